From an optimization exercise on the open Yosys and OpenROAD flow, aimed at small area; shortcuts taken in it are not production practice.
In this exercise RTL edits were held to simulation tests only and were not proved equivalent to the original.
The runs stand in the order in which they began. Some may have run side by side, so a run need not build on the results above it, and the first need not be the original design.
Not every run is shown, and edits may drop behaviour that the tests do not exercise.
The clock cells of runs 7 to 15 come from the design's own scripts or RTL, not from TritonCTS.
No driver is modelled on the clock port, so clock power and skew are understated where the tree is cut down; a real chip needs a root buffer or a tree.
Power is estimated from default activity; no workload was simulated.

$ cat design/flow/design.v
module t1b_ultrasonic(
    input clk_50M, 
    input reset, 
    input echo_rx,
    output reg trig,
    output op,
    output wire [15:0] distance_out
);
parameter IDLE        = 3'b000; 
parameter PRE_TRIGGER = 3'b001; 
parameter TRIGGER_ON  = 3'b010; 
parameter WAIT_ECHO   = 3'b011; 
parameter COUNT_ECHO_CALC_DIST  = 3'b100; 
parameter SET_OP_REG   = 3'b101; 
parameter GO_NEXT      = 3'b110; 
parameter WAIT_NEXT   = 3'b111; 
reg [2:0] state;
reg [19:0] counter;
reg [19:0] echo_counter;
reg op_reg;
reg [15:0] distance_reg;
assign op = op_reg;
assign distance_out = distance_reg;
localparam ONE_US     = 50;
localparam TEN_US     = 500;
localparam TWELVE_MS  = 600000;
always @(posedge clk_50M or negedge reset) begin
    if (!reset) begin
        state         <= IDLE;
        trig          <= 0;
        op_reg        <= 0;
        distance_reg  <= 0;
        counter       <= 0;
        echo_counter  <= 0;
    end
    else begin
        case (state)
        IDLE: begin
            trig <= 0;
            if (counter < ONE_US)
                counter <= counter + 1;
            else begin		
                counter <= 0;
                state <= PRE_TRIGGER;
            end
        end
        PRE_TRIGGER: begin
            trig    <= 1;
            counter <= 1;
            state   <= TRIGGER_ON;
        end
        TRIGGER_ON: begin   
            if (counter < TEN_US) begin 
                counter <= counter + 1;
                trig <= 1;
            end
            else begin 
                trig <= 0;
                counter <= 0;
                state <= WAIT_ECHO;
            end
        end
        WAIT_ECHO: begin
            counter <= counter + 1;
            if (echo_rx == 1) begin
                echo_counter <= 0;
                state <= COUNT_ECHO_CALC_DIST;
            end
        end
        COUNT_ECHO_CALC_DIST: begin
            counter <= counter + 1;
            if (echo_rx == 1) begin
                echo_counter <= echo_counter + 1;
            end
            else begin
                distance_reg <= (echo_counter * 34) / 10000;
                state <= SET_OP_REG;
            end
        end
        SET_OP_REG: begin
            if (distance_reg < 70) begin
                op_reg <= 1;
            end
            else begin
                op_reg <= 0;
            end
            state <= GO_NEXT;
        end
        GO_NEXT: begin
            state <= WAIT_NEXT;
        end
        WAIT_NEXT: begin
            counter <= counter + 1;
            if (counter == TWELVE_MS - 1) begin
                counter <= 0;
                state <= IDLE;
            end
        end
        endcase
    end
end
endmodule
$ cat design/flow/run.sh
#!/bin/bash
# synth_recipe.tcl (not shown) runs the flow's synth.tcl, then flattens the netlist and writes it again
# the make line also repeats each setting of config.mk as NAME=value (left out here)
make -C /OpenROAD-flow-scripts/flow DESIGN_CONFIG=/design/flow/config.mk WORK_HOME=/design/flow/orfs CLKGATE_MAP_FILE= SYNTH_SCRIPT=/design/flow/synth_recipe.tcl finish
$ cat design/flow/config.mk
export PLATFORM = sky130hd
export DESIGN_NAME = t1b_ultrasonic
export DESIGN_NICKNAME = t1b_ultrasonic
export VERILOG_FILES = /design/flow/design.v
export SDC_FILE = /design/flow/constraint.sdc
export NUM_CORES = 4
export LEC_CHECK = 0
export CAP_MARGIN = 20
export CORE_MARGIN = 2
export CORE_UTILIZATION = 40
export PLACE_DENSITY = 0.6
export SLEW_MARGIN = 20
$ cat design/flow/constraint.sdc
create_clock -name core_clock -period 20.0 [get_ports {clk_50M}]
set_input_delay 4.0000 -clock core_clock [delete_from_list [all_inputs] [get_ports {clk_50M}]]
set_output_delay 4.0000 -clock core_clock [all_outputs]
set_load 0.01 [all_outputs]
==> flow_metrics.tcl, run 1 <==
set metrics [dict create \
    result_of_the_run "timing/DRC/antenna clean" \
    die_h_um 178 \
    core.rowCount 63 \
    setup_viol_count_final 0 \
    ys_async_sr_fraction_pct 100 \
    synth_sequential_area_ratio_pct 12.0 \
    via_count_of_the_routed_design 13900 \
    worst_r2r_path_depth 50 \
    yosys_warnings 1 \
    area.sequential_um2 1450 \
    multiInputGateArea_um2 10300 \
    accumulated_negative_setup_slack_ns 0 \
    die_area_um2 31700 \
    max-clock-path-buffers 2 \
    worst-endpoint-required_ns 20.20 \
    port_buffers 17 \
    synth_area_per_cell_um2 7.01 \
    critPathMostFrequentCell "sky130_fd_sc_hd__or4_1" \
    timing.final.max_slew_violations 0 \
    synthFlopType "sky130_fd_sc_hd__dfrtp_1" \
    fin_skew_ns 0.00780 \
    post-cts-setup-buffers 0 \
    critical_path_cell_with_the_highest_stage_delay "sky130_fd_sc_hd__dfrtp_1" \
    critPathMaxFanout 22 \
    timing_worst_slew_pin_value_ns 0.981 \
    detail_route.wirelength_um 42100 \
    worst_hold_path_cell_count 1 \
    design.core.area_um2 29700 \
    max_cap_violations 0 \
    grt.overflow.total 0 \
    setup.worst_path.start_class "flop" \
    detailedRoute.firstIterationViolations 1569 \
    most_common_cell_after_layout_fill_and_taps_aside "sky130_fd_sc_hd__nand2_1" \
    diodes 0 \
    worst_setup_path_end_kind "flop" \
    holdCritPathClass "reg2reg" \
    floorplan.io_pins 21 \
    fillers 3064 \
    rsz0062_at_grt "no" \
    flow.area_growth_from_synthesis_pct 6.25 \
    synth.distinct_cells 126 \
    tritoncts "built" \
    viasPerCell 6.64 \
    detailedPlacementHpwl_um 33200 \
    clk_root_buffer_cell "sky130_fd_sc_hd__clkbuf_16" \
    clock_tree.htree_level_count 3 \
    number_of_clock_sinks 58 \
    clkTransAtPathRegs_ns 0.06 \
    worstPathArrival_ns 19.15 \
    floorplan.die.width_um 178 \
    floorplan.initialDensity_pct 40.7 \
    grt_start_max_net_pins 59 \
    antenna_violating_nets_post_route 0 \
    grt_pass1_vias 12700 \
    layout.cells.most_common_list "193 x sky130_fd_sc_hd__nand2_1, 178 x sky130_fd_sc_hd__nor2_1, 128 x sky130_fd_sc_hd__o21ai_0" \
    cts_inserted_buffers 9 \
    drive_above_1_share_pct 7.88 \
    gr-usage-all-layers_pct 26.2 \
    worst-setup-path-type "reg2reg" \
    drt_pass1_iterations 6 \
    critical-path-max-stage-delay_ns 0.78 \
    first_pass_grt_wire_length_um 67700 \
    clk_latency_ns 0.33 \
    final.min_clock_period_ns 18.95 \
    synth-seq-cells 58 \
    fin_crit_sh_pct 94.7 \
    synthesis.instances 1727 \
    drc 0 \
    report.final.hold_viol_count 0 \
    finalWeightedCongestion 0.978 \
    wl_per_cell_um 20.1 \
    max_clock_freq_mhz 52.8 \
    final_net_count 1735 \
    synth_enable_flop_cells 0 \
    synth_area_um2 12100 \
    slew_headroom_pct 34.1 \
    number_of_antenna_violations_at_the_first_check_in_global_routing 0 \
]
## per-layer routing
| metal | part of all wire (%) | global-route usage (%) |
|---|---|---|
| met5 | 0 | 0 |
| met3 | 7.5 | 3.88 |
| met4 | 2.3 | 7.89 |
| met2 | 44 | 40.8 |
| met1 | 46 | 37.2 |
## worst max-delay path: cells and delay by family, from the launching register on
family,cells,cell delay (ns)
AOI/OAI and AO/OA,19,6.75
xor gates and xnor gates,3,1.12
adders and majority gates,2,0.92
DFF,1,0.78
muxes,3,1.00
and+or+nand+nor,23,8.20
## final timing paths
check / start / endpoint / slack (ns)
min: op_reg$_DFFE_PN0P_ / op_reg$_DFFE_PN0P_ / 0.51
max in group asynchronous: reset / counter[1]$_DFFE_PN0P_ / 15.68
min reg2reg: op_reg$_DFFE_PN0P_ / op_reg$_DFFE_PN0P_ / 0.51
min in group asynchronous: reset / echo_counter[19]$_DFFE_PN0P_ / 3.81
max reg2reg: echo_counter[2]$_DFFE_PN0P_ / distance_reg[0]$_DFFE_PN0P_ / 1.05
max: echo_counter[2]$_DFFE_PN0P_ / distance_reg[0]$_DFFE_PN0P_ / 1.05
## stage by stage
stage               utilization (%)  std cells  setup WS, ns  area, um2  hold slack, ns
floorplan                         -       1729          5.13      12100           0.483
global placement               42.1       2074         0.813      12500           0.490
detailed placement             42.1       2074         0.430      12500           0.503
CTS                            43.1       2090         0.422      12800           0.514
global route                   43.3       2090       0.00479      12900           0.543
finish                         43.3       2090          1.05      12900           0.515
## cells in the mapped netlist (7+ instances only)
| master | number | area [um2] |
|---|---|---|
| sky130_fd_sc_hd__nand2_1 | 193 | 724 |
| sky130_fd_sc_hd__nor2_1 | 179 | 672 |
| sky130_fd_sc_hd__o21ai_0 | 129 | 646 |
| sky130_fd_sc_hd__a21oi_1 | 94 | 470 |
| sky130_fd_sc_hd__nor3_1 | 77 | 385 |
| sky130_fd_sc_hd__nand3_1 | 75 | 375 |
| sky130_fd_sc_hd__xnor2_1 | 74 | 648 |
| sky130_fd_sc_hd__dfrtp_1 | 58 | 1450 |
| sky130_fd_sc_hd__xor2_1 | 45 | 394 |
| sky130_fd_sc_hd__and3_1 | 42 | 263 |
| sky130_fd_sc_hd__a31oi_1 | 41 | 257 |
| sky130_fd_sc_hd__ha_1 | 36 | 450 |
| sky130_fd_sc_hd__clkbuf_1 | 34 | 128 |
| sky130_fd_sc_hd__o211ai_1 | 33 | 248 |
| sky130_fd_sc_hd__nand4_1 | 32 | 200 |
| sky130_fd_sc_hd__nor4_1 | 28 | 175 |
| sky130_fd_sc_hd__o21ai_1 | 27 | 135 |
| sky130_fd_sc_hd__a211oi_1 | 26 | 195 |
| sky130_fd_sc_hd__buf_2 | 24 | 120 |
| sky130_fd_sc_hd__a21o_1 | 23 | 173 |
| sky130_fd_sc_hd__inv_1 | 23 | 86.3 |
| sky130_fd_sc_hd__and2_1 | 21 | 131 |
| sky130_fd_sc_hd__nand2b_1 | 20 | 125 |
| sky130_fd_sc_hd__or3_1 | 20 | 125 |
| sky130_fd_sc_hd__o21a_1 | 19 | 143 |
| sky130_fd_sc_hd__mux2i_1 | 17 | 170 |
| sky130_fd_sc_hd__or4_1 | 14 | 105 |
| sky130_fd_sc_hd__o31ai_1 | 13 | 97.6 |
| sky130_fd_sc_hd__or2_2 | 11 | 68.8 |
| sky130_fd_sc_hd__a2111oi_0 | 10 | 87.6 |
| sky130_fd_sc_hd__a22o_1 | 9 | 78.8 |
| sky130_fd_sc_hd__o21bai_1 | 9 | 67.6 |
| sky130_fd_sc_hd__o22ai_1 | 9 | 56.3 |
| sky130_fd_sc_hd__a22oi_1 | 8 | 60.1 |
| sky130_fd_sc_hd__o311ai_0 | 8 | 70.1 |
| sky130_fd_sc_hd__and4_1 | 7 | 61.3 |
| sky130_fd_sc_hd__buf_4 | 7 | 52.6 |
| sky130_fd_sc_hd__nor2b_1 | 7 | 43.8 |
| sky130_fd_sc_hd__o31a_1 | 7 | 61.3 |
| sky130_fd_sc_hd__or2_1 | 7 | 43.8 |
## repair_timing
item,CTS,global route
hold buffers,0,0
hold endpoints to repair,0,0
endpoints found under the setup margin,0,2
resized for setup,0,11
## layout make-up
class,count,area share [%]
Clock buffer,12,1.99
Clock inverter,4,0.389
Inverter,23,0.671
Multi-Input combinational cell,1578,80.1
Sequential cell,58,11.3
Tap cell,390,3.79
Timing Repair Buffer,25,1.75
## cells by family (layout without fill, tap and decap cells)
kind of cell,Yosys count,after routing,synth area share [%]
buffers and inverters,93,64,3.41
flip-flops,58,58,12.0
AO/OA/AOI/OAI,599,599,35.5
XOR/XNOR,124,124,9.28
AND/OR/NAND/NOR,790,790,33.7
multiplexers,25,25,2.17
adder cells (fa/ha/maj),37,37,3.89
other,1,3,0.0310
Power of run 1 is not shown: the default activity estimate is doubtful for this run.
==> run 2: changes to the inputs <==
==> design/flow/design.v (replaced) <==
module t1b_ultrasonic(
    input clk_50M,
    input reset,
    input echo_rx,
    output trig,
    output op,
    output wire [15:0] distance_out
);
localparam IDLE = 3'd0, TRIG = 3'd2, WAIT_ECHO = 3'd3,
           COUNT = 3'd4, SET_OP = 3'd5, GO_NEXT = 3'd6, WAIT_NEXT = 3'd7;
localparam [19:0] CNT_START = 20'h3021e;       
localparam [19:0] CNT_P51_M = 20'h000a4;       
localparam [19:0] CNT_P51_V = 20'h00000;
localparam [19:0] CNT_P551_M = 20'h0d808;      
localparam [19:0] CNT_P551_V = 20'h00008;
localparam [19:0] CNT_END = 20'h98507;         
localparam [8:0] H_END_M = 9'h17a;             
localparam [8:0] H_END_V = 9'h02a;
reg [2:0]  state;
reg [19:0] cnt;
reg        op_reg;
reg [11:0] dreg;
reg [11:0] q;
reg [4:0]  g;
reg [8:0]  h;
assign trig = (state == TRIG);
assign op = op_reg;
assign distance_out = {4'b0, dreg};
wire        cnt_fb = cnt[19] ^ cnt[2] ^ (cnt[18:0] == 19'd0);
wire        cnt_end = (cnt == CNT_END);
wire        leave_wait = (state == WAIT_NEXT) && cnt_end;
wire [19:0] cnt_step = {cnt[18:0], cnt_fb};
always @(posedge clk_50M or negedge reset) begin
    if (!reset) begin
        state  <= IDLE;
        cnt    <= CNT_START;
        op_reg <= 1'b0;
        dreg   <= 12'd0;
    end else begin
        cnt <= cnt_step;
        if (leave_wait) begin
            cnt[4]  <= CNT_START[4];
            cnt[11] <= CNT_START[11];
        end
        case (state)
        IDLE:      if ((cnt & CNT_P51_M) == CNT_P51_V) state <= TRIG;
        TRIG:      if ((cnt & CNT_P551_M) == CNT_P551_V) state <= WAIT_ECHO;
        WAIT_ECHO: if (echo_rx) state <= COUNT;
        COUNT:     if (!echo_rx) begin
                       dreg  <= q;
                       state <= SET_OP;
                   end
        SET_OP:    begin
                       op_reg <= (dreg < 12'd70);
                       state  <= GO_NEXT;
                   end
        GO_NEXT:   state <= WAIT_NEXT;
        WAIT_NEXT: if (cnt_end) state <= IDLE;
        default:   state <= IDLE;
        endcase
    end
end
wire h_end = ((h & H_END_M) == H_END_V);
wire g_last = (g == 5'd16);
wire long_next = g_last || (g == 5'd7);        
wire wrap = (q[11] & q[10] & q[8] & q[7] & q[6] & q[5]) & (g[3] & g[2]) &
            (h[8] & ~h[7] & ~h[0] & h[4]);
always @(posedge clk_50M) begin
    if (state != COUNT || wrap) begin
        q <= 12'd0;
        g <= 5'd0;
        h <= 9'd0;
    end else if (h_end) begin
        q <= q + 12'd1;
        g <= g_last ? 5'd0 : g + 5'd1;
        h <= {8'd0, ~long_next};
    end else begin
        h <= {h[7:0], ~(h[8] ^ h[4])};
    end
end
endmodule
==> run 2 against run 1 <==
Compared with the run above:
- area after synthesis shrank 79%
- highest routed layer unchanged
- register-to-register slack gained 17 ns
- fmax grew to 3.3 times the previous value
- still clean on timing, DRC and antenna
- critical endpoint is now trig
- worst hold slack lost 0.15 ns
- critical path type is now reg2out
- count of clock-buffer cells in the layout shrank 1
- via count shrank 88%
==> flow_metrics.tcl, run 2 <==
set metrics [dict create \
    result_of_the_run "timing/DRC/antenna clean" \
    port_buffers 16 \
    gr-usage-all-layers_pct 15.1 \
    final.min_clock_period_ns 5.68 \
    placedCellCount 309 \
    ys_async_sr_fraction_pct 58.1 \
    synth_area_per_cell_um2 11.1 \
    worst-setup-path-type "reg2out" \
    most_common_cell_after_layout_fill_and_taps_aside "sky130_fd_sc_hd__dfrtp_1" \
    clkTransAtPathRegs_ns 0.08 \
    total_power_of_the_final_layout_w 0.000243 \
    viasPerCell 5.26 \
    cts.hold.buffers_added 0 \
    power.density_nw_per_um2 82.8 \
    worst-endpoint-required_ns 16.00 \
    synth.most_common_cell "sky130_fd_sc_hd__dfrtp_1" \
    dpl_cell_area_um2 2720 \
    fin_skew_ns 0.0139 \
    worst_setup_path_end_kind "output pin" \
    critical_path_cell_with_the_highest_stage_delay "sky130_fd_sc_hd__clkdlybuf4s50_1" \
    final_design_area_no_fill_um2 2930 \
    antenna_violating_nets_post_route 0 \
    worstPathArrival_ns 1.68 \
    crit_chain "nor3b_1 -> clkdlybuf4s50_1" \
    leading_post_synthesis_cells_by_instance_count "29 x sky130_fd_sc_hd__dfrtp_1, 26 x sky130_fd_sc_hd__dfxtp_1, 19 x sky130_fd_sc_hd__nor2_1, 12 x sky130_fd_sc_hd__mux2_2" \
    synth_enable_flop_cells 0 \
    via_count_of_the_routed_design 1708 \
    rsz0062_at_grt "no" \
    timing_worst_slew_pin_value_ns 0.723 \
    grt_pass1_vias 1604 \
    die_h_um 82.9 \
    synth_top_cell_area_share_pct 29.1 \
    cts_resized 0 \
    floorplan.die.width_um 82.9 \
    drc 0 \
    setup_viol_count_final 0 \
    floorplan.io_pins 21 \
    detailedRoute.firstIterationViolations 122 \
    grt_start_max_net_pins 37 \
    vdd_ir_drop_max_mv 0.0522 \
    cts_inserted_buffers 9 \
    synthesis.instances 225 \
    grt.overflow.total 0 \
    static-leakage-power_nw 1.09 \
    fin_crit_sh_pct 28.4 \
    accumulated_negative_setup_slack_ns 0 \
    max_clock_freq_mhz 176 \
    report.final.hold_viol_count 0 \
    synth_sequential_area_ratio_pct 57.4 \
    design.core.area_um2 5960 \
    drt_pass1_iterations 4 \
    tritoncts "built" \
    die_area_um2 6870 \
    number_of_antenna_violations_at_the_first_check_in_global_routing 0 \
    instances_no_fill 325 \
    synth_area_leader "sky130_fd_sc_hd__dfrtp_1" \
    timing.final.max_slew_violations 0 \
    synth-seq-cells 62 \
    max_flop_register "cnt" \
    clk_root_buffer_cell "sky130_fd_sc_hd__clkbuf_8" \
    largest_register_ff_count 20 \
    critical-path-max-stage-delay_ns 0.56 \
    critPathMaxFanout 13 \
    max-clock-path-buffers 2 \
    holdCritPathClass "reg2reg" \
    max_cap_violations 0 \
    detail_route.wirelength_um 4740 \
    top_cells_by_area_in_the_synthesized_netlist "sky130_fd_sc_hd__dfrtp_1 29%, sky130_fd_sc_hd__dfxtp_1 21%, sky130_fd_sc_hd__dfstp_2 7.4%, sky130_fd_sc_hd__mux2_2 5.4%, sky130_fd_sc_hd__xnor2_1 3.2%" \
    setup.worst_path.start_class "flop" \
    number_of_clock_sinks 62 \
    path_delay_family "buffers and inverters" \
    layout.cells.most_common_list "29 x sky130_fd_sc_hd__dfrtp_1, 26 x sky130_fd_sc_hd__dfxtp_1, 19 x sky130_fd_sc_hd__nor2_1" \
    flow.area_growth_from_synthesis_pct 17.6 \
    clk_latency_ns 0.34 \
    yosys_warnings 1 \
    synth_area_um2 2490 \
    detailedPlacementHpwl_um 3260 \
    worst-path-buf-inv 1 \
    diodes 0 \
    slew_headroom_pct 51.3 \
    clock_tree.htree_level_count 3 \
    first_pass_grt_wire_length_um 8190 \
    synthFlopType "sky130_fd_sc_hd__dfrtp_1" \
    r2r_slack_ns 17.87 \
    drive_above_1_share_pct 17.6 \
    post-cts-setup-buffers 0 \
    final_net_count 251 \
    wl_per_cell_um 14.6 \
    core.rowCount 28 \
    synth.distinct_cells 47 \
    finalWeightedCongestion 0.796 \
    floorplan.initialDensity_pct 41.8 \
    hold_slack_ns 0.366 \
]
run 2: per-layer routing:
metal  vias up  track usage [%]  share of wire [%]
met5         -                0                  0
met4         0             6.26                1.6
met3        10             5.07                4.5
met2        34             19.6                 41
met1       830             22.6                 53
li1        834                -                  -
run 2: metrics by stage:
step | utilization [%] | setup slack [ns]
6_report | 49.2 | 14.32
5_1_grt | 49.2 | 14.26
4_1_cts | 49.1 | 14.31
3_5_place_dp | 45.7 | 14.58
3_3_place_gp | 45.7 | 14.59
2_1_floorplan | - | 14.71
run 2: cells by family (layout without fill, tap and decap cells):
logic type | count (synthesis) | after routing | synth area share, %
simple gates | 88 | 88 | 20.0
flops | 62 | 62 | 57.4
compound gates | 28 | 28 | 7.58
buf+inv | 19 | 41 | 3.62
mux | 13 | 13 | 5.83
xor+xnor | 11 | 11 | 3.87
fa+ha+maj | 3 | 3 | 1.51
other cells | 1 | 4 | 0.151
run 2: final cells by class:
type | instances | area, um2
fillers | 560 | 3030
flip-flops and latches | 62 | 1430
multi-input cells | 147 | 1000
repair buffers | 19 | 183
clock buffers | 11 | 141
well taps | 75 | 93.8
clock inverters | 5 | 57.6
inverters | 6 | 22.5
run 2: report_power, final:
part,internal [W],total [W],switching [W]
sequential,0.000126,0.000126,0.000000606
clock,0.0000612,0.000111,0.0000493
combinational,0.00000279,0.00000579,0.00000300
total,0.000190,0.000243,0.0000529
run 2: path summary, 6_finish.rpt:
check,start,endpoint,cells past startpoint
max,state[0]$_DFFE_PN0P_,trig,2
max reg2reg,h[6]$_SDFF_PP0_,q[11]$_SDFFE_PP0P_,4
min,cnt[16]$_DFF_PN1_,cnt[17]$_DFF_PN1_,0
max in group asynchronous,reset,cnt[9]$_DFF_PN1_,2
min in group asynchronous,reset,state[2]$_DFFE_PN0P_,2
min reg2reg,cnt[16]$_DFF_PN1_,cnt[17]$_DFF_PN1_,0
==> run 3: changes to the inputs <==
--- a/design/flow/config.mk
+++ b/design/flow/config.mk
@@ -8,5 +8,7 @@
 export CAP_MARGIN = 20
 export CORE_MARGIN = 2
 export CORE_UTILIZATION = 40
+export CTS_CLUSTER_DIAMETER = 500
+export CTS_CLUSTER_SIZE = 64
 export PLACE_DENSITY = 0.6
 export SLEW_MARGIN = 20
==> run 3 against run 2 <==
Compared with the run above:
- critical endpoint unchanged
- still clean on timing, DRC and antenna
- routed wire length did not move
- via count did not move
- worst hold slack did not move
==> flow_metrics.tcl, run 3 <==
set metrics [dict create \
    result_of_the_run "timing/DRC/antenna clean" \
    vdd_ir_drop_max_mv 0.0522 \
    setup.worst_path.start_class "flop" \
    floorplan.initialDensity_pct 41.8 \
    most_common_cell_after_layout_fill_and_taps_aside "sky130_fd_sc_hd__dfrtp_1" \
    diodes 0 \
    drc 0 \
    first_pass_grt_wire_length_um 8190 \
    grt.overflow.total 0 \
    worst_setup_path_end_kind "output pin" \
    setup_viol_count_final 0 \
    wl_per_cell_um 14.6 \
    largest_register_ff_count 20 \
    die_area_um2 6870 \
    gr-usage-all-layers_pct 15.1 \
    synth.distinct_cells 47 \
    tritoncts "built" \
    worst-path-buf-inv 1 \
    drive_above_1_share_pct 17.6 \
    cts_resized 0 \
    crit_chain "nor3b_1 -> clkdlybuf4s50_1" \
    final_net_count 251 \
    yosys_warnings 1 \
    max_cap_violations 0 \
    synth_area_um2 2490 \
    synthesis.instances 225 \
    design.core.area_um2 5960 \
    leading_post_synthesis_cells_by_instance_count "29 x sky130_fd_sc_hd__dfrtp_1, 26 x sky130_fd_sc_hd__dfxtp_1, 19 x sky130_fd_sc_hd__nor2_1, 12 x sky130_fd_sc_hd__mux2_2" \
    floorplan.io_pins 21 \
    drt_pass1_iterations 4 \
    path_delay_family "buffers and inverters" \
    antenna_violating_nets_post_route 0 \
    slew_headroom_pct 51.3 \
    accumulated_negative_setup_slack_ns 0 \
    finalWeightedCongestion 0.796 \
    detailedPlacementHpwl_um 3260 \
    max-clock-path-buffers 2 \
    post-cts-setup-buffers 0 \
    number_of_clock_sinks 62 \
    synth-seq-cells 62 \
    worst-setup-path-type "reg2out" \
    cts_inserted_buffers 9 \
    clock_tree.htree_level_count 3 \
    synth_enable_flop_cells 0 \
    critical-path-max-stage-delay_ns 0.56 \
    detailedRoute.firstIterationViolations 122 \
    report.final.hold_viol_count 0 \
    worstPathArrival_ns 1.68 \
    final.min_clock_period_ns 5.68 \
    fin_skew_ns 0.0139 \
    core.rowCount 28 \
    synth.most_common_cell "sky130_fd_sc_hd__dfrtp_1" \
    clkTransAtPathRegs_ns 0.08 \
    grt_pass1_vias 1604 \
    port_buffers 16 \
    static-leakage-power_nw 1.09 \
    rsz0062_at_grt "no" \
    synthFlopType "sky130_fd_sc_hd__dfrtp_1" \
    die_h_um 82.9 \
    ys_async_sr_fraction_pct 58.1 \
    fillers 560 \
    synth_sequential_area_ratio_pct 57.4 \
    fin_crit_sh_pct 28.4 \
    clk_latency_ns 0.34 \
    synth_top_cell_area_share_pct 29.1 \
    synth_area_per_cell_um2 11.1 \
    flow.area_growth_from_synthesis_pct 17.6 \
    detail_route.wirelength_um 4740 \
    via_count_of_the_routed_design 1708 \
    critPathMaxFanout 13 \
    top_cells_by_area_in_the_synthesized_netlist "sky130_fd_sc_hd__dfrtp_1 29%, sky130_fd_sc_hd__dfxtp_1 21%, sky130_fd_sc_hd__dfstp_2 7.4%, sky130_fd_sc_hd__mux2_2 5.4%, sky130_fd_sc_hd__xnor2_1 3.2%" \
    timing_worst_slew_pin_value_ns 0.723 \
    grt_start_max_net_pins 37 \
    layout.cells.most_common_list "29 x sky130_fd_sc_hd__dfrtp_1, 26 x sky130_fd_sc_hd__dfxtp_1, 19 x sky130_fd_sc_hd__nor2_1" \
    floorplan.die.width_um 82.9 \
    clk_root_buffer_cell "sky130_fd_sc_hd__clkbuf_8" \
    number_of_antenna_violations_at_the_first_check_in_global_routing 0 \
    max_flop_register "cnt" \
    instances_no_fill 325 \
    worst-endpoint-required_ns 16.00 \
    critical_path_cell_with_the_highest_stage_delay "sky130_fd_sc_hd__clkdlybuf4s50_1" \
    timing.final.max_slew_violations 0 \
    placedCellCount 309 \
    max_clock_freq_mhz 176 \
    cts.hold.buffers_added 0 \
    holdCritPathClass "reg2reg" \
    power.density_nw_per_um2 82.8 \
    synth_area_leader "sky130_fd_sc_hd__dfrtp_1" \
    viasPerCell 5.26 \
]
[run 3: cell counts in the layout (fill, tap and decap cells not counted)]
No cell type changed its count.
[run 3: per-stage QoR]
stage	total power (W)	hold slack (ns)	utilization, %	area (um2)	worst slack, ns
CTS	0.000245	0.365	49.1	2920	14.31
global route	0.000252	0.372	49.2	2930	14.26
global placement	0.000135	0.352	45.7	2720	14.59
finish	0.000243	0.366	49.2	2930	14.32
detailed placement	0.000135	0.358	45.7	2720	14.58
floorplan	0.000131	0.346	-	2500	14.71
[run 3: logic make-up (layout without fill, tap and decap cells)]
kind of cell    after synthesis  count (layout)  share of synthesized area (%)
compound gates               28              28                           7.58
flops                        62              62                           57.4
fa+ha+maj                     3               3                           1.51
buf+inv                      19              41                           3.62
other cells                   1               4                          0.151
xor+xnor                     11              11                           3.87
mux                          13              13                           5.83
simple gates                 88              88                           20.0
[run 3: worst paths after layout]
path	endpoint	start	slack [ns]	cells after the start
worst max register to register	q[11]$_SDFFE_PP0P_	h[6]$_SDFF_PP0_	17.87	4
worst max-delay path	trig	state[0]$_DFFE_PN0P_	14.32	2
worst min-delay path	cnt[17]$_DFF_PN1_	cnt[16]$_DFF_PN1_	0.37	0
min in group asynchronous	state[2]$_DFFE_PN0P_	reset	4.07	2
max in group asynchronous	cnt[9]$_DFF_PN1_	reset	15.58	2
worst min register to register	cnt[17]$_DFF_PN1_	cnt[16]$_DFF_PN1_	0.37	0
[run 3: report_power, final]
group           total (W)  leakage (nW)  internal (W)  switching, W
Sequential       0.000126         0.634      0.000126   0.000000606
Clock            0.000111         0.104     0.0000612     0.0000493
Combinational  0.00000579         0.349    0.00000279    0.00000300
Total            0.000243          1.09      0.000190     0.0000529
[run 3: layout make-up]
cell class                      instances  area (um2)  share of cell area [%]
Multi-Input combinational cell        147        1000                    34.2
Clock inverter                          5        57.6                    1.96
Sequential cell                        62        1430                    48.8
Tap cell                               75        93.8                    3.20
Clock buffer                           11         141                    4.82
Inverter                                6        22.5                   0.769
Timing Repair Buffer                   19         183                    6.23
[run 3: per-layer routing]
metal  GRT usage, %  vias up  share of wire (%)
li1               -      834                  -
met4           6.26        0                1.6
met2           19.6       34                 41
met5              0        -                  0
met3           5.07       10                4.5
met1           22.6      830                 53
==> run 4: changes to the inputs <==
==> design/flow/flow/run.sh (new file) <==
#!/bin/bash
# Layout flow: the standard ORFS flow with three changes.
#  1. Synthesis is the standard flow's script unchanged, except that the final ABC
#     technology mapping of the combinational logic uses an area-oriented
#     script (flow/abc_area_deep.script). Flip-flops are mapped before ABC,
#     so the registers are exactly the standard synthesis's.
#  2. Ports are buffered with sky130_fd_sc_hd__buf_1 (the smallest buffer).
#  3. CTS without dummy loads and with larger sink clusters.
# Each tool's output goes to the ORFS logs under orfs/logs/; make's output to
# flow_make.log here.
set -euo pipefail
W=$PWD
F=$W/flow
cat > $W/my_synth.tcl <<EOT
# Replace the ABC script in ORFS's abc call; everything else as the standard flow's synthesis.
proc abc {args} {
  set out {}
  set skip 0
  foreach a \$args {
    if {\$skip} { set skip 0; lappend out $F/abc_area_deep.script; continue }
    if {\$a eq "-script"} { set skip 1; lappend out -script; continue }
    lappend out \$a
  }
  yosys abc {*}\$out
}
source $W/synth_recipe.tcl
EOT
bash standard.sh \
  SYNTH_SCRIPT=$W/my_synth.tcl \
  "BUFFER_PORTS_ARGS=-buffer_cell sky130_fd_sc_hd__buf_1" \
  "CTS_ARGS=-sink_clustering_enable -repair_clock_nets -dont_use_dummy_load -sink_clustering_size 64 -sink_clustering_max_diameter 500" \
  finish > $W/flow_make.log 2>&1
==> design/flow/flow/abc_area_deep.script (new file) <==
strash
&get -n
&deepsyn -T 10 -S 1
&put
&get -n
&dch -f
&nf -a -R 1000
&put
==> design/flow/standard.sh (new file) <==
#!/bin/bash
# synth_recipe.tcl (not shown) runs the flow's synth.tcl, then flattens the netlist and writes it again
# the make line also repeats each setting of config.mk as NAME=value (left out here)
make -C /OpenROAD-flow-scripts/flow DESIGN_CONFIG=/design/flow/config.mk WORK_HOME=/design/flow/orfs CLKGATE_MAP_FILE= SYNTH_SCRIPT=/design/flow/synth_recipe.tcl "${@:-finish}"
--- a/design/flow/config.mk
+++ b/design/flow/config.mk
@@ -8,7 +8,5 @@
 export CAP_MARGIN = 20
 export CORE_MARGIN = 2
 export CORE_UTILIZATION = 40
-export CTS_CLUSTER_DIAMETER = 500
-export CTS_CLUSTER_SIZE = 64
 export PLACE_DENSITY = 0.6
 export SLEW_MARGIN = 20
removed: design/flow/run.sh
==> run 4 against run 3 <==
Compared with the run above:
- still clean on timing, DRC and antenna
- register-to-register slack worse by 0.03 ns
- count of clock-buffer cells in the layout is 2 lower
- routed wire length down 11%
- flip-flop and latch count unchanged
- largest power group unchanged
==> flow_metrics.tcl, run 4 <==
set metrics [dict create \
    clkTransAtPathRegs_ns 0.07 \
    max_flop_register "cnt" \
    worst_hold_path_cell_count 0 \
    floorplan.io_pins 21 \
    max_cap_violations 0 \
    core.rowCount 27 \
    final.min_clock_period_ns 5.30 \
    power.density_nw_per_um2 86.3 \
    die_h_um 79.7 \
    design.core.area_um2 5510 \
    fin_crit_sh_pct 26.5 \
    setup.worst_path.start_class "flop" \
    worst-endpoint-required_ns 16.00 \
    path_delay_family "flip-flops" \
    synth.distinct_cells 33 \
    leading_post_synthesis_cells_by_instance_count "29 x sky130_fd_sc_hd__dfrtp_1, 26 x sky130_fd_sc_hd__dfxtp_1, 12 x sky130_fd_sc_hd__mux2_1, 11 x sky130_fd_sc_hd__and2_0, 11 x sky130_fd_sc_hd__nor3_1" \
    largest_register_ff_count 20 \
    floorplan.initialDensity_pct 41.6 \
    fillers 524 \
    detail_route.wirelength_um 4230 \
    synth_enable_flop_cells 0 \
    path_depth 2 \
    holdCritPathClass "reg2reg" \
    result_of_the_run "timing/DRC/antenna clean" \
    worst-setup-path-type "reg2out" \
    synthFlopType "sky130_fd_sc_hd__dfrtp_1" \
    layout.cells.most_common_list "29 x sky130_fd_sc_hd__dfrtp_1, 26 x sky130_fd_sc_hd__dfxtp_1, 15 x sky130_fd_sc_hd__buf_1" \
    critical-path-max-stage-delay_ns 0.44 \
    drive_above_1_share_pct 9.13 \
    final_net_count 227 \
    floorplan.die.width_um 79.7 \
    tritoncts "built" \
    worst-path-buf-inv 1 \
    cts_inserted_buffers 9 \
    via_count_of_the_routed_design 1526 \
    yosys_warnings 1 \
    setup_viol_count_final 0 \
    max_clock_freq_mhz 189 \
    viasPerCell 5.24 \
    total_power_of_the_final_layout_w 0.000222 \
    gr-usage-all-layers_pct 15.5 \
    most_common_cell_after_layout_fill_and_taps_aside "sky130_fd_sc_hd__dfrtp_1" \
    cts.hold.buffers_added 0 \
    detailedPlacementHpwl_um 2880 \
    grt.overflow.total 0 \
    wl_per_cell_um 14.5 \
    grt_start_max_net_pins 37 \
    clock_tree.htree_level_count 3 \
    synth.most_common_cell "sky130_fd_sc_hd__dfrtp_1" \
    static-leakage-power_nw 1.03 \
    diodes 0 \
    fin_skew_ns 0.0147 \
    timing_worst_slew_pin_value_ns 0.853 \
    synthesis.instances 192 \
    worst_setup_path_end_kind "output pin" \
    critical_path_cell_with_the_highest_stage_delay "sky130_fd_sc_hd__dfrtp_1" \
    rsz0062_at_grt "no" \
    max-clock-path-buffers 2 \
    slew_headroom_pct 43.1 \
    clk_root_buffer_cell "sky130_fd_sc_hd__clkbuf_8" \
    accumulated_negative_setup_slack_ns 0 \
    synth_area_per_cell_um2 11.9 \
    antenna_violating_nets_post_route 0 \
    finalWeightedCongestion 0.747 \
    detailedRoute.firstIterationViolations 90 \
    port_buffers 16 \
    clk_latency_ns 0.33 \
    grt_pass1_vias 1515 \
    critPathMaxFanout 7 \
    number_of_antenna_violations_at_the_first_check_in_global_routing 0 \
    synth_sequential_area_ratio_pct 62.4 \
    timing.final.max_slew_violations 0 \
    drt_pass1_iterations 4 \
    vdd_ir_drop_max_mv 0.0433 \
    post-cts-setup-buffers 0 \
    top_cells_by_area_in_the_synthesized_netlist "sky130_fd_sc_hd__dfrtp_1 32%, sky130_fd_sc_hd__dfxtp_1 23%, sky130_fd_sc_hd__dfstp_2 8.0%, sky130_fd_sc_hd__mux2_1 5.9%, sky130_fd_sc_hd__and2_0 3.0%" \
    crit_chain "nor3b_1 -> buf_1" \
    number_of_clock_sinks 62 \
    worst_r2r_path_depth 5 \
    first_pass_grt_wire_length_um 7320 \
    synth_area_leader "sky130_fd_sc_hd__dfrtp_1" \
    drc 0 \
    cts_resized 0 \
    worstPathArrival_ns 1.30 \
    synth-seq-cells 62 \
    ys_async_sr_fraction_pct 58.1 \
    report.final.hold_viol_count 0 \
    die_area_um2 6360 \
    flow.area_growth_from_synthesis_pct 12.2 \
    synth_area_um2 2290 \
    synth_top_cell_area_share_pct 31.6 \
]
[run 4: area by class of cell]
type | count | area (um2) | share of cell area [%]
multi-input cells | 124 | 826 | 32.1
inverters | 5 | 18.8 | 0.730
repair buffers | 19 | 83.8 | 3.26
clock buffers | 9 | 124 | 4.82
flip-flops and latches | 62 | 1430 | 55.6
well taps | 72 | 90.1 | 3.50
[run 4: final timing paths]
check | endpoint | slack (ns) | start
setup / recovery | trig | 14.70 | state[0]$_DFFE_PN0P_
hold / removal | cnt[19]$_DFF_PN0_ | 0.38 | cnt[18]$_DFF_PN0_
setup reg to reg | g[1]$_SDFFE_PP0P_ | 17.84 | q[5]$_SDFFE_PP0P_
hold reg to reg | cnt[19]$_DFF_PN0_ | 0.38 | cnt[18]$_DFF_PN0_
max in group asynchronous | dreg[0]$_DFFE_PN0P_ | 15.69 | reset
min in group asynchronous | state[1]$_DFFE_PN0P_ | 3.76 | reset
[run 4: kinds of logic after synthesis]
kind of cell | Yosys count | share of synthesized area (%)
AO/OA/AOI/OAI | 25 | 7.15
multiplexers | 12 | 5.89
buffers and inverters | 9 | 2.13
XOR/XNOR | 6 | 2.29
AND/OR/NAND/NOR | 74 | 18.4
adder cells (fa/ha/maj) | 3 | 1.64
flip-flops | 62 | 62.4
other | 1 | 0.164
[run 4: power breakdown]
part | total [W] | internal, W | switching (W)
Combinational | 0.0000113 | 0.00000430 | 0.00000696
Clock | 0.0000800 | 0.0000399 | 0.0000401
Sequential | 0.000131 | 0.000128 | 0.00000316
[run 4: metal layers]
layer / track usage, % / vias up / part of all wire [%]
met5: 0 / - / 0
met4: 8.79 / 0 / 1.8
met3: 5.09 / 7 / 4.5
met2: 20.9 / 29 / 43
met1: 21.5 / 747 / 51
li1: - / 743 / -
[run 4: per-stage QoR]
| stage | hold slack, ns | utilization [%] | setup WS [ns] | instance area (um2) | std cells |
|---|---|---|---|---|---|
| final | 0.380 | 46.7 | 14.70 | 2570 | 291 |
| after global placement | 0.362 | 44.5 | 15.08 | 2450 | 282 |
| after CTS | 0.381 | 46.7 | 14.67 | 2570 | 291 |
| after global routing | 0.388 | 46.7 | 14.55 | 2570 | 291 |
| after detailed placement | 0.369 | 44.5 | 15.05 | 2450 | 282 |
| after floorplan | 0.354 | - | 14.87 | 2300 | 195 |
==> run 5: changes to the inputs <==
--- a/design/flow/flow/run.sh
+++ b/design/flow/flow/run.sh
@@ -5,7 +5,9 @@
 #     script (flow/abc_area_deep.script). Flip-flops are mapped before ABC,
 #     so the registers are exactly the standard synthesis's.
 #  2. Ports are buffered with sky130_fd_sc_hd__buf_1 (the smallest buffer).
-#  3. CTS without dummy loads and with larger sink clusters.
+#  3. CTS without dummy loads, with sky130_fd_sc_hd__clkbuf_4 buffers.
+#  4. No full/half-adder extraction before ABC (ADDER_MAP_FILE empty), so
+#     ABC maps the adders with the rest of the logic.
 # Each tool's output goes to the ORFS logs under orfs/logs/; make's output to
 # flow_make.log here.
 set -euo pipefail
@@ -28,5 +30,6 @@
 bash standard.sh \
   SYNTH_SCRIPT=$W/my_synth.tcl \
   "BUFFER_PORTS_ARGS=-buffer_cell sky130_fd_sc_hd__buf_1" \
-  "CTS_ARGS=-sink_clustering_enable -repair_clock_nets -dont_use_dummy_load -sink_clustering_size 64 -sink_clustering_max_diameter 500" \
+  "CTS_ARGS=-sink_clustering_enable -repair_clock_nets -dont_use_dummy_load -buf_list sky130_fd_sc_hd__clkbuf_4" \
+  ADDER_MAP_FILE= \
   finish > $W/flow_make.log 2>&1
==> run 5 against run 4 <==
Compared with the run above:
- final area down 5.5%
- fmax up 0.68%
- critical path type unchanged
- largest power group unchanged
- first-iteration DRC count up 19%
==> flow_metrics.tcl, run 5 <==
set metrics [dict create \
    result_of_the_run "timing/DRC/antenna clean" \
    m1WireLength_um 1980 \
    floorplan.die.width_um 78.7 \
    critPathMaxFanout 7 \
    viasPerCell 5.07 \
    fin_skew_ns 0.0274 \
    detailedPlacementHpwl_um 2660 \
    core.rowCount 27 \
    synth_sequential_area_ratio_pct 64.1 \
    most_common_cell_after_layout_fill_and_taps_aside "sky130_fd_sc_hd__dfrtp_1" \
    worst-path-buf-inv 1 \
    synth.most_common_cell "sky130_fd_sc_hd__dfrtp_1" \
    max_clock_freq_mhz 190 \
    grt_pass1_vias 1377 \
    wl_per_cell_um 13.5 \
    clk_root_buffer_cell "sky130_fd_sc_hd__clkbuf_4" \
    final_net_count 216 \
    placedCellCount 274 \
    yosys_warnings 1 \
    path_delay_family "flip-flops" \
    detail_route.wirelength_um 3830 \
    floorplan.initialDensity_pct 41.0 \
    clkTransAtPathRegs_ns 0.10 \
    dp_slack_ns 14.55 \
    worst-endpoint-required_ns 16.00 \
    instances_no_fill 283 \
    synth_area_leader "sky130_fd_sc_hd__dfrtp_1" \
    fillers 516 \
    grt.overflow.total 0 \
    floorplan.io_pins 21 \
    finalWeightedCongestion 0.701 \
    slew_headroom_pct 30.1 \
    ys_async_sr_fraction_pct 58.1 \
    flow.area_growth_from_synthesis_pct 8.98 \
    worst-setup-path-type "reg2out" \
    synth_area_um2 2230 \
    utilization_pct 44.7 \
    power.density_nw_per_um2 91.1 \
    worstPathArrival_ns 1.27 \
    rsz0062_at_grt "no" \
    crit_chain "nand2b_1 -> nor2_1 -> buf_1" \
    synth-seq-cells 62 \
    detailedRoute.firstIterationViolations 107 \
    clock_tree.htree_level_count 3 \
    setup_viol_count_final 0 \
    synth_top_cell_area_share_pct 32.5 \
    final.min_clock_period_ns 5.27 \
    leading_post_synthesis_cells_by_instance_count "29 x sky130_fd_sc_hd__dfrtp_1, 26 x sky130_fd_sc_hd__dfxtp_1, 22 x sky130_fd_sc_hd__nor2_1, 12 x sky130_fd_sc_hd__mux2_1, 12 x sky130_fd_sc_hd__nor3_1" \
    design.core.area_um2 5440 \
    gr-usage-all-layers_pct 14.1 \
    cts_resized 0 \
    largest_register_ff_count 20 \
    port_buffers 16 \
    max_flop_register "cnt" \
    max-clock-path-buffers 2 \
    synth.distinct_cells 37 \
    fin_crit_sh_pct 26.3 \
    die_h_um 78.7 \
    grt_start_max_net_pins 37 \
    number_of_antenna_violations_at_the_first_check_in_global_routing 0 \
    setup.worst_path.start_class "flop" \
    worst_setup_path_end_kind "output pin" \
    topRoutingLayerUsed "met4" \
    layout.cells.most_common_list "29 x sky130_fd_sc_hd__dfrtp_1, 26 x sky130_fd_sc_hd__dfxtp_1, 22 x sky130_fd_sc_hd__nor2_1" \
    antenna_violating_nets_post_route 0 \
    timing.final.max_slew_violations 0 \
    static-leakage-power_nw 0.971 \
    clk_latency_ns 0.38 \
    number_of_clock_sinks 62 \
    vdd_ir_drop_max_mv 0.0378 \
    critical-path-max-stage-delay_ns 0.45 \
    via_count_of_the_routed_design 1434 \
    met3RoutedLength_um 162 \
    drc 0 \
    report.final.hold_viol_count 0 \
    tritoncts "built" \
    holdCritPathClass "reg2reg" \
    drive_above_1_share_pct 8.06 \
    timing_worst_slew_pin_value_ns 1.05 \
    layout_setup_ws_ns 14.73 \
    top_cells_by_area_in_the_synthesized_netlist "sky130_fd_sc_hd__dfrtp_1 33%, sky130_fd_sc_hd__dfxtp_1 23%, sky130_fd_sc_hd__dfstp_2 8.2%, sky130_fd_sc_hd__mux2_1 6.1%, sky130_fd_sc_hd__nor2_1 3.7%" \
    accumulated_negative_setup_slack_ns 0 \
    critical_path_cell_with_the_highest_stage_delay "sky130_fd_sc_hd__dfrtp_1" \
    die_area_um2 6190 \
    cts.hold.buffers_added 0 \
    synthFlopType "sky130_fd_sc_hd__dfrtp_1" \
    post-cts-setup-buffers 0 \
    drt_pass1_iterations 4 \
    synth_enable_flop_cells 0 \
    hold_slack_ns 0.358 \
    detailroute.wirelength.met2_um 1650 \
    diodes 0 \
    first_pass_grt_wire_length_um 6640 \
    synthesis.instances 187 \
    synth_area_per_cell_um2 11.9 \
    max_cap_violations 0 \
    cts_inserted_buffers 9 \
]
## run 5: cell types whose count changed after synthesis, moves of 3 or more
cell,before,now
sky130_fd_sc_hd__and2_0,11,8
sky130_fd_sc_hd__a211oi_1,0,5
sky130_fd_sc_hd__ha_1,3,0
sky130_fd_sc_hd__a31oi_1,5,2
sky130_fd_sc_hd__nor2_1,8,22
sky130_fd_sc_hd__nor3b_1,4,1
sky130_fd_sc_hd__a21oi_1,9,6
sky130_fd_sc_hd__nand4_1,5,2
sky130_fd_sc_hd__xnor2_1,4,1
sky130_fd_sc_hd__nand2b_1,4,1
sky130_fd_sc_hd__clkinv_1,5,2
## run 5: worst paths after layout
path                                      start                   to  slack, ns  cells after the start
setup / recovery           state[0]$_DFFE_PN0P_                 trig      14.73                      3
hold / removal                 cnt[7]$_DFF_PN0_     cnt[8]$_DFF_PN0_       0.36                      0
setup reg to reg                h[1]$_SDFF_PP0_   q[11]$_SDFFE_PP0P_      17.68                      9
hold reg to reg                cnt[7]$_DFF_PN0_     cnt[8]$_DFF_PN0_       0.36                      0
max in group asynchronous                 reset  dreg[0]$_DFFE_PN0P_      15.72                      1
min in group asynchronous                 reset    cnt[13]$_DFF_PN0_       3.71                      1
## run 5: area by class of cell
class | count | area [um2] | area share [%]
inverters | 2 | 7.51 | 0.309
clock buffers | 9 | 67.6 | 2.78
well taps | 72 | 90.1 | 3.71
repair buffers | 16 | 61.3 | 2.52
flip-flops and latches | 62 | 1430 | 58.9
multi-input cells | 122 | 773 | 31.8
## run 5: per-stage QoR
step	total power (W)	instance area (um2)
after floorplan	0.000159	2240
after global placement	0.000168	2360
after detailed placement	0.000168	2360
after CTS	0.000225	2430
after global routing	0.000236	2430
final	0.000221	2430
## run 5: metal layers
layer,up-vias,global-route usage (%)
met1,683,18.2
met3,4,6.44
met4,0,5.26
li1,724,-
met5,-,0
met2,23,20.6
## run 5: cells by family after synthesis
| family | Yosys count | share of synthesized area, % |
|---|---|---|
| buffers and inverters | 6 | 1.68 |
| other | 1 | 0.168 |
| xor gates and xnor gates | 4 | 1.57 |
| AOI/OAI and AO/OA | 22 | 6.73 |
| DFF | 62 | 64.1 |
| and+or+nand+nor | 80 | 19.6 |
| muxes | 12 | 6.06 |
## run 5: worst reg2reg max path, delay by kind of cell, from the launching register on
family,cells,cell delay [ns]
XOR/XNOR,1,0.14
flip-flops,1,0.37
AND/OR/NAND/NOR,8,1.66
## run 5: power by group
group / internal (W) / switching (W) / total [W]
Sequential: 0.000130 / 0.00000473 / 0.000134
Clock: 0.0000209 / 0.0000352 / 0.0000561
Combinational: 0.0000110 / 0.0000197 / 0.0000307
Total: 0.000162 / 0.0000597 / 0.000221
==> run 6: changes to the inputs <==
--- a/design/flow/config.mk
+++ b/design/flow/config.mk
@@ -7,6 +7,6 @@
 export LEC_CHECK = 0
 export CAP_MARGIN = 20
 export CORE_MARGIN = 2
-export CORE_UTILIZATION = 40
-export PLACE_DENSITY = 0.6
+export CORE_UTILIZATION = 70
+export PLACE_DENSITY = 0.85
 export SLEW_MARGIN = 20
==> run 6 against run 5 <==
Compared with the run above:
- global-route usage grew 12 points
- first-iteration DRC count increased by 64%
- via count rose by 5.4%
- final cell count down 9.9%
- combinational power shrank 3%
- utilization rose by 34 points
- routed wire length grew 4.2%
- largest cell class unchanged
- highest routed layer unchanged
==> flow_metrics.tcl, run 6 <==
set metrics [dict create \
    grt.overflow.total 0 \
    max-clock-path-buffers 2 \
    worst-endpoint-required_ns 16.00 \
    globalRouteMet3Util_pct 8.32 \
    drive_above_1_share_pct 8.06 \
    core.rowCount 20 \
    final_net_count 216 \
    gr-usage-all-layers_pct 26.4 \
    rsz0062_at_grt "no" \
    max_cap_violations 0 \
    antenna_violating_nets_post_route 0 \
    synth_area_um2 2230 \
    max_flop_register "cnt" \
    die_h_um 60.4 \
    worst-setup-path-type "reg2out" \
    yosys_warnings 1 \
    synthFlopType "sky130_fd_sc_hd__dfrtp_1" \
    floorplan.die.width_um 60.4 \
    wl_per_cell_um 15.7 \
    max_clock_freq_mhz 190 \
    grt-busiest-layer "met1" \
    met1_usage_pct 36.9 \
    most_common_cell_after_layout_fill_and_taps_aside "sky130_fd_sc_hd__dfrtp_1" \
    ys_async_sr_fraction_pct 58.1 \
    accumulated_negative_setup_slack_ns 0 \
    cts.hold.buffers_added 0 \
    use_met2_pct 36.6 \
    largest_register_ff_count 20 \
    vdd_ir_drop_max_mv 0.0728 \
    number_of_antenna_violations_at_the_first_check_in_global_routing 0 \
    clkTransAtPathRegs_ns 0.09 \
    synth_enable_flop_cells 0 \
    flow.area_growth_from_synthesis_pct 7.41 \
    finalWeightedCongestion 0.827 \
    static-leakage-power_nw 0.971 \
    synth_area_leader "sky130_fd_sc_hd__dfrtp_1" \
    design.core.area_um2 3050 \
    first_pass_grt_wire_length_um 6780 \
    via_count_of_the_routed_design 1511 \
    synth_sequential_area_ratio_pct 64.1 \
    fin_crit_sh_pct 26.4 \
    diodes 0 \
    drc 0 \
    synth.most_common_cell "sky130_fd_sc_hd__dfrtp_1" \
    tritoncts "built" \
    power.density_nw_per_um2 92.1 \
    setup.worst_path.start_class "flop" \
    hold_slack_ns 0.357 \
    result_of_the_run "timing/DRC/antenna clean" \
    grt_pass1_vias 1406 \
    worst_setup_path_end_kind "output pin" \
    report.final.hold_viol_count 0 \
    clock_tree.htree_level_count 3 \
    clk_latency_ns 0.38 \
    instances_no_fill 255 \
    leading_post_synthesis_cells_by_instance_count "29 x sky130_fd_sc_hd__dfrtp_1, 26 x sky130_fd_sc_hd__dfxtp_1, 22 x sky130_fd_sc_hd__nor2_1, 12 x sky130_fd_sc_hd__mux2_1, 12 x sky130_fd_sc_hd__nor3_1" \
    port_buffers 16 \
    clk_root_buffer_cell "sky130_fd_sc_hd__clkbuf_4" \
    detailedPlacementHpwl_um 2840 \
    post-cts-setup-buffers 0 \
    detail_route.wirelength_um 3990 \
    grt_start_max_net_pins 37 \
    synth-seq-cells 62 \
    timing_worst_slew_pin_value_ns 0.975 \
    slew_headroom_pct 34.8 \
    die_area_um2 3650 \
    floorplan.initialDensity_pct 73.0 \
    detailedRoute.firstIterationViolations 175 \
    floorplan.io_pins 21 \
    critPathMaxFanout 7 \
    top_cells_by_area_in_the_synthesized_netlist "sky130_fd_sc_hd__dfrtp_1 33%, sky130_fd_sc_hd__dfxtp_1 23%, sky130_fd_sc_hd__dfstp_2 8.2%, sky130_fd_sc_hd__mux2_1 6.1%, sky130_fd_sc_hd__nor2_1 3.7%" \
    worstPathArrival_ns 1.27 \
    holdCritPathClass "reg2reg" \
    cts_resized 0 \
    synth_area_per_cell_um2 11.9 \
    final.min_clock_period_ns 5.27 \
    setup_viol_count_final 0 \
    viasPerCell 5.93 \
    cts_inserted_buffers 9 \
    timing.final.max_slew_violations 0 \
    layout.cells.most_common_list "29 x sky130_fd_sc_hd__dfrtp_1, 26 x sky130_fd_sc_hd__dfxtp_1, 22 x sky130_fd_sc_hd__nor2_1" \
    number_of_clock_sinks 62 \
    drt_pass1_iterations 4 \
    synthesis.instances 187 \
    synth.distinct_cells 37 \
    fin_skew_ns 0.0230 \
    placedCellCount 246 \
    synth_top_cell_area_share_pct 32.5 \
]
[run 6: cell type report]
| cell class | count | area [um2] |
|---|---|---|
| Timing Repair Buffer | 16 | 61.3 |
| Inverter | 2 | 7.51 |
| Multi-Input combinational cell | 122 | 773 |
| Fill cell | 193 | 658 |
| Tap cell | 44 | 55.1 |
| Sequential cell | 62 | 1430 |
| Clock buffer | 9 | 67.6 |
[run 6: worst paths after layout]
path / start / cells past startpoint / slack (ns) / end
max: state[0]$_DFFE_PN0P_ / 3 / 14.73 / trig
max in group asynchronous: reset / 1 / 15.76 / cnt[5]$_DFF_PN0_
max reg2reg: h[6]$_SDFF_PP0_ / 10 / 17.68 / q[11]$_SDFFE_PP0P_
min reg2reg: cnt[5]$_DFF_PN0_ / 0 / 0.36 / cnt[6]$_DFF_PN0_
min: cnt[5]$_DFF_PN0_ / 0 / 0.36 / cnt[6]$_DFF_PN0_
min in group asynchronous: reset / 1 / 3.70 / cnt[0]$_DFF_PN0_
[run 6: logic make-up after synthesis]
family	after synthesis	share of synthesized area, %
and+or+nand+nor	80	19.6
DFF	62	64.1
AOI/OAI and AO/OA	22	6.73
muxes	12	6.06
buffers and inverters	6	1.68
xor gates and xnor gates	4	1.57
other	1	0.168
[run 6: power by group]
group	switching [W]	internal (W)	leakage [nW]
logic	0.0000188	0.0000110	0.290
clock network	0.0000353	0.0000209	0.0414
registers	0.00000482	0.000130	0.640
total	0.0000589	0.000162	0.971
[run 6: per-layer routing]
metal,wire length (um),vias to the layer above
met3,195,10
met5,0,-
met1,1820,734
met2,1900,48
li1,-,719
met4,80,0
[run 6: critical path, cell delays in order, from the launching register on]
cell and delay (ns):
sky130_fd_sc_hd__dfrtp_1 0.45, sky130_fd_sc_hd__nand2b_1 0.21, sky130_fd_sc_hd__nor2_1 0.09, sky130_fd_sc_hd__buf_1 0.15
[run 6: per-stage QoR]
step,util (%),total power (W),cell area [um2],setup WS (ns)
6_report,78.4,0.000220,2390,14.73
3_3_place_gp,76.2,0.000165,2330,14.72
4_1_cts,78.4,0.000222,2390,14.71
2_1_floorplan,-,0.000159,2240,14.94
5_1_grt,78.4,0.000233,2390,14.61
3_5_place_dp,76.2,0.000167,2330,14.62
==> run 7: changes to the inputs <==
==> design/flow/design.v (replaced) <==
module t1b_ultrasonic(
    input clk_50M,
    input reset,
    input echo_rx,
    output trig,
    output op,
    output wire [15:0] distance_out
);
localparam IDLE = 3'd0, TRIG = 3'd2, WAIT_ECHO = 3'd3,
           COUNT = 3'd4, SET_OP = 3'd5, GO_NEXT = 3'd6, WAIT_NEXT = 3'd7;
localparam [19:0] CNT_P499_M = 20'h04a64;      
localparam [19:0] CNT_P499_V = 20'h04000;
localparam [19:0] CNT_END = 20'h02180;         
localparam [8:0] H_END_M = 9'h17a;             
localparam [8:0] H_END_V = 9'h02a;
reg [2:0]  state;
reg [19:0] cnt;
reg        op_reg;
reg [11:0] dreg;
reg [5:0]  q_lo;           
reg [11:6] q_hi;
wire [11:0] q = {q_hi, q_lo};
reg [4:0]  g;
reg [8:0]  h;
assign trig = (state == TRIG);
assign op = op_reg;
assign distance_out = {4'b0, dreg};
wire in_idle  = (state == IDLE);
wire in_count = (state == COUNT);
wire cnt_fb = cnt[19] ^ cnt[18] ^ cnt[15] ^ cnt[1] ^ (cnt[18:0] == 19'd0);
wire cnt_end = (cnt == CNT_END);
always @(posedge clk_50M) begin
    cnt <= {cnt[18:0], cnt_fb & ~in_idle};
end
always @(posedge clk_50M or negedge reset) begin
    if (!reset) begin
        state  <= IDLE;
        op_reg <= 1'b0;
        dreg   <= 12'd0;
    end else begin
        case (state)
        IDLE:      if (q[5] & q[4] & q[1] & q[0]) state <= TRIG;    
        TRIG:      if ((cnt & CNT_P499_M) == CNT_P499_V) state <= WAIT_ECHO;
        WAIT_ECHO: if (echo_rx) state <= COUNT;
        COUNT:     if (!echo_rx) begin
                       dreg  <= q;
                       state <= SET_OP;
                   end
        SET_OP:    begin
                       op_reg <= (dreg < 12'd70);
                       state  <= GO_NEXT;
                   end
        GO_NEXT:   state <= WAIT_NEXT;
        WAIT_NEXT: if (cnt_end) state <= IDLE;
        default:   state <= IDLE;
        endcase
    end
end
wire h_end = ((h & H_END_M) == H_END_V);
wire g_last = (g == 5'd16);
wire long_next = g_last || (g == 5'd7);        
wire wrap = (q[11] & q[10] & q[8] & q[7] & q[6] & q[5]) & (g[3] & g[2]) &
            (h[8] & ~h[7] & ~h[0] & h[4]);
wire q_run = in_idle || (in_count && !wrap);
wire q_inc = in_idle || h_end;
always @(posedge clk_50M or negedge reset) begin
    if (!reset)
        q_lo <= 6'd0;
    else
        q_lo <= q_run ? q_lo + {5'd0, q_inc} : 6'd0;
end
always @(posedge clk_50M) begin
    q_hi <= q_run ? q_hi + {5'd0, q_inc && (q_lo == 6'h3f)} : 6'd0;
end
always @(posedge clk_50M) begin
    if (!in_count || wrap) begin
        g <= 5'd0;
        h <= 9'd0;
    end else if (h_end) begin
        g <= g_last ? 5'd0 : g + 5'd1;
        h <= {8'd0, ~long_next};
    end else begin
        h <= {h[7:0], ~(h[8] ^ h[4])};
    end
end
endmodule
==> design/flow/flow/run.sh (replaced) <==
#!/bin/bash
# Layout flow: the standard ORFS flow (standard.sh) with these changes.
#  1. Synthesis is the standard flow's script unchanged, except that the final ABC
#     technology mapping of the combinational logic uses an area-oriented
#     script (flow/abc_area_deep.script), and no full/half-adder cells are
#     extracted before it (ADDER_MAP_FILE empty), so ABC maps the adders with
#     the rest of the logic. Flip-flops are mapped before ABC, so the
#     registers are exactly the standard synthesis's.
#  2. Ports are buffered with sky130_fd_sc_hd__buf_1 (the smallest buffer).
#  3. Clock tree: flow/manual_cts.tcl (sourced as PRE_CTS_TCL) replaces
#     TritonCTS with one level of three clock buffers, each driving a third of
#     the flip-flops; the rest of ORFS's CTS step (placement legalisation,
#     timing repair) runs as usual.
# Each tool's output goes to ORFS's own logs under orfs/logs/, and make's
# output to flow_make.log in this folder.
set -euo pipefail
W=$PWD
F=$W/flow
cat > $W/my_synth.tcl <<EOT
# Replace the ABC script in ORFS's abc call; everything else as the standard flow's synthesis.
proc abc {args} {
  set out {}
  set skip 0
  foreach a \$args {
    if {\$skip} { set skip 0; lappend out $F/abc_area_deep.script; continue }
    if {\$a eq "-script"} { set skip 1; lappend out -script; continue }
    lappend out \$a
  }
  yosys abc {*}\$out
}
source $W/synth_recipe.tcl
EOT
bash standard.sh \
  SYNTH_SCRIPT=$W/my_synth.tcl \
  ADDER_MAP_FILE= \
  "BUFFER_PORTS_ARGS=-buffer_cell sky130_fd_sc_hd__buf_1" \
  PRE_CTS_TCL=$F/manual_cts.tcl \
  finish > $W/flow_make.log 2>&1
==> design/flow/flow/manual_cts.tcl (new file) <==
proc mcts_split {sinks ngroups} {
  if {$ngroups <= 1 || [llength $sinks] < 2} { return [list $sinks] }
  set xs [lmap s $sinks {lindex $s 1}]
  set ys [lmap s $sinks {lindex $s 2}]
  set dx [expr {[tcl::mathfunc::max {*}$xs] - [tcl::mathfunc::min {*}$xs]}]
  set dy [expr {[tcl::mathfunc::max {*}$ys] - [tcl::mathfunc::min {*}$ys]}]
  set ax [expr {$dx >= $dy ? 1 : 2}]
  set sorted [lsort -real -index $ax $sinks]
  set g1 [expr {$ngroups / 2}]
  set g2 [expr {$ngroups - $g1}]
  set n1 [expr {([llength $sorted] * $g1) / $ngroups}]
  return [concat [mcts_split [lrange $sorted 0 [expr {$n1 - 1}]] $g1] \
                 [mcts_split [lrange $sorted $n1 end] $g2]]
}

proc clock_tree_synthesis {args} {
  set ngroups 3
  set bufname sky130_fd_sc_hd__clkbuf_8
  if {[info exists ::env(MCTS_GROUPS)]} { set ngroups $::env(MCTS_GROUPS) }
  if {[info exists ::env(MCTS_BUF)]} { set bufname $::env(MCTS_BUF) }
  set db [ord::get_db]
  set block [ord::get_db_block]
  set src [lindex [get_property [lindex [all_clocks] 0] sources] 0]
  set clk [[$block findBTerm [get_full_name $src]] getNet]
  set master [$db findMaster $bufname]
  set sinks {}
  foreach it [$clk getITerms] {
    set b [[$it getInst] getBBox]
    lappend sinks [list $it [expr {([$b xMin] + [$b xMax]) / 2.0}] [expr {([$b yMin] + [$b yMax]) / 2.0}]]
  }
  puts "manual CTS: [llength $sinks] sinks, $ngroups buffers of $bufname"
  set g 0
  foreach grp [mcts_split $sinks $ngroups] {
    set buf [odb::dbInst_create $block $master "clkbuf_mcts_$g"]
    set net [odb::dbNet_create $block "clknet_mcts_$g"]
    $net setSigType CLOCK
    set sx 0.0; set sy 0.0
    foreach s $grp {
      lassign $s it x y
      set sx [expr {$sx + $x}]; set sy [expr {$sy + $y}]
      $it disconnect
      $it connect $net
    }
    set k [llength $grp]
    [$buf findITerm A] connect $clk
    [$buf findITerm X] connect $net
    $buf setLocation [expr {int($sx / $k)}] [expr {int($sy / $k)}]
    $buf setPlacementStatus PLACED
    puts "manual CTS: clkbuf_mcts_$g drives $k sinks"
    incr g
  }
  set_propagated_clock [all_clocks]
}
==> run 7 against run 6 <==
Compared with the run above:
- clock power down 24%
- largest power group unchanged
- final cell count down 5.9%
- synthesized cell count up 0.53%
- setup slack better by 0.17 ns
- utilization down 2.2 points
- critical endpoint unchanged
- combinational power up 130%
- largest cell class unchanged
- sequential power up 29%
- highest routed layer unchanged
- die area down 3.0%
- global-route usage down 5.6 points
==> flow_metrics.tcl, run 7 <==
set metrics [dict create \
    timing_worst_slew_pin_value_ns 0.776 \
    diodes 0 \
    multiInputGateArea_um2 772 \
    flow.area_growth_from_synthesis_pct 6.15 \
    port_buffers 16 \
    complex_gate_fraction_of_the_synthesized_area_pct 7.08 \
    ys_async_sr_fraction_pct 35.5 \
    worstPathArrival_ns 1.11 \
    synth_top_cell_area_share_pct 37.1 \
    synthesis.instances 188 \
    result_of_the_run "timing/DRC/antenna clean" \
    crit_chain "nor3b_1 -> buf_1" \
    synth_area_per_cell_um2 11.5 \
    synth_area_um2 2160 \
    cts_resized 0 \
    grt_start_max_net_pins 23 \
    max_cap_violations 0 \
    setup_viol_count_final 0 \
    grt.overflow.total 0 \
    final_net_count 212 \
    synth_sequential_area_ratio_pct 62.6 \
    area.sequential_um2 1350 \
    critical-path-max-stage-delay_ns 0.50 \
    static-leakage-power_nw 0.970 \
    post-cts-setup-buffers 0 \
    worst-endpoint-required_ns 16.00 \
    floorplan.die.width_um 59.5 \
    drive_above_1_share_pct 2.42 \
    clk_latency_ns 0.17 \
    synthXorXnorAreaFrac_pct 4.47 \
    synth_mux_area_share_pct 6.26 \
    synth_top_family_by_area "simple AND/OR/NAND/NOR gates" \
    synthFlopType "sky130_fd_sc_hd__dfxtp_1" \
    critPathMaxFanout 9 \
    accumulated_negative_setup_slack_ns 0 \
    fillers 215 \
    max_clock_freq_mhz 196 \
    clkTransAtPathRegs_ns 0.11 \
    grt_pass1_vias 1314 \
    die_h_um 59.5 \
    power.density_nw_per_um2 125 \
    number_of_antenna_violations_at_the_first_check_in_global_routing 0 \
    worst-setup-path-type "reg2out" \
    holdCritPathClass "reg2reg" \
    largest_register_ff_count 20 \
    core.rowCount 20 \
    slew_headroom_pct 48.1 \
    finalWeightedCongestion 0.790 \
    path_delay_family "flip-flops" \
    synth_area_leader "sky130_fd_sc_hd__dfxtp_1" \
    final.min_clock_period_ns 5.11 \
    die_area_um2 3540 \
    viasPerCell 5.80 \
    setup.worst_path.start_class "flop" \
    synth-seq-cells 62 \
    floorplan.io_pins 21 \
    via_count_of_the_routed_design 1392 \
    fin_skew_ns 0.00669 \
    top_cells_by_area_in_the_synthesized_netlist "sky130_fd_sc_hd__dfxtp_1 37%, sky130_fd_sc_hd__dfrtp_1 26%, sky130_fd_sc_hd__mux2_1 6.3%, sky130_fd_sc_hd__nor2_1 3.0%, sky130_fd_sc_hd__and2_0 2.9%" \
    worst_setup_path_end_kind "output pin" \
    first_pass_grt_wire_length_um 5860 \
    drt_pass1_iterations 4 \
    detail_route.wirelength_um 3490 \
    post_synth_and_or_nand_nor_area_fraction_pct 17.3 \
    critical_path_cell_with_the_highest_stage_delay "sky130_fd_sc_hd__dfrtp_1" \
    cts.hold.buffers_added 0 \
    most_common_cell_after_layout_fill_and_taps_aside "sky130_fd_sc_hd__dfxtp_1" \
    synth_enable_flop_cells 0 \
    wl_per_cell_um 14.5 \
    utilization_pct 76.3 \
    antenna_violating_nets_post_route 0 \
    synth.most_common_cell "sky130_fd_sc_hd__dfxtp_1" \
    synth.distinct_cells 35 \
    design.core.area_um2 3000 \
    timing.final.max_slew_violations 0 \
    detailedRoute.firstIterationViolations 26 \
    post_synth_fa_ha_maj_area_fraction_pct 0 \
    yosys_warnings 1 \
    gr-usage-all-layers_pct 20.8 \
    floorplan.initialDensity_pct 71.8 \
    max_flop_register "cnt" \
    vdd_ir_drop_max_mv 0.0824 \
    detailedPlacementHpwl_um 2600 \
    fin_crit_sh_pct 25.5 \
    layout.cells.most_common_list "40 x sky130_fd_sc_hd__dfxtp_1, 22 x sky130_fd_sc_hd__dfrtp_1, 17 x sky130_fd_sc_hd__nor2_1" \
    worst-path-buf-inv 1 \
    total_power_of_the_final_layout_w 0.000285 \
    report.final.hold_viol_count 0 \
    drc 0 \
    rsz0062_at_grt "no" \
    leading_post_synthesis_cells_by_instance_count "40 x sky130_fd_sc_hd__dfxtp_1, 22 x sky130_fd_sc_hd__dfrtp_1, 17 x sky130_fd_sc_hd__nor2_1, 12 x sky130_fd_sc_hd__mux2_1" \
]
-- run 7: cell count changes in the layout (fill, tap and decap cells not counted), sizes merged, moves of 3 or more --
cell    delta
dfxtp     +14
dfrtp      -7
dfstp      -7
clkbuf     -6
a21oi      +5
nor2       -5
xnor2      +5
a211oi     -4
nand4b     -3
-- run 7: final cells by class --
cell class / count / share of cell area (%)
inverters: 4 / 0.656
repair buffers: 17 / 3.01
well taps: 33 / 1.80
plain buffers: 3 / 1.80
flip-flops and latches: 62 / 59.0
multi-input cells: 121 / 33.7
-- run 7: per-layer routing --
metal / up-vias / GRT usage, % / routed length [um]
met5: - / 0 / 0
met4: 0 / 2.22 / 39
met3: 4 / 1.31 / 93
met2: 24 / 35.9 / 1690
met1: 666 / 30.2 / 1660
li1: 698 / - / -
-- run 7: cell families (layout without fill, tap and decap cells) --
group | after synthesis | count (layout)
XOR/XNOR | 11 | 11
multiplexers | 12 | 12
AO/OA/AOI/OAI | 23 | 23
other | 1 | 4
AND/OR/NAND/NOR | 71 | 71
flip-flops | 62 | 62
buffers and inverters | 8 | 24
-- run 7: report_power, final --
group          total [W]  switching (W)  internal, W
logic          0.0000691      0.0000402    0.0000289
clock network  0.0000427      0.0000286    0.0000141
registers       0.000174      0.0000220     0.000152
total           0.000285      0.0000908     0.000195
-- run 7: final timing paths --
kind	from	endpoint	slack (ns)	cells past startpoint
min in group asynchronous	reset	dreg[4]$_DFFE_PN0P_	3.78	1
setup / recovery	state[2]$_DFFE_PN0P_	trig	14.89	2
max in group asynchronous	reset	state[2]$_DFFE_PN0P_	15.87	1
hold reg to reg	cnt[4]$_DFF_P_	cnt[5]$_DFF_P_	0.36	0
hold / removal	cnt[4]$_DFF_P_	cnt[5]$_DFF_P_	0.36	0
setup reg to reg	g[2]$_SDFFE_PP0P_	q_hi[10]$_SDFF_PN0_	17.35	6
-- run 7: per-stage QoR --
step	area (um2)	cells	setup WS, ns	hold WS (ns)
2_1_floorplan	2170	191	14.52	0.331
5_1_grt	2290	240	14.85	0.368
3_5_place_dp	2250	237	15.00	0.343
6_report	2290	240	14.89	0.359
3_3_place_gp	2250	237	15.06	0.336
4_1_cts	2290	240	14.91	0.361
==> run 8: changes to the inputs <==
--- a/design/flow/flow/run.sh
+++ b/design/flow/flow/run.sh
@@ -11,6 +11,7 @@
 #     TritonCTS with one level of three clock buffers, each driving a third of
 #     the flip-flops; the rest of ORFS's CTS step (placement legalisation,
 #     timing repair) runs as usual.
+#  4. The constant-0 outputs share one tie cell (SKIP_REPAIR_TIE_FANOUT=1).
 # Each tool's output goes to ORFS's own logs under orfs/logs/, and make's
 # output to flow_make.log in this folder.
 set -euo pipefail
@@ -35,4 +36,5 @@
   ADDER_MAP_FILE= \
   "BUFFER_PORTS_ARGS=-buffer_cell sky130_fd_sc_hd__buf_1" \
   PRE_CTS_TCL=$F/manual_cts.tcl \
+  SKIP_REPAIR_TIE_FANOUT=1 \
   finish > $W/flow_make.log 2>&1
--- a/design/flow/config.mk
+++ b/design/flow/config.mk
@@ -5,8 +5,9 @@
 export SDC_FILE = /design/flow/constraint.sdc
 export NUM_CORES = 4
 export LEC_CHECK = 0
-export CAP_MARGIN = 20
+export CAP_MARGIN = 0
 export CORE_MARGIN = 2
 export CORE_UTILIZATION = 70
+export GPL_TIMING_DRIVEN = 0
 export PLACE_DENSITY = 0.85
-export SLEW_MARGIN = 20
+export SLEW_MARGIN = 0
==> run 8 against run 7 <==
Compared with the run above:
- critical path depth up 1
- die area unchanged
- final cell count unchanged
- area after synthesis unchanged
- global-route usage up 2.0 points
- flip-flop and latch count unchanged
- clock power up 1%
- sequential share of layout area down 0.38 points
- clock skew down 0.0026 ns
- combinational power up 1%
- final area up 0.66%
- worst hold slack worse by 0.0011 ns
- highest routed layer unchanged
==> flow_metrics.tcl, run 8 <==
set metrics [dict create \
    synth-seq-cells 62 \
    timing.final.max_slew_violations 0 \
    worst_r2r_path_depth 6 \
    synth_area_per_cell_um2 11.5 \
    worstSetupEndpoint "dreg[1]$_DFFE_PN0P_" \
    floorplan.die.width_um 59.5 \
    antenna_violating_nets_post_route 0 \
    wl_per_cell_um 15.7 \
    utilization_pct 76.8 \
    report.final.hold_viol_count 0 \
    worst_setup_path_end_kind "flop" \
    final.min_clock_period_ns 5.23 \
    fin_crit_sh_pct 26.2 \
    drive_above_1_share_pct 3.86 \
    detailedPlacementHpwl_um 2850 \
    worstReg2RegEnd "q_hi[6]$_SDFF_PN0_" \
    static-leakage-power_nw 0.976 \
    layout.cells.most_common_list "40 x sky130_fd_sc_hd__dfxtp_1, 22 x sky130_fd_sc_hd__dfrtp_1, 17 x sky130_fd_sc_hd__nor2_1" \
    core.rowCount 20 \
    max_clock_freq_mhz 191 \
    viasPerCell 6.01 \
    diodes 0 \
    max_flop_register "cnt" \
    synth_area_um2 2160 \
    largest_register_ff_count 20 \
    detail_route.wirelength_um 3770 \
    via_count_of_the_routed_design 1442 \
    worst-path-buf-inv 1 \
    top_cells_by_area_in_the_synthesized_netlist "sky130_fd_sc_hd__dfxtp_1 37%, sky130_fd_sc_hd__dfrtp_1 26%, sky130_fd_sc_hd__mux2_1 6.3%, sky130_fd_sc_hd__nor2_1 3.0%, sky130_fd_sc_hd__and2_0 2.9%" \
    setup.worst_path.start_class "input port" \
    grt_start_max_net_pins 23 \
    post-cts-setup-buffers 0 \
    cts_resized 0 \
    finalWeightedCongestion 0.784 \
    synthesis.instances 188 \
    floorplan.initialDensity_pct 71.8 \
    r2r_slack_ns 17.23 \
    timing_worst_slew_pin_value_ns 1.11 \
    worst-setup-path-type "in2reg" \
    floorplan.io_pins 21 \
    drc 0 \
    vdd_ir_drop_max_mv 0.0817 \
    first_pass_grt_wire_length_um 6310 \
    synthFlopType "sky130_fd_sc_hd__dfxtp_1" \
    synth.most_common_cell "sky130_fd_sc_hd__dfxtp_1" \
    critical_path_start "echo_rx" \
    synth.distinct_cells 35 \
    gr-usage-all-layers_pct 22.8 \
    r2r_start "g[2]$_SDFFE_PP0P_" \
    flow.area_growth_from_synthesis_pct 6.84 \
    path_depth 3 \
    die_h_um 59.5 \
    synth_area_leader "sky130_fd_sc_hd__dfxtp_1" \
    clk_latency_ns 0.17 \
    design.core.area_um2 3000 \
    ys_async_sr_fraction_pct 35.5 \
    fin_skew_ns 0.00409 \
    critical_path_cell_with_the_highest_stage_delay "sky130_fd_sc_hd__nor3_2" \
    synth_enable_flop_cells 0 \
    leading_post_synthesis_cells_by_instance_count "40 x sky130_fd_sc_hd__dfxtp_1, 22 x sky130_fd_sc_hd__dfrtp_1, 17 x sky130_fd_sc_hd__nor2_1, 12 x sky130_fd_sc_hd__mux2_1" \
    slew_headroom_pct 26.3 \
    max_cap_violations 0 \
    final_design_area_no_fill_um2 2300 \
    power.density_nw_per_um2 125 \
    holdCritPathClass "reg2reg" \
    critPathMaxFanout 13 \
    fillers 194 \
    critical-path-max-stage-delay_ns 0.79 \
    number_of_antenna_violations_at_the_first_check_in_global_routing 0 \
    synth_top_cell_area_share_pct 37.1 \
    grt.overflow.total 0 \
    detailedRoute.firstIterationViolations 40 \
    yosys_warnings 1 \
    die_area_um2 3540 \
    crit_chain "buf_1 -> nor3_2 -> mux2_1" \
    rsz0062_at_grt "no" \
    worst-endpoint-required_ns 20.06 \
    cts.hold.buffers_added 0 \
    synth_sequential_area_ratio_pct 62.6 \
    drt_pass1_iterations 5 \
    dpl_cell_area_um2 2260 \
    clkTransAtPathRegs_ns 0.11 \
    path_delay_family "simple AND/OR/NAND/NOR gates" \
    worstPathArrival_ns 5.29 \
    grt_pass1_vias 1475 \
    final_net_count 212 \
    accumulated_negative_setup_slack_ns 0 \
    port_buffers 16 \
    result_of_the_run "timing/DRC/antenna clean" \
    setup_viol_count_final 0 \
    most_common_cell_after_layout_fill_and_taps_aside "sky130_fd_sc_hd__dfxtp_1" \
]
run 8: cell types whose count changed in the layout (fill, tap and decap cells not counted), sizes merged:
cell,change
buf,+4
clkbuf,-1
conb,-3
run 8: worst min path at each step:
stage / start / endpoint / cells past startpoint
finish: cnt[11]$_DFF_P_ / cnt[12]$_DFF_P_ / 0
global route: cnt[17]$_DFF_P_ / cnt[18]$_DFF_P_ / 0
CTS: cnt[6]$_DFF_P_ / cnt[7]$_DFF_P_ / 0
detailed placement: cnt[6]$_DFF_P_ / cnt[7]$_DFF_P_ / 0
global placement: cnt[17]$_DFF_P_ / cnt[18]$_DFF_P_ / 0
floorplan: cnt[10]$_DFF_P_ / cnt[11]$_DFF_P_ / 0
run 8: kinds of logic (layout without fill, tap and decap cells):
group / after synthesis / in the layout / synth area share [%]
xor+xnor: 11 / 11 / 4.47
simple gates: 71 / 71 / 17.3
flops: 62 / 62 / 62.6
mux: 12 / 12 / 6.26
compound gates: 23 / 23 / 7.08
other cells: 1 / 1 / 0.174
buf+inv: 8 / 27 / 2.09
run 8: cell type report:
type	instances	area [um2]	area share, %
sequential	62	1350	58.6
multi-input combinational	118	766	33.2
buffer	7	71.3	3.09
timing repair buffer	16	60.1	2.61
tap	33	41.3	1.79
inverter	4	15.0	0.651
run 8: where the power goes:
group,internal (W),switching (W),total [W]
logic,0.0000287,0.0000412,0.0000699
clock network,0.0000141,0.0000291,0.0000432
registers,0.000152,0.0000226,0.000174
total,0.000194,0.0000929,0.000287
run 8: worst reg2reg max path: stages (launching register included):
cell,delay (ns)
sky130_fd_sc_hd__dfxtp_1,0.46
sky130_fd_sc_hd__nand4_1,0.13
sky130_fd_sc_hd__or4_1,0.49
sky130_fd_sc_hd__o21ai_0,0.58
sky130_fd_sc_hd__nor2b_1,0.72
sky130_fd_sc_hd__o21bai_1,0.22
sky130_fd_sc_hd__a21oi_1,0.06
run 8: routing by layer:
layer | track usage, % | routed length, um
met3 | 2.40 | 149
met4 | 6.35 | 91
met5 | 0 | 0
met1 | 26.8 | 1580
met2 | 43.5 | 1950
run 8: metrics by stage:
stage / std cells / hold WS, ns / total power (W) / setup WS (ns)
5_1_grt: 240 / 0.365 / 0.000304 / 14.66
6_report: 240 / 0.358 / 0.000287 / 14.77
3_3_place_gp: 237 / 0.335 / 0.000240 / 14.12
4_1_cts: 240 / 0.359 / 0.000288 / 14.74
3_5_place_dp: 237 / 0.340 / 0.000247 / 14.55
2_1_floorplan: 188 / 0.331 / 0.000223 / 14.52
==> run 9: changes to the inputs <==
--- a/design/flow/design.v
+++ b/design/flow/design.v
@@ -6,8 +6,7 @@
     output op,
     output wire [15:0] distance_out
 );
-localparam IDLE = 3'd0, TRIG = 3'd2, WAIT_ECHO = 3'd3,
-           COUNT = 3'd4, SET_OP = 3'd5, GO_NEXT = 3'd6, WAIT_NEXT = 3'd7;
+localparam IDLE = 3'd7, TRIG = 3'd1, WAIT_ECHO = 3'd2, COUNT = 3'd0, SET_OP = 3'd3, GO_NEXT = 3'd4, WAIT_NEXT = 3'd6;
 localparam [19:0] CNT_P499_M = 20'h04a64;      
 localparam [19:0] CNT_P499_V = 20'h04000;
 localparam [19:0] CNT_END = 20'h02180;         
@@ -73,14 +72,17 @@
     q_hi <= q_run ? q_hi + {5'd0, q_inc && (q_lo == 6'h3f)} : 6'd0;
 end
 always @(posedge clk_50M) begin
-    if (!in_count || wrap) begin
+    if (!in_count || wrap)
         g <= 5'd0;
-        h <= 9'd0;
-    end else if (h_end) begin
+    else if (h_end)
         g <= g_last ? 5'd0 : g + 5'd1;
-        h <= {8'd0, ~long_next};
-    end else begin
-        h <= {h[7:0], ~(h[8] ^ h[4])};
-    end
+end
+wire h_fb = ~(h[8] ^ h[4]);
+wire h_restart = wrap || h_end;
+always @(posedge clk_50M) begin
+    h[8]   <= h[7];
+    h[7:2] <= h[6:1] & ~({6{h_restart}} & 6'b111111);
+    h[1]   <= h[0];
+    h[0]   <= in_count && (h_restart ? (h_end && !wrap && !long_next) : h_fb);
 end
 endmodule
--- a/design/flow/flow/run.sh
+++ b/design/flow/flow/run.sh
@@ -11,7 +11,6 @@
 #     TritonCTS with one level of three clock buffers, each driving a third of
 #     the flip-flops; the rest of ORFS's CTS step (placement legalisation,
 #     timing repair) runs as usual.
-#  4. The constant-0 outputs share one tie cell (SKIP_REPAIR_TIE_FANOUT=1).
 # Each tool's output goes to ORFS's own logs under orfs/logs/, and make's
 # output to flow_make.log in this folder.
 set -euo pipefail
@@ -36,5 +35,4 @@
   ADDER_MAP_FILE= \
   "BUFFER_PORTS_ARGS=-buffer_cell sky130_fd_sc_hd__buf_1" \
   PRE_CTS_TCL=$F/manual_cts.tcl \
-  SKIP_REPAIR_TIE_FANOUT=1 \
   finish > $W/flow_make.log 2>&1
--- a/design/flow/config.mk
+++ b/design/flow/config.mk
@@ -6,8 +6,8 @@
 export NUM_CORES = 4
 export LEC_CHECK = 0
 export CAP_MARGIN = 0
-export CORE_MARGIN = 2
-export CORE_UTILIZATION = 70
+export CORE_AREA = 2.3 2.72 57.5 57.12
+export DIE_AREA = 0 0 59.51 59.51
 export GPL_TIMING_DRIVEN = 0
 export PLACE_DENSITY = 0.85
 export SLEW_MARGIN = 0
==> run 9 against run 8 <==
Compared with the run above:
- still clean on timing, DRC and antenna
- setup slack improved by 0.0040 ns
- global-route usage down 2.0 points
- fmax about the same
- final area decreased by 1.6%
- sequential share of layout area grew 1.1 points
- worst hold slack about the same
- utilization fell by 1.2 points
- clock skew up 0.0034 ns
- synthesized cell count down 4.3%
- critical endpoint is now trig
==> flow_metrics.tcl, run 9 <==
set metrics [dict create \
    antenna_violating_nets_post_route 0 \
    die_h_um 59.5 \
    timing.final.max_slew_violations 0 \
    layout.cells.most_common_list "40 x sky130_fd_sc_hd__dfxtp_1, 19 x sky130_fd_sc_hd__dfrtp_1, 16 x sky130_fd_sc_hd__buf_1" \
    worst-setup-path-type "reg2out" \
    met1_usage_pct 28.1 \
    detailedPlacementHpwl_um 2670 \
    holdCritPathClass "reg2reg" \
    max_clock_freq_mhz 191 \
    setup_viol_count_final 0 \
    clkTransAtPathRegs_ns 0.11 \
    wl_per_cell_um 15.2 \
    gr-usage-all-layers_pct 20.8 \
    synthXorXnorAreaFrac_pct 2.09 \
    worst-endpoint-required_ns 16.00 \
    slew_headroom_pct 25.5 \
    top_cells_by_area_in_the_synthesized_netlist "sky130_fd_sc_hd__dfxtp_1 38%, sky130_fd_sc_hd__dfrtp_1 23%, sky130_fd_sc_hd__mux2_1 6.4%, sky130_fd_sc_hd__dfstp_2 3.8%, sky130_fd_sc_hd__nor3_1 3.6%" \
    synth_area_um2 2100 \
    post_synth_and_or_nand_nor_area_fraction_pct 16.9 \
    post-cts-setup-buffers 0 \
    synthFlopType "sky130_fd_sc_hd__dfxtp_1" \
    flow.area_growth_from_synthesis_pct 7.99 \
    grt.overflow.total 0 \
    worstPathArrival_ns 1.23 \
    report.final.hold_viol_count 0 \
    critical-path-max-stage-delay_ns 0.63 \
    drc 0 \
    die_area_um2 3540 \
    max_flop_register "cnt" \
    synth_enable_flop_cells 0 \
    worst-path-buf-inv 1 \
    leading_post_synthesis_cells_by_instance_count "40 x sky130_fd_sc_hd__dfxtp_1, 19 x sky130_fd_sc_hd__dfrtp_1, 15 x sky130_fd_sc_hd__nor3_1, 14 x sky130_fd_sc_hd__a21oi_1, 12 x sky130_fd_sc_hd__mux2_1" \
    complex_gate_fraction_of_the_synthesized_area_pct 8.46 \
    crit_chain "nor3b_1 -> buf_1" \
    grt-busiest-layer "met2" \
    yosys_warnings 1 \
    critPathMaxFanout 9 \
    clk_latency_ns 0.17 \
    synth-seq-cells 62 \
    synth_sequential_area_ratio_pct 64.5 \
    dp_slack_ns 14.79 \
    final.min_clock_period_ns 5.23 \
    floorplan.die.width_um 59.5 \
    grt_pass1_vias 1325 \
    fillers 215 \
    ys_async_sr_fraction_pct 35.5 \
    setup.worst_path.start_class "flop" \
    cts_resized 0 \
    fin_crit_sh_pct 26.1 \
    instances_no_fill 236 \
    drt_pass1_iterations 4 \
    synth_area_per_cell_um2 11.7 \
    rsz0062_at_grt "no" \
    detail_route.wirelength_um 3600 \
    drive_above_1_share_pct 5.91 \
    core.rowCount 20 \
    viasPerCell 5.86 \
    port_buffers 16 \
    first_pass_grt_wire_length_um 5890 \
    floorplan.io_pins 21 \
    most_common_cell_after_layout_fill_and_taps_aside "sky130_fd_sc_hd__dfxtp_1" \
    synth.most_common_cell "sky130_fd_sc_hd__dfxtp_1" \
    final_net_count 208 \
    synth_top_cell_area_share_pct 38.1 \
    floorplan.initialDensity_pct 69.9 \
    globalRouteMet3Util_pct 1.53 \
    largest_register_ff_count 20 \
    synth_area_leader "sky130_fd_sc_hd__dfxtp_1" \
    diodes 0 \
    use_met2_pct 37.0 \
    max_cap_violations 0 \
    grt_start_max_net_pins 23 \
    detailedRoute.firstIterationViolations 49 \
    design.core.area_um2 3000 \
    layout_setup_ws_ns 14.77 \
    timing_worst_slew_pin_value_ns 1.12 \
    accumulated_negative_setup_slack_ns 0 \
    number_of_antenna_violations_at_the_first_check_in_global_routing 0 \
    synth.distinct_cells 29 \
    synthesis.instances 180 \
    path_delay_family "flip-flops" \
    cts.hold.buffers_added 0 \
    synth_top_family_by_area "simple AND/OR/NAND/NOR gates" \
    placedCellCount 233 \
    critical_path_cell_with_the_highest_stage_delay "sky130_fd_sc_hd__dfstp_2" \
    via_count_of_the_routed_design 1384 \
    fin_skew_ns 0.00746 \
    worst_setup_path_end_kind "output pin" \
    post_synth_fa_ha_maj_area_fraction_pct 0 \
    synth_mux_area_share_pct 6.44 \
    finalWeightedCongestion 0.749 \
    result_of_the_run "timing/DRC/antenna clean" \
]
[run 9: worst register-to-register path: stages (launching register included)]
cell and delay [ns]:
sky130_fd_sc_hd__dfxtp_1 0.33, sky130_fd_sc_hd__nand4b_1 0.16, sky130_fd_sc_hd__nor3_1 0.58, sky130_fd_sc_hd__o21a_1 0.24, sky130_fd_sc_hd__and2_0 0.27, sky130_fd_sc_hd__and3_1 0.29, sky130_fd_sc_hd__and3_1 0.27, sky130_fd_sc_hd__and3_1 0.27
sky130_fd_sc_hd__and3_1 0.28, sky130_fd_sc_hd__and3_1 0.18, sky130_fd_sc_hd__nor3_1 0.05
[run 9: path summary, 6_finish.rpt]
path,startpoint,cells after the start,slack (ns),endpoint
worst min register to register,cnt[5]$_DFF_P_,0,0.36,cnt[6]$_DFF_P_
worst max-delay path,state[0]$_DFFE_PN1P_,2,14.77,trig
min in group asynchronous,reset,1,4.01,dreg[0]$_DFFE_PN0P_
worst min-delay path,cnt[5]$_DFF_P_,0,0.36,cnt[6]$_DFF_P_
max in group asynchronous,reset,1,15.33,dreg[10]$_DFFE_PN0P_
worst max register to register,h[6]$_DFF_P_,10,16.95,q_hi[11]$_SDFF_PN0_
[run 9: layout make-up]
class                   count  area (um2)  share of cell area, %
flip-flops and latches     62        1360                   59.8
well taps                  33        41.3                   1.82
repair buffers             17        67.6                   2.98
multi-input cells         117         732                   32.3
plain buffers               7        71.3                   3.15
[run 9: logic make-up (layout without fill, tap and decap cells)]
logic type      Yosys count  in the layout
simple gates             66             66
flops                    62             62
compound gates           30             30
mux                      12             12
xor+xnor                  5              5
buf+inv                   4             24
other cells               1              4
[run 9: metal layers]
layer	share of wire, %	up-vias	wire length [um]
met3	2.8	2	101
met5	0	-	0
li1	-	686	-
met4	1.1	0	38
met1	46	668	1660
met2	50	28	1790
[run 9: stage by stage]
step                      cell area, um2  util (%)  hold WS [ns]
after floorplan                     2110         -         0.323
after global placement              2210      73.7         0.330
after detailed placement            2230      74.1         0.341
after CTS                           2270      75.5         0.360
after global routing                2270      75.5         0.368
final                               2270      75.5         0.358
Power of run 9 is not shown: the default activity estimate is doubtful for this run.
==> run 10: changes to the inputs <==
--- a/design/flow/flow/run.sh
+++ b/design/flow/flow/run.sh
@@ -11,6 +11,9 @@
 #     TritonCTS with one level of three clock buffers, each driving a third of
 #     the flip-flops; the rest of ORFS's CTS step (placement legalisation,
 #     timing repair) runs as usual.
+#  4. Buffers from synthesis are removed at floorplan (REMOVE_ABC_BUFFERS=1,
+#     as timing-driven global placement would), and the constant-0 outputs
+#     share one tie cell (SKIP_REPAIR_TIE_FANOUT=1).
 # Each tool's output goes to ORFS's own logs under orfs/logs/, and make's
 # output to flow_make.log in this folder.
 set -euo pipefail
@@ -35,4 +38,6 @@
   ADDER_MAP_FILE= \
   "BUFFER_PORTS_ARGS=-buffer_cell sky130_fd_sc_hd__buf_1" \
   PRE_CTS_TCL=$F/manual_cts.tcl \
+  REMOVE_ABC_BUFFERS=1 \
+  SKIP_REPAIR_TIE_FANOUT=1 \
   finish > $W/flow_make.log 2>&1
==> run 10 against run 9 <==
Compared with the run above:
- still clean on timing, DRC and antenna
- synthesized cell count did not move
- clock skew rose by 0.0041 ns
- flip-flop and latch count is the same
- highest routed layer unchanged
==> flow_metrics.tcl, run 10 <==
set metrics [dict create \
    worstPathArrival_ns 1.19 \
    design.core.area_um2 3000 \
    flow.area_growth_from_synthesis_pct 6.02 \
    via_count_of_the_routed_design 1374 \
    accumulated_negative_setup_slack_ns 0 \
    die_h_um 59.5 \
    floorplan.io_pins 21 \
    max_cap_violations 0 \
    post-cts-setup-buffers 0 \
    slew_headroom_pct 26.3 \
    diodes 0 \
    finalWeightedCongestion 0.779 \
    leading_post_synthesis_cells_by_instance_count "40 x sky130_fd_sc_hd__dfxtp_1, 19 x sky130_fd_sc_hd__dfrtp_1, 15 x sky130_fd_sc_hd__nor3_1, 14 x sky130_fd_sc_hd__a21oi_1, 12 x sky130_fd_sc_hd__mux2_1" \
    r2r_slack_ns 17.01 \
    drive_above_1_share_pct 4.08 \
    largest_register_ff_count 20 \
    drt_pass1_iterations 4 \
    detailedRoute.firstIterationViolations 42 \
    worst-endpoint-required_ns 16.00 \
    clkTransAtPathRegs_ns 0.12 \
    worst-setup-path-type "reg2out" \
    floorplan.die.width_um 59.5 \
    synth-seq-cells 62 \
    floorplan.initialDensity_pct 69.9 \
    synth_sequential_area_ratio_pct 64.5 \
    final_net_count 201 \
    viasPerCell 6.00 \
    max_clock_freq_mhz 192 \
    synthesis.instances 180 \
    grt_pass1_vias 1334 \
    fin_crit_sh_pct 26.0 \
    synth.most_common_cell "sky130_fd_sc_hd__dfxtp_1" \
    result_of_the_run "timing/DRC/antenna clean" \
    fin_skew_ns 0.0116 \
    detail_route.wirelength_um 3450 \
    die_area_um2 3540 \
    number_of_antenna_violations_at_the_first_check_in_global_routing 0 \
    most_common_cell_after_layout_fill_and_taps_aside "sky130_fd_sc_hd__dfxtp_1" \
    synth_enable_flop_cells 0 \
    fillers 217 \
    synth_area_leader "sky130_fd_sc_hd__dfxtp_1" \
    cts_resized 0 \
    synth_area_per_cell_um2 11.7 \
    worst_setup_path_end_kind "output pin" \
    setup.worst_path.start_class "flop" \
    grt.overflow.total 0 \
    wl_per_cell_um 15.1 \
    top_cells_by_area_in_the_synthesized_netlist "sky130_fd_sc_hd__dfxtp_1 38%, sky130_fd_sc_hd__dfrtp_1 23%, sky130_fd_sc_hd__mux2_1 6.4%, sky130_fd_sc_hd__dfstp_2 3.8%, sky130_fd_sc_hd__nor3_1 3.6%" \
    synth_top_cell_area_share_pct 38.1 \
    timing_worst_slew_pin_value_ns 1.10 \
    yosys_warnings 1 \
    rsz0062_at_grt "no" \
    setup_viol_count_final 0 \
    synth_area_um2 2100 \
    grt_start_max_net_pins 23 \
    ys_async_sr_fraction_pct 35.5 \
    cts.hold.buffers_added 0 \
    synth.distinct_cells 29 \
    core.rowCount 20 \
    report.final.hold_viol_count 0 \
    critPathMaxFanout 9 \
    final.min_clock_period_ns 5.19 \
    antenna_violating_nets_post_route 0 \
    first_pass_grt_wire_length_um 5750 \
    timing.final.max_slew_violations 0 \
    drc 0 \
    holdCritPathClass "reg2reg" \
    detailedPlacementHpwl_um 2580 \
    gr-usage-all-layers_pct 20.5 \
    clk_latency_ns 0.17 \
    synthFlopType "sky130_fd_sc_hd__dfxtp_1" \
    layout.cells.most_common_list "40 x sky130_fd_sc_hd__dfxtp_1, 19 x sky130_fd_sc_hd__dfrtp_1, 16 x sky130_fd_sc_hd__buf_1" \
    port_buffers 16 \
    max_flop_register "cnt" \
]
-- run 10: stage by stage --
stage          util [%]  setup slack [ns]  area [um2]  hold slack [ns]  cells
6_report           74.1             14.81        2230            0.355    229
5_1_grt            74.1             14.67        2230            0.366    229
4_1_cts            74.1             14.80        2230            0.358    229
3_5_place_dp       72.8             14.72        2180            0.338    226
3_3_place_gp       72.3             13.69        2170            0.329    225
2_1_floorplan         -             14.25        2070            0.323    176
-- run 10: path summary, 6_finish.rpt --
check | to | startpoint | depth (start not counted)
worst max-delay path | trig | state[0]$_DFFE_PN1P_ | 2
worst min-delay path | cnt[10]$_DFF_P_ | cnt[9]$_DFF_P_ | 0
worst max register to register | q_hi[11]$_SDFF_PN0_ | h[6]$_DFF_P_ | 10
worst min register to register | cnt[10]$_DFF_P_ | cnt[9]$_DFF_P_ | 0
max in group asynchronous | dreg[11]$_DFFE_PN0P_ | reset | 1
min in group asynchronous | dreg[6]$_DFFE_PN0P_ | reset | 1
-- run 10: final cells by class --
cell class | instances | area (um2) | area share, %
timing repair buffer | 17 | 67.6 | 3.04
multi-input combinational | 114 | 721 | 32.4
tap | 33 | 41.3 | 1.85
buffer | 3 | 41.3 | 1.85
sequential | 62 | 1360 | 60.9
-- run 10: critical path: stages (launching register included) --
cell and delay (ns):
sky130_fd_sc_hd__dfstp_2 0.63, sky130_fd_sc_hd__nor3b_1 0.20, sky130_fd_sc_hd__buf_1 0.20
-- run 10: per-layer routing --
layer  vias up  GRT usage, %  part of all wire, %
met5         -             0                    0
met4         0          6.03                  1.6
met3         7          1.97                  3.5
met2        29          37.4                   50
met1       659          25.7                   44
li1        679             -                    -
-- run 10: cell families (layout without fill, tap and decap cells) --
logic type	after synthesis	count (layout)	share of synthesized area (%)
xor gates and xnor gates	5	5	2.09
other	1	1	0.179
buffers and inverters	4	20	1.43
muxes	12	12	6.44
and+or+nand+nor	66	66	16.9
DFF	62	62	64.5
AOI/OAI and AO/OA	30	30	8.46
Power of run 10 is not shown: the default activity estimate is doubtful for this run.
==> run 11: changes to the inputs <==
==> design/flow/design.v (replaced) <==
module t1b_ultrasonic(
    input clk_50M,
    input reset,
    input echo_rx,
    output trig,
    output op,
    output wire [15:0] distance_out
);
localparam IDLE = 3'd3, TRIG = 3'd1, WAIT_ECHO = 3'd5, COUNT = 3'd7, SET_OP = 3'd4, GO_NEXT = 3'd6, WAIT_NEXT = 3'd2;
localparam [19:0] CNT_P499_M = 20'h04a64;      
localparam [19:0] CNT_P499_V = 20'h04000;
localparam [19:0] CNT_END = 20'h02180;         
localparam [8:0] H_END_M = 9'h17a;             
localparam [8:0] H_END_V = 9'h02a;
reg [2:0]  state;
reg [19:0] cnt;
reg        op_reg;
reg [11:0] dreg;
reg [5:0]  q_lo;           
reg [11:6] q_hi;
wire [11:0] q = {q_hi, q_lo};
reg [4:0]  g;
reg [8:0]  h;
wire [2:0] s = state;
wire in_trig  = (~s[1] & ~s[2]);
wire in_count = (s[0] & s[1] & s[2]);
wire in_idle  = (s[0] & s[1] & ~s[2]);
wire q_clear  = (~s[0]) | (~s[1]);     
wire q_tick   = (~s[2]);      
wire g_clear  = (~s[1]);     
wire h_flush  = (~s[1]);     
wire op_upd   = (~s[0]);      
assign trig = in_trig;
assign op = op_reg;
assign distance_out = {4'b0, dreg};
wire cnt_fb = cnt[19] ^ cnt[18] ^ cnt[15] ^ cnt[1] ^ (cnt[18:0] == 19'd0);
wire cnt_end = (cnt == CNT_END);
always @(posedge clk_50M) begin
    cnt <= {cnt[18:0], cnt_fb & ~in_idle};
end
always @(posedge clk_50M or negedge reset) begin
    if (!reset) begin
        state  <= IDLE;
        op_reg <= 1'b0;
        dreg   <= 12'd0;
    end else begin
        if (in_count && !echo_rx)
            dreg <= q;
        if (op_upd)
            op_reg <= (dreg < 12'd70);
        case (state)
        IDLE:      if (q[5] & q[4] & q[1] & q[0]) state <= TRIG;    
        TRIG:      if ((cnt & CNT_P499_M) == CNT_P499_V) state <= WAIT_ECHO;
        WAIT_ECHO: if (echo_rx) state <= COUNT;
        COUNT:     if (!echo_rx) state <= SET_OP;
        SET_OP:    state <= GO_NEXT;
        GO_NEXT:   state <= WAIT_NEXT;
        WAIT_NEXT: if (cnt_end) state <= IDLE;
        default:   state <= IDLE;
        endcase
    end
end
wire h_end = ((h & H_END_M) == H_END_V);
wire g_last = (g == 5'd16);
wire long_next = g_last || (g == 5'd7);        
wire wrap = (q[11] & q[10] & q[8] & q[7] & q[6] & q[5]) & (g[3] & g[2]) &
            (h[8] & ~h[7] & ~h[0] & h[4]);
wire q_zero = q_clear || (in_count && wrap);
wire q_inc = q_tick || h_end;
always @(posedge clk_50M or negedge reset) begin
    if (!reset)
        q_lo <= 6'd0;
    else
        q_lo <= q_zero ? 6'd0 : q_lo + {5'd0, q_inc};
end
always @(posedge clk_50M) begin
    q_hi <= q_zero ? 6'd0 : q_hi + {5'd0, q_inc && (q_lo == 6'h3f)};
end
always @(posedge clk_50M) begin
    if (g_clear || wrap)
        g <= 5'd0;
    else if (h_end)
        g <= g_last ? 5'd0 : g + 5'd1;
end
wire h_fb = ~(h[8] ^ h[4]);
wire h_restart = wrap || h_end;
always @(posedge clk_50M) begin
    h[8]   <= h[7];
    h[7:2] <= h[6:1] & ~{6{h_restart}};
    h[1]   <= h[0];
    h[0]   <= ~h_flush && (h_restart ? (h_end && !wrap && !long_next) : h_fb);
end
endmodule
==> design/flow/flow/run.sh (replaced) <==
#!/bin/bash
# Layout flow: the standard ORFS flow (standard.sh) with these changes.
#  1. Synthesis is the standard flow's script unchanged, except for ORFS's final ABC
#     technology mapping of the combinational logic: it is run with an
#     area-oriented script (&deepsyn, then &dch/&nf area mapping) for a few
#     random seeds, and the smallest result is kept. No full/half-adder cells
#     are extracted before it (ADDER_MAP_FILE empty), so ABC maps the adders
#     with the rest of the logic. Flip-flops are mapped before ABC, so the
#     registers are exactly the standard synthesis's.
#  2. Ports are buffered with sky130_fd_sc_hd__buf_1 (the smallest buffer).
#  3. Clock tree: flow/manual_cts.tcl (sourced as PRE_CTS_TCL) replaces
#     TritonCTS with one level of 2-4 clock buffers driven by the clock port,
#     each driving a cluster of flip-flops; the rest of ORFS's CTS step
#     (placement legalisation, timing repair) runs as usual.
#  4. Buffers from synthesis are removed at floorplan (REMOVE_ABC_BUFFERS=1,
#     as timing-driven global placement would), and the constant-0 outputs
#     share one tie cell (SKIP_REPAIR_TIE_FANOUT=1).
# Each tool's output goes to ORFS's own logs under orfs/logs/ (the ABC seed
# results are in orfs/logs/.../1_2_yosys.log), and make's output to
# flow_make.log in this folder.
set -euo pipefail
W=$PWD
F=$W/flow
SEEDS="1 2 3 4 5"
for k in $SEEDS; do
  printf 'strash\n&get -n\n&deepsyn -T 10 -S %s\n&put\n&get -n\n&dch -f\n&nf -a -R 1000\n&put\n' $k > $W/abc_deep_$k.script
done
cat > $W/my_synth.tcl <<EOT
# ORFS's abc call, run with each ABC script; the smallest result is kept.
# Everything else is the standard flow's synthesis script.
proc abc {args} {
  yosys design -save pre_abc
  set best -1
  set bestk ""
  foreach k {$SEEDS} {
    yosys design -load pre_abc
    set out {}
    set skip 0
    foreach a \$args {
      if {\$skip} { set skip 0; lappend out "$W/abc_deep_\$k.script"; continue }
      if {\$a eq "-script"} { set skip 1; lappend out -script; continue }
      lappend out \$a
    }
    yosys abc {*}\$out
    set st [tee -q -s result.string stat -liberty [string trim \$::env(LIB_FILES)]]
    regexp {Chip area for module [^:]*: ([0-9.]+)} \$st -> area
    puts "ABC seed \$k: area \$area"
    if {\$best < 0 || \$area < \$best} {
      set best \$area
      set bestk \$k
      yosys design -save best_abc
    }
  }
  puts "ABC: keeping seed \$bestk, area \$best"
  yosys design -load best_abc
}
source $W/synth_recipe.tcl
EOT
bash standard.sh \
  SYNTH_SCRIPT=$W/my_synth.tcl \
  ADDER_MAP_FILE= \
  "BUFFER_PORTS_ARGS=-buffer_cell sky130_fd_sc_hd__buf_1" \
  PRE_CTS_TCL=$F/manual_cts.tcl \
  REMOVE_ABC_BUFFERS=1 \
  SKIP_REPAIR_TIE_FANOUT=1 \
  finish > $W/flow_make.log 2>&1
--- a/design/flow/flow/manual_cts.tcl
+++ b/design/flow/flow/manual_cts.tcl
@@ -13,22 +13,11 @@
                  [mcts_split [lrange $sorted $n1 end] $g2]]
 }
 
-proc clock_tree_synthesis {args} {
-  set ngroups 3
-  set bufname sky130_fd_sc_hd__clkbuf_8
-  if {[info exists ::env(MCTS_GROUPS)]} { set ngroups $::env(MCTS_GROUPS) }
-  if {[info exists ::env(MCTS_BUF)]} { set bufname $::env(MCTS_BUF) }
+proc mcts_build {clk sinks ngroups bufname} {
   set db [ord::get_db]
   set block [ord::get_db_block]
-  set src [lindex [get_property [lindex [all_clocks] 0] sources] 0]
-  set clk [[$block findBTerm [get_full_name $src]] getNet]
   set master [$db findMaster $bufname]
-  set sinks {}
-  foreach it [$clk getITerms] {
-    set b [[$it getInst] getBBox]
-    lappend sinks [list $it [expr {([$b xMin] + [$b xMax]) / 2.0}] [expr {([$b yMin] + [$b yMax]) / 2.0}]]
-  }
-  puts "manual CTS: [llength $sinks] sinks, $ngroups buffers of $bufname"
+  set made {}
   set g 0
   foreach grp [mcts_split $sinks $ngroups] {
     set buf [odb::dbInst_create $block $master "clkbuf_mcts_$g"]
@@ -46,8 +35,61 @@
     [$buf findITerm X] connect $net
     $buf setLocation [expr {int($sx / $k)}] [expr {int($sy / $k)}]
     $buf setPlacementStatus PLACED
-    puts "manual CTS: clkbuf_mcts_$g drives $k sinks"
+    puts "manual CTS: clkbuf_mcts_$g ($bufname) drives $k sinks"
+    lappend made [list $buf $net]
     incr g
   }
+  return $made
+}
+
+proc mcts_undo {clk sinks made} {
+  foreach s $sinks {
+    set it [lindex $s 0]
+    $it disconnect
+    $it connect $clk
+  }
+  foreach m $made {
+    lassign $m buf net
+    odb::dbInst_destroy $buf
+    odb::dbNet_destroy $net
+  }
+}
+
+proc mcts_worst_slew {} {
+  estimate_parasitics -placement
+  set worst 0.0
+  foreach pin [get_pins -of_objects [get_cells *] -filter "is_clock==1"] {
+    set sl [get_property $pin slew_max]
+    if {$sl > $worst} { set worst $sl }
+  }
+  return $worst
+}
+
+proc clock_tree_synthesis {args} {
+  # Try the smallest tree first; use more buffers while the estimated
+  # flip-flop clock slew (before routing) is above the limit.
+  set limit 0.118
+  set tries {{3 sky130_fd_sc_hd__clkbuf_8} {2 sky130_fd_sc_hd__clkbuf_16}
+             {4 sky130_fd_sc_hd__clkbuf_8} {4 sky130_fd_sc_hd__clkbuf_16}}
+  if {[info exists ::env(MCTS_TRIES)]} { set tries $::env(MCTS_TRIES) }
+  if {[info exists ::env(MCTS_LIMIT)]} { set limit $::env(MCTS_LIMIT) }
+  set block [ord::get_db_block]
+  set src [lindex [get_property [lindex [all_clocks] 0] sources] 0]
+  set clk [[$block findBTerm [get_full_name $src]] getNet]
+  set sinks {}
+  foreach it [$clk getITerms] {
+    set b [[$it getInst] getBBox]
+    lappend sinks [list $it [expr {([$b xMin] + [$b xMax]) / 2.0}] [expr {([$b yMin] + [$b yMax]) / 2.0}]]
+  }
   set_propagated_clock [all_clocks]
+  set n [llength $tries]
+  for {set i 0} {$i < $n} {incr i} {
+    lassign [lindex $tries $i] ngroups bufname
+    puts "manual CTS: [llength $sinks] sinks, $ngroups buffers of $bufname"
+    set made [mcts_build $clk $sinks $ngroups $bufname]
+    set w [mcts_worst_slew]
+    puts "manual CTS: estimated worst clock pin slew [format %.4f $w] (limit $limit)"
+    if {$w <= $limit || $i == $n - 1} { break }
+    mcts_undo $clk $sinks $made
+  }
 }
removed: design/flow/flow/abc_area_deep.script
==> run 11 against run 10 <==
Compared with the run above:
- die area is the same
- synthesized cell count did not move
- area after synthesis fell by 0.24%
- worst hold slack about the same
==> flow_metrics.tcl, run 11 <==
set metrics [dict create \
    synth_area_um2 2090 \
    synthesis.instances 180 \
    antenna_violating_nets_post_route 0 \
    fin_skew_ns 0.00810 \
    die_area_um2 3540 \
    slew_headroom_pct 27.4 \
    leading_post_synthesis_cells_by_instance_count "40 x sky130_fd_sc_hd__dfxtp_1, 20 x sky130_fd_sc_hd__dfrtp_1, 16 x sky130_fd_sc_hd__nor2_1, 14 x sky130_fd_sc_hd__a21oi_1, 14 x sky130_fd_sc_hd__nor3_1" \
    synth_area_per_cell_um2 11.6 \
    synth_enable_flop_cells 0 \
    hold_slack_ns 0.355 \
    ys_async_sr_fraction_pct 35.5 \
    port_buffers 16 \
    design.core.area_um2 3000 \
    clkTransAtPathRegs_ns 0.11 \
    holdCritPathClass "reg2reg" \
    final_design_area_no_fill_um2 2210 \
    floorplan.io_pins 21 \
    synth.most_common_cell "sky130_fd_sc_hd__dfxtp_1" \
    first_pass_grt_wire_length_um 6140 \
    area.sequential_um2 1350 \
    clk_latency_ns 0.17 \
    wl_per_cell_um 16.0 \
    core.rowCount 20 \
    r2r_slack_ns 17.13 \
    via_count_of_the_routed_design 1392 \
    drt_pass1_iterations 4 \
    multiInputGateArea_um2 707 \
    timing_worst_slew_pin_value_ns 1.09 \
    final.min_clock_period_ns 5.18 \
    synth_sequential_area_ratio_pct 64.6 \
    flow.area_growth_from_synthesis_pct 5.38 \
    synth-seq-cells 62 \
    result_of_the_run "timing/DRC/antenna clean" \
    grt_pass1_vias 1304 \
    drc 0 \
    fillers 224 \
    accumulated_negative_setup_slack_ns 0 \
    synth.distinct_cells 32 \
    detailedRoute.firstIterationViolations 66 \
    final_net_count 200 \
    layout.cells.most_common_list "40 x sky130_fd_sc_hd__dfxtp_1, 20 x sky130_fd_sc_hd__dfrtp_1, 16 x sky130_fd_sc_hd__nor2_1, 16 x sky130_fd_sc_hd__buf_1" \
    max_flop_register "cnt" \
    worstPathArrival_ns 5.23 \
    synth_area_leader "sky130_fd_sc_hd__dfxtp_1" \
    gr-usage-all-layers_pct 22.5 \
    max_clock_freq_mhz 193 \
    viasPerCell 6.11 \
    setup_viol_count_final 0 \
    rsz0062_at_grt "no" \
    worst-setup-path-type "in2reg" \
    diodes 0 \
    yosys_warnings 1 \
    number_of_antenna_violations_at_the_first_check_in_global_routing 0 \
    worst_setup_path_end_kind "flop" \
    floorplan.die.width_um 59.5 \
    dpl_cell_area_um2 2170 \
    post-cts-setup-buffers 0 \
    top_cells_by_area_in_the_synthesized_netlist "sky130_fd_sc_hd__dfxtp_1 38%, sky130_fd_sc_hd__dfrtp_1 24%, sky130_fd_sc_hd__mux2_1 6.5%, sky130_fd_sc_hd__a21oi_1 3.3%, sky130_fd_sc_hd__nor3_1 3.3%" \
    synth_top_cell_area_share_pct 38.2 \
    most_common_cell_after_layout_fill_and_taps_aside "sky130_fd_sc_hd__dfxtp_1" \
    cts_resized 0 \
    grt.overflow.total 0 \
    setup.worst_path.start_class "input port" \
    critPathMaxFanout 12 \
    grt_start_max_net_pins 23 \
    report.final.hold_viol_count 0 \
    cts.hold.buffers_added 0 \
    drive_above_1_share_pct 2.56 \
    worst-endpoint-required_ns 20.05 \
    die_h_um 59.5 \
    timing.final.max_slew_violations 0 \
    max_cap_violations 0 \
    fin_crit_sh_pct 25.9 \
    detailedPlacementHpwl_um 2720 \
    detail_route.wirelength_um 3640 \
    floorplan.initialDensity_pct 69.8 \
    largest_register_ff_count 20 \
    synthFlopType "sky130_fd_sc_hd__dfxtp_1" \
    finalWeightedCongestion 0.726 \
    utilization_pct 73.5 \
]
[run 11: final cells by class]
class	instances	share of cell area, %
Sequential cell	62	61.3
Tap cell	33	1.87
Inverter	1	0.170
Timing Repair Buffer	16	2.72
Multi-Input combinational cell	113	32.0
Buffer	3	1.87
[run 11: worst paths after layout]
kind / depth (start not counted) / end / start
setup reg to reg: 11 / q_hi[11]$_SDFF_PN0_ / h[8]$_DFF_P_
min in group asynchronous: 1 / dreg[0]$_DFFE_PN0P_ / reset
hold reg to reg: 0 / cnt[6]$_DFF_P_ / cnt[5]$_DFF_P_
max in group asynchronous: 1 / dreg[11]$_DFFE_PN0P_ / reset
hold / removal: 0 / cnt[6]$_DFF_P_ / cnt[5]$_DFF_P_
setup / recovery: 4 / dreg[10]$_DFFE_PN0P_ / echo_rx
[run 11: metal layers]
metal	share of wire [%]	global-route usage [%]
met2	51	40.3
met4	1.3	2.86
met5	0	0
met1	44	30.6
met3	3.7	1.75
[run 11: kinds of logic after synthesis]
family	count (synthesis)	share of synthesized area [%]
buf+inv	5	1.61
compound gates	28	8.18
other cells	1	0.179
mux	12	6.45
xor+xnor	6	2.51
flops	62	64.6
simple gates	66	16.4
[run 11: per-stage QoR]
step,std cells,setup slack (ns)
2_1_floorplan,176,15.02
6_report,228,14.82
3_3_place_gp,225,14.75
4_1_cts,228,14.80
3_5_place_dp,225,14.61
5_1_grt,228,14.74
[run 11: critical path, stage by stage]
cell and delay (ns):
sky130_fd_sc_hd__buf_1 0.10, sky130_fd_sc_hd__nor2_1 0.13, sky130_fd_sc_hd__nand3_1 0.48, sky130_fd_sc_hd__mux2_1 0.52
Power of run 11 is not shown: the default activity estimate is doubtful for this run.
==> run 12: changes to the inputs <==
--- a/design/flow/flow/manual_cts.tcl
+++ b/design/flow/flow/manual_cts.tcl
@@ -69,7 +69,7 @@
   # Try the smallest tree first; use more buffers while the estimated
   # flip-flop clock slew (before routing) is above the limit.
   set limit 0.118
-  set tries {{3 sky130_fd_sc_hd__clkbuf_8} {2 sky130_fd_sc_hd__clkbuf_16}
+  set tries {{2 sky130_fd_sc_hd__clkbuf_8} {3 sky130_fd_sc_hd__clkbuf_8} {2 sky130_fd_sc_hd__clkbuf_16}
              {4 sky130_fd_sc_hd__clkbuf_8} {4 sky130_fd_sc_hd__clkbuf_16}}
   if {[info exists ::env(MCTS_TRIES)]} { set tries $::env(MCTS_TRIES) }
   if {[info exists ::env(MCTS_LIMIT)]} { set limit $::env(MCTS_LIMIT) }
--- a/design/flow/config.mk
+++ b/design/flow/config.mk
@@ -6,8 +6,8 @@
 export NUM_CORES = 4
 export LEC_CHECK = 0
 export CAP_MARGIN = 0
-export CORE_AREA = 2.3 2.72 57.5 57.12
-export DIE_AREA = 0 0 59.51 59.51
+export CORE_AREA = 2.3 2.72 51.98 51.68
+export DIE_AREA = 0 0 54.0 54.0
 export GPL_TIMING_DRIVEN = 0
-export PLACE_DENSITY = 0.85
+export PLACE_DENSITY = 0.92
 export SLEW_MARGIN = 0
==> run 12 against run 11 <==
Compared with the run above:
- synthesized cell count unchanged
- sequential share of layout area increased by 0.10 points
- final cell count decreased by 1.3%
- fmax decreased by 0.84%
- area after synthesis unchanged
- die area decreased by 18%
- final area decreased by 0.17%
- flip-flop and latch count unchanged
- utilization increased by 17 points
- global-route usage increased by 6.9 points
- largest cell class unchanged
==> flow_metrics.tcl, run 12 <==
set metrics [dict create \
    result_of_the_run "timing/DRC/antenna clean" \
    top_cells_by_area_in_the_synthesized_netlist "sky130_fd_sc_hd__dfxtp_1 38%, sky130_fd_sc_hd__dfrtp_1 24%, sky130_fd_sc_hd__mux2_1 6.5%, sky130_fd_sc_hd__a21oi_1 3.3%, sky130_fd_sc_hd__nor3_1 3.3%" \
    crit_chain "buf_1 -> nor2_1 -> nand3_1 -> mux2_1" \
    die_h_um 54 \
    detailedRoute.firstIterationViolations 37 \
    synth.most_common_cell "sky130_fd_sc_hd__dfxtp_1" \
    utilization_pct 90.6 \
    number_of_antenna_violations_at_the_first_check_in_global_routing 0 \
    worstPathArrival_ns 5.27 \
    drive_above_1_share_pct 2.56 \
    synth_top_cell_area_share_pct 38.2 \
    fin_skew_ns 0.00961 \
    design.core.area_um2 2430 \
    detail_route.wirelength_um 4140 \
    ys_async_sr_fraction_pct 35.5 \
    worst-setup-path-type "in2reg" \
    timing.final.max_slew_violations 0 \
    viasPerCell 6.44 \
    setup_viol_count_final 0 \
    synth_area_leader "sky130_fd_sc_hd__dfxtp_1" \
    worst-endpoint-required_ns 20.05 \
    grt_pass1_vias 1418 \
    accumulated_negative_setup_slack_ns 0 \
    critical_path_cell_with_the_highest_stage_delay "sky130_fd_sc_hd__mux2_1" \
    core.rowCount 18 \
    clk_latency_ns 0.17 \
    synthesis.instances 180 \
    grt_start_max_net_pins 23 \
    port_buffers 16 \
    first_pass_grt_wire_length_um 6190 \
    flow.area_growth_from_synthesis_pct 5.20 \
    synth-seq-cells 62 \
    diodes 0 \
    layout.cells.most_common_list "40 x sky130_fd_sc_hd__dfxtp_1, 20 x sky130_fd_sc_hd__dfrtp_1, 16 x sky130_fd_sc_hd__nor2_1, 16 x sky130_fd_sc_hd__buf_1" \
    cts.hold.buffers_added 0 \
    report.final.hold_viol_count 0 \
    via_count_of_the_routed_design 1448 \
    synthFlopType "sky130_fd_sc_hd__dfxtp_1" \
    yosys_warnings 1 \
    critPathMaxFanout 12 \
    finalWeightedCongestion 0.774 \
    max_cap_violations 0 \
    timing_worst_slew_pin_value_ns 1.16 \
    leading_post_synthesis_cells_by_instance_count "40 x sky130_fd_sc_hd__dfxtp_1, 20 x sky130_fd_sc_hd__dfrtp_1, 16 x sky130_fd_sc_hd__nor2_1, 14 x sky130_fd_sc_hd__a21oi_1, 14 x sky130_fd_sc_hd__nor3_1" \
    max_clock_freq_mhz 192 \
    holdCritPathClass "reg2reg" \
    setup.worst_path.start_class "input port" \
    largest_register_ff_count 20 \
    synth_enable_flop_cells 0 \
    worst_setup_path_end_kind "flop" \
    max_flop_register "cnt" \
    floorplan.die.width_um 54 \
    drt_pass1_iterations 4 \
    synth_sequential_area_ratio_pct 64.6 \
    detailedPlacementHpwl_um 3010 \
    critical-path-max-stage-delay_ns 0.55 \
    grt.overflow.total 0 \
    dpl_cell_area_um2 2160 \
    clkTransAtPathRegs_ns 0.12 \
    synth_area_per_cell_um2 11.6 \
    cts_resized 0 \
    gr-usage-all-layers_pct 29.4 \
    slew_headroom_pct 22.5 \
    rsz0062_at_grt "no" \
    die_area_um2 2920 \
    post-cts-setup-buffers 0 \
    synth.distinct_cells 32 \
    synth_area_um2 2090 \
    floorplan.io_pins 21 \
    drc 0 \
    floorplan.initialDensity_pct 86.1 \
    most_common_cell_after_layout_fill_and_taps_aside "sky130_fd_sc_hd__dfxtp_1" \
    fin_crit_sh_pct 26.1 \
    final_design_area_no_fill_um2 2200 \
    antenna_violating_nets_post_route 0 \
    final_net_count 200 \
    final.min_clock_period_ns 5.22 \
    wl_per_cell_um 18.4 \
]
==> run 12: cell counts after synthesis <==
No cell type changed its count.
==> run 12: per-layer routing <==
metal  global-route usage (%)  routed length [um]  vias to the layer above
met1                     33.5                1660                      711
met2                     56.5                2140                       48
met4                     10.4                 147                        0
met3                     2.78                 194                       17
met5                        0                   0                        -
li1                         -                   -                      672
==> run 12: worst paths after layout <==
kind,from,to,slack (ns),cells past startpoint
worst min-delay path,cnt[6]$_DFF_P_,cnt[7]$_DFF_P_,0.36,0
worst max-delay path,echo_rx,dreg[5]$_DFFE_PN0P_,14.78,4
worst min register to register,cnt[6]$_DFF_P_,cnt[7]$_DFF_P_,0.36,0
min in group asynchronous,reset,dreg[0]$_DFFE_PN0P_,4.03,1
max in group asynchronous,reset,dreg[11]$_DFFE_PN0P_,15.28,1
worst max register to register,h[8]$_DFF_P_,q_hi[11]$_SDFF_PN0_,16.91,11
==> run 12: cells by family (layout without fill, tap and decap cells) <==
logic type / count (synthesis) / in the layout / synth area share, %
AND/OR/NAND/NOR: 66 / 66 / 16.4
flip-flops: 62 / 62 / 64.6
AO/OA/AOI/OAI: 28 / 28 / 8.18
multiplexers: 12 / 12 / 6.45
XOR/XNOR: 6 / 6 / 2.51
buffers and inverters: 5 / 20 / 1.61
other: 1 / 1 / 0.179
==> run 12: worst max-delay path, delay by kind of cell <==
family | cells | cell delay (ns)
simple gates | 2 | 0.61
buf+inv | 1 | 0.11
mux | 1 | 0.55
==> run 12: stage by stage <==
step	std cells	hold WS, ns	worst slack (ns)
5_1_grt	225	0.359	14.73
2_1_floorplan	176	0.323	15.02
6_report	225	0.358	14.78
3_3_place_gp	222	0.329	14.75
4_1_cts	225	0.355	14.81
3_5_place_dp	222	0.333	14.64
==> run 12: final cells by class <==
type                       count  area, um2
sequential                    62       1350
buffer                         3       41.3
multi-input combinational    113        707
tap                           30       37.5
fill                          96        229
inverter                       1       3.75
timing repair buffer          16       60.1
Power of run 12 is not shown: the default activity estimate is doubtful for this run.
==> run 13: changes to the inputs <==
--- a/design/flow/design.v
+++ b/design/flow/design.v
@@ -7,9 +7,9 @@
     output wire [15:0] distance_out
 );
 localparam IDLE = 3'd3, TRIG = 3'd1, WAIT_ECHO = 3'd5, COUNT = 3'd7, SET_OP = 3'd4, GO_NEXT = 3'd6, WAIT_NEXT = 3'd2;
-localparam [19:0] CNT_P499_M = 20'h04a64;      
-localparam [19:0] CNT_P499_V = 20'h04000;
-localparam [19:0] CNT_END = 20'h02180;         
+localparam [19:0] CNT_P499_M = 20'h01ec0;      
+localparam [19:0] CNT_P499_V = 20'h00c80;
+localparam [19:0] CNT_END = 20'h85ea1;         
 localparam [8:0] H_END_M = 9'h17a;             
 localparam [8:0] H_END_V = 9'h02a;
 reg [2:0]  state;
@@ -33,10 +33,10 @@
 assign trig = in_trig;
 assign op = op_reg;
 assign distance_out = {4'b0, dreg};
-wire cnt_fb = cnt[19] ^ cnt[18] ^ cnt[15] ^ cnt[1] ^ (cnt[18:0] == 19'd0);
+wire cnt_fb = cnt[19] ^ cnt[2] ^ (cnt[18:0] == 19'd0);
 wire cnt_end = (cnt == CNT_END);
 always @(posedge clk_50M) begin
-    cnt <= {cnt[18:0], cnt_fb & ~in_idle};
+    cnt <= {cnt[18:0], cnt_fb | in_idle};
 end
 always @(posedge clk_50M or negedge reset) begin
     if (!reset) begin
--- a/design/flow/flow/manual_cts.tcl
+++ b/design/flow/flow/manual_cts.tcl
@@ -69,7 +69,7 @@
   # Try the smallest tree first; use more buffers while the estimated
   # flip-flop clock slew (before routing) is above the limit.
   set limit 0.118
-  set tries {{2 sky130_fd_sc_hd__clkbuf_8} {3 sky130_fd_sc_hd__clkbuf_8} {2 sky130_fd_sc_hd__clkbuf_16}
+  set tries {{3 sky130_fd_sc_hd__clkbuf_8} {2 sky130_fd_sc_hd__clkbuf_16}
              {4 sky130_fd_sc_hd__clkbuf_8} {4 sky130_fd_sc_hd__clkbuf_16}}
   if {[info exists ::env(MCTS_TRIES)]} { set tries $::env(MCTS_TRIES) }
   if {[info exists ::env(MCTS_LIMIT)]} { set limit $::env(MCTS_LIMIT) }
--- a/design/flow/config.mk
+++ b/design/flow/config.mk
@@ -6,8 +6,8 @@
 export NUM_CORES = 4
 export LEC_CHECK = 0
 export CAP_MARGIN = 0
-export CORE_AREA = 2.3 2.72 51.98 51.68
-export DIE_AREA = 0 0 54.0 54.0
+export CORE_AREA = 2.3 2.72 57.5 57.12
+export DIE_AREA = 0 0 59.51 59.51
 export GPL_TIMING_DRIVEN = 0
-export PLACE_DENSITY = 0.92
+export PLACE_DENSITY = 0.85
 export SLEW_MARGIN = 0
==> run 13 against run 12 <==
Compared with the run above:
- still clean
- die area is 21% higher
- flip-flop and latch count stayed put
- synthesized cell count rose by 1.1%
- area after synthesis barely moved
- final cell count is 2.2% higher
- clock skew down 0.0026 ns
- sequential share of layout area decreased by 0.070 points
- register-to-register slack lost 0.07 ns
- setup slack got worse by 0.035 ns
- routed wire length down 15%
- first-iteration DRC count rose by 140%
- final area grew 0.11%
==> flow_metrics.tcl, run 13 <==
set metrics [dict create \
    result_of_the_run "timing/DRC/antenna clean" \
    worst_hold_path_cell_count 0 \
    floorplan.die.width_um 59.5 \
    most_common_cell_after_layout_fill_and_taps_aside "sky130_fd_sc_hd__dfxtp_1" \
    setup_viol_count_final 0 \
    detail_route.wirelength_um 3520 \
    design.core.area_um2 3000 \
    r2r_slack_ns 16.84 \
    synth_area_per_cell_um2 11.5 \
    layout_setup_ws_ns 14.74 \
    port_buffers 16 \
    max_flop_register "cnt" \
    ys_async_sr_fraction_pct 35.5 \
    max_clock_freq_mhz 190 \
    max_cap_violations 0 \
    diodes 0 \
    gr-usage-all-layers_pct 20.7 \
    post-cts-setup-buffers 0 \
    timing.final.max_slew_violations 0 \
    setup.worst_path.start_class "input port" \
    synth_sequential_area_ratio_pct 64.7 \
    fin_crit_sh_pct 26.3 \
    holdCritPathClass "reg2reg" \
    synth_area_um2 2090 \
    synth_area_leader "sky130_fd_sc_hd__dfxtp_1" \
    first_pass_grt_wire_length_um 5760 \
    drc 0 \
    slew_headroom_pct 15.4 \
    detailedRoute.firstIterationViolations 88 \
    leading_post_synthesis_cells_by_instance_count "40 x sky130_fd_sc_hd__dfxtp_1, 20 x sky130_fd_sc_hd__dfrtp_1, 15 x sky130_fd_sc_hd__nor2_1, 14 x sky130_fd_sc_hd__a21oi_1, 13 x sky130_fd_sc_hd__nor3_1" \
    antenna_violating_nets_post_route 0 \
    dpl_cell_area_um2 2160 \
    floorplan.initialDensity_pct 69.7 \
    die_area_um2 3540 \
    clkTransAtPathRegs_ns 0.12 \
    report.final.hold_viol_count 0 \
    cts.hold.buffers_added 0 \
    worstPathArrival_ns 5.32 \
    synth.distinct_cells 30 \
    synthesis.instances 182 \
    worst_setup_path_end_kind "flop" \
    worst-endpoint-required_ns 20.06 \
    yosys_warnings 1 \
    fin_skew_ns 0.00697 \
    final_net_count 202 \
    synth-seq-cells 62 \
    worst-setup-path-type "in2reg" \
    core.rowCount 20 \
    worst_r2r_path_depth 11 \
    viasPerCell 5.98 \
    via_count_of_the_routed_design 1376 \
    final_design_area_no_fill_um2 2210 \
    detailedPlacementHpwl_um 2570 \
    timing_worst_slew_pin_value_ns 1.26 \
    synth.most_common_cell "sky130_fd_sc_hd__dfxtp_1" \
    floorplan.io_pins 21 \
    number_of_antenna_violations_at_the_first_check_in_global_routing 0 \
    synth_enable_flop_cells 0 \
    drive_above_1_share_pct 2.54 \
    wl_per_cell_um 15.3 \
    finalWeightedCongestion 0.736 \
    dp_slack_ns 14.57 \
    critPathMaxFanout 12 \
    layout.cells.most_common_list "40 x sky130_fd_sc_hd__dfxtp_1, 20 x sky130_fd_sc_hd__dfrtp_1, 16 x sky130_fd_sc_hd__buf_1" \
    cts_resized 0 \
    rsz0062_at_grt "no" \
    synthFlopType "sky130_fd_sc_hd__dfxtp_1" \
    drt_pass1_iterations 4 \
    flow.area_growth_from_synthesis_pct 5.38 \
    final.min_clock_period_ns 5.26 \
    largest_register_ff_count 20 \
    grt.overflow.total 0 \
    clk_latency_ns 0.17 \
    grt_pass1_vias 1299 \
    accumulated_negative_setup_slack_ns 0 \
    die_h_um 59.5 \
    synth_top_cell_area_share_pct 38.3 \
    grt_start_max_net_pins 23 \
    top_cells_by_area_in_the_synthesized_netlist "sky130_fd_sc_hd__dfxtp_1 38%, sky130_fd_sc_hd__dfrtp_1 24%, sky130_fd_sc_hd__mux2_1 6.5%, sky130_fd_sc_hd__a21oi_1 3.3%, sky130_fd_sc_hd__nor3_1 3.1%" \
]
==> run 13: per-stage QoR <==
stage	util [%]	std cells	hold WS, ns
5_1_grt	73.5	230	0.367
6_report	73.5	230	0.358
3_3_place_gp	72.1	227	0.337
2_1_floorplan	-	178	0.331
3_5_place_dp	72.1	227	0.337
4_1_cts	73.5	230	0.357
==> run 13: final timing paths <==
path / startpoint / endpoint
setup / recovery: echo_rx / dreg[6]$_DFFE_PN0P_
hold / removal: cnt[18]$_DFF_P_ / cnt[19]$_DFF_P_
setup reg to reg: h[6]$_DFF_P_ / q_hi[11]$_SDFF_PN0_
hold reg to reg: cnt[18]$_DFF_P_ / cnt[19]$_DFF_P_
max in group asynchronous: reset / dreg[8]$_DFFE_PN0P_
min in group asynchronous: reset / dreg[0]$_DFFE_PN0P_
==> run 13: layer usage <==
layer | track usage (%) | vias to the layer above | share of wire [%]
met5 | 0 | - | 0
met4 | 2.54 | 0 | 0.85
met3 | 1.31 | 4 | 2.8
met2 | 36.4 | 25 | 49
met1 | 29.0 | 669 | 47
li1 | - | 678 | -
==> run 13: kinds of logic (layout without fill, tap and decap cells) <==
group | count (synthesis) | in the layout | synth area share [%]
and+or+nand+nor | 69 | 69 | 17.6
DFF | 62 | 62 | 64.7
AOI/OAI and AO/OA | 31 | 31 | 8.85
muxes | 12 | 12 | 6.46
buffers and inverters | 6 | 21 | 1.79
other | 1 | 1 | 0.179
xor gates and xnor gates | 1 | 1 | 0.418
==> run 13: final cells by class <==
class,count,area (um2)
repair buffers,16,60.1
inverters,2,7.51
plain buffers,3,41.3
flip-flops and latches,62,1350
multi-input cells,114,702
well taps,33,41.3
fillers,208,797
==> run 13: worst max-delay path, cell delays in order <==
cell	delay, ns
sky130_fd_sc_hd__buf_1	0.08
sky130_fd_sc_hd__o21ai_0	0.22
sky130_fd_sc_hd__nand3_1	0.50
sky130_fd_sc_hd__mux2_1	0.51
Power of run 13 is not shown: the default activity estimate is doubtful for this run.
==> run 14: changes to the inputs <==
--- a/design/flow/flow/run.sh
+++ b/design/flow/flow/run.sh
@@ -9,7 +9,7 @@
 #     registers are exactly the standard synthesis's.
 #  2. Ports are buffered with sky130_fd_sc_hd__buf_1 (the smallest buffer).
 #  3. Clock tree: flow/manual_cts.tcl (sourced as PRE_CTS_TCL) replaces
-#     TritonCTS with one level of 2-4 clock buffers driven by the clock port,
+#     TritonCTS with one level of 2-4 buffers driven by the clock port,
 #     each driving a cluster of flip-flops; the rest of ORFS's CTS step
 #     (placement legalisation, timing repair) runs as usual.
 #  4. Buffers from synthesis are removed at floorplan (REMOVE_ABC_BUFFERS=1,
@@ -21,7 +21,7 @@
 set -euo pipefail
 W=$PWD
 F=$W/flow
-SEEDS="1 2 3 4 5"
+SEEDS="1 2 3 4 5 6 7 8"
 for k in $SEEDS; do
   printf 'strash\n&get -n\n&deepsyn -T 10 -S %s\n&put\n&get -n\n&dch -f\n&nf -a -R 1000\n&put\n' $k > $W/abc_deep_$k.script
 done
--- a/design/flow/flow/manual_cts.tcl
+++ b/design/flow/flow/manual_cts.tcl
@@ -69,7 +69,7 @@
   # Try the smallest tree first; use more buffers while the estimated
   # flip-flop clock slew (before routing) is above the limit.
   set limit 0.118
-  set tries {{3 sky130_fd_sc_hd__clkbuf_8} {2 sky130_fd_sc_hd__clkbuf_16}
+  set tries {{2 sky130_fd_sc_hd__buf_12} {3 sky130_fd_sc_hd__clkbuf_8} {2 sky130_fd_sc_hd__clkbuf_16}
              {4 sky130_fd_sc_hd__clkbuf_8} {4 sky130_fd_sc_hd__clkbuf_16}}
   if {[info exists ::env(MCTS_TRIES)]} { set tries $::env(MCTS_TRIES) }
   if {[info exists ::env(MCTS_LIMIT)]} { set limit $::env(MCTS_LIMIT) }
==> run 14 against run 13 <==
Compared with the run above:
- clock skew shrank 0.00098 ns
- global-route usage grew 1.0 points
- final cell count shrank 1.7%
- routed wire length grew 4.7%
- largest cell class unchanged
==> flow_metrics.tcl, run 14 <==
set metrics [dict create \
    critPathMaxFanout 12 \
    worst-endpoint-required_ns 20.04 \
    drive_above_1_share_pct 2.07 \
    timing.final.max_slew_violations 0 \
    worst_r2r_path_depth 11 \
    result_of_the_run "timing/DRC/antenna clean" \
    detailedPlacementHpwl_um 2610 \
    synth_area_leader "sky130_fd_sc_hd__dfxtp_1" \
    r2r_start "h[6]$_DFF_P_" \
    fin_crit_sh_pct 25.4 \
    grt_start_max_net_pins 32 \
    drc 0 \
    finalWeightedCongestion 0.839 \
    worstReg2RegEnd "q_hi[11]$_SDFF_PN0_" \
    layout.cells.most_common_list "40 x sky130_fd_sc_hd__dfxtp_1, 20 x sky130_fd_sc_hd__dfrtp_1, 18 x sky130_fd_sc_hd__nor2_1" \
    worstPathArrival_ns 5.11 \
    crit_chain "buf_1 -> or3_1 -> mux2_1" \
    hold_end "cnt[17]$_DFF_P_" \
    max_cap_violations 0 \
    wl_per_cell_um 16.3 \
    diodes 0 \
    top_cells_by_area_in_the_synthesized_netlist "sky130_fd_sc_hd__dfxtp_1 38%, sky130_fd_sc_hd__dfrtp_1 24%, sky130_fd_sc_hd__mux2_1 6.5%, sky130_fd_sc_hd__nor2_1 3.2%, sky130_fd_sc_hd__nor3_1 3.1%" \
    synth.most_common_cell "sky130_fd_sc_hd__dfxtp_1" \
    synth_area_um2 2090 \
    yosys_warnings 1 \
    largest_register_ff_count 20 \
    first_pass_grt_wire_length_um 6030 \
    accumulated_negative_setup_slack_ns 0 \
    synth-seq-cells 62 \
    final.min_clock_period_ns 5.07 \
    report.final.hold_viol_count 0 \
    rsz0062_at_grt "no" \
    die_h_um 59.5 \
    synth_top_family_by_area "simple AND/OR/NAND/NOR gates" \
    post_synth_and_or_nand_nor_area_fraction_pct 17.7 \
    worst_hold_startpoint "cnt[16]$_DFF_P_" \
    clkTransAtPathRegs_ns 0.12 \
    design.core.area_um2 3000 \
    leading_post_synthesis_cells_by_instance_count "40 x sky130_fd_sc_hd__dfxtp_1, 20 x sky130_fd_sc_hd__dfrtp_1, 18 x sky130_fd_sc_hd__nor2_1, 13 x sky130_fd_sc_hd__nor3_1, 12 x sky130_fd_sc_hd__mux2_1" \
    viasPerCell 6.11 \
    synth_area_per_cell_um2 11.7 \
    flow.area_growth_from_synthesis_pct 5.33 \
    synthesis.instances 179 \
    setup.worst_path.start_class "input port" \
    complex_gate_fraction_of_the_synthesized_area_pct 6.95 \
    floorplan.io_pins 21 \
    m1WireLength_um 1720 \
    floorplan.die.width_um 59.5 \
    cts.hold.buffers_added 0 \
    synthFlopType "sky130_fd_sc_hd__dfxtp_1" \
    layout_setup_ws_ns 14.93 \
    via_count_of_the_routed_design 1380 \
    synthXorXnorAreaFrac_pct 2.10 \
    r2r_slack_ns 16.85 \
    timing_worst_slew_pin_value_ns 1.15 \
    worst-setup-path-type "in2reg" \
    detailedRoute.firstIterationViolations 27 \
    detail_route.wirelength_um 3680 \
    number_of_antenna_violations_at_the_first_check_in_global_routing 0 \
    grt_pass1_vias 1337 \
    grt.overflow.total 0 \
    holdCritPathClass "reg2reg" \
    most_common_cell_after_layout_fill_and_taps_aside "sky130_fd_sc_hd__dfxtp_1" \
    worst_hold_path_cell_count 0 \
    setup_viol_count_final 0 \
    clk_latency_ns 0.15 \
    fin_skew_ns 0.00599 \
    synth_sequential_area_ratio_pct 64.8 \
    met3RoutedLength_um 86 \
    synth_top_cell_area_share_pct 38.3 \
    detailroute.wirelength.met2_um 1810 \
    synth.distinct_cells 33 \
    worst-path-buf-inv 1 \
    critical_path_start "echo_rx" \
    slew_headroom_pct 23.2 \
    port_buffers 16 \
    path_delay_family "simple AND/OR/NAND/NOR gates" \
    final_net_count 198 \
    max_clock_freq_mhz 197 \
    cts_resized 0 \
    core.rowCount 20 \
    worst_setup_path_end_kind "flop" \
    synth_mux_area_share_pct 6.47 \
    topRoutingLayerUsed "met4" \
    floorplan.initialDensity_pct 69.5 \
    critical-path-max-stage-delay_ns 0.59 \
    synth_enable_flop_cells 0 \
    ys_async_sr_fraction_pct 35.5 \
    dp_slack_ns 14.75 \
    gr-usage-all-layers_pct 21.7 \
    critical_path_cell_with_the_highest_stage_delay "sky130_fd_sc_hd__or3_1" \
    die_area_um2 3540 \
    drt_pass1_iterations 4 \
    post_synth_fa_ha_maj_area_fraction_pct 0 \
    post-cts-setup-buffers 0 \
    fillers 207 \
    antenna_violating_nets_post_route 0 \
    max_flop_register "cnt" \
]
==> run 14: changes by cell type in the layout (fill, tap and decap cells not counted), moves of 3 or more <==
cell / previous run / this run
sky130_fd_sc_hd__a21oi_1: 14 / 8
sky130_fd_sc_hd__nand3_1: 6 / 2
sky130_fd_sc_hd__xnor2_1: 0 / 4
sky130_fd_sc_hd__clkbuf_8: 3 / 0
sky130_fd_sc_hd__nor2_1: 15 / 18
sky130_fd_sc_hd__o21a_1: 4 / 1
==> run 14: metrics by stage <==
step / util, % / instance area [um2] / hold WS (ns) / std cells
floorplan: - / 2060 / 0.331 / 175
global placement: 71.9 / 2160 / 0.336 / 224
detailed placement: 71.9 / 2160 / 0.343 / 224
CTS: 73.3 / 2200 / 0.362 / 226
global route: 73.3 / 2200 / 0.371 / 226
finish: 73.3 / 2200 / 0.362 / 226
==> run 14: worst max path at each step <==
| stage | to | slack, ns | cells past startpoint |
|---|---|---|---|
| after floorplan | dreg[10]$_DFFE_PN0P_ | 14.99 | 2 |
| after global placement | dreg[11]$_DFFE_PN0P_ | 14.79 | 3 |
| after detailed placement | dreg[5]$_DFFE_PN0P_ | 14.75 | 3 |
| after CTS | dreg[5]$_DFFE_PN0P_ | 14.91 | 3 |
| after global routing | dreg[5]$_DFFE_PN0P_ | 14.88 | 3 |
| final | dreg[5]$_DFFE_PN0P_ | 14.93 | 3 |
==> run 14: final cells by class <==
class / count / area, um2 / share of cell area [%]
Multi-Input combinational cell: 111 / 697 / 31.7
Buffer: 2 / 40.0 / 1.82
Inverter: 2 / 7.51 / 0.341
Timing Repair Buffer: 16 / 60.1 / 2.73
Tap cell: 33 / 41.3 / 1.88
Sequential cell: 62 / 1350 / 61.5
==> run 14: cell families (layout without fill, tap and decap cells) <==
group / Yosys count / after routing
buffers and inverters: 6 / 20
AOI/OAI and AO/OA: 23 / 23
other: 1 / 1
and+or+nand+nor: 70 / 70
DFF: 62 / 62
xor gates and xnor gates: 5 / 5
muxes: 12 / 12
==> run 14: metal layers <==
metal,track usage [%],vias up
met1,30.5,680
met4,5.08,0
met3,1.97,10
met2,36.6,24
li1,-,666
met5,0,-
==> run 14: worst reg2reg max path: stages, from the launching register on <==
cell	delay (ns)
sky130_fd_sc_hd__dfxtp_1	0.33
sky130_fd_sc_hd__nand4b_1	0.17
sky130_fd_sc_hd__nor3_1	0.63
sky130_fd_sc_hd__o21a_1	0.25
sky130_fd_sc_hd__and2_0	0.25
sky130_fd_sc_hd__and3_1	0.28
sky130_fd_sc_hd__and3_1	0.25
sky130_fd_sc_hd__and2_0	0.26
sky130_fd_sc_hd__and3_1	0.28
sky130_fd_sc_hd__and3_1	0.22
sky130_fd_sc_hd__o21bai_1	0.07
sky130_fd_sc_hd__a21oi_1	0.11
Power of run 14 is not shown: the default activity estimate is doubtful for this run.
==> run 15: changes to the inputs <==
--- a/design/flow/design.v
+++ b/design/flow/design.v
@@ -61,8 +61,8 @@
     end
 end
 wire h_end = ((h & H_END_M) == H_END_V);
-wire g_last = (g == 5'd16);
-wire long_next = g_last || (g == 5'd7);        
+wire g_last = g[4];                            
+wire long_next = g_last || (~g[3] & g[2] & g[1] & g[0]);   
 wire wrap = (q[11] & q[10] & q[8] & q[7] & q[6] & q[5]) & (g[3] & g[2]) &
             (h[8] & ~h[7] & ~h[0] & h[4]);
 wire q_zero = q_clear || (in_count && wrap);
==> run 15 against run 14 <==
Compared with the run above:
- still clean on timing, DRC and antenna
- area after synthesis decreased by 0.60%
- final area down 0.57%
- routed wire length is 5.4% lower
- sequential share of layout area increased by 0.35 points
- critical path type unchanged
- highest routed layer unchanged
==> flow_metrics.tcl, run 15 <==
set metrics [dict create \
    result_of_the_run "timing/DRC/antenna clean" \
    synth_sequential_area_ratio_pct 65.2 \
    max_flop_register "cnt" \
    synth_top_cell_area_share_pct 38.6 \
    floorplan.initialDensity_pct 69.1 \
    critical-path-max-stage-delay_ns 0.50 \
    report.final.hold_viol_count 0 \
    diodes 0 \
    number_of_antenna_violations_at_the_first_check_in_global_routing 0 \
    synth_area_leader "sky130_fd_sc_hd__dfxtp_1" \
    wl_per_cell_um 15.6 \
    slew_headroom_pct 27.0 \
    drive_above_1_share_pct 2.11 \
    synth-seq-cells 62 \
    die_area_um2 3540 \
    flow.area_growth_from_synthesis_pct 5.36 \
    fin_crit_sh_pct 25.8 \
    gr-usage-all-layers_pct 20.6 \
    fin_skew_ns 0.00954 \
    fillers 218 \
    critPathMaxFanout 12 \
    drt_pass1_iterations 4 \
    leading_post_synthesis_cells_by_instance_count "40 x sky130_fd_sc_hd__dfxtp_1, 20 x sky130_fd_sc_hd__dfrtp_1, 18 x sky130_fd_sc_hd__nor2_1, 12 x sky130_fd_sc_hd__mux2_1, 12 x sky130_fd_sc_hd__nor3_1" \
    area.sequential_um2 1350 \
    crit_chain "buf_1 -> nor2b_1 -> nand3_1 -> mux2_1" \
    detailedPlacementHpwl_um 2630 \
    drc 0 \
    core.rowCount 20 \
    top_cells_by_area_in_the_synthesized_netlist "sky130_fd_sc_hd__dfxtp_1 39%, sky130_fd_sc_hd__dfrtp_1 24%, sky130_fd_sc_hd__mux2_1 6.5%, sky130_fd_sc_hd__nor2_1 3.3%, sky130_fd_sc_hd__nor3_1 2.9%" \
    max_cap_violations 0 \
    cts_resized 0 \
    worst_setup_path_end_kind "flop" \
    grt_pass1_vias 1245 \
    port_buffers 16 \
    timing.final.max_slew_violations 0 \
    synth_area_um2 2080 \
    synthFlopType "sky130_fd_sc_hd__dfxtp_1" \
    cts.hold.buffers_added 0 \
    viasPerCell 5.96 \
    first_pass_grt_wire_length_um 5710 \
    rsz0062_at_grt "no" \
    accumulated_negative_setup_slack_ns 0 \
    synthesis.instances 176 \
    detail_route.wirelength_um 3480 \
    setup_viol_count_final 0 \
    layout.cells.most_common_list "40 x sky130_fd_sc_hd__dfxtp_1, 20 x sky130_fd_sc_hd__dfrtp_1, 18 x sky130_fd_sc_hd__nor2_1" \
    max_clock_freq_mhz 193 \
    final_net_count 195 \
    worst-setup-path-type "in2reg" \
    grt_start_max_net_pins 32 \
    die_h_um 59.5 \
    worstPathArrival_ns 5.20 \
    via_count_of_the_routed_design 1328 \
    grt.overflow.total 0 \
    r2r_slack_ns 16.96 \
    timing_worst_slew_pin_value_ns 1.10 \
    most_common_cell_after_layout_fill_and_taps_aside "sky130_fd_sc_hd__dfxtp_1" \
    yosys_warnings 1 \
    design.core.area_um2 3000 \
    clk_latency_ns 0.14 \
    critical_path_cell_with_the_highest_stage_delay "sky130_fd_sc_hd__mux2_1" \
    largest_register_ff_count 20 \
    ys_async_sr_fraction_pct 35.5 \
    multiInputGateArea_um2 692 \
    clkTransAtPathRegs_ns 0.11 \
    detailedRoute.firstIterationViolations 51 \
    synth.distinct_cells 28 \
    floorplan.die.width_um 59.5 \
    antenna_violating_nets_post_route 0 \
    final.min_clock_period_ns 5.17 \
    setup.worst_path.start_class "input port" \
    worst-endpoint-required_ns 20.03 \
    finalWeightedCongestion 0.803 \
    post-cts-setup-buffers 0 \
    floorplan.io_pins 21 \
    synth_enable_flop_cells 0 \
    holdCritPathClass "reg2reg" \
    synth.most_common_cell "sky130_fd_sc_hd__dfxtp_1" \
    synth_area_per_cell_um2 11.8 \
]
==> run 15: worst max-delay path, delay by kind of cell <==
family	cells	cell delay [ns]
buffers and inverters	1	0.10
AND/OR/NAND/NOR	2	0.60
multiplexers	1	0.50
==> run 15: routing by layer <==
metal / vias to the layer above / part of all wire [%] / GRT usage [%]
li1: 655 / - / -
met1: 644 / 43 / 24.7
met2: 23 / 53 / 41.0
met3: 6 / 2.6 / 1.09
met4: 0 / 1.6 / 2.86
met5: - / 0 / 0
==> run 15: logic make-up (layout without fill, tap and decap cells) <==
group / count (synthesis) / after routing / synth area share (%)
AO/OA/AOI/OAI: 21 / 21 / 6.39
XOR/XNOR: 5 / 5 / 2.11
buffers and inverters: 4 / 18 / 1.45
flip-flops: 62 / 62 / 65.2
multiplexers: 12 / 12 / 6.51
other: 1 / 1 / 0.181
AND/OR/NAND/NOR: 71 / 71 / 18.1
==> run 15: metrics by stage <==
stage          instances  hold slack (ns)  setup slack, ns  area (um2)  util [%]
2_1_floorplan        172            0.331            15.00        2050         -
3_3_place_gp         221            0.338            14.74        2150      71.5
3_5_place_dp         221            0.341            14.67        2150      71.5
4_1_cts              223            0.359            14.80        2190      72.8
5_1_grt              223            0.362            14.74        2190      72.8
6_report             223            0.359            14.83        2190      72.8
==> run 15: path summary, 6_finish.rpt <==
path                                   start                  end  depth (start not counted)
worst min-delay path            h[7]$_DFF_P_         h[8]$_DFF_P_                          0
min in group asynchronous              reset  dreg[9]$_DFFE_PN0P_                          1
max in group asynchronous              reset    q_lo[5]$_DFF_PN0_                          1
worst min register to register  h[7]$_DFF_P_         h[8]$_DFF_P_                          0
worst max register to register  h[6]$_DFF_P_  q_hi[10]$_SDFF_PN0_                         10
worst max-delay path                 echo_rx  dreg[5]$_DFFE_PN0P_                          4
==> run 15: area by class of cell <==
cell class / instances / share of cell area, %
tap: 33 / 1.89
multi-input combinational: 110 / 31.6
sequential: 62 / 61.9
buffer: 2 / 1.83
timing repair buffer: 16 / 2.75
Power of run 15 is not shown: the default activity estimate is doubtful for this run.

-- re-timing with driven ports --
The flow's constraints put no driver on any port. The routed layouts listed below were extracted and timed again, unchanged, in two steps.
Step 1: set_driving_cell puts a clkbuf_16 on clk_50M and a buf_2 on each other input, an assumption about the parent block.
Step 2 moves the port delays by t, midway between the first and last clock arrival at a register: inputs arrive t later, outputs are due t later. That takes back most of the time a late clock gives input paths.
Three values: ideal ports, drivers, drivers and shift; two values: the first two.
run | t, ns | slack for setup (ns) | hold WS [ns] | worst data-port slew with drivers (ns)
run 1 | 0.357 | 1.052 / 1.052 / 1.052 | 0.515 / 0.515 / 0.515 | 0.04
run 2 | 0.360 | 14.320 / 14.294 / 14.563 | 0.366 / 0.366 / 0.366 | 0.03
run 3 | 0.360 | 14.320 / 14.294 / 14.563 | 0.366 / 0.366 / 0.366 | 0.03
run 4 | 0.353 | 14.697 / 14.671 / 15.024 | 0.380 / 0.380 / 0.380 | 0.04
run 5 | 0.394 | 14.733 / 14.707 / 14.561 | 0.358 / 0.358 / 0.358 | 0.03
run 6 | 0.395 | 14.726 / 14.701 / 14.619 | 0.357 / 0.357 / 0.357 | 0.03
run 7 | 0.215 | 14.895 / 14.846 / 15.015 | 0.359 / 0.359 / 0.359 | 0.03
run 8 | 0.212 | 14.768 / 14.794 / 14.582 | 0.358 / 0.358 / 0.358 | 0.03
run 9 | 0.209 | 14.772 / 14.727 / 14.825 | 0.358 / 0.358 / 0.358 | 0.03
run 10 | 0.209 | 14.805 / 14.763 / 14.750 | 0.355 / 0.355 / 0.355 | 0.03
run 11 | 0.210 | 14.824 / 14.849 / 14.639 | 0.355 / 0.355 / 0.355 | 0.03
run 12 | 0.208 | 14.780 / 14.801 / 14.592 | 0.358 / 0.358 / 0.358 | 0.03
run 13 | 0.208 | 14.745 / 14.766 / 14.557 | 0.358 / 0.358 / 0.358 | 0.03
run 14 | 0.191 | 14.929 / 14.957 / 14.767 | 0.362 / 0.362 / 0.362 | 0.03
run 15 | 0.186 | 14.831 / 14.860 / 14.673 | 0.359 / 0.359 / 0.359 | 0.03
After both steps setup and hold are still met in every run listed.
